What follows belongs to an exercise in optimizing a design on an open flow for a short achievable clock period and few clock cycles; a production flow would make more cautious choices. Function was checked by simulation only, so behaviour that the tests miss may differ from the original. The runs stand in the order in which they began. Some may have run side by side, so a run need not build on the results above it, and the first need not be the original design. Some runs may be left out. An edit can pass the tests and still lose a function that they never use.

**config.mk**
```make
export PLATFORM = sky130hd
export DESIGN_NAME = datapath
export DESIGN_NICKNAME = datapath
export VERILOG_FILES = /design/flow/design.v
export SDC_FILE = /design/flow/constraint.sdc
export NUM_CORES = 4
export LEC_CHECK = 0
export CAP_MARGIN = 20
export CORE_MARGIN = 4
export CORE_UTILIZATION = 40
export SLEW_MARGIN = 20
```
**constraint.sdc**
```tcl
create_clock -name core_clock -period 9.3 [get_ports {clk}]
set_input_delay 1.8600 -clock core_clock [delete_from_list [all_inputs] [get_ports {clk}]]
set_output_delay 1.8600 -clock core_clock [all_outputs]
set_load 0.01 [all_outputs]
```
**design.v**
```verilog
module sixteen_bit_reg(D, clk, rst, Q, enable);
	input enable;
	input[15:0] D;
	input clk, rst;
	output reg [15:0] Q;
	always @(posedge clk or posedge rst) begin
		if (rst == 1'b1)
			Q <= 16'b0;
		else if (enable == 1'b1)
			Q <= D;
		end
endmodule
module eight_bit_reg(D,clk,rst,Q);
input[7:0] D;
input clk, rst;
output reg [7:0] Q;
always @(posedge clk or posedge rst) begin
	if (rst == 1'b1)
		Q <= 8'b0;
	else 
		Q <= D;
	end
endmodule
module program_counter(clk, rst, bus, select, pc_enable, out);
	input clk, rst, pc_enable, select;
	input [15:0] bus;
	output reg [15:0] out;
	reg [15:0] mux_out;
	always @(select or out or bus) begin
		if (select == 1'b0)
			mux_out = out + 1'b1;
		else
			mux_out = bus;
	end
	always @(posedge clk or posedge rst) begin
		if (rst == 1'b1)
			out <= 16'b0;
		else if (pc_enable == 1'b1)
			out <= mux_out;
		end
endmodule
module stack_pointer(in, out, sel, enable, clk, rst);
	input enable, clk, rst;
	input [1:0] sel;
	input [15:0] in;
	output reg [15:0] out;
	reg [15:0] temp;
	always @(sel or out or in) begin
		if (sel == 2'b00)
			temp = in;
		else if (sel == 2'b01)
			temp = out + 1'b1;
		else 
			temp = out - 1'b1;
	end
	always @(posedge clk or posedge rst) begin
		if (rst == 1'b1)
			out <= 16'b1111111111111111;
		else if (enable == 1'b1)
			out <= temp;
	end
endmodule
module FA(a,b,cin,cout,s);
	input a, b, cin;
	output cout, s;
	assign s = (~a & b & ~cin) | (a & ~b & ~cin) | (~a & ~b & cin) | (a & b & cin);
	assign cout = (a & b) | (a & cin) | (b & cin);
endmodule
module sixteenBit_FA(a,b,cin,cout,s);
	input [15:0] a, b;
	input cin;
	output [15:0] s;
	output cout;
	wire c1, c2, c3;
	wire[14:0] c_outs;
	FA fa1(.a(a[0]), .b(b[0]), .cin(cin), .cout(c_outs[0]), .s(s[0]));
	FA fa2(.a(a[1]), .b(b[1]), .cin(c_outs[0]), .cout(c_outs[1]), .s(s[1]));
	FA fa3(.a(a[2]), .b(b[2]), .cin(c_outs[1]), .cout(c_outs[2]), .s(s[2]));
	FA fa4(.a(a[3]), .b(b[3]), .cin(c_outs[2]), .cout(c_outs[3]), .s(s[3]));
	FA fa5(.a(a[4]), .b(b[4]), .cin(c_outs[3]), .cout(c_outs[4]), .s(s[4]));
	FA fa6(.a(a[5]), .b(b[5]), .cin(c_outs[4]), .cout(c_outs[5]), .s(s[5]));
	FA fa7(.a(a[6]), .b(b[6]), .cin(c_outs[5]), .cout(c_outs[6]), .s(s[6]));
	FA fa8(.a(a[7]), .b(b[7]), .cin(c_outs[6]), .cout(c_outs[7]), .s(s[7]));
	FA fa9(.a(a[8]), .b(b[8]), .cin(c_outs[7]), .cout(c_outs[8]), .s(s[8]));
	FA fa10(.a(a[9]), .b(b[9]), .cin(c_outs[8]), .cout(c_outs[9]), .s(s[9]));
	FA fa11(.a(a[10]), .b(b[10]), .cin(c_outs[9]), .cout(c_outs[10]), .s(s[10]));
	FA fa12(.a(a[11]), .b(b[11]), .cin(c_outs[10]), .cout(c_outs[11]), .s(s[11]));
	FA fa13(.a(a[12]), .b(b[12]), .cin(c_outs[11]), .cout(c_outs[12]), .s(s[12]));
	FA fa14(.a(a[13]), .b(b[13]), .cin(c_outs[12]), .cout(c_outs[13]), .s(s[13]));
	FA fa15(.a(a[14]), .b(b[14]), .cin(c_outs[13]), .cout(c_outs[14]), .s(s[14]));
	FA fa16(.a(a[15]), .b(b[15]), .cin(c_outs[14]), .cout(cout), .s(s[15]));
endmodule
module sixteen_bit_xor(a,b,out);
	input [15:0] a,b;
	output [15:0] out;
	assign out = a ^ b;
endmodule
module multiplier(a, b, l_m, r_m);
input [15:0] a, b; 
output [15:0] l_m, r_m;
wire [31:0] m;
assign m = a*b;
assign l_m = m[15:0];
assign r_m = m[31:16];
endmodule
module status_register_encoder(add_out, c_out, status_reg);
input[15:0] add_out;
input c_out;
output [3:0] status_reg;
reg p,n,z,c;
assign status_reg = {n, p, z, c};
always @(add_out or c_out) begin
	if (add_out[15] == 1'b1)
		n = 1'b1;
	else
		n = 1'b0;
	if (add_out[15] == 1'b0)
		p = 1'b1;
	else 
		p = 1'b0;
	if (c_out == 1'b1)
		c = 1'b1;
	else
		c = 1'b0;
	if (add_out == 16'b0)
		z = 1'b1;
	else
		z = 1'b0;
end
endmodule
module alu(clk, rst, a, b, addsub, xor_ctrl, acc_out, acc_enable, a_enable, mul_acc_out, mul_out_ctrl, status_reg, add_ctrl);
	input clk, rst, addsub, xor_ctrl, acc_enable, a_enable, mul_out_ctrl, add_ctrl;
	input[15:0] a,b;
	output[15:0] acc_out,mul_acc_out;
	output [3:0] status_reg;
	wire [15:0] add_out, xor_out, acc_in, a_reg, l_m_out, r_m_out;
	wire c_out;
	reg [15:0] b_mux;
	always @(b or addsub) begin
		if (addsub == 1'b1)
			b_mux = ~b;
		else 
			b_mux = b;
	end
	sixteen_bit_reg a_register(.D(a), .clk(clk), .rst(rst), .Q(a_reg), .enable(a_enable));
	sixteenBit_FA adder_circuit(.a(a_reg),.b(b_mux),.cin(addsub),.cout(c_out),.s(add_out));
	sixteen_bit_xor xor_circuit(.a(a_reg),.b(b),.out(xor_out));
	multiplier multiplier_circuit(.a(a_reg), .b(b), .l_m(l_m_out), .r_m(r_m_out));
	assign acc_in = ({16{add_ctrl}} & add_out) | ({16{xor_ctrl}} & xor_out) | ({16{mul_out_ctrl}} & l_m_out);
	sixteen_bit_reg accumulator(.D(acc_in), .clk(clk), .rst(rst), .Q(acc_out), .enable(acc_enable));
	sixteen_bit_reg mul_accumulator(.D(r_m_out), .clk(clk), .rst(rst), .Q(mul_acc_out), .enable(acc_enable));
	status_register_encoder sr(.add_out(add_out), .c_out(c_out), .status_reg(status_reg));
endmodule
module binary_to_reg_sig(bin, enable, r_sig);
	input[3:0] bin;
	input enable;
	output reg[15:0] r_sig;
	wire [4:0] temp;
	assign temp = {enable,bin};
	always @(temp) begin
	case (temp)
	5'b10000 : begin r_sig = 16'b0000000000000001; end
	5'b10001 : begin r_sig = 16'b0000000000000010; end
	5'b10010 : begin r_sig = 16'b0000000000000100; end
	5'b10011 : begin r_sig = 16'b0000000000001000; end
	5'b10100 : begin r_sig = 16'b0000000000010000; end
	5'b10101 : begin r_sig = 16'b0000000000100000; end
	5'b10110 : begin r_sig = 16'b0000000001000000; end
	5'b10111 : begin r_sig = 16'b0000000010000000; end
	5'b11000 : begin r_sig = 16'b0000000100000000; end
	5'b11001 : begin r_sig = 16'b0000001000000000; end
	5'b11010 : begin r_sig = 16'b0000010000000000; end
	5'b11011 : begin r_sig = 16'b0000100000000000; end
	5'b11100 : begin r_sig = 16'b0001000000000000; end
	5'b11101 : begin r_sig = 16'b0010000000000000; end
	5'b11110 : begin r_sig = 16'b0100000000000000; end
	5'b11111 : begin r_sig = 16'b1000000000000000; end
	default : begin r_sig = 16'b0000000000000000; end
	endcase
	end
endmodule
module next_state(instr, state, next_state, status_reg);
	input [15:0] instr;
	input [7:0] state;
	output reg [7:0] next_state;
	input[3:0] status_reg;
	wire[14:0] temp;
	assign temp = {status_reg[3:1], instr[15:12], state};
	always @(temp) begin
		casez (temp)
		15'bzzzzzzz00000000: begin next_state = 8'b1111; end  
		15'bzzzzzzz00001111: begin next_state = 8'b0001; end  
		15'bzzz000000000001: begin next_state = 8'b0010; end  
		15'bzzz000100000001: begin next_state = 8'b0011; end  
		15'bzzz001000000001: begin next_state = 8'b1001; end  
		15'bzzz001100000001: begin next_state = 8'b0110; end  
		15'bzzz010000000001: begin next_state = 8'b1100; end  
		15'bzzz010100000001: begin next_state = 8'b0100; end  
		15'bzzz011000000001: begin next_state = 8'b0101; end  
		15'bzzz100000000001: begin next_state = 8'b10011; end  
		15'bzzz100100000001: begin next_state = 8'b10111; end  
		15'bzzz101000000001: begin next_state = 8'b11011; end  
		15'bzzz101100000001: begin next_state = 8'b100001; end  
		15'bzzz110000000001: begin next_state = 8'b00100110; end  
		15'bzzz110100000001: begin next_state = 8'b00101001; end  
		15'bzzz111000000001: begin next_state = 8'b00101110; end  
		15'bzzz111100000001: begin next_state = 8'b00101111; end  
		15'bzzz011100000001: begin next_state = 8'b00101000; end  
		15'bzzzzzzz00000010: begin next_state = 8'b0000; end  
		15'bzzzzzzz00000011: begin next_state = 8'b0000; end  
		15'bzzzzzzz00001011: begin next_state = 8'b0000; end  
		15'bzzzzzzz00001000: begin next_state = 8'b0000; end  
 		15'bzzzzzzz00001110: begin next_state = 8'b0000; end  
		15'bzzzzzzz00000100: begin next_state = 8'b0000; end  
		15'bzzzzzzz00000101: begin next_state = 8'b0000; end  
		15'bzzzzzzz00100111: begin next_state = 8'b0000; end  
		15'bzzzzzzz00001001: begin next_state = 8'b1010; end
		15'bzzzzzzz00001010: begin next_state = 8'b1011; end
		15'bzzzzzzz00000110: begin next_state = 8'b0111; end
		15'bzzzzzzz00000111: begin next_state = 8'b1000; end
		15'bzzzzzzz00001100: begin next_state = 8'b1101; end
		15'bzzzzzzz00001101: begin next_state = 8'b1110; end
		15'bzzzzzzz00010011: begin next_state = 8'b10100; end 
		15'bzzzzzzz00010100: begin next_state = 8'b10101; end
		15'bzzzzzzz00010101: begin next_state = 8'b10110; end
		15'bzzzzzzz00010111: begin next_state = 8'b00011000; end
		15'bzzzzzzz00011000: begin next_state = 8'b00011001; end
		15'bzzzzzzz00011001: begin next_state = 8'b00011010; end
		15'bzzzzzzz00011011: begin next_state = 8'b00011100; end
		15'bzzzzzzz00011100: begin next_state = 8'b00011101; end
		15'bzzzzzzz00011101: begin next_state = 8'b00011110; end
		15'bzzzzzzz00011110: begin next_state = 8'b00011111; end
		15'bzzzzzzz00011111: begin next_state = 8'b00100000; end
		15'bzzzzzzz00100000: begin next_state = 8'b00100101; end
		15'bzzzzzzz00100001: begin next_state = 8'b00100010; end
		15'bzzzzzzz00100010: begin next_state = 8'b00100011; end
		15'bzzzzzzz00100011: begin next_state = 8'b00100100; end
		15'bzzzzzzz00100110: begin next_state = 8'b00100111; end
		15'bzz1zzzz00101001: begin next_state = 8'b00101010; end 
		15'bzzzzzzz00101010: begin next_state = 8'b00101100; end
		15'bzzzzzzz00101100: begin next_state = 8'b00101101; end
		15'bzz0zzzz00101001: begin next_state = 8'b00101011; end
		15'b1zzzzzz00101110: begin next_state = 8'b00101010; end 
		15'b0zzzzzz00101110: begin next_state = 8'b00101011; end
		15'bz1zzzzz00101111: begin next_state = 8'b00101010; end 
		15'bz0zzzzz00101111: begin next_state = 8'b00101011; end
		15'bzzzzzzz00101000 : begin next_state = 8'b10000; end
		15'bzzzzzzz00010000 : begin next_state = 8'b10001; end
		15'bzzzzzzz00010001 : begin next_state = 8'b10010; end
		default : begin next_state = 8'b0; end
		endcase
		end
endmodule
module control_output
	(
		state, instr, rin, rout, gin, gout, pcin, pcout, addsub, 
		a_in, xorctrl, ctrl_out, ram_addr_sel, ram_out_ctrl, 
		instr_enable, pc_enable,wr_enable, sp_sel, d_select, 
		sr_sel, mul_out_ctrl, mul_acc_out_ctrl, add_ctrl	
	);
	input [7:0] state;
	input [15:0] instr;
	output [15:0] rin, rout;
	output reg gin, gout, pcin, pcout, addsub, a_in, xorctrl, ctrl_out; 
	output reg ram_addr_sel, ram_out_ctrl, instr_enable, pc_enable; 
	output reg wr_enable, d_select, sr_sel, mul_out_ctrl, mul_acc_out_ctrl, add_ctrl;
	output reg [1:0] sp_sel;
	reg rx_in,rx_out, ry_in, ry_out;
	wire [15:0] rx_in_data, rx_out_data, ry_in_data, ry_out_data, rmull_in_data;
	reg [15:0] sp_enable, SR_enable;
	reg mull_set;
	assign rin = rx_in_data | ry_in_data | {sp_enable << 15} | {SR_enable << 14} | rmull_in_data;
	assign rout = rx_out_data | ry_out_data;
	always @(state) begin
		case(state)
		8'b00000: begin ctrl_out = 1'b0; rx_in = 1'b0; rx_out = 1'b0; ry_in = 1'b0; ry_out = 1'b0; gin = 1'b0; gout = 1'b0; pcin = 1'b0; pcout = 1'b0; addsub = 1'b0; a_in = 1'b0; xorctrl = 1'b0; add_ctrl = 1'b0; ram_addr_sel = 1'b0; ram_out_ctrl = 1'b0; instr_enable = 1'b0; pc_enable = 1'b0; wr_enable = 1'b0; sp_sel = 2'b00; sp_enable = 1'b0; d_select = 1'b0; SR_enable = 1'b0; sr_sel = 1'b0; mull_set = 1'b0; mul_out_ctrl = 1'b0; mul_acc_out_ctrl	= 1'b0; end  
		8'b01111: begin ctrl_out = 1'b0; rx_in = 1'b0; rx_out = 1'b0; ry_in = 1'b0; ry_out = 1'b0; gin = 1'b0; gout = 1'b0; pcin = 1'b0; pcout = 1'b0; addsub = 1'b0; a_in = 1'b0; xorctrl = 1'b0; add_ctrl = 1'b0; ram_addr_sel = 1'b0; ram_out_ctrl = 1'b1; instr_enable = 1'b1; pc_enable = 1'b0; wr_enable = 1'b0; sp_sel = 2'b00; sp_enable = 1'b0; d_select = 1'b0; SR_enable = 1'b0; sr_sel = 1'b0; mull_set = 1'b0; mul_out_ctrl = 1'b0; mul_acc_out_ctrl	= 1'b0; end   
		8'b00001: begin ctrl_out = 1'b0; rx_in = 1'b0; rx_out = 1'b0; ry_in = 1'b0; ry_out = 1'b0; gin = 1'b0; gout = 1'b0; pcin = 1'b0; pcout = 1'b0; addsub = 1'b0; a_in = 1'b0; xorctrl = 1'b0; add_ctrl = 1'b0; ram_addr_sel = 1'b0; ram_out_ctrl = 1'b0; instr_enable = 1'b0; pc_enable = 1'b0; wr_enable = 1'b0; sp_sel = 2'b00; sp_enable = 1'b0; d_select = 1'b0; SR_enable = 1'b0; sr_sel = 1'b0; mull_set = 1'b0; mul_out_ctrl = 1'b0; mul_acc_out_ctrl	= 1'b0; end  
		8'b00010: begin ctrl_out = 1'b1; rx_in = 1'b1; rx_out = 1'b0; ry_in = 1'b0; ry_out = 1'b0; gin = 1'b0; gout = 1'b0; pcin = 1'b0; pcout = 1'b0; addsub = 1'b0; a_in = 1'b0; xorctrl = 1'b0; add_ctrl = 1'b0; ram_addr_sel = 1'b0; ram_out_ctrl = 1'b0; instr_enable = 1'b0; pc_enable = 1'b1; wr_enable = 1'b0; sp_sel = 2'b00; sp_enable = 1'b0; d_select = 1'b0; SR_enable = 1'b0; sr_sel = 1'b0; mull_set = 1'b0; mul_out_ctrl = 1'b0; mul_acc_out_ctrl	= 1'b0; end
		8'b00011: begin ctrl_out = 1'b0; rx_in = 1'b1; rx_out = 1'b0; ry_in = 1'b0; ry_out = 1'b1; gin = 1'b0; gout = 1'b0; pcin = 1'b0; pcout = 1'b0; addsub = 1'b0; a_in = 1'b0; xorctrl = 1'b0; add_ctrl = 1'b0; ram_addr_sel = 1'b0; ram_out_ctrl = 1'b0; instr_enable = 1'b0; pc_enable = 1'b1; wr_enable = 1'b0; sp_sel = 2'b00; sp_enable = 1'b0; d_select = 1'b0; SR_enable = 1'b0; sr_sel = 1'b0; mull_set = 1'b0; mul_out_ctrl = 1'b0; mul_acc_out_ctrl	= 1'b0; end
		8'b00100: begin ctrl_out = 1'b0; rx_in = 1'b1; rx_out = 1'b0; ry_in = 1'b0; ry_out = 1'b0; gin = 1'b0; gout = 1'b0; pcin = 1'b0; pcout = 1'b1; addsub = 1'b0; a_in = 1'b0; xorctrl = 1'b0; add_ctrl = 1'b0; ram_addr_sel = 1'b0; ram_out_ctrl = 1'b0; instr_enable = 1'b0; pc_enable = 1'b1; wr_enable = 1'b0; sp_sel = 2'b00;sp_enable = 1'b0;  d_select = 1'b0; SR_enable = 1'b0; sr_sel = 1'b0; mull_set = 1'b0; mul_out_ctrl = 1'b0; mul_acc_out_ctrl	= 1'b0; end
		8'b00101: begin ctrl_out = 1'b0; rx_in = 1'b0; rx_out = 1'b1; ry_in = 1'b0; ry_out = 1'b0; gin = 1'b0; gout = 1'b0; pcin = 1'b1; pcout = 1'b0; addsub = 1'b0; a_in = 1'b0; xorctrl = 1'b0; add_ctrl = 1'b0; ram_addr_sel = 1'b0; ram_out_ctrl = 1'b0; instr_enable = 1'b0; pc_enable = 1'b1; wr_enable = 1'b0; sp_sel = 2'b00; sp_enable = 1'b0; d_select = 1'b0; SR_enable = 1'b0; sr_sel = 1'b0; mull_set = 1'b0; mul_out_ctrl = 1'b0; mul_acc_out_ctrl	= 1'b0; end
		8'b00110: begin ctrl_out = 1'b0; rx_in = 1'b0; rx_out = 1'b1; ry_in = 1'b0; ry_out = 1'b0; gin = 1'b0; gout = 1'b0; pcin = 1'b0; pcout = 1'b0; addsub = 1'b0; a_in = 1'b1; xorctrl = 1'b0; add_ctrl = 1'b0; ram_addr_sel = 1'b0; ram_out_ctrl = 1'b0; instr_enable = 1'b0; pc_enable = 1'b0; wr_enable = 1'b0; sp_sel = 2'b00; sp_enable = 1'b0; d_select = 1'b0; SR_enable = 1'b0; sr_sel = 1'b0; mull_set = 1'b0; mul_out_ctrl = 1'b0; mul_acc_out_ctrl	= 1'b0; end
		8'b00111: begin ctrl_out = 1'b0; rx_in = 1'b0; rx_out = 1'b0; ry_in = 1'b0; ry_out = 1'b1; gin = 1'b1; gout = 1'b0; pcin = 1'b0; pcout = 1'b0; addsub = 1'b1; a_in = 1'b0; xorctrl = 1'b0; add_ctrl = 1'b1; ram_addr_sel = 1'b0; ram_out_ctrl = 1'b0; instr_enable = 1'b0; pc_enable = 1'b0; wr_enable = 1'b0; sp_sel = 2'b00; sp_enable = 1'b0; d_select = 1'b0; SR_enable = 1'b0; sr_sel = 1'b0; mull_set = 1'b0; mul_out_ctrl = 1'b0; mul_acc_out_ctrl	= 1'b0; end
		8'b01000: begin ctrl_out = 1'b0; rx_in = 1'b1; rx_out = 1'b0; ry_in = 1'b0; ry_out = 1'b0; gin = 1'b0; gout = 1'b1; pcin = 1'b0; pcout = 1'b0; addsub = 1'b0; a_in = 1'b0; xorctrl = 1'b0; add_ctrl = 1'b0; ram_addr_sel = 1'b0; ram_out_ctrl = 1'b0; instr_enable = 1'b0; pc_enable = 1'b1; wr_enable = 1'b0; sp_sel = 2'b00; sp_enable = 1'b0; d_select = 1'b0; SR_enable = 1'b0; sr_sel = 1'b0; mull_set = 1'b0; mul_out_ctrl = 1'b0; mul_acc_out_ctrl	= 1'b0; end
		8'b01001: begin ctrl_out = 1'b0; rx_in = 1'b0; rx_out = 1'b1; ry_in = 1'b0; ry_out = 1'b0; gin = 1'b0; gout = 1'b0; pcin = 1'b0; pcout = 1'b0; addsub = 1'b0; a_in = 1'b1; xorctrl = 1'b0; add_ctrl = 1'b0; ram_addr_sel = 1'b0; ram_out_ctrl = 1'b0; instr_enable = 1'b0; pc_enable = 1'b0; wr_enable = 1'b0; sp_sel = 2'b00; sp_enable = 1'b0; d_select = 1'b0; SR_enable = 1'b0; sr_sel = 1'b0; mull_set = 1'b0; mul_out_ctrl = 1'b0; mul_acc_out_ctrl	= 1'b0; end
		8'b01010: begin ctrl_out = 1'b0; rx_in = 1'b0; rx_out = 1'b0; ry_in = 1'b0; ry_out = 1'b1; gin = 1'b1; gout = 1'b0; pcin = 1'b0; pcout = 1'b0; addsub = 1'b0; a_in = 1'b0; xorctrl = 1'b0; add_ctrl = 1'b1; ram_addr_sel = 1'b0; ram_out_ctrl = 1'b0; instr_enable = 1'b0; pc_enable = 1'b0; wr_enable = 1'b0; sp_sel = 2'b00; sp_enable = 1'b0; d_select = 1'b0; SR_enable = 1'b0; sr_sel = 1'b0; mull_set = 1'b0; mul_out_ctrl = 1'b0; mul_acc_out_ctrl	= 1'b0; end
		8'b01011: begin ctrl_out = 1'b0; rx_in = 1'b1; rx_out = 1'b0; ry_in = 1'b0; ry_out = 1'b0; gin = 1'b0; gout = 1'b1; pcin = 1'b0; pcout = 1'b0; addsub = 1'b0; a_in = 1'b0; xorctrl = 1'b0; add_ctrl = 1'b0; ram_addr_sel = 1'b0; ram_out_ctrl = 1'b0; instr_enable = 1'b0; pc_enable = 1'b1; wr_enable = 1'b0; sp_sel = 2'b00;sp_enable = 1'b0;  d_select = 1'b0; SR_enable = 1'b0; sr_sel = 1'b0; mull_set = 1'b0; mul_out_ctrl = 1'b0; mul_acc_out_ctrl	= 1'b0; end 
		8'b01100: begin ctrl_out = 1'b0; rx_in = 1'b0; rx_out = 1'b1; ry_in = 1'b0; ry_out = 1'b0; gin = 1'b0; gout = 1'b0; pcin = 1'b0; pcout = 1'b0; addsub = 1'b0; a_in = 1'b1; xorctrl = 1'b0; add_ctrl = 1'b0; ram_addr_sel = 1'b0; ram_out_ctrl = 1'b0; instr_enable = 1'b0; pc_enable = 1'b0; wr_enable = 1'b0; sp_sel = 2'b00; sp_enable = 1'b0; d_select = 1'b0; SR_enable = 1'b0; sr_sel = 1'b0; mull_set = 1'b0; mul_out_ctrl = 1'b0; mul_acc_out_ctrl	= 1'b0; end
		8'b01101: begin ctrl_out = 1'b0; rx_in = 1'b0; rx_out = 1'b0; ry_in = 1'b0; ry_out = 1'b1; gin = 1'b1; gout = 1'b0; pcin = 1'b0; pcout = 1'b0; addsub = 1'b0; a_in = 1'b0; xorctrl = 1'b1; add_ctrl = 1'b0; ram_addr_sel = 1'b0; ram_out_ctrl = 1'b0; instr_enable = 1'b0; pc_enable = 1'b0; wr_enable = 1'b0; sp_sel = 2'b00; sp_enable = 1'b0; d_select = 1'b0; SR_enable = 1'b0; sr_sel = 1'b0; mull_set = 1'b0; mul_out_ctrl = 1'b0; mul_acc_out_ctrl	= 1'b0; end
		8'b01110: begin ctrl_out = 1'b0; rx_in = 1'b1; rx_out = 1'b0; ry_in = 1'b0; ry_out = 1'b0; gin = 1'b0; gout = 1'b1; pcin = 1'b0; pcout = 1'b0; addsub = 1'b0; a_in = 1'b0; xorctrl = 1'b0; add_ctrl = 1'b0; ram_addr_sel = 1'b0; ram_out_ctrl = 1'b0; instr_enable = 1'b0; pc_enable = 1'b1; wr_enable = 1'b0; sp_sel = 2'b00; sp_enable = 1'b0; d_select = 1'b0; SR_enable = 1'b0; sr_sel = 1'b0; mull_set = 1'b0; mul_out_ctrl = 1'b0; mul_acc_out_ctrl	= 1'b0; end 
		8'b10011: begin ctrl_out = 1'b0; rx_in = 1'b0; rx_out = 1'b0; ry_in = 1'b0; ry_out = 1'b0; gin = 1'b0; gout = 1'b0; pcin = 1'b0; pcout = 1'b0; addsub = 1'b0; a_in = 1'b0; xorctrl = 1'b0; add_ctrl = 1'b0; ram_addr_sel = 1'b1; ram_out_ctrl = 1'b0; instr_enable = 1'b0; pc_enable = 1'b0; wr_enable = 1'b0; sp_sel = 2'b00; sp_enable = 1'b0; d_select = 1'b0; SR_enable = 1'b0; sr_sel = 1'b0; mull_set = 1'b0; mul_out_ctrl = 1'b0; mul_acc_out_ctrl	= 1'b0; end
		8'b10100: begin ctrl_out = 1'b0; rx_in = 1'b0; rx_out = 1'b0; ry_in = 1'b0; ry_out = 1'b0; gin = 1'b0; gout = 1'b0; pcin = 1'b0; pcout = 1'b0; addsub = 1'b0; a_in = 1'b0; xorctrl = 1'b0; add_ctrl = 1'b0; ram_addr_sel = 1'b1; ram_out_ctrl = 1'b0; instr_enable = 1'b0; pc_enable = 1'b0; wr_enable = 1'b0; sp_sel = 2'b00; sp_enable = 1'b0; d_select = 1'b0; SR_enable = 1'b0; sr_sel = 1'b0; mull_set = 1'b0; mul_out_ctrl = 1'b0; mul_acc_out_ctrl	= 1'b0; end
		8'b10101: begin ctrl_out = 1'b0; rx_in = 1'b0; rx_out = 1'b1; ry_in = 1'b0; ry_out = 1'b0; gin = 1'b0; gout = 1'b0; pcin = 1'b0; pcout = 1'b0; addsub = 1'b0; a_in = 1'b0; xorctrl = 1'b0; add_ctrl = 1'b0; ram_addr_sel = 1'b1; ram_out_ctrl = 1'b0; instr_enable = 1'b0; pc_enable = 1'b0; wr_enable = 1'b1; sp_sel = 2'b00; sp_enable = 1'b0; d_select = 1'b0; SR_enable = 1'b0; sr_sel = 1'b0; mull_set = 1'b0; mul_out_ctrl = 1'b0; mul_acc_out_ctrl	= 1'b0; end
		8'b10110: begin ctrl_out = 1'b0; rx_in = 1'b0; rx_out = 1'b0; ry_in = 1'b0; ry_out = 1'b0; gin = 1'b0; gout = 1'b0; pcin = 1'b0; pcout = 1'b0; addsub = 1'b0; a_in = 1'b0; xorctrl = 1'b0; add_ctrl = 1'b0; ram_addr_sel = 1'b0; ram_out_ctrl = 1'b0; instr_enable = 1'b0; pc_enable = 1'b1; wr_enable = 1'b0; sp_sel = 2'b10; sp_enable = 1'b1; d_select = 1'b0; SR_enable = 1'b0; sr_sel = 1'b0; mull_set = 1'b0; mul_out_ctrl = 1'b0; mul_acc_out_ctrl	= 1'b0; end
		8'b10111: begin ctrl_out = 1'b0; rx_in = 1'b0; rx_out = 1'b0; ry_in = 1'b0; ry_out = 1'b0; gin = 1'b0; gout = 1'b0; pcin = 1'b0; pcout = 1'b0; addsub = 1'b0; a_in = 1'b0; xorctrl = 1'b0; add_ctrl = 1'b0; ram_addr_sel = 1'b0; ram_out_ctrl = 1'b0; instr_enable = 1'b0; pc_enable = 1'b0; wr_enable = 1'b0; sp_sel = 2'b01; sp_enable = 1'b1; d_select = 1'b0; SR_enable = 1'b0; sr_sel = 1'b0; mull_set = 1'b0; mul_out_ctrl = 1'b0; mul_acc_out_ctrl	= 1'b0; end
		8'b11000: begin ctrl_out = 1'b0; rx_in = 1'b0; rx_out = 1'b0; ry_in = 1'b0; ry_out = 1'b0; gin = 1'b0; gout = 1'b0; pcin = 1'b0; pcout = 1'b0; addsub = 1'b0; a_in = 1'b0; xorctrl = 1'b0; add_ctrl = 1'b0; ram_addr_sel = 1'b1; ram_out_ctrl = 1'b0; instr_enable = 1'b0; pc_enable = 1'b0; wr_enable = 1'b0; sp_sel = 2'b00; sp_enable = 1'b0; d_select = 1'b0; SR_enable = 1'b0; sr_sel = 1'b0; mull_set = 1'b0; mul_out_ctrl = 1'b0; mul_acc_out_ctrl	= 1'b0; end
		8'b11001: begin ctrl_out = 1'b0; rx_in = 1'b0; rx_out = 1'b0; ry_in = 1'b0; ry_out = 1'b0; gin = 1'b0; gout = 1'b0; pcin = 1'b0; pcout = 1'b0; addsub = 1'b0; a_in = 1'b0; xorctrl = 1'b0; add_ctrl = 1'b0; ram_addr_sel = 1'b1; ram_out_ctrl = 1'b0; instr_enable = 1'b0; pc_enable = 1'b0; wr_enable = 1'b0; sp_sel = 2'b00; sp_enable = 1'b0; d_select = 1'b0; SR_enable = 1'b0; sr_sel = 1'b0; mull_set = 1'b0; mul_out_ctrl = 1'b0; mul_acc_out_ctrl	= 1'b0; end
		8'b11010: begin ctrl_out = 1'b0; rx_in = 1'b1; rx_out = 1'b0; ry_in = 1'b0; ry_out = 1'b0; gin = 1'b0; gout = 1'b0; pcin = 1'b0; pcout = 1'b0; addsub = 1'b0; a_in = 1'b0; xorctrl = 1'b0; add_ctrl = 1'b0; ram_addr_sel = 1'b1; ram_out_ctrl = 1'b1; instr_enable = 1'b0; pc_enable = 1'b1; wr_enable = 1'b0; sp_sel = 2'b0;  sp_enable = 1'b0; d_select = 1'b0; SR_enable = 1'b0; sr_sel = 1'b0; mull_set = 1'b0; mul_out_ctrl = 1'b0; mul_acc_out_ctrl	= 1'b0; end
		8'b11011: begin ctrl_out = 1'b0; rx_in = 1'b0; rx_out = 1'b0; ry_in = 1'b0; ry_out = 1'b0; gin = 1'b0; gout = 1'b0; pcin = 1'b0; pcout = 1'b0; addsub = 1'b0; a_in = 1'b0; xorctrl = 1'b0; add_ctrl = 1'b0; ram_addr_sel = 1'b0; ram_out_ctrl = 1'b0; instr_enable = 1'b0; pc_enable = 1'b1; wr_enable = 1'b0; sp_sel = 2'b00; sp_enable = 1'b0; d_select = 1'b0; SR_enable = 1'b0; sr_sel = 1'b0; mull_set = 1'b0; mul_out_ctrl = 1'b0; mul_acc_out_ctrl	= 1'b0; end
		8'b11100: begin ctrl_out = 1'b0; rx_in = 1'b0; rx_out = 1'b0; ry_in = 1'b0; ry_out = 1'b0; gin = 1'b0; gout = 1'b0; pcin = 1'b0; pcout = 1'b0; addsub = 1'b0; a_in = 1'b0; xorctrl = 1'b0; add_ctrl = 1'b0; ram_addr_sel = 1'b0; ram_out_ctrl = 1'b0; instr_enable = 1'b0; pc_enable = 1'b0; wr_enable = 1'b0; sp_sel = 2'b00; sp_enable = 1'b0; d_select = 1'b0; SR_enable = 1'b0; sr_sel = 1'b0; mull_set = 1'b0; mul_out_ctrl = 1'b0; mul_acc_out_ctrl	= 1'b0; end
		8'b11101: begin ctrl_out = 1'b0; rx_in = 1'b0; rx_out = 1'b0; ry_in = 1'b0; ry_out = 1'b0; gin = 1'b0; gout = 1'b0; pcin = 1'b0; pcout = 1'b0; addsub = 1'b0; a_in = 1'b0; xorctrl = 1'b0; add_ctrl = 1'b0; ram_addr_sel = 1'b0; ram_out_ctrl = 1'b1; instr_enable = 1'b1; pc_enable = 1'b0; wr_enable = 1'b0; sp_sel = 2'b00; sp_enable = 1'b0; d_select = 1'b0; SR_enable = 1'b0; sr_sel = 1'b0; mull_set = 1'b0; mul_out_ctrl = 1'b0; mul_acc_out_ctrl	= 1'b0; end
		8'b11110: begin ctrl_out = 1'b0; rx_in = 1'b0; rx_out = 1'b0; ry_in = 1'b0; ry_out = 1'b0; gin = 1'b0; gout = 1'b0; pcin = 1'b0; pcout = 1'b0; addsub = 1'b0; a_in = 1'b0; xorctrl = 1'b0; add_ctrl = 1'b0; ram_addr_sel = 1'b1; ram_out_ctrl = 1'b0; instr_enable = 1'b0; pc_enable = 1'b1; wr_enable = 1'b0; sp_sel = 2'b00; sp_enable = 1'b0; d_select = 1'b0; SR_enable = 1'b0; sr_sel = 1'b0; mull_set = 1'b0; mul_out_ctrl = 1'b0; mul_acc_out_ctrl	= 1'b0; end
		8'b11111: begin ctrl_out = 1'b0; rx_in = 1'b0; rx_out = 1'b0; ry_in = 1'b0; ry_out = 1'b0; gin = 1'b0; gout = 1'b0; pcin = 1'b0; pcout = 1'b1; addsub = 1'b0; a_in = 1'b0; xorctrl = 1'b0; add_ctrl = 1'b0; ram_addr_sel = 1'b1; ram_out_ctrl = 1'b0; instr_enable = 1'b0; pc_enable = 1'b0; wr_enable = 1'b1; sp_sel = 2'b00; sp_enable = 1'b0; d_select = 1'b0; SR_enable = 1'b0; sr_sel = 1'b0; mull_set = 1'b0; mul_out_ctrl = 1'b0; mul_acc_out_ctrl	= 1'b0; end
		8'b100000: begin ctrl_out = 1'b0; rx_in = 1'b0; rx_out = 1'b0; ry_in = 1'b0; ry_out = 1'b0; gin = 1'b0; gout = 1'b0; pcin = 1'b0; pcout = 1'b0; addsub = 1'b0; a_in = 1'b0; xorctrl = 1'b0; add_ctrl = 1'b0; ram_addr_sel = 1'b0; ram_out_ctrl = 1'b0; instr_enable = 1'b0; pc_enable = 1'b1; wr_enable = 1'b0; sp_sel = 2'b10; sp_enable = 1'b1; d_select = 1'b0; SR_enable = 1'b0; sr_sel = 1'b0; mull_set = 1'b0; mul_out_ctrl = 1'b0; mul_acc_out_ctrl = 1'b0; end
		8'b100101: begin ctrl_out = 1'b1; rx_in = 1'b0; rx_out = 1'b0; ry_in = 1'b0; ry_out = 1'b0; gin = 1'b0; gout = 1'b0; pcin = 1'b1; pcout = 1'b0; addsub = 1'b0; a_in = 1'b0; xorctrl = 1'b0; add_ctrl = 1'b0; ram_addr_sel = 1'b0; ram_out_ctrl = 1'b0; instr_enable = 1'b0; pc_enable = 1'b1; wr_enable = 1'b0; sp_sel = 2'b10; sp_enable = 1'b0; d_select = 1'b1; SR_enable = 1'b0; sr_sel = 1'b0; mull_set = 1'b0; mul_out_ctrl = 1'b0; mul_acc_out_ctrl = 1'b0; end
		8'b100001: begin ctrl_out = 1'b0; rx_in = 1'b0; rx_out = 1'b0; ry_in = 1'b0; ry_out = 1'b0; gin = 1'b0; gout = 1'b0; pcin = 1'b0; pcout = 1'b0; addsub = 1'b0; a_in = 1'b0; xorctrl = 1'b0; add_ctrl = 1'b0; ram_addr_sel = 1'b0; ram_out_ctrl = 1'b0; instr_enable = 1'b0; pc_enable = 1'b0; wr_enable = 1'b0; sp_sel = 2'b01; sp_enable = 1'b1; d_select = 1'b0; SR_enable = 1'b0; sr_sel = 1'b0; mull_set = 1'b0; mul_out_ctrl = 1'b0; mul_acc_out_ctrl = 1'b0; end
		8'b100010: begin ctrl_out = 1'b0; rx_in = 1'b0; rx_out = 1'b0; ry_in = 1'b0; ry_out = 1'b0; gin = 1'b0; gout = 1'b0; pcin = 1'b0; pcout = 1'b0; addsub = 1'b0; a_in = 1'b0; xorctrl = 1'b0; add_ctrl = 1'b0; ram_addr_sel = 1'b1; ram_out_ctrl = 1'b0; instr_enable = 1'b0; pc_enable = 1'b0; wr_enable = 1'b0; sp_sel = 2'b00; sp_enable = 1'b0; d_select = 1'b0; SR_enable = 1'b0; sr_sel = 1'b0; mull_set = 1'b0; mul_out_ctrl = 1'b0; mul_acc_out_ctrl = 1'b0; end
		8'b100011: begin ctrl_out = 1'b0; rx_in = 1'b0; rx_out = 1'b0; ry_in = 1'b0; ry_out = 1'b0; gin = 1'b0; gout = 1'b0; pcin = 1'b0; pcout = 1'b0; addsub = 1'b0; a_in = 1'b0; xorctrl = 1'b0; add_ctrl = 1'b0; ram_addr_sel = 1'b1; ram_out_ctrl = 1'b0; instr_enable = 1'b0; pc_enable = 1'b0; wr_enable = 1'b0; sp_sel = 2'b00; sp_enable = 1'b0; d_select = 1'b0; SR_enable = 1'b0; sr_sel = 1'b0; mull_set = 1'b0; mul_out_ctrl = 1'b0; mul_acc_out_ctrl = 1'b0; end
		8'b100100: begin ctrl_out = 1'b0; rx_in = 1'b0; rx_out = 1'b0; ry_in = 1'b0; ry_out = 1'b0; gin = 1'b0; gout = 1'b0; pcin = 1'b1; pcout = 1'b0; addsub = 1'b0; a_in = 1'b0; xorctrl = 1'b0; add_ctrl = 1'b0; ram_addr_sel = 1'b1; ram_out_ctrl = 1'b1; instr_enable = 1'b0; pc_enable = 1'b1; wr_enable = 1'b0; sp_sel = 2'b00; sp_enable = 1'b0; d_select = 1'b0; SR_enable = 1'b0; sr_sel = 1'b0; mull_set = 1'b0; mul_out_ctrl = 1'b0; mul_acc_out_ctrl = 1'b0; end
		8'b100110: begin ctrl_out = 1'b0; rx_in = 1'b0; rx_out = 1'b1; ry_in = 1'b0; ry_out = 1'b0; gin = 1'b0; gout = 1'b0; pcin = 1'b0; pcout = 1'b0; addsub = 1'b0; a_in = 1'b1; xorctrl = 1'b0; add_ctrl = 1'b0; ram_addr_sel = 1'b0; ram_out_ctrl = 1'b0; instr_enable = 1'b0; pc_enable = 1'b0; wr_enable = 1'b0; sp_sel = 2'b00; sp_enable = 1'b0; d_select = 1'b0; SR_enable = 1'b0; sr_sel = 1'b0; mull_set = 1'b0; mul_out_ctrl = 1'b0; mul_acc_out_ctrl = 1'b0; end 
		8'b100111: begin ctrl_out = 1'b0; rx_in = 1'b0; rx_out = 1'b0; ry_in = 1'b0; ry_out = 1'b1; gin = 1'b0; gout = 1'b0; pcin = 1'b0; pcout = 1'b0; addsub = 1'b1; a_in = 1'b0; xorctrl = 1'b0; add_ctrl = 1'b0; ram_addr_sel = 1'b0; ram_out_ctrl = 1'b0; instr_enable = 1'b0; pc_enable = 1'b1; wr_enable = 1'b0; sp_sel = 2'b00; sp_enable = 1'b0; d_select = 1'b0; SR_enable = 1'b1; sr_sel = 1'b1; mull_set = 1'b0; mul_out_ctrl = 1'b0; mul_acc_out_ctrl = 1'b0; end
		8'b101001: begin ctrl_out = 1'b0; rx_in = 1'b0; rx_out = 1'b0; ry_in = 1'b0; ry_out = 1'b0; gin = 1'b0; gout = 1'b0; pcin = 1'b0; pcout = 1'b0; addsub = 1'b0; a_in = 1'b0; xorctrl = 1'b0; add_ctrl = 1'b0; ram_addr_sel = 1'b0; ram_out_ctrl = 1'b0; instr_enable = 1'b0; pc_enable = 1'b1; wr_enable = 1'b0; sp_sel = 2'b00; sp_enable = 1'b0; d_select = 1'b0; SR_enable = 1'b0; sr_sel = 1'b0; mull_set = 1'b0; mul_out_ctrl = 1'b0; mul_acc_out_ctrl = 1'b0; end
		8'b101110: begin ctrl_out = 1'b0; rx_in = 1'b0; rx_out = 1'b0; ry_in = 1'b0; ry_out = 1'b0; gin = 1'b0; gout = 1'b0; pcin = 1'b0; pcout = 1'b0; addsub = 1'b0; a_in = 1'b0; xorctrl = 1'b0; add_ctrl = 1'b0; ram_addr_sel = 1'b0; ram_out_ctrl = 1'b0; instr_enable = 1'b0; pc_enable = 1'b1; wr_enable = 1'b0; sp_sel = 2'b00; sp_enable = 1'b0; d_select = 1'b0; SR_enable = 1'b0; sr_sel = 1'b0; mull_set = 1'b0; mul_out_ctrl = 1'b0; mul_acc_out_ctrl = 1'b0; end
		8'b101111: begin ctrl_out = 1'b0; rx_in = 1'b0; rx_out = 1'b0; ry_in = 1'b0; ry_out = 1'b0; gin = 1'b0; gout = 1'b0; pcin = 1'b0; pcout = 1'b0; addsub = 1'b0; a_in = 1'b0; xorctrl = 1'b0; add_ctrl = 1'b0; ram_addr_sel = 1'b0; ram_out_ctrl = 1'b0; instr_enable = 1'b0; pc_enable = 1'b1; wr_enable = 1'b0; sp_sel = 2'b00; sp_enable = 1'b0; d_select = 1'b0; SR_enable = 1'b0; sr_sel = 1'b0; mull_set = 1'b0; mul_out_ctrl = 1'b0; mul_acc_out_ctrl = 1'b0; end
		8'b101010: begin ctrl_out = 1'b0; rx_in = 1'b0; rx_out = 1'b0; ry_in = 1'b0; ry_out = 1'b0; gin = 1'b0; gout = 1'b0; pcin = 1'b0; pcout = 1'b0; addsub = 1'b0; a_in = 1'b0; xorctrl = 1'b0; add_ctrl = 1'b0; ram_addr_sel = 1'b0; ram_out_ctrl = 1'b0; instr_enable = 1'b0; pc_enable = 1'b0; wr_enable = 1'b0; sp_sel = 2'b00; sp_enable = 1'b0; d_select = 1'b0;  SR_enable = 1'b0; sr_sel = 1'b0; mull_set = 1'b0; mul_out_ctrl = 1'b0; mul_acc_out_ctrl = 1'b0; end
		8'b101011: begin ctrl_out = 1'b0; rx_in = 1'b0; rx_out = 1'b0; ry_in = 1'b0; ry_out = 1'b0; gin = 1'b0; gout = 1'b0; pcin = 1'b0; pcout = 1'b0; addsub = 1'b0; a_in = 1'b0; xorctrl = 1'b0; add_ctrl = 1'b0; ram_addr_sel = 1'b0; ram_out_ctrl = 1'b0; instr_enable = 1'b0; pc_enable = 1'b1; wr_enable = 1'b0; sp_sel = 2'b00; sp_enable = 1'b0; d_select = 1'b0; SR_enable = 1'b0; sr_sel = 1'b0; mull_set = 1'b0; mul_out_ctrl = 1'b0; mul_acc_out_ctrl = 1'b0; end
		8'b101100: begin ctrl_out = 1'b0; rx_in = 1'b0; rx_out = 1'b0; ry_in = 1'b0; ry_out = 1'b0; gin = 1'b0; gout = 1'b0; pcin = 1'b0; pcout = 1'b0; addsub = 1'b0; a_in = 1'b0; xorctrl = 1'b0; add_ctrl = 1'b0; ram_addr_sel = 1'b0; ram_out_ctrl = 1'b1; instr_enable = 1'b1; pc_enable = 1'b0; wr_enable = 1'b0; sp_sel = 2'b00; sp_enable = 1'b0; d_select = 1'b0;  SR_enable = 1'b0; sr_sel = 1'b0; mull_set = 1'b0; mul_out_ctrl = 1'b0; mul_acc_out_ctrl = 1'b0; end
		8'b101101: begin ctrl_out = 1'b1; rx_in = 1'b0; rx_out = 1'b0; ry_in = 1'b0; ry_out = 1'b0; gin = 1'b0; gout = 1'b0; pcin = 1'b1; pcout = 1'b0; addsub = 1'b0; a_in = 1'b0; xorctrl = 1'b0; add_ctrl = 1'b0; ram_addr_sel = 1'b0; ram_out_ctrl = 1'b0; instr_enable = 1'b0; pc_enable = 1'b1; wr_enable = 1'b0; sp_sel = 2'b00; sp_enable = 1'b0; d_select = 1'b1;  SR_enable = 1'b0; sr_sel = 1'b0; mull_set = 1'b0; mul_out_ctrl = 1'b0; mul_acc_out_ctrl = 1'b0; end
		8'b00101000: begin ctrl_out = 1'b0; rx_in = 1'b0; rx_out = 1'b1; ry_in = 1'b0; ry_out = 1'b0; gin = 1'b0; gout = 1'b0; pcin = 1'b0; pcout = 1'b0; addsub = 1'b0; a_in = 1'b1; xorctrl = 1'b0; add_ctrl = 1'b0; ram_addr_sel = 1'b0; ram_out_ctrl = 1'b0; instr_enable = 1'b0; pc_enable = 1'b0; wr_enable = 1'b0; sp_sel = 2'b00; sp_enable = 1'b0; d_select = 1'b0;  SR_enable = 1'b0; sr_sel = 1'b0; mull_set = 1'b0; mul_out_ctrl = 1'b0; mul_acc_out_ctrl = 1'b0; end
		8'b00010000: begin ctrl_out = 1'b0; rx_in = 1'b0; rx_out = 1'b0; ry_in = 1'b0; ry_out = 1'b1; gin = 1'b1; gout = 1'b0; pcin = 1'b0; pcout = 1'b0; addsub = 1'b0; a_in = 1'b0; xorctrl = 1'b0; add_ctrl = 1'b0; ram_addr_sel = 1'b0; ram_out_ctrl = 1'b0; instr_enable = 1'b0; pc_enable = 1'b0; wr_enable = 1'b0; sp_sel = 2'b00; sp_enable = 1'b0; d_select = 1'b0;  SR_enable = 1'b0; sr_sel = 1'b0; mull_set = 1'b0; mul_out_ctrl = 1'b1; mul_acc_out_ctrl = 1'b0; end
		8'b00010001: begin ctrl_out = 1'b0; rx_in = 1'b1; rx_out = 1'b0; ry_in = 1'b0; ry_out = 1'b0; gin = 1'b0; gout = 1'b1; pcin = 1'b0; pcout = 1'b0; addsub = 1'b0; a_in = 1'b0; xorctrl = 1'b0; add_ctrl = 1'b0; ram_addr_sel = 1'b0; ram_out_ctrl = 1'b0; instr_enable = 1'b0; pc_enable = 1'b0; wr_enable = 1'b0; sp_sel = 2'b00; sp_enable = 1'b0; d_select = 1'b0;  SR_enable = 1'b0; sr_sel = 1'b0; mull_set = 1'b0; mul_out_ctrl = 1'b0; mul_acc_out_ctrl = 1'b0; end
		8'b00010010: begin ctrl_out = 1'b0; rx_in = 1'b0; rx_out = 1'b0; ry_in = 1'b0; ry_out = 1'b0; gin = 1'b0; gout = 1'b0; pcin = 1'b0; pcout = 1'b0; addsub = 1'b0; a_in = 1'b0; xorctrl = 1'b0; add_ctrl = 1'b0; ram_addr_sel = 1'b0; ram_out_ctrl = 1'b0; instr_enable = 1'b0; pc_enable = 1'b1; wr_enable = 1'b0; sp_sel = 2'b00; sp_enable = 1'b0; d_select = 1'b0;  SR_enable = 1'b0; sr_sel = 1'b0; mull_set = 1'b1; mul_out_ctrl = 1'b0; mul_acc_out_ctrl = 1'b1; end
		default  : begin ctrl_out = 1'b0; rx_in = 1'b0; rx_out = 1'b0; ry_in = 1'b0; ry_out = 1'b0; gin = 1'b0; gout = 1'b0; pcin = 1'b0; pcout = 1'b0; addsub = 1'b0; a_in = 1'b0; xorctrl = 1'b0; add_ctrl = 1'b0; ram_addr_sel = 1'b0; ram_out_ctrl = 1'b0; instr_enable = 1'b0; pc_enable = 1'b0; wr_enable = 1'b0; sp_sel = 2'b00; sp_enable = 1'b0; d_select = 1'b0;  SR_enable = 1'b0; sr_sel = 1'b0; mull_set = 1'b0; mul_out_ctrl = 1'b0; mul_acc_out_ctrl = 1'b0; end
	endcase
	end
	wire [3:0] rx, ry;
	assign rx = instr[11:8];
	assign ry = instr[7:4];
	binary_to_reg_sig get_rx_in(.bin(rx), .enable(rx_in), .r_sig(rx_in_data));
	binary_to_reg_sig get_rx_out(.bin(rx), .enable(rx_out), .r_sig(rx_out_data));
	binary_to_reg_sig get_ry_in(.bin(ry), .enable(ry_in), .r_sig(ry_in_data));
	binary_to_reg_sig get_ry_out(.bin(ry), .enable(ry_out), .r_sig(ry_out_data));
	wire mull_32;
	assign mull_32 = (rx >= 4'b1000 && rx <= 4'b1101 && mull_set);
	binary_to_reg_sig get_mull_R(.bin(rx + 1'b1),.enable(mull_32), .r_sig(rmull_in_data));
endmodule
module control_unit 
	(
		clk, rst, instr, rin, 
		rout, gin, gout, pcin, 
		pcout, addsub, a_in, 
		xorctrl, ctrl_out, 
		out,ram_addr_sel, ram_out_ctrl, instr_enable, pc_enable, wr_enable, sp_sel, sr_sel, current_status,
		mul_out_ctrl, mul_acc_out_ctrl, add_ctrl	
	);
	input clk, rst;
	input [3:0] current_status;
	input [15:0]instr;
	output [15:0] rin, rout;
	output gin, gout, pcin, pcout, addsub, a_in, xorctrl , ctrl_out, ram_addr_sel, ram_out_ctrl, instr_enable, pc_enable, wr_enable, sr_sel, mul_out_ctrl, mul_acc_out_ctrl,add_ctrl;
	output reg [15:0] out;
	output [1:0] sp_sel;
	wire d_select;
	always @(d_select or instr) begin
		if (d_select == 1'b0)
			out = {8'b0,instr[7:0]};
		else 
			out = instr;
	end
	wire [7:0] curr_state, next_state;
	eight_bit_reg state_reg(.D(next_state),.clk(clk),.rst(rst),.Q(curr_state));
	next_state inst_next_state(.instr(instr),.state(curr_state),.next_state(next_state), .status_reg(current_status));
	control_output get_outputs(.state(curr_state),.instr(instr),.rin(rin), .rout(rout), .gin(gin), .gout(gout)
		, .pcin(pcin), .pcout(pcout), .addsub(addsub),.a_in(a_in), .xorctrl(xorctrl) , .ctrl_out(ctrl_out),
		.ram_addr_sel(ram_addr_sel), .ram_out_ctrl(ram_out_ctrl), .instr_enable(instr_enable), .pc_enable(pc_enable),
		.wr_enable(wr_enable), .sp_sel(sp_sel), .d_select(d_select), .sr_sel(sr_sel),
		.mul_out_ctrl(mul_out_ctrl), .mul_acc_out_ctrl(mul_acc_out_ctrl),.add_ctrl(add_ctrl)	
		);
endmodule
module binary_to_7Seg(binary, sevenSeg);
	input[3:0] binary;
	output reg[6:0]  sevenSeg;
	always @(binary) begin
		case (binary)
		4'b0000 : begin sevenSeg = 7'b1000000; end
		4'b0001 : begin sevenSeg = 7'b1111001; end
		4'b0010 : begin sevenSeg = 7'b0100100; end
		4'b0011 : begin sevenSeg = 7'b0110000; end
		4'b0100 : begin sevenSeg = 7'b0011001; end
		4'b0101 : begin sevenSeg = 7'b0010010; end
		4'b0110 : begin sevenSeg = 7'b0000010; end
		4'b0111 : begin sevenSeg = 7'b1111000; end
		4'b1000 : begin sevenSeg = 7'b0000000; end
		4'b1001 : begin sevenSeg = 7'b0010000; end
		4'b1010 : begin sevenSeg = 7'b0001000; end
		4'b1011 : begin sevenSeg = 7'b0000011; end
		4'b1100 : begin sevenSeg = 7'b1000110; end
		4'b1101 : begin sevenSeg = 7'b0100001; end
		4'b1110 : begin sevenSeg = 7'b0000110; end
		4'b1111 : begin sevenSeg = 7'b0001110; end
		default : begin sevenSeg = 7'b1000000; end
	endcase
	end
endmodule
module seven_seg_controller(sw, r0, r1, r2, r3, r4, r5, r6, r7, r8,r9,r10,r11,r12,r13,r14,r15, displ);
input[3:0] sw;  
input[15:0] r0,r1,r2,r3,r4,r5,r6,r7,r8,r9,r10,r11,r12,r13,r14,r15;  
reg[15:0] val;
output[27:0] displ;  
always @(sw or r0 or r1 or r2 or r3 or r4 or r5 or r6 or r7 or r8 or r9 or r10 or r11 or r12 or r13 or r14 or r15) begin
	case (sw)
	4'b000 : begin val = r0; end
	4'b001 : begin val = r1; end
	4'b010 : begin val = r2; end
	4'b011 : begin val = r3; end
	4'b100 : begin val = r4; end
	4'b101 : begin val = r5; end
	4'b110 : begin val = r6; end
	4'b111 : begin val = r7; end
	4'b1000 : begin val = r8; end
	4'b1001 : begin val = r9; end
	4'b1010 : begin val = r10; end
	4'b1011 : begin val = r11; end
	4'b1100 : begin val = r12; end
	4'b1101 : begin val = r13; end
	4'b1110 : begin val = r14; end
	4'b1111 : begin val = r15; end
endcase
end
binary_to_7Seg bin2seg_inst0(.binary(val[3:0]), .sevenSeg(displ[6:0]));
binary_to_7Seg bin2seg_inst1(.binary(val[7:4]), .sevenSeg(displ[13:7]));
binary_to_7Seg bin2seg_inst2(.binary(val[11:8]), .sevenSeg(displ[20:14]));
binary_to_7Seg bin2seg_inst3(.binary(val[15:12]), .sevenSeg(displ[27:21]));
endmodule
module datapath(clk, rst, sw, seg0, seg1,seg2,seg3, mem_addr, mem_wdata, mem_we, mem_rdata);
	input clk, rst;
	input [3:0] sw;
	output [6:0] seg0,seg1,seg2,seg3;
	output [15:0] mem_addr;
	output [15:0] mem_wdata;
	output mem_we;
	input [15:0] mem_rdata;
	wire [15:0] rin, rout;
	wire wr_enable, ram_addr_sel, pcin, ram_out_ctrl, instr_ctrl, acc_enable, acc_out_ctrl, pc_enable, pc_out_ctrl, addsub, a_enable, xor_ctrl, cu_out_ctrl, mul_out_ctrl, mul_acc_out_ctrl, sr_sel, add_ctrl;
	wire[15:0] instr, bus, instr_address, cu_out, r0_out, r1_out,r2_out, r3_out, r4_out, r5_out, r6_out, r7_out, r8_out, r9_out,r10_out, r11_out, r12_out, r13_out, mul_acc_out, sp_out;
	wire [15:0] ra_in, acc_out, sr_out;
	reg [15:0] ram_address, sr_in;
	wire [15:0] ram_out;
	wire[1:0] sp_sel;
	wire[3:0] status_reg;
	sixteen_bit_reg instruction_register(.clk(clk),.rst(rst),.D(bus),.Q(instr),.enable(instr_ctrl));
	program_counter pc(.clk(clk),.rst(rst), .select(pcin), .bus(bus), .out(instr_address),.pc_enable(pc_enable));
	always@(ram_addr_sel or sp_out or instr_address) begin
		if (ram_addr_sel == 1'b1)
			ram_address <= sp_out;
		else 
			ram_address <= instr_address;
	end
	assign mem_addr = ram_address;
	assign mem_wdata = bus;
	assign mem_we = wr_enable;
	assign ram_out = mem_rdata;
	control_unit control_unit_inst
	(	
		.clk(clk), .rst(rst), .instr(instr), .rin(rin), 
		.rout(rout), .gin(acc_enable), .gout(acc_out_ctrl), .pcin(pcin), 
		.pcout(pc_out_ctrl), .addsub(addsub), .a_in(a_enable), 
		.xorctrl(xor_ctrl), .ctrl_out(cu_out_ctrl), 
		.out(cu_out),.ram_addr_sel(ram_addr_sel), .ram_out_ctrl(ram_out_ctrl), 
		.instr_enable(instr_ctrl),.pc_enable(pc_enable), .wr_enable(wr_enable), .sp_sel(sp_sel), .sr_sel(sr_sel), .current_status(sr_out[3:0]),
		.mul_out_ctrl(mul_out_ctrl), .mul_acc_out_ctrl(mul_acc_out_ctrl),
		.add_ctrl(add_ctrl)	
	);
	alu alu_inst(
		.clk(clk), .rst(rst), .a(bus),.a_enable(a_enable), 
		.b(bus), .addsub(addsub), .xor_ctrl(xor_ctrl), .acc_out(acc_out), .acc_enable(acc_enable)
		,.mul_acc_out(mul_acc_out), .mul_out_ctrl(mul_out_ctrl), .status_reg(status_reg), .add_ctrl(add_ctrl)
		);
	wire [27:0] displays;
	assign seg0 = displays[6:0];
	assign seg1 = displays[13:7];
	assign seg2 = displays[20:14];
	assign seg3 = displays[27:21];
	seven_seg_controller display_driver
	(
		.sw(sw), .r0(r0_out), .r1(r1_out), .r2(r2_out), 
		.r3(r3_out), .r4(r4_out), .r5(r5_out), .r6(r6_out),
		.r7(r7_out), 
		.r8(r8_out),
		.r9(r9_out),
		.r10(r10_out),
		.r11(r11_out),
		.r12(r12_out),
		.r13(r13_out),
		.r14(sr_out),
		.r15(sp_out),
		.displ(displays)
	);
	stack_pointer sp(.in(bus), .out(sp_out), .sel(sp_sel), .enable(rin[15]), .clk(clk), .rst(rst));
	sixteen_bit_reg r0(.D(bus), .clk(clk), .rst(rst), .Q(r0_out),.enable(rin[0]));
	sixteen_bit_reg r1(.D(bus), .clk(clk), .rst(rst), .Q(r1_out),.enable(rin[1]));
	sixteen_bit_reg r2(.D(bus), .clk(clk), .rst(rst), .Q(r2_out),.enable(rin[2]));
	sixteen_bit_reg r3(.D(bus), .clk(clk), .rst(rst), .Q(r3_out),.enable(rin[3]));
	sixteen_bit_reg r4(.D(bus), .clk(clk), .rst(rst), .Q(r4_out),.enable(rin[4]));
	sixteen_bit_reg r5(.D(bus), .clk(clk), .rst(rst), .Q(r5_out),.enable(rin[5]));
	sixteen_bit_reg r6(.D(bus), .clk(clk), .rst(rst), .Q(r6_out),.enable(rin[6]));
	sixteen_bit_reg r7(.D(bus), .clk(clk), .rst(rst), .Q(r7_out),.enable(rin[7]));
	sixteen_bit_reg r8(.D(bus), .clk(clk), .rst(rst), .Q(r8_out),.enable(rin[8]));
	sixteen_bit_reg r9(.D(bus), .clk(clk), .rst(rst), .Q(r9_out),.enable(rin[9]));
	sixteen_bit_reg r10(.D(bus), .clk(clk), .rst(rst), .Q(r10_out),.enable(rin[10]));
	sixteen_bit_reg r11(.D(bus), .clk(clk), .rst(rst), .Q(r11_out),.enable(rin[11]));
	sixteen_bit_reg r12(.D(bus), .clk(clk), .rst(rst), .Q(r12_out),.enable(rin[12]));
	sixteen_bit_reg r13(.D(bus), .clk(clk), .rst(rst), .Q(r13_out),.enable(rin[13]));
	assign bus = ({16{pc_out_ctrl}} & instr_address) | ({16{ram_out_ctrl}} & ram_out)
		| ({16{cu_out_ctrl}} & cu_out) | ({16{acc_out_ctrl}} & acc_out)
		| ({16{mul_acc_out_ctrl}} & mul_acc_out)
		| ({16{rout[15]}} & sp_out) | ({16{rout[14]}} & sr_out)
		| ({16{rout[0]}} & r0_out) | ({16{rout[1]}} & r1_out) | ({16{rout[2]}} & r2_out) | ({16{rout[3]}} & r3_out)
		| ({16{rout[4]}} & r4_out) | ({16{rout[5]}} & r5_out) | ({16{rout[6]}} & r6_out) | ({16{rout[7]}} & r7_out)
		| ({16{rout[8]}} & r8_out) | ({16{rout[9]}} & r9_out) | ({16{rout[10]}} & r10_out) | ({16{rout[11]}} & r11_out)
		| ({16{rout[12]}} & r12_out) | ({16{rout[13]}} & r13_out);
	always@(status_reg or bus or sr_sel) begin
		if (sr_sel == 1'b0)
			sr_in = bus;
		else
			sr_in = status_reg;
	end
	sixteen_bit_reg status_register(.D(sr_in), .clk(clk), .rst(rst), .Q(sr_out),.enable(rin[14]));
endmodule
```
**run.sh**
```bash
#!/bin/bash
# synth_recipe.tcl (not shown) runs the flow's synth.tcl, then flattens the netlist and writes it again
# the make line also repeats each setting of config.mk as NAME=value (left out here)
make -C /OpenROAD-flow-scripts/flow DESIGN_CONFIG=/design/flow/config.mk WORK_HOME=/design/flow/orfs CLKGATE_MAP_FILE= SYNTH_SCRIPT=/design/flow/synth_recipe.tcl finish
```
==> out/qor.txt, run 1 <==
Initial core utilization = 40.5%
Critical path's largest stage delay = 0.54 ns
Final period utilization = 96.7%
Syn avg cell area = 9.30 µm²
Register area = 8580 µm²
Run status = complete, no violations
CTS buffer count = 39
Synth Instances = 3185
Post-Syn Area = 29600 µm²
Design area = 35200 µm²
Maxcap violations = 0
CP most frequent cell = fa_1
Setup crit end kind = register
Largest net degree at the start of global routing = 133
Wirelength per Cell = 26.6 µm
Setup Viol. Count Final = 0
Synth Flop Type = dfrtp_1
Syn nets = 3587
Minimum clock period = 8.99 ns
GPL Wtd Cong = 0.964
Total Wirelength = 117 mm
H-Tree Depth = 2
First-pass GRT wire length = 174 mm
Die W = 280 µm
CTS Root Cell = clkbuf_16
Final antenna-violating net count = 0
Die Area = 78500 µm²
Worst-Skew Late Latency = 0.60 ns
Finished Core Util = 48.1%
Final net count = 3813
Vias/cell = 6.13
Required time worst endpoint = 9.76 ns
Final hold vios = 0
Filler cell count = 6975
Worst EP arrival = 9.45 ns
Clock transition at path regs = 0.07 ns
Die Height = 280 µm
P&R area growth vs syn = 18.9%
Ratio of cells with drive above 1 in the final layout = 20.1%
Commonest non-fill, non-tap cell in the layout = nand2_1
Number of buffers added on ports = 82
Setup TNS = 0 ns
Slew @ Worst Pin = 1.11 ns
DR pass1 iterations = 6
Fmax = 111 MHz
Seq cells post-synth = 342
Vias in the first global route = 26642
Commonest cells after routing, fill and taps aside = nand2_1, dfrtp_1, buf_4
Post-synthesis cell type count = 93
Gr ovfl total = 0
Residual DRC count = 0
Worst path slowest cell = fa_1
Seq/Total Area, Yosys = 29.0%
Via count = 26987
Initial antenna violation count = 3
Final Max Slew Viols = 0
Clock Tree Buf Depth = 3
Ports = 83
Clock Skews = 0.0280 ns
Std-Cell Rows = 99
Drt first-iter violations = 3246
CP max FO = 10
Gr usage total = 29.5%
Placed inst area = 33400 µm²
# clock sinks = 342
Core box area = 73200 µm²
Area of the multi-input gates = 19500 µm²
Worst hold-check path type = reg2reg
Number of synthesized flops with an enable pin = 0
Max_slew headroom = 25.9%
Synth warn = 13
Cts hold-fix bufs = 0
Startpoint Class = register
Setup CP Type = reg2reg
Asr flop ratio synth = 100%
CTS tree = done
Detail Placement HPWL = 84.4 mm
-- path summary, 6_finish.rpt --
| check | start | slack [ns] | cells after the start | endpoint |
|---|---|---|---|---|
| setup / recovery | control_unit_inst.state_reg.Q[0] | 0.31 | 37 | alu_inst.mul_accumulator.Q[15] |
| hold / removal | alu_inst.mul_accumulator.Q[2] | 0.49 | 2 | alu_inst.mul_accumulator.Q[2] |
| setup reg to reg | control_unit_inst.state_reg.Q[0] | 0.31 | 37 | alu_inst.mul_accumulator.Q[15] |
| hold reg to reg | alu_inst.mul_accumulator.Q[2] | 0.49 | 2 | alu_inst.mul_accumulator.Q[2] |
| max in group asynchronous | rst | 5.99 | 3 | r9.Q[15] |
| min in group asynchronous | rst | 1.85 | 2 | r3.Q[0] |
-- Yosys cell counts (18+ instances only) --
library cell / instances / share of area, %
nor3_1: 31 / 0.52
xnor2_1: 29 / 0.86
a22o_1: 33 / 0.98
a211oi_1: 18 / 0.46
buf_2: 68 / 1.1
nand4_1: 44 / 0.93
a221oi_1: 35 / 1.0
nand2b_1: 27 / 0.57
dfrtp_1: 326 / 28
mux2i_1: 41 / 1.4
fa_1: 209 / 14
inv_1: 274 / 3.5
clkbuf_1: 131 / 1.7
and2_1: 66 / 1.4
mux2_2: 181 / 6.9
xor2_1: 25 / 0.74
o22ai_1: 34 / 0.72
a222oi_1: 32 / 1.1
ha_1: 171 / 7.2
a21oi_1: 150 / 2.5
nand2_1: 377 / 4.8
o21ai_0: 161 / 2.7
a21o_1: 19 / 0.48
nand3_1: 43 / 0.73
nor2b_1: 27 / 0.57
a22oi_1: 154 / 3.9
nor2_1: 183 / 2.3
-- final cells by class --
class                   instances  share of cell area [%]
multi-input cells            2346                    55.4
clock inverters                25                    1.08
inverters                     281                    3.01
well taps                     959                    3.41
repair buffers                401                    9.75
diodes                          4                  0.0284
clock buffers                  47                    3.00
flip-flops and latches        342                    24.4
-- repair_timing --
action,in CTS,in global routing
buffers inserted,1,8
setup endpoints to repair,12,17
pin swaps,2,24
gates cloned,0,1
resized for setup,7,62
-- critical path: cells and delay by family, from the launching register on --
kind | cells | cell delay, ns
adder cells (fa/ha/maj) | 8 | 3.55
multiplexers | 1 | 0.30
buffers and inverters | 12 | 1.45
AO/OA/AOI/OAI | 11 | 2.34
flip-flops | 1 | 0.35
AND/OR/NAND/NOR | 4 | 0.72
XOR/XNOR | 1 | 0.13
-- logic make-up after synthesis --
kind of cell | after synthesis | synth area share (%)
adders and majority gates | 381 | 21.4
and+or+nand+nor | 883 | 14.1
DFF | 342 | 29.0
muxes | 225 | 8.47
AOI/OAI and AO/OA | 803 | 18.9
buffers and inverters | 497 | 6.64
xor gates and xnor gates | 54 | 1.60
-- routing by layer --
| layer | vias to the layer above | global-route usage (%) | part of all wire [%] |
|---|---|---|---|
| li1 | 11716 | - | - |
| met1 | 13389 | 37.3 | 39 |
| met2 | 1489 | 47.6 | 46 |
| met3 | 391 | 7.20 | 9.6 |
| met4 | 2 | 14.4 | 6.0 |
| met5 | - | 0 | 0.011 |
-- through the flow --
stage / hold slack, ns / worst slack, ns / cells
5_1_grt: 0.515 / -0.0931 / 4401
3_3_place_gp: 0.472 / -0.461 / 4319
6_report: 0.494 / 0.308 / 4405
3_5_place_dp: 0.478 / -0.559 / 4319
4_1_cts: 0.492 / 0.00647 / 4392
2_1_floorplan: 0.439 / 0.137 / 3185
Testbench counts, summed over its fixed seeds: cycles 250,940.
Power of run 1 is not shown: default switching activity piles up to over one toggle a cycle in this logic, so the estimate is an artifact.
==> run 2: changes to the inputs <==
==> design.v (replaced) <==
module datapath(clk, rst, sw, seg0, seg1, seg2, seg3, mem_addr, mem_wdata, mem_we, mem_rdata);
	input clk, rst;
	input [3:0] sw;
	output [6:0] seg0, seg1, seg2, seg3;
	output reg [15:0] mem_addr;
	output [15:0] mem_wdata;
	output mem_we;
	input [15:0] mem_rdata;
	localparam K_INSTR = 3'd0, K_BTGT = 3'd1, K_CTGT = 3'd2, K_POPD = 3'd3, K_RETD = 3'd4;
	reg [255:0] rf;                  
	wire [15:0] sp  = rf[255:240];
	wire [15:0] srr = rf[239:224];
	reg        av;                   
	reg [2:0]  ak;
	reg [15:0] ia;
	reg        pf;                   
	reg [2:0]  pfk;
	reg [15:0] pfa;
	reg        wp;                   
	reg [15:0] wa, wd;
	reg        mbusy;                
	reg [15:0] ma, mb;
	reg [3:0]  mrx;
	reg [3:0]  prx;                  
	reg [15:0] ra;                   
	reg [15:0] ba;                   
	reg [15:0]  sc_v;                
	reg [191:0] sc_t;
	reg [255:0] sc_d;
	reg         tv;                  
	reg [15:0]  td;
	reg [15:0]  bt_v;                
	reg [191:0] bt_t;
	reg [255:0] bt_d;
	assign mem_we = wp;
	assign mem_wdata = wd;
	wire [15:0] w = mem_rdata;
	wire [3:0] op = w[15:12];
	wire [3:0] rx = w[11:8];
	wire [3:0] ry = w[7:4];
	wire [15:0] A = rf[rx*16 +: 16];
	wire [15:0] B = rf[ry*16 +: 16];
	wire exe = av && (ak == K_INSTR);
	wire [15:0] ia1 = ia + 16'd1;
	wire [15:0] ia2 = ia + 16'd2;
	wire [15:0] spp1 = sp + 16'd1;
	wire [15:0] spm1 = sp - 16'd1;
	wire [15:0] spp2 = sp + 16'd2;
	wire [3:0]  li = spp2[3:0];
	wire        lhit = sc_v[li] && (sc_t[li*12 +: 12] == spp2[15:4]);
	wire [15:0] ldat = sc_d[li*16 +: 16];
	wire [3:0]  bi = ia[3:0];
	wire        bhit = bt_v[bi] && (bt_t[bi*12 +: 12] == ia[15:4]);
	wire [15:0] btgt = bt_d[bi*16 +: 16];
	wire cond = (op == 4'hD) ? srr[1] : (op == 4'hE) ? srr[3] : srr[2];
	wire [15:0] sum = A + B;
	wire [16:0] dif = {1'b0, A} + {1'b0, ~B} + 17'd1;
	wire [15:0] xr  = A ^ B;
	wire [3:0]  flags = {dif[15], ~dif[15], dif[15:0] == 16'd0, dif[16]};
	wire [31:0] prod = ma * mb;
	reg        we1; reg [3:0] wi1; reg [15:0] wv1;    
	reg        we2; reg [3:0] wi2; reg [15:0] wv2;    
	reg        spw; reg [15:0] spv;                   
	reg        nfv; reg [2:0] nfk; reg [15:0] nfa;    
	reg        rdv;                                   
	reg        dfr; reg [15:0] dfa;                   
	reg        wpn; reg [15:0] wan, wdn;              
	reg        scw;                                   
	reg        tpop;                                  
	reg        btw;                                   
	reg        mst;                                   
	reg        lba;                                   
	reg        lpop;                                  
	always @* begin
		we1 = 1'b0; wi1 = rx; wv1 = 16'd0;
		we2 = 1'b0; wi2 = mrx + 4'd1; wv2 = prod[31:16];
		spw = 1'b0; spv = spp1;
		nfv = 1'b0; nfk = K_INSTR; nfa = ia1; rdv = 1'b0;
		dfr = 1'b0; dfa = ia1;
		wpn = 1'b0; wan = sp; wdn = A;
		scw = 1'b0; tpop = 1'b0; btw = 1'b0; mst = 1'b0; lba = 1'b0; lpop = 1'b0;
		if (mbusy) begin
			we1 = 1'b1; wi1 = mrx; wv1 = prod[15:0];
			we2 = (mrx >= 4'd8) && (mrx <= 4'd13);
		end else if (av && ak == K_POPD) begin
			we1 = 1'b1; wi1 = prx; wv1 = w;
			nfv = 1'b1; nfa = ra;
		end else if (av && ak == K_RETD) begin
			nfv = 1'b1; nfa = w;
		end else if (av && (ak == K_BTGT || ak == K_CTGT)) begin
			nfv = 1'b1; nfa = w; btw = 1'b1;
		end else if (exe) begin
			case (op)
			4'h0: begin we1 = 1'b1; wv1 = {8'h00, w[7:0]}; nfv = 1'b1; end
			4'h1: begin we1 = 1'b1; wv1 = B; nfv = 1'b1; end
			4'h2: begin we1 = 1'b1; wv1 = sum; nfv = 1'b1; end
			4'h3: begin we1 = 1'b1; wv1 = dif[15:0]; nfv = 1'b1; end
			4'h4: begin we1 = 1'b1; wv1 = xr; nfv = 1'b1; end
			4'h5: begin we1 = 1'b1; wv1 = ia; nfv = 1'b1; end
			4'h6: begin nfv = 1'b1; nfa = A; end
			4'h7: begin mst = 1'b1; dfr = 1'b1; end
			4'h8: begin
				wpn = 1'b1; wdn = A; spw = 1'b1; spv = spm1; scw = 1'b1;
				nfv = 1'b1;
			end
			4'h9: begin
				if (tv) begin
					we1 = 1'b1; wv1 = td; spw = 1'b1; tpop = 1'b1; nfv = 1'b1;
				end else if (!wp) begin
					spw = 1'b1; tpop = 1'b1; lpop = 1'b1;
					nfv = 1'b1; rdv = 1'b1; nfk = K_POPD; nfa = spp1;
				end else begin
					dfr = 1'b1; dfa = ia;
				end
			end
			4'hA: begin
				wpn = 1'b1; wdn = ia2; spw = 1'b1; spv = spm1; scw = 1'b1;
				nfv = 1'b1;
				if (bhit) nfa = btgt;
				else begin nfk = K_CTGT; lba = 1'b1; end
			end
			4'hB: begin
				if (tv) begin
					spw = 1'b1; tpop = 1'b1; nfv = 1'b1; nfa = td;
				end else if (!wp) begin
					spw = 1'b1; tpop = 1'b1;
					nfv = 1'b1; rdv = 1'b1; nfk = K_RETD; nfa = spp1;
				end else begin
					dfr = 1'b1; dfa = ia;
				end
			end
			4'hC: begin we1 = 1'b1; wi1 = 4'd14; wv1 = {12'h000, flags}; nfv = 1'b1; end
			default: begin  
				nfv = 1'b1;
				if (!cond) nfa = ia2;
				else if (bhit) nfa = btgt;
				else begin nfk = K_BTGT; lba = 1'b1; end
			end
			endcase
		end
	end
	always @* begin
		if (wp) mem_addr = wa;
		else if (pf) mem_addr = pfa;
		else mem_addr = nfa;
	end
	integer i;
	always @(posedge clk or posedge rst) begin
		if (rst) begin
			rf <= {16'hFFFF, 240'd0};
			av <= 1'b0; ak <= K_INSTR; ia <= 16'd0;
			pf <= 1'b1; pfk <= K_INSTR; pfa <= 16'd0;
			wp <= 1'b0; wa <= 16'd0; wd <= 16'd0;
			mbusy <= 1'b0; ma <= 16'd0; mb <= 16'd0; mrx <= 4'd0;
			prx <= 4'd0; ra <= 16'd0; ba <= 16'd0;
			sc_v <= 16'd0; sc_t <= 192'd0; sc_d <= 256'd0;
			tv <= 1'b0; td <= 16'd0;
			bt_v <= 16'd0; bt_t <= 192'd0; bt_d <= 256'd0;
		end else begin
			for (i = 0; i < 16; i = i + 1) begin
				if (we1 && wi1 == i) rf[i*16 +: 16] <= wv1;
				else if (we2 && wi2 == i) rf[i*16 +: 16] <= wv2;
				else if (i == 15 && spw) rf[i*16 +: 16] <= spv;
			end
			if (scw) begin
				tv <= 1'b1; td <= wdn;
			end else if (tpop) begin
				tv <= lhit; td <= ldat;
			end
			if (we1 && wi1 == 4'd15) tv <= 1'b0;
			if (scw) begin
				sc_v[sp[3:0]] <= 1'b1;
				sc_t[sp[3:0]*12 +: 12] <= sp[15:4];
				sc_d[sp[3:0]*16 +: 16] <= wdn;
			end
			if (btw) begin
				bt_v[ba[3:0]] <= 1'b1;
				bt_t[ba[3:0]*12 +: 12] <= ba[15:4];
				bt_d[ba[3:0]*16 +: 16] <= w;
			end
			if (lba) ba <= ia;
			if (lpop) begin prx <= rx; ra <= ia1; end
			mbusy <= mst;
			if (mst) begin ma <= A; mb <= B; mrx <= rx; end
			wp <= wpn;
			if (wpn) begin wa <= wan; wd <= wdn; end
			if (wp) begin
				av <= 1'b0;
				if (nfv) begin pf <= 1'b1; pfa <= nfa; pfk <= nfk; end
			end else if (pf) begin
				av <= 1'b1; ia <= pfa; ak <= pfk; pf <= 1'b0;
			end else if (nfv) begin
				av <= 1'b1; ia <= nfa; ak <= nfk;
			end else begin
				av <= 1'b0;
			end
			if (dfr) begin pf <= 1'b1; pfa <= dfa; pfk <= K_INSTR; end
		end
	end
	function [6:0] hex7;
		input [3:0] v;
		case (v)
		4'h0: hex7 = 7'b1000000; 4'h1: hex7 = 7'b1111001;
		4'h2: hex7 = 7'b0100100; 4'h3: hex7 = 7'b0110000;
		4'h4: hex7 = 7'b0011001; 4'h5: hex7 = 7'b0010010;
		4'h6: hex7 = 7'b0000010; 4'h7: hex7 = 7'b1111000;
		4'h8: hex7 = 7'b0000000; 4'h9: hex7 = 7'b0010000;
		4'hA: hex7 = 7'b0001000; 4'hB: hex7 = 7'b0000011;
		4'hC: hex7 = 7'b1000110; 4'hD: hex7 = 7'b0100001;
		4'hE: hex7 = 7'b0000110; default: hex7 = 7'b0001110;
		endcase
	endfunction
	reg [27:0] pat [0:15];
	integer k;
	always @* begin
		for (k = 0; k < 16; k = k + 1)
			pat[k] = {hex7(rf[k*16+12 +: 4]), hex7(rf[k*16+8 +: 4]), hex7(rf[k*16+4 +: 4]), hex7(rf[k*16 +: 4])};
	end
	wire [27:0] disp = pat[sw];
	assign seg0 = disp[6:0];
	assign seg1 = disp[13:7];
	assign seg2 = disp[20:14];
	assign seg3 = disp[27:21];
endmodule
--- a/config.mk
+++ b/config.mk
@@ -5,7 +5,9 @@
 export SDC_FILE = /design/flow/constraint.sdc
 export NUM_CORES = 4
 export LEC_CHECK = 0
+export ABC_CLOCK_PERIOD_IN_PS = 4500
 export CAP_MARGIN = 20
 export CORE_MARGIN = 4
 export CORE_UTILIZATION = 40
+export SETUP_SLACK_MARGIN = 4.5
 export SLEW_MARGIN = 20
==> run 2 against run 1 <==
Net effect: final cell count grew to 3.1 times the previous value; worst hold slack lost 0.039 ns; largest cell class unchanged; flip-flop and latch count grew 1005; critical path type is now reg2out; count of clock-buffer cells in the layout grew 165; register-to-register slack gained 2.3 ns; setup slack gained 2.2 ns; sequential share of layout area grew 4.5 points; global-route usage grew 2.3 points; die area grew to 3.2 times the previous value; clock skew grew 0.012 ns.
==> out/qor.txt, run 2 <==
Critical R2R Launch = ma[7]
Top cells by count, synth = nand2_1, dfrtp_1, o21ai_0
Post-Syn Area = 96800 µm² (+230%)
Die W = 500 µm (+79%)
Adder-cell share of the synthesized area = 11.9% (-9.5 points)
R2R depth = 23 (-38%)
Post-synthesis cell type count = 93 (unchanged)
Final period utilization = 73.3% (-23 points)
Drt first-iter violations = 12581 (+290%)
Required time worst endpoint = 7.44 ns (-2.32 ns)
Slew @ Worst Pin = 1.22 ns (+0.110 ns)
Maxcap violations = 0 (unchanged)
Setup CP Type = reg2out
Final Max Slew Viols = 0 (unchanged)
Syn avg cell area = 9.51 µm² (+2.2%)
Seq cells post-synth = 1347 (+290%)
Asr flop ratio synth = 100% (unchanged)
Vias/cell = 6.49 (+6.0%)
H-Tree Depth = 4 (+2)
Setup TNS = 0 ns (unchanged)
Worst-Skew Late Latency = 0.86 ns (+0.26 ns)
Setup crit end kind = output port
Ports = 83 (unchanged)
Reg2Reg Setup Slack = 2.57 ns (+2.26 ns)
Via count = 88784 (+230%)
P&R area growth vs syn = 21.1%
Commonest non-fill, non-tap cell in the layout = nand2_1
CP max FO = 6 (-4)
Minimum clock period = 6.82 ns (-2.17 ns)
Ratio of cells with drive above 1 in the final layout = 24.8% (+4.6 points)
Hold Startpoint = sc_v[9]
Largest net degree at the start of global routing = 191 (+44%)
Final net count = 11170 (+190%)
Initial antenna violation count = 19 (+16)
Synth Flop Type = dfrtp_1
Detail Placement HPWL = 273 mm (+220%)
Worst EP arrival = 4.96 ns (-4.49 ns)
Max_slew headroom = 17.9% (-8.0 points)
Worst hold path depth = 1 (-1)
Commonest cells after routing, fill and taps aside = nand2_1, dfrtp_1, o21ai_0
Placed inst area = 101000 µm² (+200%)
Core box area = 241000 µm² (+230%)
Yosys top cell by area = dfrtp_1
Number of buffers added on ports = 82 (unchanged)
Gr usage total = 31.8% (+2.3 points)
DR pass1 iterations = 9 (+3)
# clock sinks = 1347 (+290%)
Clock Skews = 0.0404 ns (+0.0124 ns)
CTS Root Cell = clkbuf_16
Cts hold-fix bufs = 0 (unchanged)
Initial core utilization = 40.2% (-0.24 points)
Clock Tree Buf Depth = 3 (unchanged)
Startpoint Class = register
Vias in the first global route = 84415 (+220%)
Hold Path Sink = sc_v[9]
Residual DRC count = 0 (unchanged)
Multiplexer share of the synthesized area = 15.1% (+6.7 points)
Run status = complete, no violations
Design area = 117000 µm² (+230%)
Compound-Gate Fraction of Synth Area = 18.0% (-0.86 points)
Wirelength per Cell = 30.3 µm (+14%)
CTS buffer count = 155 (+300%)
Synth warn = 2 (-11)
Total Wirelength = 415 mm (+250%)
Setup Viol. Count Final = 0 (unchanged)
RSZ-0062 raised after global routing = true
Clock transition at path regs = 0.06 ns (about the same)
CTS tree = done
GPL Wtd Cong = 1.01 (+4.9%)
Worst hold-check path type = reg2reg
Die Height = 500 µm (+79%)
Die Area = 250000 µm² (+220%)
Seq/Total Area, Yosys = 34.8% (+5.9 points)
Syn nets = 11012 (+210%)
Number of synthesized flops with an enable pin = 0 (unchanged)
Share of the synthesized area in the top cell type = 34.4% (+6.8 points)
Ranking of synthesized cells by area = dfrtp_1, mux4_2, ha_1, nand2_1, o21ai_0
Synth Instances = 10188 (+220%)
Final hold vios = 0 (unchanged)
XOR/XNOR share of the synthesized area = 1.36% (-0.23 points)
Fmax = 147 MHz (+32%)
Largest family of logic cells by synthesized area = compound AO/OA/AOI/OAI gates
Gr ovfl total = 0 (unchanged)
Std-Cell Rows = 180 (+82%)
Final antenna-violating net count = 0 (unchanged)
Post-Synth Simple-Gate Area = 13.9% (-0.22 points)
First-pass GRT wire length = 593 mm (+240%)
Top-count cell post-synth = nand2_1
FF-to-FF End = rf[207]
## run 2: timing repair
item	in CTS	in global routing
gates resized for setup	1269	444
gates cloned	30	3
pin swaps	285	228
endpoints found under the setup margin	979	632
endpoints found under the hold margin	0	0
buffers inserted	281	141
## run 2: metrics by stage
step	setup slack [ns]	hold WS (ns)	utilization (%)	instances
after floorplan	-11.18	0.422	-	10188
after global placement	1.14	0.432	41.8	12917
after detailed placement	1.14	0.441	41.8	12918
after CTS	2.47	0.454	47.4	13517
after global routing	2.44	0.457	48.7	13665
final	2.48	0.455	48.7	13675
## run 2: cell families (layout without fill, tap and decap cells)
kind of cell,Yosys count,after routing
AND/OR/NAND/NOR,2992,2995
AO/OA/AOI/OAI,2785,2786
flip-flops,1347,1347
buffers and inverters,1231,1516
multiplexers,881,881
adder cells (fa/ha/maj),802,802
XOR/XNOR,150,150
other,0,13
## run 2: worst max path at each step
stage,startpoint,endpoint,slack (ns),cells after the start
2_1_floorplan,rst,ak[0],-11.18,1
3_3_place_gp,mem_rdata[14],mem_addr[6],1.14,11
3_5_place_dp,mem_rdata[14],mem_addr[6],1.14,11
4_1_cts,ia[1],mem_addr[9],2.47,13
5_1_grt,ma[7],rf[207],2.44,23
6_report,ia[1],mem_addr[9],2.48,13
## run 2: worst max-delay path, stage by stage (launching register included)
cell and delay (ns):
dfrtp_4 0.48, buf_12 0.15, buf_16 0.15, mux4_2 0.54, mux4_2 0.52, xnor2_2 0.20, nand2_4 0.12, or4b_4 0.60
buf_6 0.15, or4_4 0.48, o311a_4 0.14, a21oi_4 0.21, a31oi_4 0.15, buf_6 0.17
## run 2: cell type report
cell class	count	area [µm²]
antenna	13	32.5
fill	21658	123000
clock buffer	212	4490
sequential	1347	33900
multi-input combinational	7614	63600
tap	3185	3990
inverter	482	1860
clock inverter	76	1130
timing repair buffer	746	8330
## run 2: layer usage
| layer | GRT usage [%] | vias to the layer above | share of wire [%] |
|---|---|---|---|
| met3 | 7.76 | 1471 | 12 |
| met4 | 17.9 | 8 | 7.0 |
| met2 | 47.2 | 5835 | 43 |
| met1 | 42.6 | 44436 | 39 |
| met5 | 0 | - | 0.013 |
| li1 | - | 37034 | - |
Testbench counts for the RTL of run 2, summed over its fixed seeds: cycles 52,024.
Power of run 2 is not shown: the default activity estimate is doubtful for this run.
==> run 3: changes to the inputs <==
==> design.v (replaced) <==
module datapath(clk, rst, sw, seg0, seg1, seg2, seg3, mem_addr, mem_wdata, mem_we, mem_rdata);
	input clk, rst;
	input [3:0] sw;
	output [6:0] seg0, seg1, seg2, seg3;
	output [15:0] mem_addr;
	output [15:0] mem_wdata;
	output mem_we;
	input [15:0] mem_rdata;
	localparam BB = 6;               
	localparam BN = 1 << BB;
	localparam BT = 16 - BB;
	localparam IB = 6;               
	localparam IN = 1 << IB;
	localparam IT = 16 - IB;
	localparam T_EQ = 3'd1, T_LO = 3'd2, T_HI = 3'd3, T_CALL = 3'd4, T_BR = 3'd5, T_RET = 3'd6;
	reg [255:0] rf;                  
	wire [15:0] sp  = rf[255:240];
	wire [15:0] srr = rf[239:224];
	reg [15:0] S;                    
	reg        swe;                  
	reg [15:0] wa, swd;
	reg        sf;                   
	reg        sr;                   
	reg        af, ar;               
	reg        afc;                  
	reg [15:0] icw;
	reg        dq;                   
	reg [15:0] i2w;
	reg [15:0] ia, ia1r, ia2r;       
	reg        ah;                   
	reg [2:0]  aty;
	reg [15:0] atg;
	reg [15:0] epc;                  
	reg        et;                   
	reg        dw;                   
	reg        dpop;                 
	reg [3:0]  prx;
	reg        fp;                   
	reg [15:0] fpa;
	reg [2:0]  fpt;
	reg        bq;                   
	reg [15:0] bqa, bqd;
	reg [2:0]  bqt;
	reg        mbusy;                
	reg [3:0]  mrx, mrx1;            
	reg        mh, m15, m14;         
	reg [191:0] mrow;                
	reg [15:0]  sc_v;                
	reg [191:0] sc_t;
	reg [255:0] sc_d;
	reg         tv;                  
	reg [15:0]  td;
	reg [BN-1:0]    bt_v;            
	reg [BN*BT-1:0] bt_t;
	reg [BN*3-1:0]  bt_k;
	reg [BN*16-1:0] bt_d;
	reg [IN-1:0]    ic_v;            
	reg [IN*IT-1:0] ic_t;
	reg [IN*16-1:0] ic_d;
	assign mem_addr = swe ? wa : S;
	assign mem_we = swe;
	assign mem_wdata = swd;
	wire [15:0] w = afc ? icw : mem_rdata;
	wire [3:0] op = w[15:12];
	wire [3:0] rx = w[11:8];
	wire [3:0] ry = w[7:4];
	wire [15:0] dx = 16'd1 << rx;
	wire [15:0] dy = 16'd1 << ry;
	reg  [15:0] A, B;
	integer j;
	always @* begin
		A = 16'd0; B = 16'd0;
		for (j = 0; j < 16; j = j + 1) begin
			A = A | ({16{dx[j]}} & rf[j*16 +: 16]);
			B = B | ({16{dy[j]}} & rf[j*16 +: 16]);
		end
	end
	wire [15:0] spp1 = sp + 16'd1;
	wire [15:0] spm1 = sp - 16'd1;
	wire [15:0] spp2 = sp + 16'd2;
	wire [3:0]  li = spp2[3:0];
	wire        lhit = sc_v[li] && (sc_t[li*12 +: 12] == spp2[15:4]);
	wire [15:0] ldat = sc_d[li*16 +: 16];
	wire [15:0] sum, dif;
	wire        c_add, c_sub;
	ksadd #(16) add_u(.a(A), .b(B), .cin(1'b0), .s(sum), .cout(c_add));
	ksadd #(16) sub_u(.a(A), .b(~B), .cin(1'b1), .s(dif), .cout(c_sub));
	wire [15:0] xr = A ^ B;
	wire [3:0]  flags = {dif[15], ~dif[15], A == B, c_sub};
	function [63:0] csa;
		input [31:0] x, y, z;
		begin
			csa[31:0]  = x ^ y ^ z;
			csa[63:32] = ((x & y) | (x & z) | (y & z)) << 1;
		end
	endfunction
	reg [31:0] pp [0:15];
	reg [31:0] l1 [0:10];
	reg [31:0] l2 [0:7];
	reg [31:0] l3 [0:5];
	integer q;
	always @* begin
		for (q = 0; q < 16; q = q + 1) pp[q] = ({16'd0, {16{B[q]}} & A}) << q;
		for (q = 0; q < 5; q = q + 1) {l1[2*q+1], l1[2*q]} = csa(pp[3*q], pp[3*q+1], pp[3*q+2]);
		l1[10] = pp[15];
		for (q = 0; q < 3; q = q + 1) {l2[2*q+1], l2[2*q]} = csa(l1[3*q], l1[3*q+1], l1[3*q+2]);
		l2[6] = l1[9]; l2[7] = l1[10];
		for (q = 0; q < 2; q = q + 1) {l3[2*q+1], l3[2*q]} = csa(l2[3*q], l2[3*q+1], l2[3*q+2]);
		l3[4] = l2[6]; l3[5] = l2[7];
	end
	wire [31:0] m0 = mrow[31:0],    m1 = mrow[63:32],   m2 = mrow[95:64];
	wire [31:0] m3 = mrow[127:96],  m4 = mrow[159:128], m5 = mrow[191:160];
	wire [63:0] l4a = csa(m0, m1, m2);
	wire [63:0] l4b = csa(m3, m4, m5);
	wire [63:0] l5  = csa(l4a[31:0], l4a[63:32], l4b[31:0]);
	wire [63:0] l6  = csa(l5[31:0], l5[63:32], l4b[63:32]);
	wire [31:0] prod;
	wire        pco;
	ksadd #(.W(32), .L(6)) mul_u(.a(l6[31:0]), .b(l6[63:32]), .cin(1'b0), .s(prod), .cout(pco));
	wire inst = af && (ia == epc) && !et && !dw;     
	wire tgtw = af && (ia == epc) && et;             
	wire data = ar && dw;                            
	wire cond = (op == 4'hD) ? srr[1] : (op == 4'hE) ? srr[3] : srr[2];
	wire [2:0] bkind = (op == 4'hD) ? T_EQ : (op == 4'hE) ? T_LO : (op == 4'hF) ? T_HI :
		(op == 4'hA) ? T_CALL : (op == 4'h6) ? T_BR : T_RET;
	wire rdA = (op == 4'h2) | (op == 4'h3) | (op == 4'h4) | (op == 4'h6) | (op == 4'h7) | (op == 4'h8) | (op == 4'hC);
	wire rdB = (op == 4'h1) | (op == 4'h2) | (op == 4'h3) | (op == 4'h4) | (op == 4'h7) | (op == 4'hC);
	wire usp = (op == 4'h8) | (op == 4'h9) | (op == 4'hA) | (op == 4'hB);
	wire usr = (op == 4'hD) | (op == 4'hE) | (op == 4'hF);
	wire haz = mbusy & (
		(rdA & ((rx == mrx) | (mh & (rx == mrx1)))) |
		(rdB & ((ry == mrx) | (mh & (ry == mrx1)))) |
		(usp & m15) | (usr & m14));
	wire [3:0] op2 = i2w[15:12];
	wire [3:0] rx2 = i2w[11:8];
	wire [3:0] ry2 = i2w[7:4];
	wire [15:0] dx2 = 16'd1 << rx2;
	wire [15:0] dy2 = 16'd1 << ry2;
	reg  [15:0] A2, B2;
	always @* begin
		A2 = 16'd0; B2 = 16'd0;
		for (j = 0; j < 16; j = j + 1) begin
			A2 = A2 | ({16{dx2[j]}} & rf[j*16 +: 16]);
			B2 = B2 | ({16{dy2[j]}} & rf[j*16 +: 16]);
		end
	end
	wire [15:0] sum2, dif2;
	wire        c_add2, c_sub2;
	ksadd add2_u(.a(A2), .b(B2), .cin(1'b0), .s(sum2), .cout(c_add2));
	ksadd sub2_u(.a(A2), .b(~B2), .cin(1'b1), .s(dif2), .cout(c_sub2));
	wire [3:0]  flags2 = {dif2[15], ~dif2[15], A2 == B2, c_sub2};
	reg  [15:0] wv2;
	always @* begin
		case (op2)
		4'h0: wv2 = {8'h00, i2w[7:0]};
		4'h1: wv2 = B2;
		4'h2: wv2 = sum2;
		4'h3: wv2 = dif2;
		4'h4: wv2 = A2 ^ B2;
		4'h5: wv2 = ia1r;
		default: wv2 = {12'h000, flags2};
		endcase
	end
	wire [3:0] wi2 = (op2 == 4'hC) ? 4'd14 : rx2;
	wire rdA2 = (op2 == 4'h2) | (op2 == 4'h3) | (op2 == 4'h4) | (op2 == 4'hC);
	wire rdB2 = (op2 == 4'h1) | rdA2;
	wire haz2 = mbusy & (
		(rdA2 & ((rx2 == mrx) | (mh & (rx2 == mrx1)))) |
		(rdB2 & ((ry2 == mrx) | (mh & (ry2 == mrx1)))));
	wire go = inst & ~haz & ~(dq & haz2);
	wire go2 = go & dq;
	wire [15:0] S1 = S + 16'd1;
	wire [15:0] S2 = S + 16'd2;
	wire [IB-1:0] ici = S[IB-1:0];
	wire        ich = ic_v[ici] && (ic_t[ici*IT +: IT] == S[15:IB]);
	wire [15:0] icd = ic_d[ici*16 +: 16];
	wire        sfe = sf && (!swe || ich);       
	wire [IB-1:0] ici2 = S1[IB-1:0];
	wire        ich2 = ic_v[ici2] && (ic_t[ici2*IT +: IT] == S1[15:IB]);
	wire [15:0] icd2 = ic_d[ici2*16 +: 16];
	wire [3:0] c1op = icd[15:12], c2op = icd2[15:12];
	wire c1s = (c1op <= 4'h5) | (c1op == 4'h8) | (c1op == 4'hC);
	wire c2s = (c2op <= 4'h5) | (c2op == 4'hC);
	wire [3:0] c1d = (c1op == 4'h8) ? 4'd15 : (c1op == 4'hC) ? 4'd14 : icd[11:8];
	wire c2rA = (c2op == 4'h2) | (c2op == 4'h3) | (c2op == 4'h4) | (c2op == 4'hC);
	wire c2rB = (c2op == 4'h1) | c2rA;
	wire dual = sfe && ich && ich2 && c1s && c2s &&
		!(c2rA && icd2[11:8] == c1d) && !(c2rB && icd2[7:4] == c1d);
	wire s_ep = sfe && (S == epc);
	wire s_i1 = sfe && (S == ia1r);
	wire s_i2 = sfe && (S == ia2r);
	wire s_at = sfe && (S == atg);
	wire s_td = sfe && (S == td);
	wire s_A  = sfe && (S == A);
	wire s_w  = sfe && (S == w);
	reg        we1; reg [3:0] wi1; reg [15:0] wv1;    
	reg        spw; reg [15:0] spv;                   
	reg [15:0] epn; reg etn; reg dwn; reg ok;         
	reg        wpn; reg [15:0] wdn;                   
	reg        rdn;                                   
	reg        tpop;                                  
	reg        bqn; reg [15:0] bqan, bqdn; reg [2:0] bqtn;    
	reg        fpn;                                   
	reg        mst;                                   
	reg        lpop;                                  
	reg        cpx;                                   
	always @* begin
		we1 = 1'b0; wi1 = rx; wv1 = 16'd0;
		spw = 1'b0; spv = spp1;
		epn = epc; etn = et; dwn = dw; ok = s_ep;
		wpn = 1'b0; wdn = A; rdn = 1'b0;
		tpop = 1'b0;
		bqn = 1'b0; bqan = fpa; bqdn = w; bqtn = fpt;
		fpn = 1'b0; mst = 1'b0; lpop = 1'b0; cpx = 1'b0;
		if (data) begin
			dwn = 1'b0;
			if (dpop) begin
				we1 = 1'b1; wi1 = prx; wv1 = w;
			end else begin
				epn = w; ok = s_w;
			end
		end else if (tgtw) begin
			epn = w; ok = s_w; etn = 1'b0;
		end else if (go) begin
			epn = dq ? ia2r : ia1r; ok = dq ? s_i2 : s_i1;
			case (op)
			4'h0: begin we1 = 1'b1; wv1 = {8'h00, w[7:0]}; end
			4'h1: begin we1 = 1'b1; wv1 = B; end
			4'h2: begin we1 = 1'b1; wv1 = sum; end
			4'h3: begin we1 = 1'b1; wv1 = dif; end
			4'h4: begin we1 = 1'b1; wv1 = xr; end
			4'h5: begin we1 = 1'b1; wv1 = ia; end
			4'h6: begin
				epn = A; ok = s_A;
				if (!(ah && aty == T_BR && atg == A)) begin
					bqn = 1'b1; bqan = ia; bqtn = T_BR; bqdn = A;
				end
			end
			4'h7: mst = 1'b1;
			4'h8: begin wpn = 1'b1; wdn = A; spw = 1'b1; spv = spm1; end
			4'h9: begin
				spw = 1'b1; tpop = 1'b1;
				if (tv) begin
					we1 = 1'b1; wv1 = td;
				end else begin
					lpop = 1'b1; rdn = 1'b1; dwn = 1'b1;
				end
			end
			4'hA: begin
				wpn = 1'b1; wdn = ia2r; spw = 1'b1; spv = spm1;
				if (ah) begin epn = atg; ok = s_at; end
				else begin etn = 1'b1; fpn = 1'b1; end
			end
			4'hB: begin
				spw = 1'b1; tpop = 1'b1;
				if (!(ah && aty == T_RET)) begin bqn = 1'b1; bqan = ia; bqtn = T_RET; end
				if (tv) begin epn = td; ok = s_td; end
				else begin rdn = 1'b1; dwn = 1'b1; end
			end
			4'hC: begin we1 = 1'b1; wi1 = 4'd14; wv1 = {12'h000, flags}; cpx = 1'b1; end
			default: begin  
				if (!ah) fpn = 1'b1;
				if (!cond) begin epn = ia2r; ok = s_i2; end
				else if (ah) begin epn = atg; ok = s_at; end
				else etn = 1'b1;
			end
			endcase
		end
		if (fp && af && ia == fpa + 16'd1) bqn = 1'b1;
	end
	reg        tvn;
	reg [15:0] tdn;
	always @* begin
		tvn = tv; tdn = td;
		if (wpn) begin tvn = 1'b1; tdn = wdn; end
		else if (tpop) begin tvn = lhit; tdn = ldat; end
		if ((we1 && wi1 == 4'd15) || (go2 && wi2 == 4'd15) || (mbusy && m15)) tvn = 1'b0;
	end
	wire [15:0] wam1 = wa - 16'd1;
	wire [BB-1:0] bli = S[BB-1:0];
	wire        blh = bt_v[bli] && (bt_t[bli*BT +: BT] == S[15:BB]);
	wire [2:0]  blk = bt_k[bli*3 +: 3];
	wire [15:0] bld = bt_d[bli*16 +: 16];
	wire [3:0]  srn = (go2 && op2 == 4'hC) ? flags2 : cpx ? flags : srr[3:0];
	reg  [15:0] pred;
	always @* begin
		pred = dual ? S2 : S1;
		if (blh) begin
			case (blk)
			T_EQ: pred = srn[1] ? bld : S2;
			T_LO: pred = srn[3] ? bld : S2;
			T_HI: pred = srn[2] ? bld : S2;
			T_CALL, T_BR: pred = bld;
			T_RET: pred = tvn ? tdn : S1;
			default: pred = S1;
			endcase
		end
	end
	integer i;
	always @(posedge clk or posedge rst) begin
		if (rst) begin
			rf <= {16'hFFFF, 240'd0};
			S <= 16'd0; swe <= 1'b0; wa <= 16'd0; swd <= 16'd0; sf <= 1'b1; sr <= 1'b0;
			afc <= 1'b0; icw <= 16'd0; dq <= 1'b0; i2w <= 16'd0;
			ic_v <= {IN{1'b0}}; ic_t <= {IN*IT{1'b0}}; ic_d <= {IN*16{1'b0}};
			af <= 1'b0; ar <= 1'b0; ia <= 16'd0; ia1r <= 16'd1; ia2r <= 16'd2;
			ah <= 1'b0; aty <= 3'd0; atg <= 16'd0;
			epc <= 16'd0; et <= 1'b0; dw <= 1'b0; dpop <= 1'b0; prx <= 4'd0;
			fp <= 1'b0; fpa <= 16'd0; fpt <= 3'd0;
			bq <= 1'b0; bqa <= 16'd0; bqd <= 16'd0; bqt <= 3'd0;
			mbusy <= 1'b0; mrx <= 4'd0; mrx1 <= 4'd1; mh <= 1'b0; m15 <= 1'b0; m14 <= 1'b0;
			sc_v <= 16'd0; sc_t <= 192'd0; sc_d <= 256'd0;
			tv <= 1'b0; td <= 16'd0;
			bt_v <= {BN{1'b0}}; bt_t <= {BN*BT{1'b0}}; bt_k <= {BN*3{1'b0}}; bt_d <= {BN*16{1'b0}};
		end else begin
			for (i = 0; i < 16; i = i + 1) begin
				if (go2 && wi2 == i) rf[i*16 +: 16] <= wv2;
				else if (we1 && wi1 == i) rf[i*16 +: 16] <= wv1;
				else if (i == 15 && spw) rf[i*16 +: 16] <= spv;
				else if (mbusy && mrx == i) rf[i*16 +: 16] <= prod[15:0];
				else if (mbusy && mh && mrx1 == i) rf[i*16 +: 16] <= prod[31:16];
			end
			tv <= tvn; td <= tdn;
			if (wpn) begin
				sc_v[sp[3:0]] <= 1'b1;
				sc_t[sp[3:0]*12 +: 12] <= sp[15:4];
				sc_d[sp[3:0]*16 +: 16] <= wdn;
			end
			bq <= bqn; bqa <= bqan; bqd <= bqdn; bqt <= bqtn;
			if (bq) begin
				bt_v[bqa[BB-1:0]] <= 1'b1;
				bt_t[bqa[BB-1:0]*BT +: BT] <= bqa[15:BB];
				bt_k[bqa[BB-1:0]*3 +: 3] <= bqt;
				bt_d[bqa[BB-1:0]*16 +: 16] <= bqd;
			end
			fp <= fpn;
			if (fpn) begin fpa <= ia; fpt <= bkind; end
			epc <= epn; et <= etn; dw <= dwn;
			if (lpop) prx <= rx;
			if (rdn) dpop <= (op == 4'h9);
			mbusy <= mst;
			if (mst) begin
				mrx <= rx; mrx1 <= rx + 4'd1;
				mh <= (rx >= 4'd8) && (rx <= 4'd13);
				m15 <= (rx == 4'd15);
				m14 <= (rx == 4'd13) || (rx == 4'd14);
			end
			af <= sfe; ar <= sr; ia <= S; ia1r <= S1; ia2r <= S2;
			afc <= ich; icw <= icd; dq <= dual; i2w <= icd2;
			if (af && !afc) begin
				ic_v[ia[IB-1:0]] <= 1'b1;
				ic_t[ia[IB-1:0]*IT +: IT] <= ia[15:IB];
				ic_d[ia[IB-1:0]*16 +: 16] <= mem_rdata;
			end
			if (swe && ic_t[wa[IB-1:0]*IT +: IT] == wa[15:IB]) ic_v[wa[IB-1:0]] <= 1'b0;
			if (swe && bt_t[wa[BB-1:0]*BT +: BT] == wa[15:BB]) bt_v[wa[BB-1:0]] <= 1'b0;
			if (swe && bt_t[wam1[BB-1:0]*BT +: BT] == wam1[15:BB]) bt_v[wam1[BB-1:0]] <= 1'b0;
			ah <= blh; aty <= blk; atg <= bld;
			swe <= wpn; sr <= rdn; sf <= !rdn;
			if (wpn) begin wa <= sp; swd <= wdn; end
			if (rdn) begin
				S <= spp1;
			end else if (ok && !dwn) begin
				S <= pred;
			end else begin
				S <= epn;
			end
		end
	end
	always @(posedge clk) begin
		if (mst) mrow <= {l3[5], l3[4], l3[3], l3[2], l3[1], l3[0]};
	end
	function [6:0] hex7;
		input [3:0] v;
		case (v)
		4'h0: hex7 = 7'b1000000; 4'h1: hex7 = 7'b1111001;
		4'h2: hex7 = 7'b0100100; 4'h3: hex7 = 7'b0110000;
		4'h4: hex7 = 7'b0011001; 4'h5: hex7 = 7'b0010010;
		4'h6: hex7 = 7'b0000010; 4'h7: hex7 = 7'b1111000;
		4'h8: hex7 = 7'b0000000; 4'h9: hex7 = 7'b0010000;
		4'hA: hex7 = 7'b0001000; 4'hB: hex7 = 7'b0000011;
		4'hC: hex7 = 7'b1000110; 4'hD: hex7 = 7'b0100001;
		4'hE: hex7 = 7'b0000110; default: hex7 = 7'b0001110;
		endcase
	endfunction
	wire [15:0] ds = 16'd1 << sw;
	reg [27:0] disp;
	integer k;
	always @* begin
		disp = 28'd0;
		for (k = 0; k < 16; k = k + 1)
			disp = disp | ({28{ds[k]}} &
				{hex7(rf[k*16+12 +: 4]), hex7(rf[k*16+8 +: 4]), hex7(rf[k*16+4 +: 4]), hex7(rf[k*16 +: 4])});
	end
	assign seg0 = disp[6:0];
	assign seg1 = disp[13:7];
	assign seg2 = disp[20:14];
	assign seg3 = disp[27:21];
endmodule
module ksadd #(parameter W = 16, parameter L = 5) (a, b, cin, s, cout);    
	input [W-1:0] a, b;
	input cin;
	output [W-1:0] s;
	output cout;
	wire [W:0] G [0:L];
	wire [W:0] P [0:L];
	assign G[0] = {a & b, cin};
	assign P[0] = {a ^ b, 1'b0};
	genvar l, n;
	generate
		for (l = 0; l < L; l = l + 1) begin : lev
			for (n = 0; n <= W; n = n + 1) begin : bitn
				if (n >= (1 << l)) begin : pre
					assign G[l+1][n] = G[l][n] | (P[l][n] & G[l][n-(1<<l)]);
					assign P[l+1][n] = P[l][n] & P[l][n-(1<<l)];
				end else begin : pass
					assign G[l+1][n] = G[l][n];
					assign P[l+1][n] = P[l][n];
				end
			end
		end
	endgenerate
	assign s = a ^ b ^ G[L][W-1:0];
	assign cout = G[L][W];
endmodule
==> run 3 against run 2 <==
Net effect: still clean on timing, DRC and antenna; synthesized area rose to 3.1 times the previous value; worst hold slack got worse by 0.10 ns; synthesized cell count rose to 2.6 times the previous value; fmax rose by 4.5%; non-clock buffer count rose by 1704; flip-flop and latch count rose by 3399; first-iteration DRC count rose to 3.1 times the previous value; wire length rose to 3.8 times the previous value; final area rose to 3.0 times the previous value; sequential share of layout area rose by 4.9 points; final cell count rose to 2.8 times the previous value; critical endpoint is now S[0].
==> out/qor.txt, run 3 <==
Run status = complete, no violations
Clock Tree Buf Depth = 4 (+1)
Die W = 868 µm (+74%)
RSZ-0062 raised after global routing = true
Setup TNS = 0 ns (unchanged)
Maxcap violations = 0 (unchanged)
Startpoint Class = primary input
Gr usage total = 40.6% (+8.8 points)
Number of synthesized flops with an enable pin = 116 (+116)
Drt first-iter violations = 38516 (+210%)
Setup CP Type = in2reg
Post-Syn Area = 296000 µm² (+210%)
Gr ovfl total = 0 (unchanged)
Top cells by count, synth = dfrtp_1, nand2_1, mux4_2
Fmax = 153 MHz (+4.5%)
First-pass GRT wire length = 2130 mm (+260%)
Worst EP arrival = 7.51 ns (+2.55 ns)
Commonest cells after routing, fill and taps aside = dfrtp_1, nand2_1, mux4_2
Final period utilization = 70.2% (-3.2 points)
P&R area growth vs syn = 19.8%
Critical R2R Launch = icw[7]
Minimum clock period = 6.52 ns (-0.295 ns)
CTS Root Cell = clkbuf_16
Critical Path End = S[0]
Hold Startpoint = sr
Ports = 83 (unchanged)
Die Height = 868 µm (+74%)
GPL Wtd Cong = 1.07 (+6.2%)
Cts hold-fix bufs = 0 (unchanged)
Clock Skews = 0.0848 ns (+0.0443 ns)
FF-to-FF End = S[0]
Synth Instances = 26652 (+160%)
Final hold vios = 0 (unchanged)
Total Wirelength = 1590 mm (+280%)
Seq cells post-synth = 4746 (+250%)
CP max FO = 6 (unchanged)
CTS buffer count = 554 (+260%)
Synth warn = 8 (+6)
Core box area = 737000 µm² (+210%)
Syn nets = 27523 (+150%)
Setup Viol. Count Final = 0 (unchanged)
Post-synthesis cell type count = 107 (+15%)
CP Launch Point = mem_rdata[8]
Syn avg cell area = 11.1 µm² (+17%)
Detail Placement HPWL = 1060 mm (+290%)
Residual DRC count = 0 (unchanged)
Max_slew headroom = 16.1% (-1.8 points)
Register area = 120000 µm² (+250%)
CTS tree = done
Share of the synthesized area in the top cell type = 39.0% (+4.6 points)
Number of buffers added on ports = 82 (unchanged)
Reg2Reg Setup Slack = 2.95 ns (+0.38 ns)
DR pass1 iterations = 10 (+1)
Vias in the first global route = 250725 (+200%)
Seq/Total Area, Yosys = 40.4% (+5.5 points)
Die Area = 753000 µm² (+200%)
Via count = 264588 (+200%)
Area of the multi-input gates = 174000 µm² (+170%)
R2R depth = 27 (+17%)
Vias/cell = 7.00 (+7.8%)
Clock transition at path regs = 0.06 ns (about the same)
Ratio of cells with drive above 1 in the final layout = 33.6% (+8.8 points)
Final antenna-violating net count = 0 (unchanged)
Commonest non-fill, non-tap cell in the layout = dfrtp_1
Worst-Skew Late Latency = 1.16 ns (+0.30 ns)
Top-count cell post-synth = dfrtp_1
Largest net degree at the start of global routing = 190 (-0.52%)
Critical path's largest stage delay = 0.41 ns (-0.19 ns)
Worst path depth = 32 (+19)
Final net count = 28274 (+150%)
Yosys top cell by area = dfrtp_1
Setup crit end kind = register
Ranking of synthesized cells by area = dfrtp_1, mux4_2, mux2_2, nand2_1, o21ai_0
Wirelength per Cell = 42.0 µm (+38%)
Initial antenna violation count = 187 (+168)
Worst Path Buf+Inv = 12 (+8)
H-Tree Depth = 6 (+2)
Synth Flop Type = dfrtp_1
Worst hold-check path type = reg2reg
Crit-path leading delay family = compound AO/OA/AOI/OAI gates
Required time worst endpoint = 10.29 ns (+2.85 ns)
Worst path slowest cell = or3b_4
Initial core utilization = 40.2% (-0.065 points)
Final Max Slew Viols = 0 (unchanged)
Asr flop ratio synth = 97.6% (-2.4 points)
# clock sinks = 4746 (+250%)
Filler cell count = 66173 (+210%)
Slew @ Worst Pin = 1.26 ns (+0.0403 ns)
Std-Cell Rows = 315 (+75%)
[run 3: through the flow]
stage | cells | setup WS [ns] | area (µm²) | hold WS (ns) | util (%)
4_1_cts | 37340 | 2.92 | 347000 | 0.354 | 47.0
5_1_grt | 37692 | 2.65 | 354000 | 0.366 | 48.1
6_report | 37822 | 2.78 | 354000 | 0.354 | 48.1
3_3_place_gp | 35592 | -0.0585 | 311000 | 0.337 | 42.3
2_1_floorplan | 26652 | -57.09 | 296000 | 0.331 | -
3_5_place_dp | 35601 | -0.0783 | 312000 | 0.341 | 42.3
[run 3: repair_timing]
item,4_1_cts,5_1_grt
hold endpoints to repair,0,0
setup buffers,678,280
gates resized for setup,2277,952
gates cloned,64,43
pin swaps,557,437
endpoints found under the setup margin,3080,2295
[run 3: worst min path at each step]
stage | endpoint | slack (ns) | cells after the start
global route | ar | 0.37 | 0
CTS | ar | 0.35 | 0
floorplan | ar | 0.33 | 0
global placement | ar | 0.34 | 0
detailed placement | ar | 0.34 | 0
finish | ar | 0.35 | 0
[run 3: logic make-up (layout without fill, tap and decap cells)]
family	count (synthesis)	after routing	synth area share [%]
xor gates and xnor gates	446	446	1.32
buffers and inverters	2868	4049	4.10
DFF	4746	4746	40.4
adders and majority gates	849	849	4.11
AOI/OAI and AO/OA	6221	6222	14.0
other	0	151	0
and+or+nand+nor	6721	6731	9.74
muxes	4801	4801	26.4
[run 3: final cells by class]
type	count	area share (%)
inverter	600	0.756
timing repair buffer	2450	7.48
clock buffer	795	4.49
antenna	151	0.107
sequential	4746	33.8
tap	9827	3.47
multi-input combinational	19049	49.2
clock inverter	202	0.737
timing repair inverter	2	0.00777
[run 3: worst reg2reg max path: stages (launching register included)]
cell and delay [ns]:
dfrtp_1 0.94, nand3b_1 0.30, a22oi_1 0.15, buf_6 0.22, a22o_1 0.27, a221oi_1 0.21, nand3_1 0.13, nor2_1 0.26
buf_6 0.28, inv_1 0.19, ha_4 0.35, o21bai_4 0.09, a21oi_4 0.17, o211ai_1 0.10, buf_4 0.17, a211oi_2 0.21
buf_4 0.18, nor4b_4 0.05, a211oi_2 0.21, buf_4 0.18, o22ai_2 0.07, or3b_4 0.41, a311oi_2 0.27, o21a_1 0.21
buf_4 0.13, a21o_2 0.12, nand2_2 0.05, mux2_4 0.30
[run 3: routing by layer]
metal | up-vias | part of all wire (%) | track usage (%)
met2 | 20925 | 41 | 57.0
met4 | 100 | 9.6 | 30.0
met5 | - | 0.067 | 0.576
li1 | 101868 | - | -
met3 | 6198 | 14 | 16.2
met1 | 135497 | 36 | 50.3
Testbench counts for the RTL of run 3, summed over its fixed seeds: cycles 41,024.
Power of run 3 is not shown: the default activity estimate is doubtful for this run.
==> run 4: changes to the inputs <==
--- a/design.v
+++ b/design.v
@@ -6,7 +6,7 @@
 	output [15:0] mem_wdata;
 	output mem_we;
 	input [15:0] mem_rdata;
-	localparam BB = 6;               
+	localparam BB = 5;               
 	localparam BN = 1 << BB;
 	localparam BT = 16 - BB;
 	localparam IB = 6;               
@@ -26,6 +26,9 @@
 	reg [15:0] icw;
 	reg        dq;                   
 	reg [15:0] i2w;
+	reg [15:0] icx, icy, i2x, i2y;   
+	reg        dcb;                  
+	reg [15:0] at2, ia3r;
 	reg [15:0] ia, ia1r, ia2r;       
 	reg        ah;                   
 	reg [2:0]  aty;
@@ -44,7 +47,7 @@
 	reg        mbusy;                
 	reg [3:0]  mrx, mrx1;            
 	reg        mh, m15, m14;         
-	reg [191:0] mrow;                
+	reg [255:0] mrow;                
 	reg [15:0]  sc_v;                
 	reg [191:0] sc_t;
 	reg [255:0] sc_d;
@@ -64,29 +67,83 @@
 	wire [3:0] op = w[15:12];
 	wire [3:0] rx = w[11:8];
 	wire [3:0] ry = w[7:4];
-	wire [15:0] dx = 16'd1 << rx;
-	wire [15:0] dy = 16'd1 << ry;
-	reg  [15:0] A, B;
-	integer j;
-	always @* begin
-		A = 16'd0; B = 16'd0;
-		for (j = 0; j < 16; j = j + 1) begin
-			A = A | ({16{dx[j]}} & rf[j*16 +: 16]);
-			B = B | ({16{dy[j]}} & rf[j*16 +: 16]);
+	function [15:0] sel16;
+		input [3:0] r;
+		input [255:0] f;
+		reg [127:0] a;
+		reg [63:0] b;
+		reg [31:0] c;
+		integer n;
+		begin
+			for (n = 0; n < 8; n = n + 1) a[n*16 +: 16] = r[0] ? f[(2*n+1)*16 +: 16] : f[(2*n)*16 +: 16];
+			for (n = 0; n < 4; n = n + 1) b[n*16 +: 16] = r[1] ? a[(2*n+1)*16 +: 16] : a[(2*n)*16 +: 16];
+			for (n = 0; n < 2; n = n + 1) c[n*16 +: 16] = r[2] ? b[(2*n+1)*16 +: 16] : b[(2*n)*16 +: 16];
+			sel16 = r[3] ? c[31:16] : c[15:0];
 		end
-	end
+	endfunction
+	function [15:0] selh;
+		input [15:0] h;
+		input [255:0] f;
+		integer n;
+		begin
+			selh = 16'd0;
+			for (n = 0; n < 16; n = n + 1) selh = selh | ({16{h[n]}} & f[n*16 +: 16]);
+		end
+	endfunction
+	function [3:0] cpflags;
+		input [15:0] a, b;
+		reg [15:0] g, l, e, el;
+		reg [7:0] g1, l1, e1, el1;
+		reg [3:0] g2, l2, e2, el2;
+		reg [1:0] g3, l3, e3, el3;
+		reg gt, lt, eq, n15;
+		integer n;
+		begin
+			g = a & ~b; l = ~a & b; e = ~(a ^ b);
+			l[15] = 1'b0; el = e; el[15] = 1'b1;
+			for (n = 0; n < 8; n = n + 1) begin
+				g1[n] = g[2*n+1] | (e[2*n+1] & g[2*n]);
+				l1[n] = l[2*n+1] | (el[2*n+1] & l[2*n]);
+				e1[n] = e[2*n+1] & e[2*n];
+				el1[n] = el[2*n+1] & el[2*n];
+			end
+			for (n = 0; n < 4; n = n + 1) begin
+				g2[n] = g1[2*n+1] | (e1[2*n+1] & g1[2*n]);
+				l2[n] = l1[2*n+1] | (el1[2*n+1] & l1[2*n]);
+				e2[n] = e1[2*n+1] & e1[2*n];
+				el2[n] = el1[2*n+1] & el1[2*n];
+			end
+			for (n = 0; n < 2; n = n + 1) begin
+				g3[n] = g2[2*n+1] | (e2[2*n+1] & g2[2*n]);
+				l3[n] = l2[2*n+1] | (el2[2*n+1] & l2[2*n]);
+				e3[n] = e2[2*n+1] & e2[2*n];
+				el3[n] = el2[2*n+1] & el2[2*n];
+			end
+			gt = g3[1] | (e3[1] & g3[0]);
+			eq = e3[1] & e3[0];
+			lt = l3[1] | (el3[1] & l3[0]);
+			n15 = a[15] ^ b[15] ^ lt;
+			cpflags = {n15, ~n15, eq, gt | eq};
+		end
+	endfunction
+	wire [15:0] A = sel16(rx, rf);
+	wire [15:0] B = sel16(ry, rf);
 	wire [15:0] spp1 = sp + 16'd1;
 	wire [15:0] spm1 = sp - 16'd1;
 	wire [15:0] spp2 = sp + 16'd2;
 	wire [3:0]  li = spp2[3:0];
 	wire        lhit = sc_v[li] && (sc_t[li*12 +: 12] == spp2[15:4]);
 	wire [15:0] ldat = sc_d[li*16 +: 16];
+	wire [15:0] spp3 = sp + 16'd3;
+	wire [3:0]  li3 = spp3[3:0];
+	wire        lhit3 = sc_v[li3] && (sc_t[li3*12 +: 12] == spp3[15:4]);
+	wire [15:0] ldat3 = sc_d[li3*16 +: 16];
 	wire [15:0] sum, dif;
 	wire        c_add, c_sub;
 	ksadd #(16) add_u(.a(A), .b(B), .cin(1'b0), .s(sum), .cout(c_add));
 	ksadd #(16) sub_u(.a(A), .b(~B), .cin(1'b1), .s(dif), .cout(c_sub));
 	wire [15:0] xr = A ^ B;
-	wire [3:0]  flags = {dif[15], ~dif[15], A == B, c_sub};
+	wire [3:0]  flags = cpflags(A, B);
 	function [63:0] csa;
 		input [31:0] x, y, z;
 		begin
@@ -97,7 +154,6 @@
 	reg [31:0] pp [0:15];
 	reg [31:0] l1 [0:10];
 	reg [31:0] l2 [0:7];
-	reg [31:0] l3 [0:5];
 	integer q;
 	always @* begin
 		for (q = 0; q < 16; q = q + 1) pp[q] = ({16'd0, {16{B[q]}} & A}) << q;
@@ -105,13 +161,13 @@
 		l1[10] = pp[15];
 		for (q = 0; q < 3; q = q + 1) {l2[2*q+1], l2[2*q]} = csa(l1[3*q], l1[3*q+1], l1[3*q+2]);
 		l2[6] = l1[9]; l2[7] = l1[10];
-		for (q = 0; q < 2; q = q + 1) {l3[2*q+1], l3[2*q]} = csa(l2[3*q], l2[3*q+1], l2[3*q+2]);
-		l3[4] = l2[6]; l3[5] = l2[7];
 	end
-	wire [31:0] m0 = mrow[31:0],    m1 = mrow[63:32],   m2 = mrow[95:64];
-	wire [31:0] m3 = mrow[127:96],  m4 = mrow[159:128], m5 = mrow[191:160];
-	wire [63:0] l4a = csa(m0, m1, m2);
-	wire [63:0] l4b = csa(m3, m4, m5);
+	wire [31:0] m0 = mrow[31:0],    m1 = mrow[63:32],   m2 = mrow[95:64],   m3 = mrow[127:96];
+	wire [31:0] m4 = mrow[159:128], m5 = mrow[191:160], m6 = mrow[223:192], m7 = mrow[255:224];
+	wire [63:0] l3a = csa(m0, m1, m2);
+	wire [63:0] l3b = csa(m3, m4, m5);
+	wire [63:0] l4a = csa(l3a[31:0], l3a[63:32], l3b[31:0]);
+	wire [63:0] l4b = csa(l3b[63:32], m6, m7);
 	wire [63:0] l5  = csa(l4a[31:0], l4a[63:32], l4b[31:0]);
 	wire [63:0] l6  = csa(l5[31:0], l5[63:32], l4b[63:32]);
 	wire [31:0] prod;
@@ -134,21 +190,13 @@
 	wire [3:0] op2 = i2w[15:12];
 	wire [3:0] rx2 = i2w[11:8];
 	wire [3:0] ry2 = i2w[7:4];
-	wire [15:0] dx2 = 16'd1 << rx2;
-	wire [15:0] dy2 = 16'd1 << ry2;
-	reg  [15:0] A2, B2;
-	always @* begin
-		A2 = 16'd0; B2 = 16'd0;
-		for (j = 0; j < 16; j = j + 1) begin
-			A2 = A2 | ({16{dx2[j]}} & rf[j*16 +: 16]);
-			B2 = B2 | ({16{dy2[j]}} & rf[j*16 +: 16]);
-		end
-	end
+	wire [15:0] A2 = selh(i2x, rf);
+	wire [15:0] B2 = selh(i2y, rf);
 	wire [15:0] sum2, dif2;
 	wire        c_add2, c_sub2;
 	ksadd add2_u(.a(A2), .b(B2), .cin(1'b0), .s(sum2), .cout(c_add2));
 	ksadd sub2_u(.a(A2), .b(~B2), .cin(1'b1), .s(dif2), .cout(c_sub2));
-	wire [3:0]  flags2 = {dif2[15], ~dif2[15], A2 == B2, c_sub2};
+	wire [3:0]  flags2 = cpflags(A2, B2);
 	reg  [15:0] wv2;
 	always @* begin
 		case (op2)
@@ -158,17 +206,24 @@
 		4'h3: wv2 = dif2;
 		4'h4: wv2 = A2 ^ B2;
 		4'h5: wv2 = ia1r;
+		4'h9: wv2 = (op == 4'h9) ? ldat : td;
 		default: wv2 = {12'h000, flags2};
 		endcase
 	end
 	wire [3:0] wi2 = (op2 == 4'hC) ? 4'd14 : rx2;
 	wire rdA2 = (op2 == 4'h2) | (op2 == 4'h3) | (op2 == 4'h4) | (op2 == 4'hC);
 	wire rdB2 = (op2 == 4'h1) | rdA2;
-	wire haz2 = mbusy & (
+	wire haz2 = mbusy & ((op2 == 4'h9) & m15 |
 		(rdA2 & ((rx2 == mrx) | (mh & (rx2 == mrx1)))) |
 		(rdB2 & ((ry2 == mrx) | (mh & (ry2 == mrx1)))));
 	wire go = inst & ~haz & ~(dq & haz2);
-	wire go2 = go & dq;
+	wire go2 = go & dq & ~dcb & ~(op == 4'h9 && !tv) & ~(op2 == 4'h9 && !(tv && (op != 4'h9 || lhit)));
+	wire pop2 = go2 & (op2 == 4'h9);
+	wire gocb = go & dcb;
+	wire [15:0] Ac = selh(icx, rf);
+	wire [15:0] Bc = selh(icy, rf);
+	wire [3:0]  flagsc = cpflags(Ac, Bc);
+	wire cond2 = (op2 == 4'hD) ? flagsc[1] : (op2 == 4'hE) ? flagsc[3] : flagsc[2];
 	wire [15:0] S1 = S + 16'd1;
 	wire [15:0] S2 = S + 16'd2;
 	wire [IB-1:0] ici = S[IB-1:0];
@@ -179,21 +234,51 @@
 	wire        ich2 = ic_v[ici2] && (ic_t[ici2*IT +: IT] == S1[15:IB]);
 	wire [15:0] icd2 = ic_d[ici2*16 +: 16];
 	wire [3:0] c1op = icd[15:12], c2op = icd2[15:12];
-	wire c1s = (c1op <= 4'h5) | (c1op == 4'h8) | (c1op == 4'hC);
+	wire c1s = (c1op <= 4'h5) | (c1op == 4'h7) | (c1op == 4'h8) | (c1op == 4'h9) | (c1op == 4'hC);
 	wire c2s = (c2op <= 4'h5) | (c2op == 4'hC);
-	wire [3:0] c1d = (c1op == 4'h8) ? 4'd15 : (c1op == 4'hC) ? 4'd14 : icd[11:8];
+	wire [3:0] c1x = icd[11:8];
+	reg  [15:0] c1d;
+	always @* begin
+		c1d = 16'd0;
+		case (c1op)
+		4'h7: begin c1d[c1x] = 1'b1; if (c1x >= 4'd8 && c1x <= 4'd13) c1d[c1x + 4'd1] = 1'b1; end
+		4'h8: c1d[15] = 1'b1;
+		4'h9: begin c1d[c1x] = 1'b1; c1d[15] = 1'b1; end
+		4'hC: c1d[14] = 1'b1;
+		default: c1d[c1x] = 1'b1;
+		endcase
+	end
 	wire c2rA = (c2op == 4'h2) | (c2op == 4'h3) | (c2op == 4'h4) | (c2op == 4'hC);
 	wire c2rB = (c2op == 4'h1) | c2rA;
+	wire [3:0] c2w = (c2op == 4'hC) ? 4'd14 : icd2[11:8];
+	wire dualpop = sfe && ich && ich2 && (c2op == 4'h9) &&
+		((((c1op <= 4'h5) || (c1op == 4'hC)) && !c1d[15]) || ((c1op == 4'h9) && (c1x != 4'd15)));
 	wire dual = sfe && ich && ich2 && c1s && c2s &&
-		!(c2rA && icd2[11:8] == c1d) && !(c2rB && icd2[7:4] == c1d);
+		!(c2rA && c1d[icd2[11:8]]) && !(c2rB && c1d[icd2[7:4]]) &&
+		!(c1op == 4'h7 && c1d[c2w]);
+	wire [15:0] S3 = S + 16'd3;
+	wire [BB-1:0] bli2 = S1[BB-1:0];
+	wire        blh2 = bt_v[bli2] && (bt_t[bli2*BT +: BT] == S1[15:BB]);
+	wire [2:0]  blk2 = bt_k[bli2*3 +: 3];
+	wire [15:0] bld2 = bt_d[bli2*16 +: 16];
+	wire dualcb = sfe && ich && ich2 && (c1op == 4'hC) && blh2 &&
+		(((c2op == 4'hD) && (blk2 == T_EQ)) || ((c2op == 4'hE) && (blk2 == T_LO)) || ((c2op == 4'hF) && (blk2 == T_HI)));
+	wire back2 = bld2 <= S;
 	wire s_ep = sfe && (S == epc);
 	wire s_i1 = sfe && (S == ia1r);
 	wire s_i2 = sfe && (S == ia2r);
+	wire s_i3 = sfe && (S == ia3r);
+	wire s_a2 = sfe && (S == at2);
 	wire s_at = sfe && (S == atg);
 	wire s_td = sfe && (S == td);
 	wire s_A  = sfe && (S == A);
 	wire s_w  = sfe && (S == w);
-	reg        we1; reg [3:0] wi1; reg [15:0] wv1;    
+	wire [15:0] wv1 =
+		({16{op == 4'h0}} & {8'h00, w[7:0]}) | ({16{op == 4'h1}} & B) |
+		({16{op == 4'h2}} & sum) | ({16{op == 4'h3}} & dif) | ({16{op == 4'h4}} & xr) |
+		({16{op == 4'h5}} & ia) | ({16{op == 4'h9}} & td) | ({16{op == 4'hC}} & {12'h000, flags});
+	reg        we1; reg [3:0] wi1;                    
+	reg        pdw;                                   
 	reg        spw; reg [15:0] spv;                   
 	reg [15:0] epn; reg etn; reg dwn; reg ok;         
 	reg        wpn; reg [15:0] wdn;                   
@@ -205,7 +290,7 @@
 	reg        lpop;                                  
 	reg        cpx;                                   
 	always @* begin
-		we1 = 1'b0; wi1 = rx; wv1 = 16'd0;
+		we1 = 1'b0; wi1 = rx; pdw = 1'b0;
 		spw = 1'b0; spv = spp1;
 		epn = epc; etn = et; dwn = dw; ok = s_ep;
 		wpn = 1'b0; wdn = A; rdn = 1'b0;
@@ -215,21 +300,24 @@
 		if (data) begin
 			dwn = 1'b0;
 			if (dpop) begin
-				we1 = 1'b1; wi1 = prx; wv1 = w;
+				pdw = 1'b1;
 			end else begin
 				epn = w; ok = s_w;
 			end
 		end else if (tgtw) begin
 			epn = w; ok = s_w; etn = 1'b0;
 		end else if (go) begin
-			epn = dq ? ia2r : ia1r; ok = dq ? s_i2 : s_i1;
+			epn = go2 ? ia2r : ia1r; ok = go2 ? s_i2 : s_i1;
+			if (gocb) begin
+				epn = cond2 ? at2 : ia3r; ok = cond2 ? s_a2 : s_i3;
+			end
 			case (op)
-			4'h0: begin we1 = 1'b1; wv1 = {8'h00, w[7:0]}; end
-			4'h1: begin we1 = 1'b1; wv1 = B; end
-			4'h2: begin we1 = 1'b1; wv1 = sum; end
-			4'h3: begin we1 = 1'b1; wv1 = dif; end
-			4'h4: begin we1 = 1'b1; wv1 = xr; end
-			4'h5: begin we1 = 1'b1; wv1 = ia; end
+			4'h0: we1 = 1'b1;
+			4'h1: we1 = 1'b1;
+			4'h2: we1 = 1'b1;
+			4'h3: we1 = 1'b1;
+			4'h4: we1 = 1'b1;
+			4'h5: we1 = 1'b1;
 			4'h6: begin
 				epn = A; ok = s_A;
 				if (!(ah && aty == T_BR && atg == A)) begin
@@ -241,7 +329,7 @@
 			4'h9: begin
 				spw = 1'b1; tpop = 1'b1;
 				if (tv) begin
-					we1 = 1'b1; wv1 = td;
+					we1 = 1'b1;
 				end else begin
 					lpop = 1'b1; rdn = 1'b1; dwn = 1'b1;
 				end
@@ -257,7 +345,7 @@
 				if (tv) begin epn = td; ok = s_td; end
 				else begin rdn = 1'b1; dwn = 1'b1; end
 			end
-			4'hC: begin we1 = 1'b1; wi1 = 4'd14; wv1 = {12'h000, flags}; cpx = 1'b1; end
+			4'hC: begin we1 = 1'b1; wi1 = 4'd14; cpx = 1'b1; end
 			default: begin  
 				if (!ah) fpn = 1'b1;
 				if (!cond) begin epn = ia2r; ok = s_i2; end
@@ -265,6 +353,7 @@
 				else etn = 1'b1;
 			end
 			endcase
+			if (pop2) begin spw = 1'b1; spv = (op == 4'h9) ? spp2 : spp1; end
 		end
 		if (fp && af && ia == fpa + 16'd1) bqn = 1'b1;
 	end
@@ -273,18 +362,18 @@
 	always @* begin
 		tvn = tv; tdn = td;
 		if (wpn) begin tvn = 1'b1; tdn = wdn; end
-		else if (tpop) begin tvn = lhit; tdn = ldat; end
-		if ((we1 && wi1 == 4'd15) || (go2 && wi2 == 4'd15) || (mbusy && m15)) tvn = 1'b0;
+		else if (pop2 && op == 4'h9) begin tvn = lhit3; tdn = ldat3; end
+		else if (tpop || pop2) begin tvn = lhit; tdn = ldat; end
+		if ((we1 && wi1 == 4'd15) || (go2 && wi2 == 4'd15) || (pdw && prx == 4'd15) || (mbusy && m15)) tvn = 1'b0;
 	end
-	wire [15:0] wam1 = wa - 16'd1;
 	wire [BB-1:0] bli = S[BB-1:0];
 	wire        blh = bt_v[bli] && (bt_t[bli*BT +: BT] == S[15:BB]);
 	wire [2:0]  blk = bt_k[bli*3 +: 3];
 	wire [15:0] bld = bt_d[bli*16 +: 16];
-	wire [3:0]  srn = (go2 && op2 == 4'hC) ? flags2 : cpx ? flags : srr[3:0];
+	wire [3:0]  srn = (go2 && op2 == 4'hC) ? flags2 : (cpx && afc) ? flagsc : srr[3:0];
 	reg  [15:0] pred;
 	always @* begin
-		pred = dual ? S2 : S1;
+		pred = dualcb ? (back2 ? bld2 : S3) : (dual | dualpop) ? S2 : S1;
 		if (blh) begin
 			case (blk)
 			T_EQ: pred = srn[1] ? bld : S2;
@@ -302,20 +391,23 @@
 			rf <= {16'hFFFF, 240'd0};
 			S <= 16'd0; swe <= 1'b0; wa <= 16'd0; swd <= 16'd0; sf <= 1'b1; sr <= 1'b0;
 			afc <= 1'b0; icw <= 16'd0; dq <= 1'b0; i2w <= 16'd0;
-			ic_v <= {IN{1'b0}}; ic_t <= {IN*IT{1'b0}}; ic_d <= {IN*16{1'b0}};
+			icx <= 16'd1; icy <= 16'd1; i2x <= 16'd1; i2y <= 16'd1;
+			dcb <= 1'b0; at2 <= 16'd0; ia3r <= 16'd3;
+			ic_v <= {IN{1'b0}};
 			af <= 1'b0; ar <= 1'b0; ia <= 16'd0; ia1r <= 16'd1; ia2r <= 16'd2;
 			ah <= 1'b0; aty <= 3'd0; atg <= 16'd0;
 			epc <= 16'd0; et <= 1'b0; dw <= 1'b0; dpop <= 1'b0; prx <= 4'd0;
 			fp <= 1'b0; fpa <= 16'd0; fpt <= 3'd0;
 			bq <= 1'b0; bqa <= 16'd0; bqd <= 16'd0; bqt <= 3'd0;
 			mbusy <= 1'b0; mrx <= 4'd0; mrx1 <= 4'd1; mh <= 1'b0; m15 <= 1'b0; m14 <= 1'b0;
-			sc_v <= 16'd0; sc_t <= 192'd0; sc_d <= 256'd0;
+			sc_v <= 16'd0;
 			tv <= 1'b0; td <= 16'd0;
-			bt_v <= {BN{1'b0}}; bt_t <= {BN*BT{1'b0}}; bt_k <= {BN*3{1'b0}}; bt_d <= {BN*16{1'b0}};
+			bt_v <= {BN{1'b0}};
 		end else begin
 			for (i = 0; i < 16; i = i + 1) begin
 				if (go2 && wi2 == i) rf[i*16 +: 16] <= wv2;
 				else if (we1 && wi1 == i) rf[i*16 +: 16] <= wv1;
+				else if (pdw && prx == i) rf[i*16 +: 16] <= w;
 				else if (i == 15 && spw) rf[i*16 +: 16] <= spv;
 				else if (mbusy && mrx == i) rf[i*16 +: 16] <= prod[15:0];
 				else if (mbusy && mh && mrx1 == i) rf[i*16 +: 16] <= prod[31:16];
@@ -323,15 +415,10 @@
 			tv <= tvn; td <= tdn;
 			if (wpn) begin
 				sc_v[sp[3:0]] <= 1'b1;
-				sc_t[sp[3:0]*12 +: 12] <= sp[15:4];
-				sc_d[sp[3:0]*16 +: 16] <= wdn;
 			end
 			bq <= bqn; bqa <= bqan; bqd <= bqdn; bqt <= bqtn;
 			if (bq) begin
 				bt_v[bqa[BB-1:0]] <= 1'b1;
-				bt_t[bqa[BB-1:0]*BT +: BT] <= bqa[15:BB];
-				bt_k[bqa[BB-1:0]*3 +: 3] <= bqt;
-				bt_d[bqa[BB-1:0]*16 +: 16] <= bqd;
 			end
 			fp <= fpn;
 			if (fpn) begin fpa <= ia; fpt <= bkind; end
@@ -346,15 +433,14 @@
 				m14 <= (rx == 4'd13) || (rx == 4'd14);
 			end
 			af <= sfe; ar <= sr; ia <= S; ia1r <= S1; ia2r <= S2;
-			afc <= ich; icw <= icd; dq <= dual; i2w <= icd2;
+			afc <= ich; icw <= icd; dq <= dual | dualcb | dualpop; i2w <= icd2;
+			icx <= 16'd1 << icd[11:8]; icy <= 16'd1 << icd[7:4];
+			i2x <= 16'd1 << icd2[11:8]; i2y <= 16'd1 << icd2[7:4];
+			dcb <= dualcb; at2 <= bld2; ia3r <= S3;
 			if (af && !afc) begin
 				ic_v[ia[IB-1:0]] <= 1'b1;
-				ic_t[ia[IB-1:0]*IT +: IT] <= ia[15:IB];
-				ic_d[ia[IB-1:0]*16 +: 16] <= mem_rdata;
 			end
 			if (swe && ic_t[wa[IB-1:0]*IT +: IT] == wa[15:IB]) ic_v[wa[IB-1:0]] <= 1'b0;
-			if (swe && bt_t[wa[BB-1:0]*BT +: BT] == wa[15:BB]) bt_v[wa[BB-1:0]] <= 1'b0;
-			if (swe && bt_t[wam1[BB-1:0]*BT +: BT] == wam1[15:BB]) bt_v[wam1[BB-1:0]] <= 1'b0;
 			ah <= blh; aty <= blk; atg <= bld;
 			swe <= wpn; sr <= rdn; sf <= !rdn;
 			if (wpn) begin wa <= sp; swd <= wdn; end
@@ -368,7 +454,20 @@
 		end
 	end
 	always @(posedge clk) begin
-		if (mst) mrow <= {l3[5], l3[4], l3[3], l3[2], l3[1], l3[0]};
+		if (wpn) begin
+			sc_t[sp[3:0]*12 +: 12] <= sp[15:4];
+			sc_d[sp[3:0]*16 +: 16] <= wdn;
+		end
+		if (bq) begin
+			bt_t[bqa[BB-1:0]*BT +: BT] <= bqa[15:BB];
+			bt_k[bqa[BB-1:0]*3 +: 3] <= bqt;
+			bt_d[bqa[BB-1:0]*16 +: 16] <= bqd;
+		end
+		if (af && !afc) begin
+			ic_t[ia[IB-1:0]*IT +: IT] <= ia[15:IB];
+			ic_d[ia[IB-1:0]*16 +: 16] <= mem_rdata;
+		end
+		if (mst) mrow <= {l2[7], l2[6], l2[5], l2[4], l2[3], l2[2], l2[1], l2[0]};
 	end
 	function [6:0] hex7;
 		input [3:0] v;
@@ -383,14 +482,19 @@
 		4'hE: hex7 = 7'b0000110; default: hex7 = 7'b0001110;
 		endcase
 	endfunction
+	reg [447:0] pat;
+	integer k;
+	always @(posedge clk or posedge rst) begin
+		if (rst) pat <= {{4{7'b0001110}}, {60{7'b1000000}}};
+		else for (k = 0; k < 16; k = k + 1)
+			pat[k*28 +: 28] <= {hex7(rf[k*16+12 +: 4]), hex7(rf[k*16+8 +: 4]), hex7(rf[k*16+4 +: 4]), hex7(rf[k*16 +: 4])};
+	end
 	wire [15:0] ds = 16'd1 << sw;
 	reg [27:0] disp;
-	integer k;
 	always @* begin
 		disp = 28'd0;
 		for (k = 0; k < 16; k = k + 1)
-			disp = disp | ({28{ds[k]}} &
-				{hex7(rf[k*16+12 +: 4]), hex7(rf[k*16+8 +: 4]), hex7(rf[k*16+4 +: 4]), hex7(rf[k*16 +: 4])});
+			disp = disp | ({28{ds[k]}} & pat[k*28 +: 28]);
 	end
 	assign seg0 = disp[6:0];
 	assign seg1 = disp[13:7];
--- a/config.mk
+++ b/config.mk
@@ -7,6 +7,8 @@
 export LEC_CHECK = 0
 export ABC_CLOCK_PERIOD_IN_PS = 4500
 export CAP_MARGIN = 20
+export CELL_PAD_IN_SITES_DETAIL_PLACEMENT = 1
+export CELL_PAD_IN_SITES_GLOBAL_PLACEMENT = 1
 export CORE_MARGIN = 4
 export CORE_UTILIZATION = 40
 export SETUP_SLACK_MARGIN = 4.5
==> run 4 against run 3 <==
Net effect: final area shrank 1.0%; global-route usage grew 3.0 points; critical path depth grew 1; setup slack gained 0.047 ns; first-iteration DRC count shrank 2.6%; synthesized cell count shrank 7.2%; die area shrank 1.5%; wire length grew 5.8%; largest cell class unchanged.
==> out/qor.txt, run 4 <==
Max_slew headroom = 5.20% (-11 points)
GPL Wtd Cong = 1.06 (-1.5%)
First-pass GRT wire length = 2230 mm (+4.5%)
Die Area = 742000 µm² (-1.5%)
Commonest cells after routing, fill and taps aside = edfxtp_1, nand2_1, mux4_2
GRT Max-Usage Layer = met2
Grt met2 use = 64.0% (+7.0 points)
Final hold vios = 0 (unchanged)
Ranking of synthesized cells by area = edfxtp_1, mux4_2, dfrtp_1, mux2_2, a22o_1
Initial antenna violation count = 170 (-9.1%)
Number of synthesized flops with an enable pin = 3215 (+2700%)
Setup crit end kind = register
Reg2Reg Setup Slack = 2.86 ns (-0.09 ns)
GR Util met1 = 53.0% (+2.6 points)
Setup CP Type = in2reg
H-Tree Depth = 6 (unchanged)
Worst-Skew Late Latency = 1.17 ns (about the same)
Worst hold-check path type = reg2reg
Via count = 257046 (-2.9%)
Wirelength per Cell = 47.1 µm (+12%)
Number of buffers added on ports = 82 (unchanged)
Fmax = 154 MHz (+0.73%)
Global routing usage on met3 = 13.5% (-2.8 points)
Yosys top cell by area = edfxtp_1
Synth Flop Type = edfxtp_1
Critical path's largest stage delay = 0.53 ns (+0.12 ns)
Vias/cell = 7.21 (+3.1%)
Syn nets = 25608 (-7.0%)
CTS tree = done
DR pass1 iterations = 13 (+3)
Clock Tree Buf Depth = 4 (unchanged)
Top cells by count, synth = edfxtp_1, nand2_1, mux4_2
Hold Startpoint = sr
Residual DRC count = 0 (unchanged)
CTS buffer count = 549 (-0.90%)
Setup Viol. Count Final = 0 (unchanged)
Die Height = 861 µm (-0.76%)
Final net count = 26335 (-6.9%)
Initial core utilization = 40.1% (-0.042 points)
Critical R2R Launch = rf[208]
Minimum clock period = 6.48 ns (-0.0474 ns)
Die W = 861 µm (-0.76%)
FF-to-FF End = S[3]
# clock sinks = 4389 (-7.5%)
Startpoint Class = primary input
Worst hold path depth = 0 (unchanged)
Ratio of cells with drive above 1 in the final layout = 34.5% (+0.91 points)
Final period utilization = 69.6% (-0.51 points)
Detail Placement HPWL = 1120 mm (+5.5%)
Synth Instances = 24741 (-7.2%)
Placed inst area = 308000 µm² (-1.2%)
CTS Root Cell = clkbuf_16
Required time worst endpoint = 10.29 ns (about the same)
Clock transition at path regs = 0.06 ns (about the same)
Slew @ Worst Pin = 1.42 ns (+0.164 ns)
RSZ-0062 raised after global routing = true
Maxcap violations = 0 (unchanged)
P&R area growth vs syn = 20.4%
Largest register FFs = 1024
Commonest non-fill, non-tap cell in the layout = edfxtp_1
Worst path slowest cell = mux4_2
Final antenna-violating net count = 0 (unchanged)
Design area = 351000 µm² (-1.0%)
Worst EP arrival = 7.46 ns (-0.05 ns)
Ports = 83 (unchanged)
CP max FO = 7 (+1)
Filler cell count = 73555 (+11%)
Vias in the first global route = 247630 (-1.2%)
Syn avg cell area = 11.8 µm² (+6.1%)
Run status = complete, no violations
Clock Skews = 0.0638 ns (-0.0209 ns)
Post-synthesis cell type count = 130 (+21%)
Seq cells post-synth = 4389 (-7.5%)
Synth warn = 7 (-1)
Drt first-iter violations = 37511 (-2.6%)
Final Max Slew Viols = 0 (unchanged)
Seq/Total Area, Yosys = 43.3% (+2.9 points)
Asr flop ratio synth = 26.7% (-71 points)
Largest net degree at the start of global routing = 169 (-11%)
R2R depth = 26 (-3.7%)
Cts hold-fix bufs = 0 (unchanged)
Top-count cell post-synth = edfxtp_1
Hold Path Sink = ar
Std-Cell Rows = 313 (-0.63%)
Post-Syn Area = 291000 µm² (-1.5%)
Total Wirelength = 1680 mm (+5.8%)
Gr usage total = 43.6% (+3.0 points)
Share of the synthesized area in the top cell type = 33.1% (-5.9 points)
Core box area = 726000 µm² (-1.4%)
Setup TNS = 0 ns (unchanged)
Gr ovfl total = 0 (unchanged)
CP Launch Point = mem_rdata[9]
-- run 4: layer usage --
layer	share of wire (%)	vias to the layer above
li1	-	97760
met1	36	134332
met2	42	18836
met3	11	6034
met4	10	84
met5	0.049	-
-- run 4: cell families after synthesis --
group | after synthesis | share of synthesized area, %
multiplexers | 4383 | 24.2
flip-flops | 4389 | 43.3
buffers and inverters | 2999 | 4.33
AO/OA/AOI/OAI | 6235 | 14.5
adder cells (fa/ha/maj) | 845 | 4.16
AND/OR/NAND/NOR | 5445 | 8.17
XOR/XNOR | 445 | 1.37
-- run 4: worst max-delay path by stage --
stage	cells after the start	slack [ns]	to
after CTS	30	3.03	rf[207]
after global routing	31	2.68	rf[15]
after detailed placement	28	0.74	rf[207]
final	33	2.82	rf[109]
after global placement	28	0.63	rf[207]
after floorplan	9	-19.71	ic_v[56]
-- run 4: what timing repair did --
item,in CTS,in global routing
gates resized for setup,2320,801
setup buffers,695,278
setup endpoints to repair,2628,1885
gates cloned,79,16
pin swaps,418,344
-- run 4: metrics by stage --
stage | utilization [%] | hold slack (ns) | worst slack [ns] | instances
final | 48.3 | 0.362 | 2.82 | 35643
after detailed placement | 42.4 | 0.346 | 0.737 | 33453
after global placement | 42.4 | 0.337 | 0.631 | 33448
after global routing | 48.3 | 0.383 | 2.68 | 35551
after floorplan | - | 0.331 | -19.71 | 24741
after CTS | 47.4 | 0.368 | 3.03 | 35215
-- run 4: final cells by class --
| type | instances | area [µm²] | area share, % |
|---|---|---|---|
| Tap cell | 9607 | 12000 | 3.43 |
| Clock inverter | 267 | 2730 | 0.779 |
| Clock buffer | 721 | 15100 | 4.30 |
| Sequential cell | 4389 | 126000 | 36.0 |
| Timing Repair inverter | 4 | 35.0 | 0.00999 |
| Antenna cell | 131 | 328 | 0.0934 |
| Timing Repair Buffer | 2570 | 28000 | 7.98 |
| Multi-Input combinational cell | 17363 | 164000 | 46.7 |
| Inverter | 591 | 2460 | 0.701 |
-- run 4: critical path, delay by kind of cell --
kind	cells	cell delay, ns
adder cells (fa/ha/maj)	1	0.25
buffers and inverters	11	1.60
AO/OA/AOI/OAI	15	2.62
AND/OR/NAND/NOR	4	0.34
multiplexers	2	0.70
Testbench counts for the RTL of run 4, summed over its fixed seeds: cycles 38,173.
Power of run 4 is not shown: the default activity estimate is doubtful for this run.
==> run 5: changes to the inputs <==
--- a/design.v
+++ b/design.v
@@ -6,7 +6,7 @@
 	output [15:0] mem_wdata;
 	output mem_we;
 	input [15:0] mem_rdata;
-	localparam BB = 5;               
+	localparam BB = 6;               
 	localparam BN = 1 << BB;
 	localparam BT = 16 - BB;
 	localparam IB = 6;               
@@ -19,6 +19,8 @@
 	reg [15:0] S;                    
 	reg        swe;                  
 	reg [15:0] wa, swd;
+	reg        qv;                   
+	reg [15:0] qa, qd;
 	reg        sf;                   
 	reg        sr;                   
 	reg        af, ar;               
@@ -131,6 +133,7 @@
 	wire [15:0] spp1 = sp + 16'd1;
 	wire [15:0] spm1 = sp - 16'd1;
 	wire [15:0] spp2 = sp + 16'd2;
+	wire [15:0] spm2 = sp - 16'd2;
 	wire [3:0]  li = spp2[3:0];
 	wire        lhit = sc_v[li] && (sc_t[li*12 +: 12] == spp2[15:4]);
 	wire [15:0] ldat = sc_d[li*16 +: 16];
@@ -211,14 +214,18 @@
 		endcase
 	end
 	wire [3:0] wi2 = (op2 == 4'hC) ? 4'd14 : rx2;
-	wire rdA2 = (op2 == 4'h2) | (op2 == 4'h3) | (op2 == 4'h4) | (op2 == 4'hC);
+	wire rdA2 = (op2 == 4'h2) | (op2 == 4'h3) | (op2 == 4'h4) | (op2 == 4'h8) | (op2 == 4'hC);
 	wire rdB2 = (op2 == 4'h1) | rdA2;
-	wire haz2 = mbusy & ((op2 == 4'h9) & m15 |
+	wire haz2 = mbusy & (((op2 == 4'h9) | (op2 == 4'h8)) & m15 |
 		(rdA2 & ((rx2 == mrx) | (mh & (rx2 == mrx1)))) |
 		(rdB2 & ((ry2 == mrx) | (mh & (ry2 == mrx1)))));
-	wire go = inst & ~haz & ~(dq & haz2);
+	wire qblk = qv & (((op == 4'h8) & dq & (op2 == 4'h8)) | (((op == 4'h9) | (op == 4'hB)) & !tv));
+	wire go = inst & ~haz & ~(dq & haz2) & ~qblk;
 	wire go2 = go & dq & ~dcb & ~(op == 4'h9 && !tv) & ~(op2 == 4'h9 && !(tv && (op != 4'h9 || lhit)));
 	wire pop2 = go2 & (op2 == 4'h9);
+	wire push2 = go2 & (op2 == 4'h8);
+	wire wr2 = go2 & (op2 != 4'h8);                   
+	wire [15:0] wd2 = (rx2 == 4'd15) ? spm1 : A2;    
 	wire gocb = go & dcb;
 	wire [15:0] Ac = selh(icx, rf);
 	wire [15:0] Bc = selh(icy, rf);
@@ -253,6 +260,7 @@
 	wire [3:0] c2w = (c2op == 4'hC) ? 4'd14 : icd2[11:8];
 	wire dualpop = sfe && ich && ich2 && (c2op == 4'h9) &&
 		((((c1op <= 4'h5) || (c1op == 4'hC)) && !c1d[15]) || ((c1op == 4'h9) && (c1x != 4'd15)));
+	wire dualpush = sfe && ich && ich2 && (c1op == 4'h8) && (c2op == 4'h8);
 	wire dual = sfe && ich && ich2 && c1s && c2s &&
 		!(c2rA && c1d[icd2[11:8]]) && !(c2rB && c1d[icd2[7:4]]) &&
 		!(c1op == 4'h7 && c1d[c2w]);
@@ -354,6 +362,7 @@
 			end
 			endcase
 			if (pop2) begin spw = 1'b1; spv = (op == 4'h9) ? spp2 : spp1; end
+			if (push2) spv = spm2;
 		end
 		if (fp && af && ia == fpa + 16'd1) bqn = 1'b1;
 	end
@@ -361,10 +370,11 @@
 	reg [15:0] tdn;
 	always @* begin
 		tvn = tv; tdn = td;
-		if (wpn) begin tvn = 1'b1; tdn = wdn; end
+		if (push2) begin tvn = 1'b1; tdn = wd2; end
+		else if (wpn) begin tvn = 1'b1; tdn = wdn; end
 		else if (pop2 && op == 4'h9) begin tvn = lhit3; tdn = ldat3; end
 		else if (tpop || pop2) begin tvn = lhit; tdn = ldat; end
-		if ((we1 && wi1 == 4'd15) || (go2 && wi2 == 4'd15) || (pdw && prx == 4'd15) || (mbusy && m15)) tvn = 1'b0;
+		if ((we1 && wi1 == 4'd15) || (wr2 && wi2 == 4'd15) || (pdw && prx == 4'd15) || (mbusy && m15)) tvn = 1'b0;
 	end
 	wire [BB-1:0] bli = S[BB-1:0];
 	wire        blh = bt_v[bli] && (bt_t[bli*BT +: BT] == S[15:BB]);
@@ -373,7 +383,7 @@
 	wire [3:0]  srn = (go2 && op2 == 4'hC) ? flags2 : (cpx && afc) ? flagsc : srr[3:0];
 	reg  [15:0] pred;
 	always @* begin
-		pred = dualcb ? (back2 ? bld2 : S3) : (dual | dualpop) ? S2 : S1;
+		pred = dualcb ? (back2 ? bld2 : S3) : (dual | dualpop | dualpush) ? S2 : S1;
 		if (blh) begin
 			case (blk)
 			T_EQ: pred = srn[1] ? bld : S2;
@@ -390,6 +400,7 @@
 		if (rst) begin
 			rf <= {16'hFFFF, 240'd0};
 			S <= 16'd0; swe <= 1'b0; wa <= 16'd0; swd <= 16'd0; sf <= 1'b1; sr <= 1'b0;
+			qv <= 1'b0; qa <= 16'd0; qd <= 16'd0;
 			afc <= 1'b0; icw <= 16'd0; dq <= 1'b0; i2w <= 16'd0;
 			icx <= 16'd1; icy <= 16'd1; i2x <= 16'd1; i2y <= 16'd1;
 			dcb <= 1'b0; at2 <= 16'd0; ia3r <= 16'd3;
@@ -405,7 +416,7 @@
 			bt_v <= {BN{1'b0}};
 		end else begin
 			for (i = 0; i < 16; i = i + 1) begin
-				if (go2 && wi2 == i) rf[i*16 +: 16] <= wv2;
+				if (wr2 && wi2 == i) rf[i*16 +: 16] <= wv2;
 				else if (we1 && wi1 == i) rf[i*16 +: 16] <= wv1;
 				else if (pdw && prx == i) rf[i*16 +: 16] <= w;
 				else if (i == 15 && spw) rf[i*16 +: 16] <= spv;
@@ -416,6 +427,7 @@
 			if (wpn) begin
 				sc_v[sp[3:0]] <= 1'b1;
 			end
+			if (push2) sc_v[spm1[3:0]] <= 1'b1;
 			bq <= bqn; bqa <= bqan; bqd <= bqdn; bqt <= bqtn;
 			if (bq) begin
 				bt_v[bqa[BB-1:0]] <= 1'b1;
@@ -433,7 +445,7 @@
 				m14 <= (rx == 4'd13) || (rx == 4'd14);
 			end
 			af <= sfe; ar <= sr; ia <= S; ia1r <= S1; ia2r <= S2;
-			afc <= ich; icw <= icd; dq <= dual | dualcb | dualpop; i2w <= icd2;
+			afc <= ich; icw <= icd; dq <= dual | dualcb | dualpop | dualpush; i2w <= icd2;
 			icx <= 16'd1 << icd[11:8]; icy <= 16'd1 << icd[7:4];
 			i2x <= 16'd1 << icd2[11:8]; i2y <= 16'd1 << icd2[7:4];
 			dcb <= dualcb; at2 <= bld2; ia3r <= S3;
@@ -442,8 +454,12 @@
 			end
 			if (swe && ic_t[wa[IB-1:0]*IT +: IT] == wa[15:IB]) ic_v[wa[IB-1:0]] <= 1'b0;
 			ah <= blh; aty <= blk; atg <= bld;
-			swe <= wpn; sr <= rdn; sf <= !rdn;
-			if (wpn) begin wa <= sp; swd <= wdn; end
+			swe <= qv | wpn; sr <= rdn; sf <= !rdn;
+			if (qv) begin wa <= qa; swd <= qd; end
+			else if (wpn) begin wa <= sp; swd <= wdn; end
+			qv <= qv ? wpn : push2;
+			if (qv) begin qa <= sp; qd <= wdn; end
+			else begin qa <= spm1; qd <= wd2; end
 			if (rdn) begin
 				S <= spp1;
 			end else if (ok && !dwn) begin
@@ -458,6 +474,10 @@
 			sc_t[sp[3:0]*12 +: 12] <= sp[15:4];
 			sc_d[sp[3:0]*16 +: 16] <= wdn;
 		end
+		if (push2) begin
+			sc_t[spm1[3:0]*12 +: 12] <= spm1[15:4];
+			sc_d[spm1[3:0]*16 +: 16] <= wd2;
+		end
 		if (bq) begin
 			bt_t[bqa[BB-1:0]*BT +: BT] <= bqa[15:BB];
 			bt_k[bqa[BB-1:0]*3 +: 3] <= bqt;
@@ -509,7 +529,7 @@
 	wire [W:0] G [0:L];
 	wire [W:0] P [0:L];
 	assign G[0] = {a & b, cin};
-	assign P[0] = {a ^ b, 1'b0};
+	assign P[0] = {a | b, 1'b0};
 	genvar l, n;
 	generate
 		for (l = 0; l < L; l = l + 1) begin : lev
--- a/config.mk
+++ b/config.mk
@@ -6,10 +6,10 @@
 export NUM_CORES = 4
 export LEC_CHECK = 0
 export ABC_CLOCK_PERIOD_IN_PS = 4500
-export CAP_MARGIN = 20
+export CAP_MARGIN = 35
 export CELL_PAD_IN_SITES_DETAIL_PLACEMENT = 1
 export CELL_PAD_IN_SITES_GLOBAL_PLACEMENT = 1
 export CORE_MARGIN = 4
 export CORE_UTILIZATION = 40
 export SETUP_SLACK_MARGIN = 4.5
-export SLEW_MARGIN = 20
+export SLEW_MARGIN = 35
==> run 5 against run 4 <==
Net effect: still clean; fmax is 2.6% higher; final cell count is 24% higher; synthesized cell count is 25% higher; setup slack better by 0.16 ns; register-to-register slack better by 0.13 ns; clock skew is 0.064 ns higher; via count is 25% higher; worst hold slack better by 0.030 ns; first-iteration DRC count is 37% higher; global-route usage is 0.35 points lower; non-clock buffer count is 400 higher.
==> out/qor.txt, run 5 <==
Final net count = 32727 (+24%)
R2R depth = 20 (-23%)
Worst hold-check path type = reg2reg
Gr usage total = 43.3% (-0.35 points)
Worst-Skew Late Latency = 1.19 ns (+0.02 ns)
Ports = 83 (unchanged)
Commonest cells after routing, fill and taps aside = nand2_1, edfxtp_1, mux4_2
Largest net degree at the start of global routing = 170 (+0.59%)
Setup Viol. Count Final = 0 (unchanged)
Die Height = 949 µm (+10%)
CTS buffer count = 693 (+26%)
Final Max Slew Viols = 0 (unchanged)
Wirelength per Cell = 46.2 µm (-2.1%)
Worst EP arrival = 7.33 ns (-0.13 ns)
Syn nets = 31858 (+24%)
Share of the synthesized area in the top cell type = 31.1% (-2.1 points)
Final period utilization = 67.9% (-1.8 points)
Run status = complete, no violations
Seq cells post-synth = 5350 (+22%)
Core box area = 882000 µm² (+22%)
Yosys top cell by area = edfxtp_1
Startpoint Class = register
# clock sinks = 5350 (+22%)
P&R area growth vs syn = 21.3%
Drt first-iter violations = 51355 (+37%)
Reg2Reg Setup Slack = 2.99 ns (+0.13 ns)
DR pass1 iterations = 14 (+1)
Fmax = 158 MHz (+2.6%)
H-Tree Depth = 6 (unchanged)
Total Wirelength = 2040 mm (+22%)
Top-count cell post-synth = nand2_1
Vias in the first global route = 307007 (+24%)
GPL Wtd Cong = 1.06 (+0.41%)
Std-Cell Rows = 345 (+10%)
Synth Flop Type = edfxtp_1
Initial core utilization = 40.1% (about the same)
Seq/Total Area, Yosys = 42.4% (-0.85 points)
Gr ovfl total = 0 (unchanged)
Detail Placement HPWL = 1340 mm (+19%)
CTS tree = done
Vias/cell = 7.26 (+0.71%)
Via count = 321318 (+25%)
Synth Instances = 30918 (+25%)
Number of buffers added on ports = 82 (unchanged)
Max_slew headroom = 21.0% (+16 points)
CP max FO = 16 (+9)
CTS Root Cell = clkbuf_16
Final antenna-violating net count = 0 (unchanged)
Setup crit end kind = register
Minimum clock period = 6.31 ns (-0.164 ns)
Maxcap violations = 0 (unchanged)
Post-synthesis cell type count = 139 (+6.9%)
Post-Syn Area = 354000 µm² (+21%)
Die Area = 900000 µm² (+21%)
Worst hold path depth = 0 (unchanged)
Slew @ Worst Pin = 1.18 ns (-0.240 ns)
Syn avg cell area = 11.4 µm² (-2.8%)
Initial antenna violation count = 210 (+24%)
Number of synthesized flops with an enable pin = 3663 (+14%)
Required time worst endpoint = 10.31 ns (+0.02 ns)
Cts hold-fix bufs = 0 (unchanged)
Clock Tree Buf Depth = 5 (+1)
Ranking of synthesized cells by area = edfxtp_1, mux4_2, dfrtp_1, mux2_2, o21ai_0
Synth warn = 7 (unchanged)
Top cells by count, synth = nand2_1, edfxtp_1, o21ai_0
RSZ-0062 raised after global routing = true
Final hold vios = 0 (unchanged)
Setup TNS = 0 ns (unchanged)
Residual DRC count = 0 (unchanged)
Filler cell count = 90168 (+23%)
Asr flop ratio synth = 23.2% (-3.6 points)
Commonest non-fill, non-tap cell in the layout = nand2_1
Die W = 949 µm (+10%)
First-pass GRT wire length = 2700 mm (+21%)
Ratio of cells with drive above 1 in the final layout = 34.9% (+0.41 points)
Clock Skews = 0.128 ns (+0.0643 ns)
Setup CP Type = reg2reg
Clock transition at path regs = 0.06 ns (about the same)
-- run 5: changes by cell type in the layout (fill, tap and decap cells not counted), sizes merged, moves of 130 or more --
cell    before   now
o21ai     1764  3379
dfxtp        0   448
edfxtp    3215  3663
clkbuf     734   970
mux2i      678   808
buf       2483  2830
nor2      1432  1668
nand2     2525  4073
mux2      1761  1992
mux4      1950  2634
-- run 5: area by class of cell --
cell class | instances | area, µm² | area share (%)
Sequential cell | 5350 | 150000 | 35.0
Inverter | 694 | 2920 | 0.680
Clock inverter | 289 | 2980 | 0.695
Antenna cell | 140 | 350 | 0.0816
Multi-Input combinational cell | 22071 | 204000 | 47.6
Clock buffer | 922 | 18900 | 4.41
Tap cell | 11798 | 14800 | 3.44
Timing Repair Buffer | 2970 | 34700 | 8.08
Timing Repair inverter | 7 | 86.3 | 0.0201
-- run 5: metal layers --
| layer | global-route usage, % | up-vias | wire [µm] |
|---|---|---|---|
| met4 | 32.0 | 100 | 198000 |
| met3 | 16.1 | 7374 | 281000 |
| met2 | 61.1 | 25956 | 837000 |
| met5 | 0.565 | - | 1430 |
| met1 | 54.0 | 166930 | 724000 |
| li1 | - | 120958 | - |
-- run 5: what timing repair did --
item                        CTS  global route
setup buffers               916           347
gates resized for setup    2955          2068
setup endpoints to repair  3573          2079
pin swaps                   652           786
cloned                      121            65
-- run 5: metrics by stage --
| stage | setup slack [ns] | util [%] | hold slack (ns) | cell area (µm²) | cells |
|---|---|---|---|---|---|
| final | 2.99 | 48.6 | 0.392 | 429000 | 44241 |
| after floorplan | -20.66 | - | 0.331 | 354000 | 30918 |
| after global placement | 0.830 | 42.0 | 0.384 | 371000 | 41381 |
| after detailed placement | 0.819 | 42.2 | 0.384 | 372000 | 41424 |
| after global routing | 2.97 | 48.6 | 0.409 | 429000 | 44130 |
| after CTS | 3.20 | 47.3 | 0.385 | 418000 | 43672 |
-- run 5: cell families (layout without fill, tap and decap cells) --
| group | count (synthesis) | count (layout) | share of synthesized area [%] |
|---|---|---|---|
| AOI/OAI and AO/OA | 7716 | 7716 | 13.9 |
| muxes | 5431 | 5434 | 25.4 |
| adders and majority gates | 918 | 918 | 3.69 |
| DFF | 5350 | 5350 | 42.4 |
| other | 0 | 140 | 0 |
| and+or+nand+nor | 7495 | 7507 | 9.07 |
| buffers and inverters | 3512 | 4882 | 4.27 |
| xor gates and xnor gates | 496 | 496 | 1.25 |
-- run 5: worst max-delay path: stages, from the launching register on --
cell,delay [ns]
dfrtp_4,0.57
buf_12,0.16
buf_12,0.12
buf_16,0.18
nand3b_4,0.22
buf_4,0.49
buf_4,0.43
o22ai_1,0.13
a2111oi_0,0.63
a21oi_1,0.30
xnor2_1,0.22
o41ai_2,0.49
nand4_4,0.15
buf_12,0.19
a21oi_2,0.27
and4_1,0.37
o21ai_1,0.16
and2_1,0.25
a22o_1,0.29
a31o_1,0.22
a31o_4,0.27
-- run 5: worst paths after layout --
| check | from | endpoint |
|---|---|---|
| max in group asynchronous | rst | S[0] |
| worst min-delay path | sr | ar |
| worst max register to register | S[1] | S[0] |
| worst min register to register | sr | ar |
| min in group asynchronous | rst | pat[147] |
| worst max-delay path | S[1] | S[0] |
Testbench counts for the RTL of run 5, summed over its fixed seeds: cycles 37,483.
Power of run 5 is not shown: the default activity estimate is doubtful for this run.

separate check: timing with driven ports:
No port has a modelled driver above. Below, the same layouts with a new extraction and two added sets of constraints.
Step 1 (the two cells are an assumption about what drives the block):
set clk [get_ports {clk}]
set_driving_cell -lib_cell sky130_fd_sc_hd__clkbuf_16 $clk
set_driving_cell -lib_cell sky130_fd_sc_hd__buf_2 [delete_from_list [all_inputs] $clk]
Step 2 moves the port delays by t, midway between the first and last clock arrival at a register: inputs arrive t later, outputs are due t later. That takes back most of the time a late clock gives input paths.
Three values: ideal, step 1, step 2; two values: the first two.
run | shift t [ns] | setup slack, ns | hold WS [ns] | worst slew at a driven data input, ns | pins driven straight from the clock port
run 1 | 0.643 | 0.308 / 0.308 / 0.008 | 0.494 / 0.494 / 0.494 | 0.09 | 1
run 2 | 0.946 | 2.481 / 2.022 / 1.694 | 0.455 / 0.455 / 0.455 | 0.80 | 1
run 3 | 1.264 | 2.775 / 2.759 / 1.495 | 0.354 / 0.354 / 0.354 | 0.39 | 1
run 4 | 1.284 | 2.823 / 2.862 / 1.626 | 0.362 / 0.362 / 0.362 | 0.07 | 1
run 5 | 1.288 | 2.987 / 2.987 / 2.018 | 0.392 / 0.392 / 0.392 | 0.13 | 1
After both steps every run listed still meets setup and hold. The setup slack of run 3, which loses most, moves by -0.016 ns with the drivers and by -1.280 ns with both steps.
